This is an optimization exercise on Yosys and OpenROAD, whose aim is small area, a short achievable clock period and few clock cycles, not a production implementation.
At most, simulation tests tie the RTL to the original design; equivalence was not proved.
Runs are listed by start time; runs that overlapped did not see each other's results, and the first one shown may already differ from the original design.
Not every run is shown, and edits may drop behaviour that the tests do not exercise.
The RTL of runs 6 to 19 was laid out without a check of its function.

## run.sh

```bash
#!/bin/bash
# synth_recipe.tcl (not shown) runs the flow's synth.tcl, then flattens the netlist and writes it again
# the make line also repeats each setting of config.mk as NAME=value (left out here)
make -C /OpenROAD-flow-scripts/flow DESIGN_CONFIG=/design/flow/config.mk WORK_HOME=/design/flow/orfs CLKGATE_MAP_FILE= SYNTH_SCRIPT=/design/flow/synth_recipe.tcl finish
```

## config.mk

```make
export PLATFORM = sky130hd
export DESIGN_NAME = process
export DESIGN_NICKNAME = process
export VERILOG_FILES = /design/flow/design.v
export SDC_FILE = /design/flow/constraint.sdc
export NUM_CORES = 4
export LEC_CHECK = 0
export CAP_MARGIN = 20
export CORE_MARGIN = 2
export CORE_UTILIZATION = 40
export SLEW_MARGIN = 20
```

## constraint.sdc

```tcl
create_clock -name core_clock -period 8.0 [get_ports {clk}]
set_input_delay 1.6000 -clock core_clock [delete_from_list [all_inputs] [get_ports {clk}]]
set_output_delay 1.6000 -clock core_clock [all_outputs]
set_load 0.01 [all_outputs]
```

## design.v

```verilog
`timescale 1ns / 1ps
module process(
  input clk,  
  input rst,  
  input [23:0] in_pix,  
  output reg [5:0] row, col,  
  output reg out_we,  
  output reg [23:0] out_pix,  
  output reg mirror_done,  
  output reg gray_done,  
  output reg filter_done  
);
reg [5:0] state;
reg [5:0] in_row_mirror;
reg [7:0] gray_value;
reg [23:0] min_val, max_val;
reg [23:0] copy_1, copy_2;
reg [7:0] max_pix, min_pix;
reg freq1, freq2, freq3, freq4, freq5, freq6, freq7, freq8, freq9;
reg[23:0] sum1, sum2, sum_both;
reg[5:0] copy_row, copy_col;
parameter S0 = 0;
parameter S1 = 1;
parameter S2 = 2;
parameter S3 = 3;
parameter S23 = 29;
parameter S4 = 4;
parameter S5 = 5;
parameter S6 = 6;
parameter S7 = 7;
parameter S8 = 8;
parameter S9 = 9;
parameter S10 = 10;
parameter S11 = 11;
parameter S12 = 12;
parameter S13 = 13;
parameter S14 = 14;
parameter S15 = 15;
parameter S_in_between = 28;
parameter Sanother = 27;
parameter Sceva = 26;
parameter Scoord = 25;
always @(posedge clk) begin
	if(rst) begin
		state <= S0;
		row <= 0;
		col <= 0;
		out_we <= 0;
		mirror_done <= 0;
		gray_done <= 0;
		filter_done <= 0;
	end
	else case(state)
		S0: begin
			row <= 0;
			col <= 0;
			mirror_done <= 0;
			gray_done <= 0;
			filter_done <= 0;
			state <= S1;
		end
		S1: begin
			out_we <= 0;
			copy_1 <= in_pix;
			state <= Sanother;
		end
		Sanother: begin
			row <= 63 - row;
			col <= col;
			state <= S2;
		end
		S2: begin
			out_we <= 1;
			copy_2 <= in_pix;
			out_pix <= copy_1;
			state <= S23;
		end
		S23: begin
		   row <= 63 - row;
			col <= col;
			out_pix <= copy_2;
			state <= S3;
		end
		S3: begin
		   out_we <= 0;
			if(row == 31 && col == 63) begin
				mirror_done <= 1;
				state <= S4;
			end
			else if(col == 63) begin
				col <= 0;
				row <= row + 1;
				state <= S1;
			end
			else begin
				col <= col + 1;
				row <= row;
				state <= S1;
			end
		end
		S4: begin
			row <= 0;
			col <= 0;
			state <= S5;
		end
		S5: begin
			max_pix <= (in_pix[23:16] >= in_pix[15:8] ? in_pix[23:16] : in_pix[15:8]) >= (in_pix[23:16] >= in_pix[7:0] ? in_pix[23:16] : in_pix[7:0]) ? (in_pix[23:16] >= in_pix[15:8] ? in_pix[23:16] : in_pix[15:8]) : (in_pix[23:16] >= in_pix[7:0] ? in_pix[23:16] : in_pix[7:0]);
			min_pix <= (in_pix[23:16] <= in_pix[15:8] ? in_pix[23:16] : in_pix[15:8]) <= (in_pix[23:16] <= in_pix[7:0] ? in_pix[23:16] : in_pix[7:0]) ? (in_pix[23:16] <= in_pix[15:8] ? in_pix[23:16] : in_pix[15:8]) : (in_pix[23:16] <= in_pix[7:0] ? in_pix[23:16] : in_pix[7:0]);
			state <= S6;
		end
		S6: begin
			out_we <= 1;
			out_pix[23:16] <= 0;
			out_pix[15:8] <= (max_pix + min_pix)/2;
			out_pix[7:0] <= 0;
			state <= Sceva;
		end
		Sceva: begin
			out_we <= 0;
			if(row == 63 && col == 63) begin
				gray_done <= 1;
				state <= S7;
			end
			else if(col == 63) begin
				col <= 0;
				row <= row + 1;
				state <= S5;
			end
			else begin
				col <= col + 1;
				row <= row;
				state <= S5;
			end
		end
		S7: begin
			row <= 0;
			col <= 0;
			state <= S8;
		end
		S8: begin
			sum1 <= 0;
			sum2 <= 0;
			sum_both <= 0;
			if(row == 0) begin
				freq1 <= 0;
				freq2 <= 0;
				freq3 <= 0;
				if(col == 0) begin
					freq1 <= 0;
					freq4 <= 0;
					freq7 <= 0;
					freq5 <= 1;
					freq6 <= 1;
					freq8 <= 1;
					freq9 <= 1;
					state <= S9;
				end
				else if(col == 63) begin
					freq3 <= 0;
					freq6 <= 0;
					freq9 <= 0;
					freq4 <= 1;
					freq8 <= 1;
					freq5 <= 1;
					freq7 <= 1;
					state <= S9;
				end
				else begin
					freq4 <= 1;
					freq7 <= 1;
					freq5 <= 1;
					freq6 <= 1;
					freq8 <= 1;
					freq9 <= 1;
					state <= S9;
				end
			end
			else if(row == 63) begin
				freq7 <= 0;
				freq8 <= 0;
				freq9 <= 0;
				if(col == 0) begin
					freq1 <= 0;
					freq4 <= 0;
					freq7 <= 0;
					freq2 <= 1;
					freq3 <= 1;
					freq5 <= 1;
					freq6 <= 1;
					state <= S9;
				end
				else if(col == 63) begin
					freq3 <= 0;
					freq6 <= 0;
					freq9 <= 0;
					freq1 <= 1;
					freq2 <= 1;
					freq4 <= 1;
					freq5 <= 1;
					state <= S9;
				end
				else begin
					freq1 <= 1;
					freq2 <= 1;
					freq3 <= 1;
					freq4 <= 1;
					freq5 <= 1;
					freq6 <= 1;
					state <= S9;
				end
			end
			else begin
				if(col == 0) begin
					freq1 <= 0;
					freq2 <= 1;
					freq3 <= 1;
					freq4 <= 0;
					freq5 <= 1;
					freq6 <= 1;
					freq7 <= 0;
					freq8 <= 1;
					freq9 <= 1;
					state <= S9;
				end
				else if(col == 63) begin
					freq1 <= 1;
					freq2 <= 1;
					freq3 <= 0;
					freq4 <= 1;
					freq5 <= 1;
					freq6 <= 0;
					freq7 <= 1;
					freq8 <= 1;
					freq9 <= 0;
					state <= S9;
				end
				else begin
					freq1 <= 1;
					freq2 <= 1;
					freq3 <= 1;
					freq4 <= 1;
					freq5 <= 1;
					freq6 <= 1;
					freq7 <= 1;
					freq8 <= 1;
					freq9 <= 1;
					state <= S9;
				end
			end
		end
		S9: begin
			if(freq1 > 0) begin
				copy_row <= row;
				copy_col <= col;
				row <= row - 1;
				col <= col - 1;
				freq1 <= 0;
				state <= S10;
			end
			else if(freq2 > 0) begin
				copy_row <= row;
				copy_col <= col;
				row <= row - 1;
				col <= col;
				freq2 <= 0;
				state <= S10;
			end
			else if(freq3 > 0) begin
				copy_row <= row;
				copy_col <= col;
				row <= row - 1;
				col <= col + 1;
				freq3 <= 0;
				state <= S10;
			end
			else if(freq4 > 0) begin
				copy_row <= row;
				copy_col <= col;
				row <= row;
				col <= col - 1;
				freq4 <= 0;
				state <= S10;
			end
			else if(freq5 > 0) begin
				sum1 <= 9 * in_pix[15:8];
				freq5 <= 0;
				state <= S9;
			end
			else if(freq6 > 0) begin
				freq6 <= 0;
				copy_row <= row;
				copy_col <= col;
				row <= row;
				col <= col + 1;
				state <= S10;
			end
			else if(freq7 > 0) begin
				freq7 <= 0;
				copy_row <= row;
				copy_col <= col;
				row <= row + 1;
				col <= col - 1;
				state <= S10;
			end
			else if(freq8 > 0) begin
				freq8 <= 0;
				copy_row <= row;
				copy_col <= col;
				row <= row + 1;
				col <= col;
				state <= S10;
			end
			else if(freq9 > 0) begin
				freq9 <= 0;
				copy_row <= row;
				copy_col <= col;
				row <= row + 1;
				col <= col + 1;
				state <= S10;
			end
			else begin
				if(sum1 > sum2) begin
					sum_both <= sum1 - sum2;
				end
				else begin
					sum_both <= 0;
				end
				state <= S_in_between;
			end
		end
		S_in_between: begin
			out_we <= 1;
			out_pix[15:8] <= in_pix[15:8];
			out_pix[7:0] <= in_pix[7:0];
			if(sum_both < 255) begin
				out_pix[23:16] <= sum_both;
			end
			else if(sum_both >= 255) begin
				out_pix[23:16] <= 255;
			end
			state <= S11;
		end
		S10: begin
			sum2 <= sum2 + in_pix[15:8];
			state <= Scoord;
		end
		Scoord: begin
			row <= copy_row;
			col <= copy_col;
			state <= S9;
		end
		S11: begin
			out_we <= 0;
			if(row == 63 && col == 63) begin
				state <= S12;
			end
			else if(col == 63) begin
				col <= 0;
				row <= row + 1;
				state <= S8;
			end
			else begin
				col <= col + 1;
				row <= row;
				state <= S8;
			end
		end
		S12: begin
			row <= 0;
			col <= 0;
			state <= S13;
		end
		S13: begin
			out_pix[15:8] <= in_pix[23:16];
			out_we <= 1;
			state <= S14;
		end
		S14: begin
			out_pix[23:16] <= 0;
			out_pix[7:0] <= 0;
			state <= S15;
		end
		S15: begin
			out_we <= 0;
			if(row == 63 && col == 63) begin
				filter_done <= 1;
			end
			else if(col == 63) begin
				col <= 0;
				row <= row + 1;
				state <= S13;
			end
			else begin
				col <= col + 1;
				row <= row;
				state <= S13;
			end
		end
	endcase
end
endmodule
```

==> results of run 1 <==
## final timing paths
| kind | slack (ps) | end | startpoint |
|---|---|---|---|
| worst max register to register | 4970 | col[1] | state[0] |
| worst max-delay path | 1650 | max_pix[2] | in_pix[17] |
| worst min register to register | 470 | gray_done | gray_done |
| worst min-delay path | 470 | gray_done | gray_done |
## Yosys cell counts (all sizes together), types with 6 or more instances
library cell / number / share of area
a221oi: 7 / 0.0052
a211oi: 12 / 0.0081
clkbuf: 31 / 0.0099
nor3b: 6 / 0.0039
o21a: 14 / 0.0090
nand3: 28 / 0.012
nor3: 56 / 0.025
a222oi: 13 / 0.011
a22oi: 11 / 0.0071
a31oi: 7 / 0.0037
and3: 9 / 0.0048
a21o: 14 / 0.0090
nor2: 83 / 0.027
dfxtp: 21 / 0.036
xor2: 17 / 0.013
o21ai: 89 / 0.039
xnor2: 22 / 0.016
a311oi: 21 / 0.016
and2: 9 / 0.0048
nand4: 14 / 0.0080
or3: 13 / 0.0074
ha: 74 / 0.079
mux2i: 7 / 0.0060
edfxtp: 169 / 0.43
a21oi: 79 / 0.034
inv: 70 / 0.022
nand2b: 19 / 0.011
nand2: 62 / 0.020
nor4: 44 / 0.027
nor2b: 20 / 0.011
buf: 28 / 0.012
## final cells by class
class / instances / area [sq um] / area share
clock buffer: 24 / 589 / 0.0440
multi-input combinational: 835 / 5720 / 0.427
clock inverter: 8 / 78.8 / 0.00588
tap: 384 / 480 / 0.0358
timing repair buffer: 82 / 778 / 0.0580
inverter: 71 / 267 / 0.0199
sequential: 190 / 5500 / 0.410
## kinds of logic (layout without fill, tap and decap cells)
group,count (synthesis),after routing,synth area share
compound gates,320,320,0.186
xor+xnor,39,39,0.0292
fa+ha+maj,78,78,0.0860
buf+inv,131,185,0.0458
flops,190,190,0.470
mux,9,9,0.00792
other cells,1,6,0.000321
simple gates,383,383,0.175
## routing by layer
| layer | vias up | track usage |
|---|---|---|
| met1 | 4456 | 0.287 |
| met3 | 46 | 0.0322 |
| met5 | - | 0 |
| li1 | 4479 | - |
| met4 | 0 | 0.0635 |
| met2 | 329 | 0.315 |
## flip-flops by register name (all words and copies together), names as in the netlist, 5 cells and up
register,flops
out_pix,24
sum2,24
copy_col,6
sum_both,24
state,5
max_pix,8
copy_row,6
copy_2,24
sum1,12
col,6
row,6
copy_1,24
min_pix,8
## worst register-to-register path: stages (launching register included)
cell	delay (ps)
dfxtp_1	780
nand2b_1	470
nor3_2	320
inv_2	250
o311ai_2	750
a21oi_1	90
a221oi_1	290
## metrics by stage
step                std cells   util  setup WS (ps)
CTS                      1594  0.466           1800
finish                   1594  0.466           1650
global placement         1562  0.442           1470
floorplan                1156      -           2930
detailed placement       1562  0.443           1350
global route             1594  0.466           1340
==> results.py, run 1 <==
metrics = {
    "status": {
        "outcome": "no timing/DRC/antenna violations",
    },
    "die": {
        "rows": 62,
        "core_sq_um": 28800,
        "die_h_um": 175,
        "initial_core_util": 0.406,
        "die_area_sq_um": 30600,
        "ioPinCount": 66,
        "dieWidth_um": 175,
    },
    "detailed_routing": {
        "ant_nets": 0,
        "avgRoutedWirePerCell_um": 19.2,
        "drt_iter0_drc": 1087,
        "met1_length_um": 14500,
        "vias": 9310,
        "wl_um": 30600,
        "first_pass_iters": 5,
        "wl_met2_um": 13800,
        "dr.max_layer_used": "met4",
        "met3_length_um": 1720,
        "drc": 0,
        "routed_via_density": 5.84,
    },
    "clock_tree": {
        "cts_root_buf": "clkbuf_16",
        "worstSkewPairLatency_ps": 440,
        "cts_tree": "built",
        "cts_made_buffers": 17,
        "clockBufferDepth": 2,
        "cts_resized": 0,
        "cts.clk_slew.worst_paths_ps": 70,
        "clkSinkCount": 190,
        "hold_buffers": 0,
        "post_cts_buffers": 0,
        "htree_levels": 4,
    },
    "setup_path": {
        "critical_path_depth": 15,
        "cpLargestDelayFamily": "simple AND/OR/NAND/NOR gates",
        "cp_data_required_time_ps": 8250,
        "crit_arrival_ps": 6600,
        "path_cells": "clkdlybuf4s50_1 > ha_1 > nor2b_1 > o21ai_1 > a21oi_1 > o32ai_4 > nand2_1 > mux2_1 > ha_1 > nand2b_4 > a211oi_2 > nor3_1 > nor4_4 > nand3_1 > a311oi_1",
        "cp_max_fo": 17,
        "cp_slowest_cell": "clkdlybuf4s50_1",
        "crit_buf_inv": 1,
        "critPathKind": "in2reg",
        "cp-end-kind": "register",
        "start_kind": "input pin",
        "slowest_delay_ps": 850,
        "crit_top_cell": "ha_1",
        "reg2regPathDepth": 6,
    },
    "sta": {
        "fin_crit_ps": 6350,
        "finalSetupViolCount": 0,
        "period_share": 0.793,
        "final.setup.tns_ps": 0,
        "finalHoldViolations": 0,
        "worst_pin_slew_ps": 816,
        "drv_slew": 0,
        "slew_headroom": 0.455,
        "max_freq_mhz": 158,
        "fin_skew_ps": 10.8,
        "grt_setup_unrepaired": "false",
        "whs_ps": 470,
    },
    "cells_and_area": {
        "drive_above_1_share": 0.0702,
        "area_growth_pct": 14.6,
        "layout_common_cells": "edfxtp_1, nor2_1, o21ai_0",
        "layout_commonest_cell": "edfxtp_1",
        "final_nets": 1301,
        "n_antenna_cell": 0,
        "num-fill-cells": 2687,
        "design_area_sq_um": 13400,
    },
    "grt": {
        "grt_overflow": 0,
        "track_usage": 0.202,
        "grt_pass1_vias": 8888,
        "grt_pass1_wl_um": 48700,
        "grt_max_degree": 42,
        "antenna_found_initial": 0,
    },
    "yosys": {
        "syn_inst": 1151,
        "synth-seq-cells": 190,
        "yosysUniqueCellTypes": 92,
        "synthesis.area_sq_um": 11700,
        "synth_edf_count": 169,
        "syn_area_per_cell_sq_um": 10.2,
        "yosys_warnings": 1,
        "ys_seq_area_frac": 0.470,
        "synthArstFlopShare": 0,
        "synth_ff_type": "edfxtp_1",
    },
    "hold_path": {
        "worstHoldPathCells": 2,
        "hold_path_class": "reg2reg",
    },
    "placement": {
        "dp_hpwl_um": 21900,
        "dpl_cell_area_sq_um": 12700,
        "io_buffers": 65,
        "place_congestion": 0.894,
    },
    "run": {
        "max_cap_viol_count": 0,
    },
}
Testbench counts, summed over its fixed seeds: cycles 1,815,744.
Power of run 1 is not shown: the default activity estimate is doubtful for this run.
==> run 2: changes to the inputs <==
==> design.v (replaced) <==
`timescale 1ns / 1ps
module process(
  input clk,
  input rst,
  input [23:0] in_pix,
  output reg [5:0] row, col,
  output reg out_we,
  output reg [23:0] out_pix,
  output reg mirror_done,
  output reg gray_done,
  output reg filter_done
);
localparam integer K   = 4;            
localparam integer NS  = 64 / K;       
localparam integer LS  = 2 * K + 2;    
localparam [1:0] ST_MIR = 2'd0, ST_GRAY = 2'd1, ST_SHP = 2'd2, ST_DONE = 2'd3;
reg [1:0]  stage;
reg [10:0] mi;        
reg [1:0]  mph;       
reg [12:0] gi;        
reg        gph;       
reg [6:0]  r0;        
reg [6:0]  sc;        
reg [4:0]  slot;      
reg [5:0] n_row, n_col;
reg       n_we;
reg [2:0] n_wsel;     
reg       n_gr;       
reg       n_sr;       
reg       n_virt;     
reg       n_proc;     
reg       n_jl;       
reg       n_jk;       
reg       n_c0;       
localparam [2:0] WS_PIX = 3'd0, WS_GRAY = 3'd1, WS_TOP = 3'd2, WS_LAST = 3'd3,
                 WS_LASTF = 3'd4, WS_S = 3'd5;
reg [1:0]  x_stage;
reg [10:0] x_mi;
reg [1:0]  x_mph;
reg [12:0] x_gi;
reg        x_gph;
reg [6:0]  x_r0, x_sc;
reg [4:0]  x_slot;
reg [11:0] gp;
reg [6:0]  rr;        
reg [6:0]  cc;
integer j, wi;
always @* begin
  n_row = 0; n_col = 0; n_we = 0; n_wsel = WS_PIX;
  n_gr = 0; n_sr = 0; n_virt = 0; n_proc = 0; n_jl = 0; n_jk = 0; n_c0 = 0;
  x_stage = stage; x_mi = mi; x_mph = mph; x_gi = gi; x_gph = gph;
  x_r0 = r0; x_sc = sc; x_slot = slot;
  gp = 0; rr = 0; cc = 0; j = 0; wi = 0;
  case (stage)
    ST_MIR: begin
      n_row = (mph == 2'd1) ? ~{1'b0, mi[10:6]} : {1'b0, mi[10:6]};
      n_col = mi[5:0];
      n_we  = (mph != 2'd0);
      n_wsel = WS_PIX;
      if (mph == 2'd2) begin
        x_mph = 0;
        x_mi = mi + 1'b1;
        if (mi == 11'h7ff) x_stage = ST_GRAY;
      end else
        x_mph = mph + 1'b1;
    end
    ST_GRAY: begin
      gp = gph ? (gi[11:0] - 1'b1) : gi[11:0];
      n_row = gp[11:6];
      n_col = gp[5:0];
      n_gr = !gph && !gi[12];
      n_we = gph && (gi != 0);
      n_wsel = WS_GRAY;
      if (gph) begin
        x_gi = gi + 1'b1;
        if (gi[12]) x_stage = ST_SHP;
      end
      x_gph = !gph;
    end
    ST_SHP: begin
      n_c0 = (sc == 0);
      cc = sc;
      if (slot == 0) begin
        rr = r0 - 1'b1;
        n_sr = 1;
        n_virt = (r0 == 0) || (sc == 64) || (r0 == 64);
      end else if (slot[0]) begin
        j = (slot + 1) >> 1;
        rr = r0 - 1 + j;
        n_sr = 1;
        n_virt = (sc == 64) || (rr >= 64);
        n_proc = (j >= 2);
        n_jl = (j == K + 1);
        n_jk = (j == K);
      end else if (slot == 2) begin
        rr = r0 - 1'b1;
        n_we = (r0 != 0) && (r0 != 64) && (sc != 64);
        n_wsel = WS_TOP;
      end else if (slot == 4) begin
        n_wsel = WS_LAST;
        if (sc == 0) begin
          rr = r0 - 1'b1;
          cc = 63;
          n_we = (r0 != 0);
          if (r0 == 64) n_wsel = WS_LASTF;
        end else begin
          rr = r0 + K - 1;
          cc = sc - 2;
          n_we = (sc >= 2);
          if (r0 == 64 - K) n_wsel = WS_LASTF;
        end
      end else begin
        wi = (slot - 4) >> 1;
        rr = r0 - 1 + wi;
        cc = sc - 1;
        n_we = (sc != 0);
        n_wsel = WS_S;
      end
      n_row = rr[5:0];
      n_col = cc[5:0];
      if (r0 == 64 && slot == 4) begin
        x_stage = ST_DONE;
      end else if (slot == LS) begin
        x_slot = 0;
        if (sc == 64) begin
          x_sc = 0;
          x_r0 = r0 + K;
        end else
          x_sc = sc + 1'b1;
      end else
        x_slot = slot + 1'b1;
    end
    default: begin
      n_we = 0;
    end
  endcase
end
reg t0_gr, t0_sr, t0_virt, t0_proc, t0_jl, t0_jk, t0_c0;
reg t1_gr, t1_sr, t1_virt, t1_proc, t1_jl, t1_jk, t1_c0;
reg t2_proc, t2_jl;
always @(posedge clk) begin
  if (rst) begin
    stage <= ST_MIR;
    mi <= 0; mph <= 2'd1;            
    gi <= 0; gph <= 0;
    r0 <= 0; sc <= 0; slot <= 0;
    row <= 0; col <= 0; out_we <= 0;
    mirror_done <= 0; gray_done <= 0; filter_done <= 0;
    t0_gr <= 0; t0_sr <= 0; t0_virt <= 0; t0_proc <= 0; t0_jl <= 0; t0_jk <= 0; t0_c0 <= 0;
  end else begin
    stage <= x_stage; mi <= x_mi; mph <= x_mph; gi <= x_gi; gph <= x_gph;
    r0 <= x_r0; sc <= x_sc; slot <= x_slot;
    row <= n_row; col <= n_col; out_we <= n_we;
    mirror_done <= (stage != ST_MIR);
    gray_done <= (stage == ST_SHP) || (stage == ST_DONE);
    filter_done <= (stage == ST_DONE);
    t0_gr <= n_gr; t0_sr <= n_sr; t0_virt <= n_virt; t0_proc <= n_proc;
    t0_jl <= n_jl; t0_jk <= n_jk; t0_c0 <= n_c0;
  end
end
always @(posedge clk) begin
  t1_gr <= t0_gr; t1_sr <= t0_sr; t1_virt <= t0_virt; t1_proc <= t0_proc;
  t1_jl <= t0_jl; t1_jk <= t0_jk; t1_c0 <= t0_c0;
  t2_proc <= t1_proc && t1_sr; t2_jl <= t1_jl;
end
reg [23:0] cap;                   
reg [7:0] mx, mn;
wire [7:0] cr = cap[23:16], cg = cap[15:8], cb = cap[7:0];
wire rg = cr >= cg, rb = cr >= cb, gb = cg >= cb;
wire [7:0] c_mx = (rg && rb) ? cr : (gb ? cg : cb);
wire [7:0] c_mn = (!rg && !rb) ? cr : (!gb ? cg : cb);
wire [8:0] gsum = mx + mn;
wire [7:0] gval = gsum[8:1];
reg  [7:0]  gu, gm;               
reg  [7:0]  gl_cur, gl_prev;      
reg  [7:0]  sl;                   
reg  [9:0]  vr;                   
reg  [12:0] tr;            
reg  [12:0] ra [0:K-1];    
reg  [9:0]  rv [0:K-1];           
wire [7:0]  gnew = t1_virt ? 8'd0 : cap[15:8];
wire [9:0]  vsum = gu + gm + gnew;
wire [9:0]  vold = t1_c0 ? 10'd0 : rv[0];
wire [12:0] ten_gm = {2'b00, gm, 3'b000} + {4'b0000, gm, 1'b0};
wire [12:0] tval = ten_gm - {3'b000, vold};
wire [12:0] sraw = ra[0] - {3'b000, vr};
wire [12:0] anew = tr - {3'b000, vr};
wire [7:0]  sclamp = sraw[12] ? 8'd0 : (|sraw[11:8] ? 8'd255 : sraw[7:0]);
integer e;
always @(posedge clk) begin
  cap <= in_pix;
  mx <= c_mx;
  mn <= c_mn;
  vr <= vsum;
  tr <= tval;
  if (t1_sr) begin
    gu <= gm;
    gm <= gnew;
  end
  if (t1_sr && t1_jk) begin
    gl_prev <= gl_cur;
    gl_cur <= gnew;
  end
  if (t2_proc) begin
    for (e = 0; e < K - 1; e = e + 1) begin
      ra[e] <= ra[e + 1];
      rv[e] <= rv[e + 1];
    end
    ra[K - 1] <= anew;
    rv[K - 1] <= vr;
    if (t2_jl) sl <= sclamp;
  end
  case (n_wsel)
    WS_PIX:   out_pix <= in_pix;
    WS_GRAY:  out_pix <= {8'd0, gval, 8'd0};
    WS_TOP:   out_pix <= {8'd0, cap[23:16], 8'd0};
    WS_LAST:  out_pix <= {sl, gl_prev, 8'd0};
    WS_LASTF: out_pix <= {8'd0, sl, 8'd0};
    default:  out_pix <= {8'd0, sclamp, 8'd0};
  endcase
end
endmodule
==> run 2 against run 1 <==
Net effect:
- still clean
- utilization decreased by 0.48 points
- critical path depth decreased by 7
- clock skew increased by 5.5 ps
- non-clock buffer count decreased by 13
- first-iteration DRC count decreased by 28%
- flip-flop and latch count increased by 105
- worst setup slack improved by 2600 ps
- clock-buffer cell count increased by 21
- largest cell class is now sequential cells
==> results.py, run 2 <==
metrics = {
    "cells_and_area": {
        "layout_commonest_cell": "dfxtp_1",
        "n_antenna_cell": 0,
        "num-fill-cells": 3251,
        "top_register": "ra",
        "layout_common_cells": "dfxtp_1, edfxtp_1, nor2_1",
        "area_growth_pct": 14.6,
        "instances_no_fill": 1841,
        "final_nets": 1511,
        "drive_above_1_share": 0.0623,
        "reg_top3": "ra: 52 flops, rv: 40 flops",
        "largest_reg_flops": 52,
    },
    "die": {
        "die_area_sq_um": 37000,
        "dieWidth_um": 192,
        "die_h_um": 192,
        "initial_core_util": 0.402,
        "rows": 69,
        "ioPinCount": 66,
        "core_sq_um": 35300,
    },
    "clock_tree": {
        "cts_tree": "built",
        "hold_buffers": 0,
        "cts_resized": 0,
        "cts.clk_slew.worst_paths_ps": 60,
        "worstSkewPairLatency_ps": 580,
        "cts_made_buffers": 31,
        "htree_levels": 1,
        "cts_root_buf": "clkbuf_16",
        "post_cts_buffers": 0,
        "clkSinkCount": 295,
        "clockBufferDepth": 3,
    },
    "detailed_routing": {
        "drt_iter0_drc": 782,
        "avgRoutedWirePerCell_um": 17.0,
        "wl_um": 31300,
        "routed_via_density": 5.15,
        "first_pass_iters": 6,
        "ant_nets": 0,
        "vias": 9477,
        "drc": 0,
    },
    "yosys": {
        "synth_top_area_frac": 0.279,
        "yosys-top-cells-count": "dfxtp_1, edfxtp_1, nor2_1",
        "yosysUniqueCellTypes": 82,
        "synth_ff_type": "dfxtp_1",
        "synthesis.area_sq_um": 14200,
        "ys_seq_area_frac": 0.509,
        "ys_top_cells_by_area": "edfxtp_1, dfxtp_1, ha_1",
        "synth_most_common_cell": "dfxtp_1",
        "syn_inst": 1298,
        "synth-seq-cells": 295,
        "yosysTopAreaCell": "edfxtp_1",
        "synth_edf_count": 132,
        "synthArstFlopShare": 0,
        "yosys_warnings": 3,
        "syn_area_per_cell_sq_um": 10.9,
    },
    "sta": {
        "grt_setup_unrepaired": "false",
        "worst_pin_slew_ps": 1060,
        "finalHoldViolations": 0,
        "fin_crit_ps": 3700,
        "fin_skew_ps": 16.3,
        "max_freq_mhz": 270,
        "post-route-worst-setup-slack_ps": 4300,
        "drv_slew": 0,
        "whs_ps": 324,
        "final.setup.tns_ps": 0,
        "slew_headroom": 0.290,
        "finalSetupViolCount": 0,
        "period_share": 0.463,
    },
    "grt": {
        "grt_max_degree": 94,
        "grt_overflow": 0,
        "grt_pass1_vias": 9156,
        "antenna_found_initial": 0,
        "grt_pass1_wl_um": 50000,
        "track_usage": 0.171,
    },
    "setup_path": {
        "cp_max_fo": 13,
        "cp_data_required_time_ps": 8410,
        "cp-end-kind": "register",
        "path_cells": "inv_1 > ha_1 > or4b_4 > o21ai_0 > o2111ai_1 > nor2_1 > and2_0 > a311oi_1",
        "critPathKind": "reg2reg",
        "start_kind": "register",
        "crit_arrival_ps": 4120,
        "cp_slowest_cell": "o21ai_0",
        "r2r-start": "sc[1]",
        "slowest_delay_ps": 690,
        "startpoint": "sc[1]",
    },
    "placement": {
        "place_congestion": 0.842,
        "io_buffers": 65,
        "pre_cts_ws_ps": 4350,
        "dp_hpwl_um": 22700,
        "dpl.cell_count": 1782,
    },
    "status": {
        "outcome": "no timing/DRC/antenna violations",
    },
    "hold_path": {
        "hold_path_class": "reg2reg",
        "hold_start": "t0_sr",
    },
    "run": {
        "max_cap_viol_count": 0,
    },
}
## run 2: cell types whose count changed in the layout (fill, tap and decap cells not counted), moves of 27 or more
| cell | previous run | this run |
|---|---|---|
| edfxtp_1 | 169 | 132 |
| ha_1 | 74 | 111 |
| xor2_1 | 17 | 48 |
| nor4_1 | 40 | 6 |
| nor3_1 | 49 | 22 |
| nor2_1 | 83 | 112 |
| dfxtp_1 | 21 | 162 |
| inv_1 | 69 | 96 |
## run 2: per-stage QoR
| step | utilization | instance area, sq um |
|---|---|---|
| after global placement | 0.433 | 15300 |
| after floorplan | - | 14200 |
| after detailed placement | 0.433 | 15300 |
| after global routing | 0.461 | 16300 |
| final | 0.461 | 16300 |
| after CTS | 0.461 | 16300 |
## run 2: critical path: cells and delay by family, from the launching register on
kind                       cells  cell delay, ps
AOI/OAI and AO/OA              3            1060
adders and majority gates      1             280
buffers and inverters          1             140
DFF                            1             380
and+or+nand+nor                3            1670
## run 2: area by class of cell
cell class / instances / area, sq um / share of cell area
multi-input cells: 862 / 6430 / 0.395
flip-flops and latches: 295 / 7230 / 0.444
clock buffers: 45 / 890 / 0.0546
inverters: 96 / 360 / 0.0221
repair buffers: 69 / 684 / 0.0420
clock inverters: 13 / 104 / 0.00638
well taps: 461 / 577 / 0.0354
## run 2: worst paths after layout
check	to	slack, ps	cells past startpoint
max reg2reg	out_pix[8]	4300	8
min	t1_sr	320	0
max	out_pix[8]	4300	8
min reg2reg	t1_sr	320	0
## run 2: kinds of logic (layout without fill, tap and decap cells)
kind of cell | Yosys count | after routing | share of synthesized area
AO/OA/AOI/OAI | 249 | 249 | 0.118
buffers and inverters | 141 | 223 | 0.0388
flip-flops | 295 | 295 | 0.509
XOR/XNOR | 90 | 90 | 0.0555
AND/OR/NAND/NOR | 349 | 349 | 0.122
adder cells (fa/ha/maj) | 130 | 130 | 0.125
multiplexers | 44 | 44 | 0.0323
## run 2: routing by layer
metal | global-route usage | up-vias | share of wire
met5 | 0 | - | 0
met4 | 0.0464 | 0 | 0.019
met3 | 0.0266 | 45 | 0.052
met2 | 0.279 | 200 | 0.46
met1 | 0.236 | 4523 | 0.47
li1 | - | 4709 | -
Testbench counts for the RTL of run 2, summed over its fixed seeds: cycles 309,396.
Power of run 2 is not shown: the default activity estimate is doubtful for this run.
==> run 3: changes to the inputs <==
--- a/config.mk
+++ b/config.mk
@@ -5,7 +5,9 @@
 export SDC_FILE = /design/flow/constraint.sdc
 export NUM_CORES = 4
 export LEC_CHECK = 0
+export ABC_CLOCK_PERIOD_IN_PS = 2500
 export CAP_MARGIN = 20
 export CORE_MARGIN = 2
 export CORE_UTILIZATION = 40
+export SETUP_SLACK_MARGIN = 5
 export SLEW_MARGIN = 20
==> run 3 against run 2 <==
Net effect:
- still clean on timing, DRC and antenna
- synthesized cell count unchanged
- flip-flop and latch count unchanged
- sequential share of layout area fell by 1.1 points
- die area stayed put
- clock skew is 1.2 ps lower
- cell count rose by 0.65%
- first-iteration DRC count is 8.4% lower
- utilization increased by 1.3 points
- non-clock buffer count rose by 9
- via count rose by 0.66%
- register-to-register slack better by 810 ps
- critical endpoint is now out_pix[16]
- largest cell class unchanged
- highest routed layer unchanged
==> results.py, run 3 <==
metrics = {
    "status": {
        "outcome": "no timing/DRC/antenna violations",
    },
    "clock_tree": {
        "clockBufferDepth": 3,
        "worstSkewPairLatency_ps": 510,
        "cts_root_buf": "clkbuf_16",
        "cts_made_buffers": 34,
        "clkSinkCount": 295,
        "cts_tree": "built",
        "htree_levels": 2,
        "cts.clk_slew.worst_paths_ps": 60,
    },
    "grt": {
        "grtUsageMet1": 0.232,
        "grt_use_met3": 0.0264,
        "grt_pass1_wl_um": 49400,
        "track_usage": 0.170,
        "grt_max_degree": 93,
        "antenna_found_initial": 0,
        "grt-busiest-layer": "met2",
        "grt_pass1_vias": 9219,
        "grt.met2_usage": 0.278,
        "grt_overflow": 0,
    },
    "die": {
        "core_sq_um": 35300,
        "initial_core_util": 0.402,
        "ioPinCount": 66,
        "dieWidth_um": 192,
        "die_area_sq_um": 37000,
        "die_h_um": 192,
        "rows": 69,
    },
    "sta": {
        "fin_skew_ps": 15.1,
        "max_freq_mhz": 339,
        "slew_headroom": 0.291,
        "worst_pin_slew_ps": 1060,
        "period_share": 0.369,
        "whs_ps": 325,
        "fin_crit_ps": 2950,
        "drv_slew": 0,
        "finalSetupViolCount": 0,
        "post-route-worst-setup-slack_ps": 5050,
        "final.setup.tns_ps": 0,
        "finalHoldViolations": 0,
        "grt_setup_unrepaired": "true",
    },
    "hold_path": {
        "hold_start": "t0_sr",
        "worstHoldPathCells": 0,
        "worst_hold_path.endpoint": "t1_sr",
        "hold_path_class": "reg2reg",
    },
    "yosys": {
        "synthesis.area_sq_um": 14200,
        "synth_ff_type": "dfxtp_1",
        "yosysUniqueCellTypes": 82,
        "synth_edf_count": 132,
        "syn_inst": 1298,
        "yosys-top-cells-count": "dfxtp_1, edfxtp_1, nor2_1",
        "synth_most_common_cell": "dfxtp_1",
        "synth_top_area_frac": 0.279,
        "synthArstFlopShare": 0,
        "ys_seq_area_frac": 0.509,
        "synth-seq-cells": 295,
        "yosys_warnings": 3,
        "syn_area_per_cell_sq_um": 10.9,
        "yosysTopAreaCell": "edfxtp_1",
        "ys_top_cells_by_area": "edfxtp_1, dfxtp_1, ha_1",
    },
    "setup_path": {
        "r2r-start": "sc[1]",
        "cp_slowest_cell": "clkdlybuf4s50_1",
        "r2r_setup_slack_ps": 5110,
        "crit_arrival_ps": 1350,
        "reg2regPathDepth": 9,
        "start_kind": "register",
        "rr_endpoint": "out_pix[11]",
        "slowest_delay_ps": 530,
        "critPathKind": "reg2out",
        "path_cells": "clkdlybuf4s50_1",
        "cp_max_fo": 1,
        "cp-end-kind": "output port",
        "cp_data_required_time_ps": 6400,
        "crit_buf_inv": 1,
        "cpLargestDelayFamily": "buffers and inverters",
    },
    "placement": {
        "pre_cts_ws_ps": 4390,
        "place_congestion": 0.872,
        "dp_hpwl_um": 22600,
        "io_buffers": 65,
    },
    "cells_and_area": {
        "n_antenna_cell": 0,
        "final_nets": 1523,
        "layout_commonest_cell": "dfxtp_1",
        "num-fill-cells": 3192,
        "multi_input_area_sq_um": 6570,
        "largest_reg_flops": 52,
        "utilization": 0.474,
        "drive_above_1_share": 0.0963,
        "area_growth_pct": 17.7,
        "layout_common_cells": "dfxtp_1, edfxtp_1, ha_1",
        "top_register": "ra",
        "reg_top3": "ra: 52 flops, rv: 40 flops",
        "regArea_sq_um": 7240,
    },
    "detailed_routing": {
        "first_pass_iters": 5,
        "wl_um": 31300,
        "routed_via_density": 5.15,
        "vias": 9540,
        "avgRoutedWirePerCell_um": 16.9,
        "ant_nets": 0,
        "drt_iter0_drc": 716,
        "drc": 0,
    },
    "run": {
        "max_cap_viol_count": 0,
    },
}
-- run 3: worst max-delay path by stage --
stage	startpoint	depth (start not counted)	end	slack (ps)
floorplan	sc[1]	10	out_pix[11]	5130
global placement	sc[1]	8	out_pix[9]	4560
detailed placement	sc[1]	8	out_pix[12]	4390
CTS	slot[0]	8	row[0]	4940
global route	slot[0]	8	col[0]	4980
finish	out_pix[16]	1	out_pix[16]	5050
-- run 3: kinds of logic after synthesis --
| kind of cell | synth area share |
|---|---|
| and+or+nand+nor | 0.122 |
| DFF | 0.509 |
| AOI/OAI and AO/OA | 0.118 |
| buffers and inverters | 0.0388 |
| adders and majority gates | 0.125 |
| xor gates and xnor gates | 0.0555 |
| muxes | 0.0323 |
-- run 3: repair_timing --
action | 4_1_cts | 5_1_grt
hold buffers | 0 | 0
setup endpoints to repair | 37 | 50
buffers inserted | 1 | 9
pin swaps | 1 | 8
gates resized for setup | 26 | 29
-- run 3: metal layers --
| metal | vias up | wire length [um] | share of wire |
|---|---|---|---|
| met3 | 50 | 1670 | 0.053 |
| met4 | 0 | 680 | 0.022 |
| met2 | 253 | 14300 | 0.46 |
| met1 | 4507 | 14700 | 0.47 |
| met5 | - | 0 | 0 |
| li1 | 4730 | - | - |
-- run 3: cell type report --
cell class                 instances  area share
clock buffer                      48      0.0633
clock inverter                    13      0.0103
inverter                          96      0.0215
multi-input combinational        862       0.393
sequential                       295       0.433
tap                              461      0.0345
timing repair buffer              78      0.0450
-- run 3: per-stage QoR --
stage               instances  instance area, sq um
floorplan                1298                 14200
global placement         1782                 15300
detailed placement       1782                 15300
CTS                      1844                 16600
global route             1853                 16700
finish                   1853                 16700
Power of run 3 is not shown: the default activity estimate is doubtful for this run.
==> run 4: changes to the inputs <==
==> design.v (replaced) <==
`timescale 1ns / 1ps
module process(
  input clk,
  input rst,
  input [23:0] in_pix,
  output reg [5:0] row, col,
  output reg out_we,
  output reg [23:0] out_pix,
  output reg mirror_done,
  output reg gray_done,
  output reg filter_done
);
localparam integer K  = 4;             
localparam integer KB = 2;              
localparam integer NS = 64 / K;        
localparam integer LS = 2 * K + 2;     
localparam [1:0] ST_MIR = 2'd0, ST_GRAY = 2'd1, ST_SHP = 2'd2, ST_DONE = 2'd3;
localparam [2:0] WS_PIX = 3'd0, WS_GRAY = 3'd1, WS_TOP = 3'd2, WS_LAST = 3'd3,
                 WS_LASTF = 3'd4, WS_S = 3'd5, WS_HOLD = 3'd6;
reg [1:0]  stage;
reg [12:0] cnt;       
reg [4:0]  slot;      
wire [12:0] inc = cnt + ((stage == ST_SHP && cnt[6]) ? 13'd64 : 13'd1);
wire [6:0]  sc = cnt[6:0];
wire [4:0]  strip = cnt[11:7];
wire [5:0]  r0 = strip[5-KB:0] << KB;
wire        c64 = sc[6];
wire        c0 = (sc == 7'd0);
wire        s_first = (strip == 0);
wire        s_last = (strip == NS - 1);
wire        s_virt = (strip == NS);
reg [5:0] n_row, n_col;
reg       n_we;
reg [2:0] n_wsel;
reg       n_gr, n_sr, n_virt, n_proc, n_swap, n_jk;
reg [1:0]  x_stage;
reg [12:0] x_cnt;
reg [4:0]  x_slot;
integer j;
always @* begin
  n_row = 0; n_col = 0; n_we = 0; n_wsel = WS_S;
  n_gr = 0; n_sr = 0; n_virt = 0; n_proc = 0; n_swap = 0; n_jk = 0;
  x_stage = stage; x_cnt = cnt; x_slot = slot;
  j = 0;
  case (stage)
    ST_MIR: begin
      n_row = (slot == 5'd1) ? ~{1'b0, cnt[10:6]} : {1'b0, cnt[10:6]};
      n_col = cnt[5:0];
      n_we  = (slot != 5'd0);
      n_wsel = WS_PIX;
      if (slot == 5'd2) begin
        x_slot = 0;
        x_cnt = inc;
        if (cnt[10:0] == 11'h7ff) begin
          x_stage = ST_GRAY;
          x_cnt = 13'h1fff;
        end
      end else
        x_slot = slot + 1'b1;
    end
    ST_GRAY: begin
      if (!slot[0]) begin
        n_row = inc[11:6];
        n_col = inc[5:0];
        n_gr = 1;
        n_wsel = WS_GRAY;
        x_slot = 1;
      end else begin
        n_row = cnt[11:6];
        n_col = cnt[5:0];
        n_we = !cnt[12];
        n_wsel = WS_HOLD;
        x_slot = 0;
        x_cnt = inc;
        if (cnt == 13'h0fff) begin
          x_stage = ST_SHP;
          x_cnt = 0;
        end
      end
    end
    ST_SHP: begin
      n_col = sc[5:0];
      if (slot == 5'd0) begin
        n_row = r0 + 1'b1;
        n_sr = 1;
        n_virt = c64 || s_virt;
        n_jk = (K == 2);
      end else if (slot == 5'd1) begin
        n_row = r0;
        n_sr = 1;
        n_virt = c64 || s_virt;
        n_wsel = s_virt ? WS_LASTF : (s_last && !c0) ? WS_LASTF : WS_LAST;
      end else if (slot == 5'd2) begin
        n_wsel = WS_HOLD;
        if (c0) begin
          n_row = r0 - 1'b1;
          n_col = 6'd63;
          n_we = !s_first;
        end else begin
          n_row = r0 + (K - 1);
          n_col = sc[5:0] - 2'd2;
          n_we = (sc != 7'd1);
        end
      end else if (slot == 5'd3) begin
        n_row = r0 - 1'b1;
        n_sr = 1;
        n_virt = c64 || s_first;
        n_proc = 1;
        n_swap = 1;
      end else if (slot == 5'd4) begin
        n_row = r0 - 1'b1;
        n_we = !s_first && !c64;
        n_wsel = WS_TOP;
      end else if (slot[0]) begin
        j = (slot + 1) >> 1;
        n_row = r0 + j - 1;
        n_sr = 1;
        n_virt = c64 || (s_last && j == K + 1);
        n_proc = 1;
        n_jk = (j == K);
      end else begin
        j = (slot - 4) >> 1;
        n_row = r0 + j - 1;
        n_col = sc[5:0] - 1'b1;
        n_we = !c0;
      end
      if (s_virt && slot == 5'd2) begin
        x_stage = ST_DONE;
      end else if (slot == LS) begin
        x_slot = 0;
        x_cnt = inc;
      end else
        x_slot = slot + 1'b1;
    end
    default: ;
  endcase
end
reg t0_gr, t0_sr, t0_virt, t0_proc, t0_swap, t0_jk, t0_c0;
reg t1_sr, t1_virt, t1_proc, t1_swap, t1_jk, t1_c0;
reg t2_proc;
always @(posedge clk) begin
  if (rst) begin
    stage <= ST_MIR;
    cnt <= 0;
    slot <= 5'd1;                    
    row <= 0; col <= 0; out_we <= 0;
    mirror_done <= 0; gray_done <= 0; filter_done <= 0;
    t0_gr <= 0; t0_sr <= 0; t0_virt <= 0; t0_proc <= 0; t0_swap <= 0; t0_jk <= 0; t0_c0 <= 0;
  end else begin
    stage <= x_stage; cnt <= x_cnt; slot <= x_slot;
    row <= n_row; col <= n_col; out_we <= n_we;
    mirror_done <= (stage != ST_MIR);
    gray_done <= stage[1];
    filter_done <= (stage == ST_DONE);
    t0_gr <= n_gr; t0_sr <= n_sr; t0_virt <= n_virt; t0_proc <= n_proc;
    t0_swap <= n_swap; t0_jk <= n_jk; t0_c0 <= c0;
  end
end
always @(posedge clk) begin
  t1_sr <= t0_sr; t1_virt <= t0_virt; t1_proc <= t0_proc && t0_sr;
  t1_swap <= t0_swap; t1_jk <= t0_jk; t1_c0 <= t0_c0;
  t2_proc <= t1_proc;
end
wire [7:0] ir = in_pix[23:16], ig = in_pix[15:8], ib = in_pix[7:0];
wire rg = ir >= ig, rb = ir >= ib, gb = ig >= ib;
wire [7:0] i_mx = (rg && rb) ? ir : (gb ? ig : ib);
wire [7:0] i_mn = (!rg && !rb) ? ir : (!gb ? ig : ib);
reg  [7:0] pa, pb;
wire [8:0] gsum = pa + pb;
wire [7:0] gval = gsum[8:1];
reg  [7:0]  gu, gm;               
reg  [7:0]  gl_cur, gl_prev;      
reg  [9:0]  vr;                   
reg  [10:0] tr;                   
reg  [9:0]  ra [0:K-1];           
reg  [9:0]  rv [0:K-1];           
wire [7:0]  gnew = t1_virt ? 8'd0 : pb;
wire [9:0]  vsum = gu + gm + gnew;
wire [9:0]  vold = t1_c0 ? 10'd0 : rv[0];
wire [12:0] tval = {2'b00, gm, 3'b000} + {4'b0000, gm, 1'b0} - {3'b000, vold};
wire [11:0] anew = {1'b0, tr} - {2'b00, vr};
wire [9:0]  asat = anew[11] ? 10'd0 : (anew[10] ? 10'd1023 : anew[9:0]);
wire [10:0] sraw = {1'b0, ra[0]} - {1'b0, vr};
wire [7:0]  sclamp = sraw[10] ? 8'd0 : (|sraw[9:8] ? 8'd255 : sraw[7:0]);
integer e;
always @(posedge clk) begin
  pa <= i_mx;
  pb <= t0_gr ? i_mn : ig;
  vr <= vsum;
  tr <= tval[12] ? 11'd0 : (tval[11] ? 11'd2047 : tval[10:0]);
  if (t1_sr) begin
    gu <= gm;
    gm <= t1_swap ? gu : gnew;
  end
  if (t1_sr && t1_jk) begin
    gl_prev <= gl_cur;
    gl_cur <= gnew;
  end
  if (t2_proc) begin
    for (e = 0; e < K - 1; e = e + 1) begin
      ra[e] <= ra[e + 1];
      rv[e] <= rv[e + 1];
    end
    ra[K - 1] <= asat;
    rv[K - 1] <= vr;
  end
  case (n_wsel)
    WS_PIX:   out_pix <= in_pix;
    WS_GRAY:  out_pix <= {8'd0, gval, 8'd0};
    WS_TOP:   out_pix <= {8'd0, ir, 8'd0};
    WS_LAST:  out_pix <= {sclamp, gl_prev, 8'd0};
    WS_LASTF: out_pix <= {8'd0, sclamp, 8'd0};
    WS_HOLD:  out_pix <= out_pix;
    default:  out_pix <= {8'd0, sclamp, 8'd0};
  endcase
end
endmodule
==> run 4 against run 3 <==
Net effect:
- hold slack hardly changed
- flip-flop and latch count fell by 72
- wire length increased by 2.4%
- global-route usage up 1.9 points
- utilization is 2.5 points higher
- non-clock buffer count is 35 higher
- critical path type is now in2reg
- highest routed layer unchanged
==> results.py, run 4 <==
metrics = {
    "sta": {
        "max_freq_mhz": 320,
        "finalSetupViolCount": 0,
        "grt_setup_unrepaired": "true",
        "worst_pin_slew_ps": 1030,
        "finalHoldViolations": 0,
        "drv_slew": 0,
        "final.setup.tns_ps": 0,
        "period_share": 0.391,
        "fin_crit_ps": 3130,
        "fin_skew_ps": 29.5,
        "slew_headroom": 0.314,
    },
    "setup_path": {
        "rr_endpoint": "out_pix[9]",
        "crit_buf_inv": 3,
        "r2r-start": "cnt[1]",
        "path_cells": "buf_12 > inv_16 > ha_4 > nand2b_4 > a21o_1 > a21oi_2 > o21ai_2 > o41a_4 > buf_12 > nand2_8 > mux2_4",
        "cp_slowest_cell": "o41a_4",
        "crit_arrival_ps": 3550,
        "critPathKind": "in2reg",
        "cpLargestDelayFamily": "compound AO/OA/AOI/OAI gates",
        "cp-end-kind": "register",
        "r2r_setup_slack_ps": 5070,
        "slowest_delay_ps": 480,
        "startpoint": "in_pix[16]",
        "critical_path_depth": 11,
        "reg2regPathDepth": 10,
        "crit_top_cell": "buf_12",
        "cp_data_required_time_ps": 8420,
        "cp_max_fo": 8,
        "start_kind": "input pin",
    },
    "hold_path": {
        "worstHoldPathCells": 0,
        "worst_hold_path.endpoint": "t1_jk",
        "hold_path_class": "reg2reg",
        "hold_start": "t0_jk",
    },
    "yosys": {
        "yosysTopAreaCell": "edfxtp_1",
        "synth_top_area_frac": 0.322,
        "ys_seq_area_frac": 0.460,
        "synthArstFlopShare": 0,
        "synthesis.area_sq_um": 12700,
        "synth_xor_area_frac": 0.0339,
        "synthSimpleGateAreaFrac": 0.118,
        "syn_inst": 1194,
        "synth_compound_area_frac": 0.171,
        "syn_area_per_cell_sq_um": 10.6,
        "synth_edf_count": 136,
        "yosys-top-cells-count": "edfxtp_1, ha_1, inv_1",
        "synth_fa_ha_area_frac": 0.145,
        "synth_top_family_by_area": "compound AO/OA/AOI/OAI gates",
        "ys_top_cells_by_area": "edfxtp_1, dfxtp_1, ha_1",
        "synth-seq-cells": 223,
        "synth_ff_type": "edfxtp_1",
        "synth_most_common_cell": "edfxtp_1",
        "yosys_warnings": 3,
        "synthMuxAreaShare": 0.0291,
        "yosysUniqueCellTypes": 80,
    },
    "die": {
        "die_h_um": 182,
        "die_area_sq_um": 33100,
        "initial_core_util": 0.404,
        "ioPinCount": 66,
        "dieWidth_um": 182,
        "rows": 65,
        "core_sq_um": 31400,
    },
    "detailed_routing": {
        "drt_iter0_drc": 740,
        "avgRoutedWirePerCell_um": 18.6,
        "routed_via_density": 5.62,
        "first_pass_iters": 5,
        "ant_nets": 0,
        "drc": 0,
        "vias": 9664,
        "wl_um": 32100,
    },
    "clock_tree": {
        "htree_levels": 1,
        "cts_root_buf": "clkbuf_16",
        "worstSkewPairLatency_ps": 540,
        "cts.clk_slew.worst_paths_ps": 60,
        "cts_made_buffers": 26,
        "clkSinkCount": 223,
        "clockBufferDepth": 3,
        "hold_buffers": 0,
        "cts_tree": "built",
    },
    "placement": {
        "io_buffers": 65,
        "dpl_cell_area_sq_um": 13800,
        "place_congestion": 0.868,
        "dp_hpwl_um": 21700,
    },
    "cells_and_area": {
        "reg_top3": "ra: 40 flops, rv: 40 flops, out_pix: 24 flops",
        "layout_common_cells": "edfxtp_1, ha_1, inv_1",
        "drive_above_1_share": 0.189,
        "n_antenna_cell": 0,
        "design_area_sq_um": 15600,
        "area_growth_pct": 23.5,
        "final_nets": 1459,
        "layout_commonest_cell": "edfxtp_1",
        "utilization": 0.498,
    },
    "grt": {
        "grt_pass1_wl_um": 50300,
        "antenna_found_initial": 0,
        "grt_max_degree": 81,
        "grt_pass1_vias": 9308,
        "track_usage": 0.188,
        "grt_overflow": 0,
    },
    "status": {
        "outcome": "no timing/DRC/antenna violations",
    },
    "run": {
        "max_cap_viol_count": 0,
    },
}
[run 4: area by class of cell]
| cell class | count | area, sq um |
|---|---|---|
| clock buffer | 35 | 724 |
| clock inverter | 13 | 105 |
| fill | 2805 | 15800 |
| inverter | 98 | 388 |
| multi-input combinational | 837 | 7040 |
| sequential | 223 | 5850 |
| tap | 402 | 503 |
| timing repair buffer | 113 | 1030 |
[run 4: logic make-up after synthesis]
logic type | after synthesis
AOI/OAI and AO/OA | 319
xor gates and xnor gates | 49
adders and majority gates | 134
buffers and inverters | 140
DFF | 223
muxes | 35
and+or+nand+nor | 294
[run 4: how the worst max path moves through the flow]
stage / end / slack [ps]
floorplan: pb[5] / 4620
global placement: pb[5] / 3510
detailed placement: pb[2] / 3400
CTS: out_pix[15] / 4980
global route: pa[5] / 4860
finish: pa[6] / 4870
[run 4: metal layers]
| layer | track usage | vias up | part of all wire |
|---|---|---|---|
| met3 | 0.0231 | 67 | 0.049 |
| met5 | 0 | - | 0 |
| met2 | 0.299 | 278 | 0.45 |
| li1 | - | 4617 | - |
| met1 | 0.271 | 4702 | 0.47 |
| met4 | 0.0539 | 0 | 0.030 |
[run 4: through the flow]
stage                     setup WS, ps  std cells  hold slack, ps
after floorplan                   4620       1194             310
after global routing              4860       1721             335
after global placement            3510       1624             312
after detailed placement          3400       1624             319
final                             4870       1721             325
after CTS                         4980       1694             329
[run 4: what timing repair did]
| item | in CTS | in global routing |
|---|---|---|
| endpoints found under the setup margin | 134 | 98 |
| resized for setup | 151 | 95 |
| cloned | 5 | 2 |
| setup buffers | 17 | 25 |
| pin swaps | 20 | 33 |
Testbench counts for the RTL of run 4, summed over its fixed seeds: cycles 309,372.
Power of run 4 is not shown: the default activity estimate is doubtful for this run.
==> run 5: changes to the inputs <==
==> design.v (replaced) <==
`timescale 1ns / 1ps
module process(
  input clk,
  input rst,
  input [23:0] in_pix,
  output reg [5:0] row, col,
  output reg out_we,
  output reg [23:0] out_pix,
  output reg mirror_done,
  output reg gray_done,
  output reg filter_done
);
localparam integer K  = 4;             
localparam integer NS = 64 / K;        
localparam integer LS = 2 * K + 2;     
localparam [1:0] ST_MIR = 2'd0, ST_GRAY = 2'd1, ST_SHP = 2'd2, ST_DONE = 2'd3;
localparam [2:0] WS_PIX = 3'd0, WS_GRAY = 3'd1, WS_TOP = 3'd2, WS_LAST = 3'd3,
                 WS_LASTF = 3'd4, WS_S = 3'd5, WS_HOLD = 3'd6;
reg [1:0]  stage;
reg [12:0] cnt;       
reg [4:0]  slot;      
wire [12:0] inc = cnt + ((stage == ST_SHP && cnt[6]) ? 13'd64 : 13'd1);
wire [6:0]  sc = cnt[6:0];
wire [4:0]  strip = cnt[11:7];
wire        c64 = sc[6];
wire        c0 = (sc == 7'd0);
wire        s_first = (strip == 0);
wire        s_last = (strip == NS - 1);
wire        s_virt = (strip == NS);
reg [5:0] n_row, n_col;
reg       n_we;
reg [2:0] n_wsel;
reg       n_sr, n_virt, n_proc, n_swap, n_jk;
reg [1:0]  x_stage;
reg [12:0] x_cnt;
reg [4:0]  x_slot;
reg [1:0] hs, lo, cs;
wire [3:0] sm1 = strip[3:0] - 1'b1, sp1 = strip[3:0] + 1'b1;
always @* begin
  n_row = 0; n_col = 0; n_we = 0; n_wsel = WS_S;
  n_sr = 0; n_virt = 0; n_proc = 0; n_swap = 0; n_jk = 0;
  x_stage = stage; x_cnt = cnt; x_slot = slot;
  hs = 0; lo = 0; cs = 0;
  case (stage)
    ST_MIR: begin
      n_row = (slot == 5'd1) ? ~{1'b0, cnt[10:6]} : {1'b0, cnt[10:6]};
      n_col = cnt[5:0];
      n_we  = (slot != 5'd0);
      n_wsel = WS_PIX;
      if (slot == 5'd2) begin
        x_slot = 0;
        x_cnt = inc;
        if (cnt[10:0] == 11'h7ff) begin
          x_stage = ST_GRAY;
          x_cnt = 13'h1fff;
        end
      end else
        x_slot = slot + 1'b1;
    end
    ST_GRAY: begin
      if (!slot[0]) begin
        n_row = inc[11:6];
        n_col = inc[5:0];
        n_wsel = WS_GRAY;
        x_slot = 1;
      end else begin
        n_row = cnt[11:6];
        n_col = cnt[5:0];
        n_we = !cnt[12];
        n_wsel = WS_HOLD;
        x_slot = 0;
        x_cnt = inc;
        if (cnt == 13'h0fff) begin
          x_stage = ST_SHP;
          x_cnt = 0;
        end
      end
    end
    ST_SHP: begin
      hs = 2'd0; lo = 2'd0; cs = 2'd0;
      case (slot[3:0])
        4'd0: begin                                    
          lo = 2'd1; n_sr = 1; n_virt = c64 || s_virt;
        end
        4'd1: begin                                    
          n_sr = 1; n_virt = c64 || s_virt;
          n_wsel = (s_virt || (s_last && !c0)) ? WS_LASTF : WS_LAST;
        end
        4'd2: begin                                    
          n_wsel = WS_HOLD; lo = 2'd3;
          if (c0) begin hs = 2'd1; cs = 2'd3; n_we = !s_first; end
          else begin cs = 2'd2; n_we = (sc != 7'd1); end
        end
        4'd3: begin                                    
          hs = 2'd1; lo = 2'd3; n_sr = 1; n_virt = c64 || s_first;
          n_proc = 1; n_swap = 1;
        end
        4'd4: begin                                    
          hs = 2'd1; lo = 2'd3; n_we = !s_first && !c64; n_wsel = WS_TOP;
        end
        4'd5: begin                                    
          lo = 2'd2; n_sr = 1; n_virt = c64; n_proc = 1;
        end
        4'd6: begin                                    
          cs = 2'd1; n_we = !c0;
        end
        4'd7: begin                                    
          lo = 2'd3; n_sr = 1; n_virt = c64; n_proc = 1; n_jk = 1;
        end
        4'd8: begin                                    
          lo = 2'd1; cs = 2'd1; n_we = !c0;
        end
        4'd9: begin                                    
          hs = 2'd2; n_sr = 1; n_virt = c64 || s_last; n_proc = 1;
        end
        default: begin                                 
          lo = 2'd2; cs = 2'd1; n_we = !c0;
        end
      endcase
      n_row = {(hs == 2'd1) ? sm1 : (hs == 2'd2) ? sp1 : strip[3:0], lo};
      n_col = (cs == 2'd0) ? sc[5:0] : (cs == 2'd1) ? sc[5:0] - 1'b1 :
              (cs == 2'd2) ? sc[5:0] - 2'd2 : 6'd63;
      if (s_virt && slot == 5'd2) begin
        x_stage = ST_DONE;
      end else if (slot == LS) begin
        x_slot = 0;
        x_cnt = inc;
      end else
        x_slot = slot + 1'b1;
    end
    default: ;
  endcase
end
reg t0_sr, t0_virt, t0_proc, t0_swap, t0_jk, t0_c0;
reg t1_sr, t1_virt, t1_proc, t1_swap, t1_jk, t1_c0;
reg t2_proc;
always @(posedge clk) begin
  if (rst) begin
    stage <= ST_MIR;
    cnt <= 0;
    slot <= 5'd1;                    
    row <= 0; col <= 0; out_we <= 0;
    mirror_done <= 0; gray_done <= 0; filter_done <= 0;
    t0_sr <= 0; t0_virt <= 0; t0_proc <= 0; t0_swap <= 0; t0_jk <= 0; t0_c0 <= 0;
  end else begin
    stage <= x_stage; cnt <= x_cnt; slot <= x_slot;
    row <= n_row; col <= n_col; out_we <= n_we;
    mirror_done <= (stage != ST_MIR);
    gray_done <= stage[1];
    filter_done <= (stage == ST_DONE);
    t0_sr <= n_sr; t0_virt <= n_virt; t0_proc <= n_proc;
    t0_swap <= n_swap; t0_jk <= n_jk; t0_c0 <= c0;
  end
end
always @(posedge clk) begin
  t1_sr <= t0_sr; t1_virt <= t0_virt; t1_proc <= t0_proc && t0_sr;
  t1_swap <= t0_swap; t1_jk <= t0_jk; t1_c0 <= t0_c0;
  t2_proc <= t1_proc;
end
reg  [23:0] cap;
wire [7:0] ir = in_pix[23:16];
wire [7:0] cr = cap[23:16], cg = cap[15:8], cb = cap[7:0];
wire rg = cr >= cg, rb = cr >= cb, gb = cg >= cb;
wire [7:0] c_mx = (rg && rb) ? cr : (gb ? cg : cb);
wire [7:0] c_mn = (!rg && !rb) ? cr : (!gb ? cg : cb);
wire [8:0] gsum = c_mx + c_mn;
wire [7:0] gval = gsum[8:1];
reg  [7:0]  gu, gm;               
reg  [7:0]  gl_cur, gl_prev;      
reg  [9:0]  vr;                   
reg  [10:0] tr;                   
reg  [9:0]  ra [0:K-1];           
reg  [9:0]  rv [0:K-1];           
wire [7:0]  gnew = t1_virt ? 8'd0 : cap[15:8];
wire [9:0]  vsum = gu + gm + gnew;
wire [9:0]  vold = t1_c0 ? 10'd0 : rv[0];
wire [12:0] tval = {2'b00, gm, 3'b000} + {4'b0000, gm, 1'b0} - {3'b000, vold};
wire [11:0] anew = {1'b0, tr} - {2'b00, vr};
wire [9:0]  asat = anew[11] ? 10'd0 : (anew[10] ? 10'd1023 : anew[9:0]);
wire [10:0] sraw = {1'b0, ra[0]} - {1'b0, vr};
wire [7:0]  sclamp = sraw[10] ? 8'd0 : (|sraw[9:8] ? 8'd255 : sraw[7:0]);
integer e;
always @(posedge clk) begin
  cap <= in_pix;
  vr <= vsum;
  tr <= tval[12] ? 11'd0 : (tval[11] ? 11'd2047 : tval[10:0]);
  if (t1_sr) begin
    gu <= gm;
    gm <= t1_swap ? gu : gnew;
  end
  if (t1_sr && t1_jk) begin
    gl_prev <= gl_cur;
    gl_cur <= gnew;
  end
  if (t2_proc) begin
    for (e = 0; e < K - 1; e = e + 1) begin
      ra[e] <= ra[e + 1];
      rv[e] <= rv[e + 1];
    end
    ra[K - 1] <= asat;
    rv[K - 1] <= vr;
  end
  case (n_wsel)
    WS_PIX:   out_pix <= in_pix;
    WS_GRAY:  out_pix <= {8'd0, gval, 8'd0};
    WS_TOP:   out_pix <= {8'd0, ir, 8'd0};
    WS_LAST:  out_pix <= {sclamp, gl_prev, 8'd0};
    WS_LASTF: out_pix <= {8'd0, sclamp, 8'd0};
    WS_HOLD:  out_pix <= out_pix;
    default:  out_pix <= {8'd0, sclamp, 8'd0};
  endcase
end
endmodule
==> run 5 against run 4 <==
Net effect:
- still clean on timing, DRC and antenna
- clock skew is 19 ps lower
- via count is 5.8% lower
- fmax is 15% lower
- register-to-register slack worse by 770 ps
- flip-flop and latch count is 7 higher
- sequential share of layout area is 1.8 points higher
- cell count is 0.70% lower
- die area is 5.0% lower
- first-iteration DRC count is 11% lower
- global-route usage is 0.58 points lower
- clock-buffer cell count is 1 lower
==> results.py, run 5 <==
metrics = {
    "run": {
        "max_cap_viol_count": 0,
    },
    "placement": {
        "dpl.cell_count": 1581,
        "dp_hpwl_um": 20000,
        "io_buffers": 65,
        "place_congestion": 0.838,
    },
    "grt": {
        "grt-busiest-layer": "met2",
        "track_usage": 0.183,
        "grt_overflow": 0,
        "antenna_found_initial": 0,
        "grt_max_degree": 81,
        "grt_use_met3": 0.0249,
        "grt_pass1_wl_um": 45700,
        "grt.met2_usage": 0.295,
        "grt_pass1_vias": 8692,
        "grtUsageMet1": 0.252,
    },
    "yosys": {
        "synth_most_common_cell": "edfxtp_1",
        "yosysTopAreaCell": "edfxtp_1",
        "synth_ff_type": "edfxtp_1",
        "synthArstFlopShare": 0,
        "synth_edf_count": 136,
        "syn_inst": 1173,
        "yosys-top-cells-count": "edfxtp_1, a21oi_1, nor2_1",
        "yosys_warnings": 3,
        "synth_top_area_frac": 0.340,
        "ys_top_cells_by_area": "edfxtp_1, dfxtp_1, ha_1",
        "synthesis.area_sq_um": 12000,
        "yosysUniqueCellTypes": 74,
        "ys_seq_area_frac": 0.496,
        "synth-seq-cells": 230,
        "syn_area_per_cell_sq_um": 10.2,
    },
    "sta": {
        "drv_slew": 0,
        "fin_crit_ps": 3700,
        "period_share": 0.462,
        "finalHoldViolations": 0,
        "fin_skew_ps": 10.1,
        "slew_headroom": 0.301,
        "final.setup.tns_ps": 0,
        "finalSetupViolCount": 0,
        "max_freq_mhz": 270,
        "worst_pin_slew_ps": 1050,
        "whs_ps": 322,
        "grt_setup_unrepaired": "true",
    },
    "setup_path": {
        "r2r-start": "cap[14]",
        "rr_endpoint": "out_pix[15]",
        "cp-end-kind": "register",
        "path_cells": "inv_2 > ha_4 > a21o_1 > a21oi_2 > o21ai_4 > buf_4 > buf_4 > nand4_1 > nand4_4 > nor2_4 > fa_2 > nor2b_1 > o21ai_1 > nand2b_1 > a21o_1 > a21o_1 > a21o_1 > a21oi_2 > o21ai_1 > a221oi_1 > o21ai_1",
        "cp_data_required_time_ps": 8280,
        "reg2regPathDepth": 21,
        "cpLargestDelayFamily": "compound AO/OA/AOI/OAI gates",
        "r2r_setup_slack_ps": 4300,
        "crit_buf_inv": 3,
        "critPathKind": "reg2reg",
        "cp_slowest_cell": "dfxtp_4",
        "startpoint": "cap[14]",
        "start_kind": "register",
        "crit_top_cell": "a21o_1",
        "cp_max_fo": 5,
        "slowest_delay_ps": 360,
        "crit_arrival_ps": 3980,
    },
    "die": {
        "die_area_sq_um": 31500,
        "initial_core_util": 0.406,
        "rows": 63,
        "die_h_um": 177,
        "dieWidth_um": 177,
        "core_sq_um": 29600,
        "ioPinCount": 66,
    },
    "clock_tree": {
        "cts_made_buffers": 27,
        "cts_root_buf": "clkbuf_16",
        "cts_tree": "built",
        "hold_buffers": 0,
        "htree_levels": 1,
        "worstSkewPairLatency_ps": 540,
        "clkSinkCount": 230,
        "clockBufferDepth": 3,
        "cts.clk_slew.worst_paths_ps": 60,
    },
    "cells_and_area": {
        "n_antenna_cell": 0,
        "layout_common_cells": "edfxtp_1, nor2_1, nand2_1",
        "area_growth_pct": 27.6,
        "drive_above_1_share": 0.221,
        "final_nets": 1436,
        "layout_commonest_cell": "edfxtp_1",
        "instances_no_fill": 1709,
        "utilization": 0.517,
        "reg_top3": "ra: 40 flops, rv: 40 flops",
    },
    "hold_path": {
        "hold_start": "t0_c0",
        "hold_path_class": "reg2reg",
        "worstHoldPathCells": 0,
        "worst_hold_path.endpoint": "t1_c0",
    },
    "detailed_routing": {
        "drc": 0,
        "avgRoutedWirePerCell_um": 17.2,
        "vias": 9099,
        "ant_nets": 0,
        "first_pass_iters": 5,
        "wl_um": 29400,
        "routed_via_density": 5.32,
        "drt_iter0_drc": 658,
    },
    "status": {
        "outcome": "no timing/DRC/antenna violations",
    },
}
==> run 5: stage by stage <==
step | instance area [sq um] | worst slack, ps
3_3_place_gp | 13100 | 3800
4_1_cts | 14800 | 4340
5_1_grt | 15300 | 4090
3_5_place_dp | 13100 | 3760
2_1_floorplan | 12100 | 4520
6_report | 15300 | 4300
==> run 5: cells by family (layout without fill, tap and decap cells) <==
kind of cell / count (synthesis) / count (layout) / share of synthesized area
DFF: 230 / 230 / 0.496
adders and majority gates: 112 / 112 / 0.128
muxes: 7 / 7 / 0.00583
AOI/OAI and AO/OA: 312 / 315 / 0.160
buffers and inverters: 145 / 288 / 0.0465
and+or+nand+nor: 327 / 327 / 0.134
xor gates and xnor gates: 40 / 40 / 0.0291
==> run 5: timing repair <==
item / in CTS / in global routing
setup buffers: 54 / 20
pin swaps: 55 / 54
gates cloned: 4 / 0
setup endpoints to repair: 91 / 75
gates resized for setup: 136 / 94
==> run 5: final cells by class <==
| type | count | area [sq um] |
|---|---|---|
| repair buffers | 143 | 1300 |
| fillers | 2624 | 14300 |
| well taps | 390 | 488 |
| clock buffers | 34 | 702 |
| flip-flops and latches | 230 | 6010 |
| clock inverters | 16 | 200 |
| multi-input cells | 801 | 6270 |
| inverters | 95 | 362 |
==> run 5: worst register-to-register path: cells and delay by family (launching register included) <==
kind            cells  cell delay, ps
compound gates     11            1650
simple gates        5             530
buf+inv             3             440
fa+ha+maj           2             440
flops               1             360
==> run 5: worst max path at each step <==
stage / to / slack (ps) / cells past startpoint
after global placement: out_pix[13] / 3800 / 19
final: out_pix[15] / 4300 / 21
after detailed placement: out_pix[13] / 3760 / 19
after floorplan: out_pix[15] / 4520 / 22
after CTS: out_pix[13] / 4340 / 18
after global routing: out_pix[13] / 4090 / 18
==> run 5: layer usage <==
layer  vias up  part of all wire
li1       4430                 -
met1      4311              0.45
met2       281              0.46
met3        77             0.059
met4         0             0.033
met5         -                 0
Testbench counts for the RTL of run 5, summed over its fixed seeds: cycles 309,372.
Power of run 5 is not shown: the default activity estimate is doubtful for this run.
==> run 6: changes to the inputs <==
--- a/design.v
+++ b/design.v
@@ -160,7 +160,8 @@
 reg  [23:0] cap;
 wire [7:0] ir = in_pix[23:16];
 wire [7:0] cr = cap[23:16], cg = cap[15:8], cb = cap[7:0];
-wire rg = cr >= cg, rb = cr >= cb, gb = cg >= cb;
+wire [7:0] ig = in_pix[15:8], ib = in_pix[7:0];
+reg  rg, rb, gb;                  
 wire [7:0] c_mx = (rg && rb) ? cr : (gb ? cg : cb);
 wire [7:0] c_mn = (!rg && !rb) ? cr : (!gb ? cg : cb);
 wire [8:0] gsum = c_mx + c_mn;
@@ -182,6 +183,9 @@
 integer e;
 always @(posedge clk) begin
   cap <= in_pix;
+  rg <= ir >= ig;
+  rb <= ir >= ib;
+  gb <= ig >= ib;
   vr <= vsum;
   tr <= tval[12] ? 11'd0 : (tval[11] ? 11'd2047 : tval[10:0]);
   if (t1_sr) begin
==> run 6 against run 5 <==
Net effect:
- still clean
- sequential share of layout area grew 2.8 points
- non-clock buffer count down 57
- cell count fell by 4.8%
- via count shrank 4.2%
- highest routed layer unchanged
==> results.py, run 6 <==
metrics = {
    "yosys": {
        "synth_ff_type": "edfxtp_1",
        "yosys-top-cells-count": "edfxtp_1, dfxtp_1, ha_1",
        "syn_area_per_cell_sq_um": 10.7,
        "synthesis.area_sq_um": 12300,
        "synth_most_common_cell": "edfxtp_1",
        "synth_top_area_frac": 0.332,
        "syn_inst": 1149,
        "yosysTopAreaCell": "edfxtp_1",
        "synth_edf_count": 136,
        "ys_top_cells_by_area": "edfxtp_1, dfxtp_1, ha_1",
        "synthArstFlopShare": 0,
        "synth-seq-cells": 233,
        "yosys_warnings": 3,
        "yosysUniqueCellTypes": 78,
        "ys_seq_area_frac": 0.489,
    },
    "detailed_routing": {
        "wl_um": 28200,
        "drt_iter0_drc": 493,
        "routed_via_density": 5.36,
        "avgRoutedWirePerCell_um": 17.3,
        "vias": 8714,
        "ant_nets": 0,
        "first_pass_iters": 5,
        "drc": 0,
    },
    "die": {
        "core_sq_um": 30400,
        "die_h_um": 179,
        "dieWidth_um": 179,
        "initial_core_util": 0.405,
        "die_area_sq_um": 32200,
        "ioPinCount": 66,
        "rows": 64,
    },
    "cells_and_area": {
        "multi_input_area_sq_um": 5920,
        "num-fill-cells": 2851,
        "design_area_sq_um": 14400,
        "layout_common_cells": "edfxtp_1, inv_1, ha_1",
        "regArea_sq_um": 6050,
        "layout_commonest_cell": "edfxtp_1",
        "final_nets": 1350,
        "drive_above_1_share": 0.115,
        "area_growth_pct": 16.9,
        "utilization": 0.473,
        "n_antenna_cell": 0,
        "reg_top3": "ra: 40 flops, rv: 40 flops",
    },
    "sta": {
        "fin_crit_ps": 3140,
        "finalSetupViolCount": 0,
        "slew_headroom": 0.314,
        "grt_setup_unrepaired": "true",
        "finalHoldViolations": 0,
        "drv_slew": 0,
        "final.setup.tns_ps": 0,
        "worst_pin_slew_ps": 1030,
        "fin_skew_ps": 9.21,
        "max_freq_mhz": 318,
        "period_share": 0.393,
    },
    "clock_tree": {
        "htree_levels": 1,
        "cts_made_buffers": 25,
        "worstSkewPairLatency_ps": 530,
        "clockBufferDepth": 3,
        "cts_tree": "built",
        "clkSinkCount": 233,
        "hold_buffers": 0,
        "cts_root_buf": "clkbuf_16",
        "cts.clk_slew.worst_paths_ps": 60,
    },
    "hold_path": {
        "worstHoldPathCells": 0,
        "hold_path_class": "reg2reg",
        "worst_hold_path.endpoint": "t2_proc",
        "hold_start": "t1_proc",
    },
    "setup_path": {
        "cp-end-kind": "register",
        "cp_max_fo": 3,
        "r2r-start": "cap[8]",
        "reg2regPathDepth": 11,
        "critPathKind": "reg2reg",
        "r2r_setup_slack_ps": 4860,
        "rr_endpoint": "out_pix[13]",
        "start_kind": "register",
        "cp_data_required_time_ps": 8270,
        "crit_arrival_ps": 3410,
    },
    "placement": {
        "dp_hpwl_um": 20000,
        "io_buffers": 65,
        "place_congestion": 0.860,
        "dpl_cell_area_sq_um": 13300,
    },
    "status": {
        "outcome": "no timing/DRC/antenna violations",
    },
    "grt": {
        "grt_max_degree": 81,
        "grt_pass1_vias": 8546,
        "grt_overflow": 0,
        "antenna_found_initial": 0,
        "track_usage": 0.173,
        "grt_pass1_wl_um": 45700,
    },
    "run": {
        "max_cap_viol_count": 0,
    },
}
-- run 6: cell types whose count changed in the layout (fill, tap and decap cells not counted), sizes merged, moves of 11 or more --
cell | previous run | this run
buf | 78 | 21
o21ai | 92 | 59
a21oi | 108 | 81
nand2 | 90 | 67
nor2 | 100 | 80
o21a | 5 | 18
xor2 | 10 | 22
clkdlybuf4s50 | 30 | 19
-- run 6: worst max path at each step --
stage | from | to | slack (ps) | depth (start not counted)
2_1_floorplan | gb | out_pix[13] | 4930 | 11
6_report | cap[8] | out_pix[13] | 4860 | 11
4_1_cts | cap[8] | out_pix[13] | 4850 | 11
3_5_place_dp | in_pix[16] | rb | 4240 | 10
5_1_grt | rg | out_pix[13] | 4680 | 11
3_3_place_gp | in_pix[16] | rb | 4320 | 10
-- run 6: cell families (layout without fill, tap and decap cells) --
kind of cell	Yosys count	count (layout)	synth area share
AND/OR/NAND/NOR	304	304	0.128
AO/OA/AOI/OAI	286	286	0.155
flip-flops	233	233	0.489
buffers and inverters	141	223	0.0459
adder cells (fa/ha/maj)	112	112	0.125
XOR/XNOR	46	46	0.0327
multiplexers	27	27	0.0239
-- run 6: layer usage --
metal / vias up / track usage / wire length [um]
li1: 4269 / - / -
met1: 4196 / 0.235 / 13100
met2: 200 / 0.284 / 13000
met3: 49 / 0.0288 / 1330
met4: 0 / 0.0485 / 658
met5: - / 0 / 0
-- run 6: cell type report --
cell class	instances	share of cell area
clock inverters	15	0.00887
multi-input cells	775	0.412
clock buffers	31	0.0450
repair buffers	86	0.0558
inverters	91	0.0237
well taps	396	0.0344
flip-flops and latches	233	0.420
-- run 6: stage by stage --
| stage | hold slack, ps | std cells | setup WS [ps] |
|---|---|---|---|
| finish | 324 | 1627 | 4860 |
| floorplan | 310 | 1149 | 4930 |
| global placement | 312 | 1563 | 4320 |
| detailed placement | 314 | 1564 | 4240 |
| global route | 335 | 1627 | 4680 |
| CTS | 326 | 1620 | 4850 |
-- run 6: critical path, stage by stage (launching register included) --
cell and delay (ps):
dfxtp_4 360, and2_4 150, mux4_2 470, a22o_1 240, fa_2 350, a211o_1 260
a31o_2 240, a21oi_2 160, xnor2_1 80, a221o_1 300, a221oi_2 200, nor3_2 60
-- run 6: repair_timing --
| item | in CTS | in global routing |
|---|---|---|
| endpoints found under the setup margin | 93 | 77 |
| pin swaps | 14 | 15 |
| hold endpoints to repair | 0 | 0 |
| resized for setup | 70 | 41 |
| buffers inserted | 10 | 7 |
| gates cloned | 0 | 0 |
Power of run 6 is not shown: the default activity estimate is doubtful for this run.
==> run 7: changes to the inputs <==
==> flow/run.sh (new file) <==
#!/bin/bash
set -euo pipefail
bash standard.sh SETUP_SLACK_MARGIN=5.6 finish > standard_flow.log 2>&1
==> standard.sh (new file) <==
#!/bin/bash
# synth_recipe.tcl (not shown) runs the flow's synth.tcl, then flattens the netlist and writes it again
# the make line also repeats each setting of config.mk as NAME=value (left out here)
make -C /OpenROAD-flow-scripts/flow DESIGN_CONFIG=/design/flow/config.mk WORK_HOME=/design/flow/orfs CLKGATE_MAP_FILE= SYNTH_SCRIPT=/design/flow/synth_recipe.tcl "${@:-finish}"
removed: run.sh
==> run 7 against run 6 <==
Net effect:
- still clean on timing, DRC and antenna
- via count increased by 5.2%
- synthesized cell count unchanged
- first-iteration DRC count increased by 18%
- global-route usage increased by 1.5 points
- area after synthesis unchanged
- fmax increased by 0.23%
- die area unchanged
- wire length increased by 10%
- critical path depth unchanged
- largest cell class is now multi-input combinational cells
==> results.py, run 7 <==
metrics = {
    "clock_tree": {
        "cts_made_buffers": 26,
        "cts_root_buf": "clkbuf_16",
        "clockBufferDepth": 3,
        "cts_tree": "built",
        "cts.clk_slew.worst_paths_ps": 70,
        "htree_levels": 1,
        "worstSkewPairLatency_ps": 530,
        "clkSinkCount": 233,
        "hold_buffers": 0,
    },
    "die": {
        "initial_core_util": 0.405,
        "ioPinCount": 66,
        "dieWidth_um": 179,
        "die_area_sq_um": 32200,
        "core_sq_um": 30400,
        "die_h_um": 179,
        "rows": 64,
    },
    "sta": {
        "slew_headroom": 0.305,
        "worst_pin_slew_ps": 1040,
        "post-route-worst-setup-slack_ps": 4870,
        "finalSetupViolCount": 0,
        "drv_slew": 0,
        "finalHoldViolations": 0,
        "whs_ps": 324,
        "fin_crit_ps": 3130,
        "final.setup.tns_ps": 0,
        "max_freq_mhz": 319,
        "fin_skew_ps": 14.1,
        "period_share": 0.392,
        "grt_setup_unrepaired": "true",
    },
    "yosys": {
        "yosysTopAreaCell": "edfxtp_1",
        "synth_ff_type": "edfxtp_1",
        "yosys_warnings": 3,
        "synth_most_common_cell": "edfxtp_1",
        "ys_top_cells_by_area": "edfxtp_1, dfxtp_1, ha_1",
        "yosysUniqueCellTypes": 78,
        "synthesis.area_sq_um": 12300,
        "syn_inst": 1149,
        "yosys-top-cells-count": "edfxtp_1, dfxtp_1, ha_1",
        "synth_edf_count": 136,
        "synth_top_area_frac": 0.332,
        "synth-seq-cells": 233,
        "ys_seq_area_frac": 0.489,
        "syn_area_per_cell_sq_um": 10.7,
        "synthArstFlopShare": 0,
    },
    "setup_path": {
        "crit_arrival_ps": 3400,
        "critPathKind": "reg2reg",
        "cp_slowest_cell": "mux4_2",
        "slowest_delay_ps": 480,
        "crit_buf_inv": 0,
        "start_kind": "register",
        "cp-end-kind": "register",
        "cp_max_fo": 3,
        "cp_data_required_time_ps": 8270,
        "path_cells": "and2_1 > mux4_2 > a22o_1 > fa_2 > a211o_1 > a31o_2 > a21oi_2 > xnor2_1 > a221o_1 > a221oi_2 > nor3_1",
        "cpLargestDelayFamily": "compound AO/OA/AOI/OAI gates",
    },
    "run": {
        "max_cap_viol_count": 0,
    },
    "detailed_routing": {
        "vias": 9171,
        "avgRoutedWirePerCell_um": 18.3,
        "first_pass_iters": 6,
        "wl_um": 31100,
        "drt_iter0_drc": 581,
        "ant_nets": 0,
        "routed_via_density": 5.39,
        "drc": 0,
    },
    "placement": {
        "pre_cts_ws_ps": 4280,
        "place_congestion": 0.855,
        "io_buffers": 65,
        "dp_hpwl_um": 20200,
    },
    "grt": {
        "track_usage": 0.188,
        "grt_pass1_wl_um": 49200,
        "grt_overflow": 0,
        "grt_pass1_vias": 9037,
        "antenna_found_initial": 0,
        "grt_max_degree": 81,
    },
    "cells_and_area": {
        "layout_commonest_cell": "edfxtp_1",
        "n_antenna_cell": 0,
        "utilization": 0.526,
        "reg_top3": "ra: 40 flops, rv: 40 flops",
        "layout_common_cells": "edfxtp_1, nor2_1, inv_1",
        "num-fill-cells": 2648,
        "final_nets": 1422,
        "area_growth_pct": 29.9,
        "drive_above_1_share": 0.328,
    },
    "hold_path": {
        "hold_path_class": "reg2reg",
    },
    "status": {
        "outcome": "no timing/DRC/antenna violations",
    },
}
-- run 7: cell counts after synthesis --
Identical to the previous run, type by type.
-- run 7: path summary, 6_finish.rpt --
path                            startpoint           to  slack, ps  depth (start not counted)
worst max-delay path                cap[8]  out_pix[13]       4870                         11
worst min-delay path               t0_swap      t1_swap        320                          0
worst max register to register      cap[8]  out_pix[13]       4870                         11
worst min register to register     t0_swap      t1_swap        320                          0
-- run 7: what timing repair did --
item | CTS | global route
gates resized for setup | 377 | 91
setup endpoints to repair | 149 | 142
gates cloned | 5 | 2
buffers inserted | 65 | 16
pin swaps | 60 | 51
-- run 7: cell type report --
cell class | instances | area [sq um] | share of cell area
Timing Repair Buffer | 153 | 1310 | 0.0816
Sequential cell | 233 | 6110 | 0.382
Clock inverter | 15 | 165 | 0.0103
Inverter | 91 | 380 | 0.0238
Multi-Input combinational cell | 779 | 6820 | 0.426
Tap cell | 396 | 495 | 0.0310
Clock buffer | 33 | 719 | 0.0450
-- run 7: worst reg2reg max path, cell delays in order (launching register included) --
cell	delay, ps
dfxtp_4	360
and2_1	150
mux4_2	480
a22o_1	240
fa_2	350
a211o_1	260
a31o_2	230
a21oi_2	160
xnor2_1	80
a221o_1	300
a221oi_2	180
nor3_1	80
-- run 7: metal layers --
metal	routed length [um]	GRT usage
met1	14500	0.262
met2	14400	0.306
met3	1340	0.0267
met4	852	0.0507
met5	0	0
-- run 7: cells by family after synthesis --
family,after synthesis,share of synthesized area
simple gates,304,0.128
compound gates,286,0.155
mux,27,0.0239
xor+xnor,46,0.0327
buf+inv,141,0.0459
fa+ha+maj,112,0.125
flops,233,0.489
-- run 7: stage by stage --
step | area [sq um] | cells
detailed placement | 13700 | 1564
global route | 16000 | 1700
CTS | 15500 | 1682
finish | 16000 | 1700
floorplan | 12800 | 1149
global placement | 13700 | 1564
Power of run 7 is not shown: the default activity estimate is doubtful for this run.
==> run 8: changes to the inputs <==
--- a/design.v
+++ b/design.v
@@ -162,22 +162,21 @@
 wire [7:0] cr = cap[23:16], cg = cap[15:8], cb = cap[7:0];
 wire [7:0] ig = in_pix[15:8], ib = in_pix[7:0];
 reg  rg, rb, gb;                  
-wire [7:0] c_mx = (rg && rb) ? cr : (gb ? cg : cb);
-wire [7:0] c_mn = (!rg && !rb) ? cr : (!gb ? cg : cb);
-wire [8:0] gsum = c_mx + c_mn;
+wire [8:0] s_rg = cr + cg, s_rb = cr + cb, s_gb = cg + cb;
+wire [8:0] gsum = (rg != rb) ? s_gb : (rg == gb) ? s_rb : s_rg;
 wire [7:0] gval = gsum[8:1];
 reg  [7:0]  gu, gm;               
 reg  [7:0]  gl_cur, gl_prev;      
 reg  [9:0]  vr;                   
-reg  [10:0] tr;                   
+reg  [12:0] tr;                   
 reg  [9:0]  ra [0:K-1];           
 reg  [9:0]  rv [0:K-1];           
 wire [7:0]  gnew = t1_virt ? 8'd0 : cap[15:8];
 wire [9:0]  vsum = gu + gm + gnew;
 wire [9:0]  vold = t1_c0 ? 10'd0 : rv[0];
 wire [12:0] tval = {2'b00, gm, 3'b000} + {4'b0000, gm, 1'b0} - {3'b000, vold};
-wire [11:0] anew = {1'b0, tr} - {2'b00, vr};
-wire [9:0]  asat = anew[11] ? 10'd0 : (anew[10] ? 10'd1023 : anew[9:0]);
+wire [12:0] anew = tr - {3'b000, vr};
+wire [9:0]  asat = anew[12] ? 10'd0 : (|anew[11:10] ? 10'd1023 : anew[9:0]);
 wire [10:0] sraw = {1'b0, ra[0]} - {1'b0, vr};
 wire [7:0]  sclamp = sraw[10] ? 8'd0 : (|sraw[9:8] ? 8'd255 : sraw[7:0]);
 integer e;
@@ -187,7 +186,7 @@
   rb <= ir >= ib;
   gb <= ig >= ib;
   vr <= vsum;
-  tr <= tval[12] ? 11'd0 : (tval[11] ? 11'd2047 : tval[10:0]);
+  tr <= tval;
   if (t1_sr) begin
     gu <= gm;
     gm <= t1_swap ? gu : gnew;
==> run.sh (new file) <==
#!/bin/bash
# synth_recipe.tcl (not shown) runs the flow's synth.tcl, then flattens the netlist and writes it again
# the make line also repeats each setting of config.mk as NAME=value (left out here)
make -C /OpenROAD-flow-scripts/flow DESIGN_CONFIG=/design/flow/config.mk WORK_HOME=/design/flow/orfs CLKGATE_MAP_FILE= SYNTH_SCRIPT=/design/flow/synth_recipe.tcl finish
removed: flow/run.sh
removed: standard.sh
==> run 8 against run 7 <==
Net effect:
- still clean on timing, DRC and antenna
- die area is 0.69% higher
- wire length down 8.4%
- clock skew is 27 ps higher
- cell count fell by 5.0%
- worst setup slack improved by 160 ps
- clock-buffer cell count down 3
- fmax is 5.4% higher
- critical endpoint is now out_pix[14]
- highest routed layer unchanged
==> results.py, run 8 <==
metrics = {
    "sta": {
        "worst_pin_slew_ps": 1030,
        "grt_setup_unrepaired": "true",
        "final.setup.tns_ps": 0,
        "drv_slew": 0,
        "fin_skew_ps": 40.6,
        "fin_crit_ps": 2970,
        "slew_headroom": 0.314,
        "whs_ps": 319,
        "period_share": 0.372,
        "finalHoldViolations": 0,
        "max_freq_mhz": 336,
        "finalSetupViolCount": 0,
    },
    "setup_path": {
        "critPathKind": "reg2reg",
        "cp-end-kind": "register",
        "path_cells": "xnor2_4 > mux2_2 > ha_1 > nand3_1 > mux2_2 > a211oi_2 > a2111oi_2 > xor2_1 > o311a_1 > a311oi_2",
        "reg2regPathDepth": 10,
        "startpoint": "gb",
        "cp_data_required_time_ps": 8380,
        "start_kind": "register",
        "crit_arrival_ps": 3350,
        "cp_slowest_cell": "o311a_1",
        "r2r-start": "gb",
        "crit_top_cell": "mux2_2",
        "cp_max_fo": 4,
        "rr_endpoint": "out_pix[14]",
        "r2r_setup_slack_ps": 5030,
        "slowest_delay_ps": 410,
    },
    "hold_path": {
        "worst_hold_path.endpoint": "t2_proc",
        "hold_path_class": "reg2reg",
        "hold_start": "t1_proc",
        "worstHoldPathCells": 0,
    },
    "detailed_routing": {
        "vias": 8768,
        "drc": 0,
        "wl_um": 28500,
        "avgRoutedWirePerCell_um": 17.6,
        "first_pass_iters": 5,
        "routed_via_density": 5.43,
        "drt_iter0_drc": 740,
        "ant_nets": 0,
    },
    "yosys": {
        "yosysTopAreaCell": "edfxtp_1",
        "synth_top_area_frac": 0.329,
        "synthesis.area_sq_um": 12400,
        "synthArstFlopShare": 0,
        "synth_edf_count": 136,
        "syn_area_per_cell_sq_um": 10.9,
        "synth_ff_type": "edfxtp_1",
        "yosys_warnings": 3,
        "synth-seq-cells": 235,
        "ys_top_cells_by_area": "edfxtp_1, dfxtp_1, ha_1",
        "ys_seq_area_frac": 0.489,
        "syn_inst": 1136,
        "yosys-top-cells-count": "edfxtp_1, ha_1, dfxtp_1",
        "yosysUniqueCellTypes": 77,
        "synth_most_common_cell": "edfxtp_1",
    },
    "die": {
        "die_h_um": 180,
        "initial_core_util": 0.405,
        "core_sq_um": 30600,
        "die_area_sq_um": 32400,
        "ioPinCount": 66,
        "rows": 64,
        "dieWidth_um": 180,
    },
    "grt": {
        "grt_pass1_vias": 8445,
        "track_usage": 0.173,
        "antenna_found_initial": 0,
        "grt_max_degree": 81,
        "grt_pass1_wl_um": 45800,
        "grt_overflow": 0,
    },
    "cells_and_area": {
        "design_area_sq_um": 14600,
        "utilization": 0.477,
        "area_growth_pct": 17.6,
        "reg_top3": "ra: 40 flops, rv: 40 flops",
        "num-fill-cells": 2837,
        "n_antenna_cell": 0,
        "drive_above_1_share": 0.116,
        "final_nets": 1345,
        "layout_commonest_cell": "edfxtp_1",
        "layout_common_cells": "edfxtp_1, ha_1, dfxtp_1",
    },
    "clock_tree": {
        "cts_made_buffers": 26,
        "htree_levels": 1,
        "cts.clk_slew.worst_paths_ps": 70,
        "clkSinkCount": 235,
        "worstSkewPairLatency_ps": 560,
        "cts_root_buf": "clkbuf_16",
        "clockBufferDepth": 3,
        "hold_buffers": 0,
        "cts_tree": "built",
    },
    "run": {
        "max_cap_viol_count": 0,
    },
    "status": {
        "outcome": "no timing/DRC/antenna violations",
    },
    "placement": {
        "dpl_cell_area_sq_um": 13500,
        "place_congestion": 0.849,
        "dp_hpwl_um": 19900,
        "io_buffers": 65,
    },
}
==> run 8: cell types whose count changed after synthesis, moves of 6 or more <==
cell      change
a21oi_1      -11
a22o_1        +8
clkbuf_1      -6
ha_1          +7
inv_1         -7
mux2_2        +6
mux2i_1       -7
nand2_1      -10
nand3_1      +13
nor2_1        -8
==> run 8: repair_timing <==
action / 4_1_cts / 5_1_grt
setup endpoints to repair: 78 / 58
cloned: 0 / 0
setup buffers: 2 / 0
gates resized for setup: 53 / 52
pin swaps: 5 / 9
==> run 8: cell families after synthesis <==
group                      synth area share
DFF                                   0.489
AOI/OAI and AO/OA                     0.163
xor gates and xnor gates             0.0312
adders and majority gates             0.133
and+or+nand+nor                       0.123
buffers and inverters                0.0386
muxes                                0.0217
==> run 8: how the worst max path moves through the flow <==
stage	endpoint	slack, ps	depth (start not counted)
6_report	out_pix[14]	5030	10
3_3_place_gp	rb	4350	10
3_5_place_dp	rb	4290	10
5_1_grt	out_pix[14]	4910	10
4_1_cts	out_pix[14]	4930	9
2_1_floorplan	out_pix[14]	5010	10
==> run 8: stage by stage <==
step,setup WS [ps],instances
after CTS,4930,1615
after global routing,4910,1615
after global placement,4350,1564
final,5030,1615
after detailed placement,4290,1565
after floorplan,5010,1136
==> run 8: final cells by class <==
class	instances	area, sq um	area share
tap	396	495	0.0340
clock buffer	30	666	0.0456
multi-input combinational	778	6120	0.420
inverter	84	315	0.0216
clock inverter	18	194	0.0133
sequential	235	6080	0.417
timing repair buffer	74	712	0.0488
==> run 8: per-layer routing <==
| layer | global-route usage | share of wire | vias to the layer above |
|---|---|---|---|
| met5 | 0 | 0 | - |
| met4 | 0.0506 | 0.029 | 0 |
| met3 | 0.0273 | 0.048 | 61 |
| met2 | 0.268 | 0.45 | 233 |
| met1 | 0.251 | 0.48 | 4201 |
| li1 | - | - | 4273 |
==> run 8: worst max-delay path: cells and delay by family, from the launching register on <==
kind                       cells  cell delay [ps]
muxes                          2              720
xor gates and xnor gates       2              400
AOI/OAI and AO/OA              4              970
DFF                            1              340
and+or+nand+nor                1               70
adders and majority gates      1              300
Power of run 8 is not shown: the default activity estimate is doubtful for this run.
==> run 9: changes to the inputs <==
--- a/config.mk
+++ b/config.mk
@@ -9,5 +9,7 @@
 export CAP_MARGIN = 20
 export CORE_MARGIN = 2
 export CORE_UTILIZATION = 40
+export CTS_CLUSTER_DIAMETER = 120
+export CTS_CLUSTER_SIZE = 30
 export SETUP_SLACK_MARGIN = 5
 export SLEW_MARGIN = 20
==> run 9 against run 8 <==
Net effect:
- still clean on timing, DRC and antenna
- worst setup slack got worse by 22 ps
- non-clock buffer count increased by 1
- hold slack got worse by 19 ps
- flip-flop and latch count unchanged
- fmax decreased by 0.74%
- die area is the same
- utilization fell by 1.6 points
- critical path depth increased by 2
- cell count decreased by 1.7%
==> results.py, run 9 <==
metrics = {
    "setup_path": {
        "cp_max_fo": 4,
        "r2r_setup_slack_ps": 5010,
        "crit_arrival_ps": 3230,
        "cp-end-kind": "register",
        "cp_data_required_time_ps": 8230,
        "start_kind": "register",
        "critPathKind": "reg2reg",
    },
    "die": {
        "initial_core_util": 0.405,
        "rows": 64,
        "die_area_sq_um": 32400,
        "die_h_um": 180,
        "core_sq_um": 30600,
        "ioPinCount": 66,
        "dieWidth_um": 180,
    },
    "yosys": {
        "yosys_warnings": 3,
        "ys_seq_area_frac": 0.489,
        "synth_top_area_frac": 0.329,
        "syn_inst": 1136,
        "synthesis.area_sq_um": 12400,
        "synth-seq-cells": 235,
        "yosysTopAreaCell": "edfxtp_1",
        "yosysUniqueCellTypes": 77,
        "synth_ff_type": "edfxtp_1",
        "synthArstFlopShare": 0,
        "syn_area_per_cell_sq_um": 10.9,
        "ys_top_cells_by_area": "edfxtp_1, dfxtp_1, ha_1",
        "synth_edf_count": 136,
        "yosys-top-cells-count": "edfxtp_1, ha_1, dfxtp_1",
        "synth_most_common_cell": "edfxtp_1",
    },
    "cells_and_area": {
        "area_growth_pct": 13.6,
        "layout_common_cells": "edfxtp_1, ha_1, dfxtp_1",
        "drive_above_1_share": 0.0923,
        "reg_top3": "ra: 40 flops, rv: 40 flops",
        "utilization": 0.460,
        "final_nets": 1332,
        "n_antenna_cell": 0,
        "layout_commonest_cell": "edfxtp_1",
    },
    "grt": {
        "grt_max_degree": 81,
        "antenna_found_initial": 0,
        "grt_pass1_vias": 8282,
        "grt-busiest-layer": "met2",
        "grtUsageMet1": 0.250,
        "grt_overflow": 0,
        "grt_use_met3": 0.0243,
        "track_usage": 0.169,
        "grt_pass1_wl_um": 45000,
        "grt.met2_usage": 0.263,
    },
    "sta": {
        "finalHoldViolations": 0,
        "final.setup.tns_ps": 0,
        "drv_slew": 0,
        "worst_pin_slew_ps": 1040,
        "finalSetupViolCount": 0,
        "fin_crit_ps": 2990,
        "max_freq_mhz": 334,
        "slew_headroom": 0.306,
        "post-route-worst-setup-slack_ps": 5010,
        "period_share": 0.374,
        "fin_skew_ps": 32.7,
        "grt_setup_unrepaired": "true",
    },
    "placement": {
        "io_buffers": 65,
        "dp_hpwl_um": 19900,
        "pre_cts_ws_ps": 4290,
        "place_congestion": 0.849,
    },
    "hold_path": {
        "hold_path_class": "reg2reg",
    },
    "detailed_routing": {
        "ant_nets": 0,
        "drc": 0,
        "vias": 8617,
        "wl_um": 27900,
        "avgRoutedWirePerCell_um": 17.6,
        "routed_via_density": 5.43,
        "drt_iter0_drc": 740,
        "first_pass_iters": 5,
    },
    "status": {
        "outcome": "no timing/DRC/antenna violations",
    },
    "clock_tree": {
        "cts.clk_slew.worst_paths_ps": 120,
        "cts_root_buf": "clkbuf_16",
        "worstSkewPairLatency_ps": 500,
        "htree_levels": 1,
        "clkSinkCount": 235,
        "clockBufferDepth": 3,
        "cts_tree": "built",
        "cts_made_buffers": 12,
    },
    "run": {
        "max_cap_viol_count": 0,
    },
}
run 9: cell counts after synthesis:
Identical to the previous run, type by type.
run 9: area by class of cell:
| class | count | area [sq um] |
|---|---|---|
| timing repair buffer | 75 | 751 |
| sequential | 235 | 6080 |
| inverter | 84 | 315 |
| multi-input combinational | 778 | 6060 |
| tap | 396 | 495 |
| clock buffer | 17 | 340 |
| clock inverter | 3 | 43.8 |
| fill | 2860 | 16500 |
run 9: worst max-delay path, cell delays in order, from the launching register on:
cell and delay (ps):
dfxtp_2 380, xnor2_4 200, buf_4 160, mux2i_1 200, nor2b_1 80, fa_2 370
a21oi_2 240, o31ai_4 100, o311a_1 290, o21ai_0 150, a22oi_1 120, a221oi_2 330
a311oi_2 90
run 9: path summary, 6_finish.rpt:
check / cells after the start / from / endpoint
min reg2reg: 0 / t1_proc / t2_proc
min: 0 / t1_proc / t2_proc
max reg2reg: 12 / rg / out_pix[15]
max: 12 / rg / out_pix[15]
run 9: per-layer routing:
layer | share of wire | routed length [um]
met1 | 0.49 | 13600
met4 | 0.021 | 593
met2 | 0.45 | 12600
met3 | 0.043 | 1190
met5 | 0 | 0
run 9: cell families after synthesis:
| kind of cell | Yosys count | share of synthesized area |
|---|---|---|
| AO/OA/AOI/OAI | 295 | 0.163 |
| XOR/XNOR | 42 | 0.0312 |
| multiplexers | 25 | 0.0217 |
| flip-flops | 235 | 0.489 |
| AND/OR/NAND/NOR | 296 | 0.123 |
| adder cells (fa/ha/maj) | 120 | 0.133 |
| buffers and inverters | 123 | 0.0386 |
run 9: stage by stage:
stage               cells  hold slack, ps  area (sq um)
detailed placement   1565             312         13500
global placement     1564             311         13400
global route         1588             307         14100
CTS                  1587             300         13900
finish               1588             300         14100
floorplan            1136             310         12400
run 9: timing repair:
item / 4_1_cts / 5_1_grt
endpoints found under the hold margin: 0 / 0
pin swaps: 4 / 6
hold buffers: 0 / 0
setup buffers: 2 / 1
resized for setup: 37 / 41
endpoints found under the setup margin: 58 / 58
Power of run 9 is not shown: the default activity estimate is doubtful for this run.
==> run 10: changes to the inputs <==
==> flow/run.sh (new file) <==
#!/bin/bash
set -euo pipefail
bash standard.sh SETUP_SLACK_MARGIN=5.4 finish > standard_flow.log 2>&1
==> standard.sh (new file) <==
#!/bin/bash
# synth_recipe.tcl (not shown) runs the flow's synth.tcl, then flattens the netlist and writes it again
# the make line also repeats each setting of config.mk as NAME=value (left out here)
make -C /OpenROAD-flow-scripts/flow DESIGN_CONFIG=/design/flow/config.mk WORK_HOME=/design/flow/orfs CLKGATE_MAP_FILE= SYNTH_SCRIPT=/design/flow/synth_recipe.tcl "${@:-finish}"
--- a/config.mk
+++ b/config.mk
@@ -10,6 +10,5 @@
 export CORE_MARGIN = 2
 export CORE_UTILIZATION = 40
 export CTS_CLUSTER_DIAMETER = 120
-export CTS_CLUSTER_SIZE = 30
-export SETUP_SLACK_MARGIN = 5
+export CTS_CLUSTER_SIZE = 25
 export SLEW_MARGIN = 20
removed: run.sh
==> run 10 against run 9 <==
Net effect:
- largest cell class is now multi-input combinational cells
- highest routed layer unchanged
- non-clock buffer count is 63 higher
- die area unchanged
- register-to-register slack worse by 20 ps
- clock skew down 9.8 ps
==> results.py, run 10 <==
metrics = {
    "cells_and_area": {
        "reg_top3": "ra: 40 flops, rv: 40 flops",
        "layout_common_cells": "edfxtp_1, dfxtp_1, ha_1",
        "design_area_sq_um": 15200,
        "n_antenna_cell": 0,
        "drive_above_1_share": 0.260,
        "area_growth_pct": 22.9,
        "num-fill-cells": 2774,
        "layout_commonest_cell": "edfxtp_1",
        "final_nets": 1398,
    },
    "sta": {
        "drv_slew": 0,
        "grt_setup_unrepaired": "true",
        "post-route-worst-setup-slack_ps": 4990,
        "finalSetupViolCount": 0,
        "slew_headroom": 0.314,
        "finalHoldViolations": 0,
        "fin_crit_ps": 3010,
        "fin_skew_ps": 22.8,
        "period_share": 0.377,
        "max_freq_mhz": 332,
        "worst_pin_slew_ps": 1030,
        "final.setup.tns_ps": 0,
    },
    "setup_path": {
        "cp-endpoint": "out_pix[14]",
        "rr_endpoint": "out_pix[14]",
        "r2r_setup_slack_ps": 4990,
        "cp_slowest_cell": "dfxtp_4",
        "crit_arrival_ps": 3330,
        "critPathKind": "reg2reg",
        "reg2regPathDepth": 11,
        "startpoint": "gb",
        "r2r-start": "gb",
        "cp_max_fo": 4,
        "start_kind": "register",
        "critical_path_depth": 11,
        "path_cells": "xnor2_4 > buf_12 > mux2_4 > ha_4 > or2_2 > a21oi_4 > a211oi_2 > a2111oi_2 > xor2_1 > o311a_1 > a311oi_2",
        "cp_data_required_time_ps": 8310,
        "cpLargestDelayFamily": "compound AO/OA/AOI/OAI gates",
        "slowest_delay_ps": 380,
        "crit_buf_inv": 1,
        "cp-end-kind": "register",
    },
    "die": {
        "core_sq_um": 30600,
        "initial_core_util": 0.405,
        "ioPinCount": 66,
        "dieWidth_um": 180,
        "die_h_um": 180,
        "die_area_sq_um": 32400,
        "rows": 64,
    },
    "placement": {
        "place_congestion": 0.865,
        "pre_cts_ws_ps": 4300,
        "dp_hpwl_um": 20000,
        "io_buffers": 65,
        "dpl_cell_area_sq_um": 13600,
    },
    "detailed_routing": {
        "drc": 0,
        "vias": 8934,
        "wl_um": 29800,
        "drt_iter0_drc": 612,
        "routed_via_density": 5.40,
        "avgRoutedWirePerCell_um": 18.0,
        "ant_nets": 0,
        "first_pass_iters": 5,
    },
    "clock_tree": {
        "cts_root_buf": "clkbuf_16",
        "cts.clk_slew.worst_paths_ps": 110,
        "worstSkewPairLatency_ps": 480,
        "cts_made_buffers": 13,
        "clkSinkCount": 235,
        "htree_levels": 1,
        "cts_tree": "built",
        "clockBufferDepth": 3,
    },
    "yosys": {
        "synth_most_common_cell": "edfxtp_1",
        "synth_edf_count": 136,
        "syn_inst": 1136,
        "synth_top_area_frac": 0.329,
        "synth-seq-cells": 235,
        "ys_seq_area_frac": 0.489,
        "yosys_warnings": 3,
        "yosysUniqueCellTypes": 77,
        "synth_ff_type": "edfxtp_1",
        "yosys-top-cells-count": "edfxtp_1, ha_1, dfxtp_1",
        "yosysTopAreaCell": "edfxtp_1",
        "syn_area_per_cell_sq_um": 10.9,
        "ys_top_cells_by_area": "edfxtp_1, dfxtp_1, ha_1",
        "synthesis.area_sq_um": 12400,
        "synthArstFlopShare": 0,
    },
    "status": {
        "outcome": "no timing/DRC/antenna violations",
    },
    "grt": {
        "grt_pass1_vias": 8645,
        "grt_pass1_wl_um": 46700,
        "grt_max_degree": 81,
        "antenna_found_initial": 0,
        "track_usage": 0.176,
        "grt_overflow": 0,
    },
    "hold_path": {
        "hold_path_class": "reg2reg",
    },
    "run": {
        "max_cap_viol_count": 0,
    },
}
==> run 10: cell counts after synthesis <==
No cell type changed its count.
==> run 10: layout make-up <==
type,count,area [sq um],area share
clock buffers,19,348,0.0228
clock inverters,2,20.0,0.00131
inverters,84,344,0.0226
multi-input cells,780,6840,0.449
flip-flops and latches,235,6120,0.402
well taps,396,495,0.0325
repair buffers,138,1070,0.0705
==> run 10: worst min-delay path by stage <==
| stage | endpoint | startpoint | depth (start not counted) |
|---|---|---|---|
| 2_1_floorplan | t1_c0 | t0_c0 | 0 |
| 3_3_place_gp | t1_virt | t0_virt | 0 |
| 3_5_place_dp | t2_proc | t1_proc | 0 |
| 4_1_cts | t1_c0 | t0_c0 | 0 |
| 5_1_grt | t1_c0 | t0_c0 | 0 |
| 6_report | t1_c0 | t0_c0 | 0 |
==> run 10: cells by family (layout without fill, tap and decap cells) <==
kind of cell	Yosys count	in the layout	share of synthesized area
flops	235	235	0.489
xor+xnor	42	43	0.0312
mux	25	26	0.0217
simple gates	296	296	0.123
fa+ha+maj	120	120	0.133
compound gates	295	295	0.163
buf+inv	123	243	0.0386
==> run 10: routing by layer <==
metal  vias to the layer above  part of all wire  GRT usage
met5                         -                 0          0
met3                        27             0.039     0.0202
met2                       174              0.47      0.289
met1                      4358              0.47      0.255
li1                       4375                 -          -
met4                         0             0.015     0.0313
==> run 10: stage by stage <==
| step | cells | hold slack [ps] | utilization |
|---|---|---|---|
| 3_5_place_dp | 1560 | 312 | 0.444 |
| 5_1_grt | 1654 | 316 | 0.498 |
| 2_1_floorplan | 1136 | 310 | - |
| 6_report | 1654 | 306 | 0.498 |
| 3_3_place_gp | 1560 | 310 | 0.443 |
| 4_1_cts | 1612 | 312 | 0.471 |
==> run 10: repair_timing <==
item | in CTS | in global routing
endpoints found under the setup margin | 138 | 100
buffers inserted | 30 | 40
resized for setup | 293 | 119
hold buffers | 0 | 0
hold endpoints to repair | 0 | 0
cloned | 1 | 2
pin swaps | 27 | 61
Power of run 10 is not shown: the default activity estimate is doubtful for this run.
==> run 11: changes to the inputs <==
==> flow/run.sh (replaced) <==
#!/bin/bash
set -euo pipefail
bash standard.sh SETUP_SLACK_MARGIN=5.7 finish > standard_flow.log 2>&1
==> run 11 against run 10 <==
Net effect:
- flip-flop and latch count did not move
- highest routed layer unchanged
- non-clock buffer count grew 35
- die area unchanged
- still clean
- critical path depth is 1 lower
- largest cell class unchanged
==> results.py, run 11 <==
metrics = {
    "status": {
        "outcome": "no timing/DRC/antenna violations",
    },
    "cells_and_area": {
        "final_nets": 1437,
        "layout_commonest_cell": "edfxtp_1",
        "reg_top3": "ra: 40 flops, rv: 40 flops",
        "num-fill-cells": 2670,
        "area_growth_pct": 28.9,
        "layout_common_cells": "edfxtp_1, buf_4, nor2_1, ha_1, inv_1",
        "drive_above_1_share": 0.324,
        "design_area_sq_um": 16000,
        "n_antenna_cell": 0,
    },
    "setup_path": {
        "r2r_setup_slack_ps": 5140,
        "r2r-start": "rg",
        "rr_endpoint": "out_pix[15]",
        "reg2regPathDepth": 10,
        "cp_max_fo": 4,
        "cp_data_required_time_ps": 8240,
        "crit_buf_inv": 0,
        "critPathKind": "reg2reg",
        "cp_slowest_cell": "fa_2",
        "start_kind": "register",
        "startpoint": "rg",
        "path_cells": "xnor2_4 > mux2_4 > fa_2 > a21oi_4 > o31ai_4 > o311a_1 > o21ai_2 > a22oi_2 > a221oi_2 > a311oi_1",
        "crit_arrival_ps": 3100,
        "critical_path_depth": 10,
        "cp-end-kind": "register",
        "cp-endpoint": "out_pix[15]",
        "slowest_delay_ps": 400,
        "cpLargestDelayFamily": "compound AO/OA/AOI/OAI gates",
    },
    "yosys": {
        "synthSimpleGateAreaFrac": 0.123,
        "synth_compound_area_frac": 0.163,
        "synth_top_area_frac": 0.329,
        "synth_edf_count": 136,
        "synth_ff_type": "edfxtp_1",
        "yosysTopAreaCell": "edfxtp_1",
        "synthArstFlopShare": 0,
        "yosys-top-cells-count": "edfxtp_1, ha_1, dfxtp_1",
        "synth_fa_ha_area_frac": 0.133,
        "yosys_warnings": 3,
        "synth-seq-cells": 235,
        "synth_xor_area_frac": 0.0312,
        "ys_top_cells_by_area": "edfxtp_1, dfxtp_1, ha_1",
        "synth_most_common_cell": "edfxtp_1",
        "syn_inst": 1136,
        "synthesis.area_sq_um": 12400,
        "ys_seq_area_frac": 0.489,
        "syn_area_per_cell_sq_um": 10.9,
        "synth_top_family_by_area": "compound AO/OA/AOI/OAI gates",
        "synthMuxAreaShare": 0.0217,
        "yosysUniqueCellTypes": 77,
    },
    "sta": {
        "grt_setup_unrepaired": "true",
        "fin_crit_ps": 2860,
        "worst_pin_slew_ps": 1080,
        "finalSetupViolCount": 0,
        "fin_skew_ps": 19.0,
        "whs_ps": 330,
        "finalHoldViolations": 0,
        "period_share": 0.357,
        "max_freq_mhz": 350,
        "drv_slew": 0,
        "slew_headroom": 0.283,
        "final.setup.tns_ps": 0,
    },
    "placement": {
        "io_buffers": 65,
        "dp_hpwl_um": 20400,
        "place_congestion": 0.854,
        "dpl_cell_area_sq_um": 13800,
    },
    "die": {
        "ioPinCount": 66,
        "die_h_um": 180,
        "die_area_sq_um": 32400,
        "rows": 64,
        "dieWidth_um": 180,
        "core_sq_um": 30600,
        "initial_core_util": 0.405,
    },
    "detailed_routing": {
        "wl_um": 31600,
        "routed_via_density": 5.44,
        "vias": 9214,
        "first_pass_iters": 5,
        "drc": 0,
        "avgRoutedWirePerCell_um": 18.7,
        "ant_nets": 0,
        "drt_iter0_drc": 683,
    },
    "clock_tree": {
        "cts_root_buf": "clkbuf_16",
        "clkSinkCount": 235,
        "htree_levels": 1,
        "worstSkewPairLatency_ps": 500,
        "cts_tree": "built",
        "hold_buffers": 0,
        "clockBufferDepth": 3,
        "cts_made_buffers": 13,
        "cts.clk_slew.worst_paths_ps": 100,
    },
    "hold_path": {
        "hold_start": "t0_c0",
        "hold_path_class": "reg2reg",
    },
    "run": {
        "max_cap_viol_count": 0,
    },
    "grt": {
        "grt_max_degree": 81,
        "grt_overflow": 0,
        "grt_pass1_wl_um": 49500,
        "track_usage": 0.189,
        "antenna_found_initial": 0,
        "grt_pass1_vias": 9008,
    },
}
## run 11: cell counts after synthesis
Identical to the previous run, type by type.
## run 11: cell type report
class | instances | area [sq um] | area share
well taps | 396 | 495 | 0.0310
inverters | 84 | 357 | 0.0223
repair buffers | 173 | 1440 | 0.0900
flip-flops and latches | 235 | 6150 | 0.385
multi-input cells | 784 | 7140 | 0.447
clock inverters | 2 | 25.0 | 0.00157
clock buffers | 20 | 373 | 0.0233
## run 11: cell families after synthesis
kind of cell,count (synthesis)
DFF,235
xor gates and xnor gates,42
buffers and inverters,123
muxes,25
AOI/OAI and AO/OA,295
adders and majority gates,120
and+or+nand+nor,296
## run 11: what timing repair did
item                       CTS  global route
gates resized for setup    410            63
setup endpoints to repair  145           122
buffers inserted            75            32
cloned                       3             3
pin swaps                   61            49
## run 11: worst min path at each step
stage,endpoint,cells after the start
2_1_floorplan,t1_c0,0
3_3_place_gp,t1_virt,0
3_5_place_dp,t1_c0,0
4_1_cts,t1_c0,0
5_1_grt,t1_c0,0
6_report,t1_c0,0
## run 11: routing by layer
metal / wire length, um / vias up / GRT usage / share of wire
met5: 0 / - / 0 / 0
met4: 597 / 0 / 0.0484 / 0.019
met3: 1330 / 40 / 0.0243 / 0.042
met2: 14600 / 210 / 0.303 / 0.46
met1: 15100 / 4496 / 0.271 / 0.48
li1: - / 4468 / - / -
## run 11: through the flow
step            util  setup slack, ps  std cells
6_report       0.522             5140       1694
5_1_grt        0.522             5050       1694
4_1_cts        0.505             5160       1659
3_5_place_dp   0.450             4320       1559
3_3_place_gp   0.450             4330       1559
2_1_floorplan      -             5200       1136
## run 11: worst reg2reg max path, cell delays in order, from the launching register on
cell and delay (ps):
dfxtp_4 380, xnor2_4 260, mux2_4 360, fa_2 400, a21oi_4 180, o31ai_4 110
o311a_1 310, o21ai_2 120, a22oi_2 90, a221oi_2 310, a311oi_1 80
Power of run 11 is not shown: the default activity estimate is doubtful for this run.
==> run 12: changes to the inputs <==
--- a/design.v
+++ b/design.v
@@ -141,37 +141,34 @@
     slot <= 5'd1;                    
     row <= 0; col <= 0; out_we <= 0;
     mirror_done <= 0; gray_done <= 0; filter_done <= 0;
-    t0_sr <= 0; t0_virt <= 0; t0_proc <= 0; t0_swap <= 0; t0_jk <= 0; t0_c0 <= 0;
   end else begin
     stage <= x_stage; cnt <= x_cnt; slot <= x_slot;
     row <= n_row; col <= n_col; out_we <= n_we;
     mirror_done <= (stage != ST_MIR);
     gray_done <= stage[1];
     filter_done <= (stage == ST_DONE);
-    t0_sr <= n_sr; t0_virt <= n_virt; t0_proc <= n_proc;
-    t0_swap <= n_swap; t0_jk <= n_jk; t0_c0 <= c0;
   end
 end
 always @(posedge clk) begin
-  t1_sr <= t0_sr; t1_virt <= t0_virt; t1_proc <= t0_proc && t0_sr;
+  t0_sr <= n_sr; t0_virt <= n_virt; t0_proc <= n_proc;
+  t0_swap <= n_swap; t0_jk <= n_jk; t0_c0 <= c0;
+  t1_sr <= t0_sr; t1_virt <= t0_virt; t1_proc <= t0_proc;
   t1_swap <= t0_swap; t1_jk <= t0_jk; t1_c0 <= t0_c0;
   t2_proc <= t1_proc;
 end
-reg  [23:0] cap;
-wire [7:0] ir = in_pix[23:16];
-wire [7:0] cr = cap[23:16], cg = cap[15:8], cb = cap[7:0];
-wire [7:0] ig = in_pix[15:8], ib = in_pix[7:0];
-reg  rg, rb, gb;                  
-wire [8:0] s_rg = cr + cg, s_rb = cr + cb, s_gb = cg + cb;
+wire [7:0] ir = in_pix[23:16], ig = in_pix[15:8], ib = in_pix[7:0];
+wire rg = ir >= ig, rb = ir >= ib, gb = ig >= ib;
+wire [8:0] s_rg = ir + ig, s_rb = ir + ib, s_gb = ig + ib;
 wire [8:0] gsum = (rg != rb) ? s_gb : (rg == gb) ? s_rb : s_rg;
-wire [7:0] gval = gsum[8:1];
+reg  [7:0] gval;                  
+reg  [7:0] capg;                  
 reg  [7:0]  gu, gm;               
 reg  [7:0]  gl_cur, gl_prev;      
 reg  [9:0]  vr;                   
 reg  [12:0] tr;                   
 reg  [9:0]  ra [0:K-1];           
 reg  [9:0]  rv [0:K-1];           
-wire [7:0]  gnew = t1_virt ? 8'd0 : cap[15:8];
+wire [7:0]  gnew = t1_virt ? 8'd0 : capg;
 wire [9:0]  vsum = gu + gm + gnew;
 wire [9:0]  vold = t1_c0 ? 10'd0 : rv[0];
 wire [12:0] tval = {2'b00, gm, 3'b000} + {4'b0000, gm, 1'b0} - {3'b000, vold};
@@ -181,10 +178,8 @@
 wire [7:0]  sclamp = sraw[10] ? 8'd0 : (|sraw[9:8] ? 8'd255 : sraw[7:0]);
 integer e;
 always @(posedge clk) begin
-  cap <= in_pix;
-  rg <= ir >= ig;
-  rb <= ir >= ib;
-  gb <= ig >= ib;
+  gval <= gsum[8:1];
+  capg <= ig;
   vr <= vsum;
   tr <= tval;
   if (t1_sr) begin
==> run.sh (new file) <==
#!/bin/bash
# synth_recipe.tcl (not shown) runs the flow's synth.tcl, then flattens the netlist and writes it again
# the make line also repeats each setting of config.mk as NAME=value (left out here)
make -C /OpenROAD-flow-scripts/flow DESIGN_CONFIG=/design/flow/config.mk WORK_HOME=/design/flow/orfs CLKGATE_MAP_FILE= SYNTH_SCRIPT=/design/flow/synth_recipe.tcl finish
--- a/config.mk
+++ b/config.mk
@@ -11,4 +11,5 @@
 export CORE_UTILIZATION = 40
 export CTS_CLUSTER_DIAMETER = 120
 export CTS_CLUSTER_SIZE = 25
+export SETUP_SLACK_MARGIN = 5
 export SLEW_MARGIN = 20
removed: flow/run.sh
removed: standard.sh
==> run 12 against run 11 <==
Net effect:
- die area fell by 2.3%
- clock-buffer cell count did not move
- utilization shrank 3.4 points
- fmax fell by 32%
- area after synthesis is 2.3% lower
- hold slack lost 1.2 ps
- global-route usage shrank 1.3 points
- critical path depth up 9
- flip-flop and latch count shrank 11
- final area down 9.2%
- clock skew grew 8.7 ps
- largest cell class unchanged
==> results.py, run 12 <==
metrics = {
    "setup_path": {
        "slowest_delay_ps": 410,
        "cp-end-kind": "register",
        "critPathKind": "in2reg",
        "path_cells": "buf_8 > clkinvlp_4 > ha_4 > a21o_1 > a31oi_4 > o21ai_4 > o41ai_4 > xnor2_4 > buf_6 > nand2_2 > o21ai_2 > ha_2 > a21o_1 > a21o_1 > a21o_1 > a21oi_2 > o21bai_1 > a21oi_1 > mux2i_1",
        "start_kind": "input pin",
        "crit_top_cell": "a21o_1",
        "cp_max_fo": 4,
        "crit_arrival_ps": 4600,
        "cpLargestDelayFamily": "compound AO/OA/AOI/OAI gates",
        "cp_data_required_time_ps": 8370,
        "cp_slowest_cell": "o41ai_4",
        "crit_buf_inv": 3,
    },
    "cells_and_area": {
        "instances_no_fill": 1624,
        "final_nets": 1374,
        "layout_common_cells": "edfxtp_1, inv_1, ha_1",
        "n_antenna_cell": 0,
        "reg_top3": "ra: 40 flops, rv: 40 flops, out_pix: 24 flops",
        "layout_commonest_cell": "edfxtp_1",
        "area_growth_pct": 19.8,
        "drive_above_1_share": 0.193,
    },
    "clock_tree": {
        "cts_made_buffers": 12,
        "worstSkewPairLatency_ps": 490,
        "clockBufferDepth": 3,
        "cts_root_buf": "clkbuf_16",
        "hold_buffers": 0,
        "cts.clk_slew.worst_paths_ps": 110,
        "htree_levels": 1,
        "cts_tree": "built",
        "clkSinkCount": 224,
    },
    "placement": {
        "place_congestion": 0.866,
        "pre_cts_ws_ps": 2320,
        "io_buffers": 65,
        "dpl.cell_count": 1557,
        "dp_hpwl_um": 19400,
    },
    "detailed_routing": {
        "ant_nets": 0,
        "avgRoutedWirePerCell_um": 17.3,
        "drc": 0,
        "routed_via_density": 5.26,
        "first_pass_iters": 5,
        "wl_um": 28200,
        "drt_iter0_drc": 751,
        "vias": 8548,
    },
    "yosys": {
        "synth_ff_type": "edfxtp_1",
        "ys_seq_area_frac": 0.483,
        "syn_area_per_cell_sq_um": 10.7,
        "yosysTopAreaCell": "edfxtp_1",
        "yosys-top-cells-count": "edfxtp_1, inv_1, ha_1",
        "synthesis.area_sq_um": 12100,
        "synth_top_area_frac": 0.337,
        "synth_most_common_cell": "edfxtp_1",
        "syn_inst": 1136,
        "ys_top_cells_by_area": "edfxtp_1, dfxtp_1, ha_1",
        "yosys_warnings": 3,
        "synthArstFlopShare": 0,
        "yosysUniqueCellTypes": 78,
        "synth_edf_count": 136,
        "synth-seq-cells": 224,
    },
    "die": {
        "core_sq_um": 29700,
        "die_h_um": 178,
        "rows": 63,
        "initial_core_util": 0.408,
        "ioPinCount": 66,
        "die_area_sq_um": 31700,
        "dieWidth_um": 178,
    },
    "sta": {
        "drv_slew": 0,
        "slew_headroom": 0.257,
        "fin_crit_ps": 4230,
        "max_freq_mhz": 237,
        "fin_skew_ps": 27.8,
        "period_share": 0.528,
        "finalSetupViolCount": 0,
        "worst_pin_slew_ps": 1110,
        "finalHoldViolations": 0,
        "post-route-worst-setup-slack_ps": 3770,
        "final.setup.tns_ps": 0,
        "grt_setup_unrepaired": "true",
    },
    "grt": {
        "grt_max_degree": 81,
        "grt_pass1_wl_um": 44500,
        "antenna_found_initial": 0,
        "grt_overflow": 0,
        "track_usage": 0.176,
        "grt_pass1_vias": 8478,
    },
    "hold_path": {
        "hold_path_class": "reg2reg",
    },
    "status": {
        "outcome": "no timing/DRC/antenna violations",
    },
    "run": {
        "max_cap_viol_count": 0,
    },
}
## run 12: cell count changes in the layout (fill, tap and decap cells not counted), moves of 11 or more
| cell | previous run | this run |
|---|---|---|
| ha_4 | 27 | 11 |
| buf_2 | 33 | 6 |
| dfxtp_4 | 16 | 5 |
| inv_1 | 62 | 93 |
| buf_4 | 89 | 42 |
| clkdlybuf4s50_1 | 10 | 27 |
| o21bai_1 | 1 | 12 |
| dfxtp_2 | 22 | 8 |
| ha_1 | 68 | 83 |
| dfxtp_1 | 61 | 75 |
| and2_1 | 18 | 6 |
| buf_6 | 25 | 9 |
| xnor2_1 | 18 | 30 |
## run 12: logic make-up after synthesis
kind of cell,Yosys count,share of synthesized area
simple gates,299,0.126
compound gates,281,0.152
flops,224,0.483
buf+inv,142,0.0483
fa+ha+maj,120,0.136
xor+xnor,46,0.0339
mux,24,0.0211
## run 12: stage by stage
stage               hold slack, ps  cell area, sq um   util
finish                         329             14500  0.488
global route                   338             14500  0.488
CTS                            330             14000  0.471
detailed placement             312             13100  0.442
global placement               311             13100  0.442
floorplan                      310             12200      -
## run 12: metal layers
layer  GRT usage  vias up  share of wire  wire, um
met5           0        -              0         0
met3      0.0226       29          0.037      1040
li1            -     4218              -         -
met2       0.297      177           0.48     13400
met4      0.0369        0          0.015       433
met1       0.243     4124           0.47     13300
## run 12: what timing repair did
item / CTS / global route
endpoints found under the setup margin: 65 / 63
pin swaps: 30 / 44
resized for setup: 150 / 109
setup buffers: 27 / 19
cloned: 0 / 1
## run 12: final timing paths
check             cells past startpoint      start  slack [ps]          end
hold reg to reg                       0    t1_proc         330      t2_proc
setup / recovery                     19  in_pix[1]        3770      gval[7]
setup reg to reg                     11      vr[0]        5060  out_pix[14]
hold / removal                        0    t1_proc         330      t2_proc
## run 12: final cells by class
cell class	count	area, sq um
Tap cell	390	488
Timing Repair Buffer	115	1060
Clock buffer	20	352
Fill cell	2703	15200
Inverter	104	397
Sequential cell	224	5870
Multi-Input combinational cell	771	6350
## run 12: worst register-to-register path, cell delays in order (launching register included)
cell	delay [ps]
dfxtp_1	380
ha_4	200
fa_2	380
nor2b_2	130
o21ai_2	70
a21boi_2	180
o21ai_2	100
a211oi_2	360
nand2b_4	230
nand2_8	70
or2_4	280
o311a_1	320
Power of run 12 is not shown: the default activity estimate is doubtful for this run.
==> run 13: changes to the inputs <==
==> flow/run.sh (new file) <==
#!/bin/bash
set -euo pipefail
bash standard.sh SETUP_SLACK_MARGIN=5.5 MATCH_CELL_FOOTPRINT=0 finish > standard_flow.log 2>&1
==> standard.sh (new file) <==
#!/bin/bash
# synth_recipe.tcl (not shown) runs the flow's synth.tcl, then flattens the netlist and writes it again
# the make line also repeats each setting of config.mk as NAME=value (left out here)
make -C /OpenROAD-flow-scripts/flow DESIGN_CONFIG=/design/flow/config.mk WORK_HOME=/design/flow/orfs CLKGATE_MAP_FILE= SYNTH_SCRIPT=/design/flow/synth_recipe.tcl "${@:-finish}"
--- a/config.mk
+++ b/config.mk
@@ -11,5 +11,4 @@
 export CORE_UTILIZATION = 40
 export CTS_CLUSTER_DIAMETER = 120
 export CTS_CLUSTER_SIZE = 25
-export SETUP_SLACK_MARGIN = 5
 export SLEW_MARGIN = 20
removed: run.sh
==> run 13 against run 12 <==
Net effect:
- still clean
- clock-buffer cell count stayed put
- register-to-register slack better by 130 ps
- area after synthesis stayed put
- wire length is 7.8% higher
- final area is 7.4% higher
- global-route usage is 1.4 points higher
- sequential share of layout area is 2.5 points lower
- fmax is 1.6% lower
- synthesized cell count stayed put
- hold slack better by 1.0 ps
- largest cell class unchanged
- highest routed layer unchanged
==> results.py, run 13 <==
metrics = {
    "sta": {
        "slew_headroom": 0.311,
        "worst_pin_slew_ps": 1030,
        "fin_skew_ps": 34.3,
        "final.setup.tns_ps": 0,
        "max_freq_mhz": 233,
        "grt_setup_unrepaired": "true",
        "period_share": 0.537,
        "finalHoldViolations": 0,
        "drv_slew": 0,
        "fin_crit_ps": 4300,
        "finalSetupViolCount": 0,
    },
    "hold_path": {
        "hold_path_class": "reg2reg",
        "hold_start": "t1_proc",
        "worstHoldPathCells": 0,
        "worst_hold_path.endpoint": "t2_proc",
    },
    "clock_tree": {
        "worstSkewPairLatency_ps": 490,
        "cts_root_buf": "clkbuf_16",
        "htree_levels": 1,
        "clockBufferDepth": 3,
        "cts.clk_slew.worst_paths_ps": 110,
        "clkSinkCount": 224,
        "cts_tree": "built",
        "cts_made_buffers": 12,
    },
    "die": {
        "rows": 63,
        "die_h_um": 178,
        "dieWidth_um": 178,
        "core_sq_um": 29700,
        "die_area_sq_um": 31700,
        "ioPinCount": 66,
        "initial_core_util": 0.408,
    },
    "grt": {
        "antenna_found_initial": 0,
        "grt_pass1_wl_um": 47700,
        "grt_pass1_vias": 8799,
        "grt_max_degree": 81,
        "grt_overflow": 0,
        "track_usage": 0.190,
    },
    "setup_path": {
        "r2r-start": "vr[0]",
        "cp_data_required_time_ps": 8380,
        "reg2regPathDepth": 11,
        "cp_max_fo": 3,
        "crit_arrival_ps": 4670,
        "rr_endpoint": "out_pix[14]",
        "critPathKind": "in2reg",
        "r2r_setup_slack_ps": 5190,
        "startpoint": "in_pix[10]",
        "start_kind": "input pin",
        "cp-end-kind": "register",
    },
    "yosys": {
        "syn_area_per_cell_sq_um": 10.7,
        "synthesis.area_sq_um": 12100,
        "synthArstFlopShare": 0,
        "synth_ff_type": "edfxtp_1",
        "yosysTopAreaCell": "edfxtp_1",
        "synth-seq-cells": 224,
        "ys_seq_area_frac": 0.483,
        "ys_top_cells_by_area": "edfxtp_1, dfxtp_1, ha_1",
        "yosys-top-cells-count": "edfxtp_1, inv_1, ha_1",
        "synth_edf_count": 136,
        "yosysUniqueCellTypes": 78,
        "yosys_warnings": 3,
        "synth_most_common_cell": "edfxtp_1",
        "synth_top_area_frac": 0.337,
        "syn_inst": 1136,
    },
    "detailed_routing": {
        "first_pass_iters": 5,
        "drt_iter0_drc": 700,
        "ant_nets": 0,
        "vias": 9134,
        "routed_via_density": 5.36,
        "wl_um": 30400,
        "drc": 0,
        "avgRoutedWirePerCell_um": 17.8,
    },
    "status": {
        "outcome": "no timing/DRC/antenna violations",
    },
    "placement": {
        "place_congestion": 0.831,
        "dpl_cell_area_sq_um": 13300,
        "dp_hpwl_um": 19400,
        "io_buffers": 65,
    },
    "cells_and_area": {
        "area_growth_pct": 28.7,
        "reg_top3": "ra: 40 flops, rv: 40 flops, out_pix: 24 flops",
        "design_area_sq_um": 15600,
        "final_nets": 1455,
        "layout_common_cells": "edfxtp_1, buf_4, inv_1",
        "utilization": 0.524,
        "drive_above_1_share": 0.331,
        "layout_commonest_cell": "edfxtp_1",
        "n_antenna_cell": 0,
    },
    "run": {
        "max_cap_viol_count": 0,
    },
}
==> run 13: cell counts after synthesis <==
No cell type changed its count.
==> run 13: repair_timing <==
action,CTS,global route
hold buffers,0,0
gates cloned,4,1
setup endpoints to repair,149,111
pin swaps,79,58
gates resized for setup,333,91
buffers inserted,80,44
==> run 13: cell families (layout without fill, tap and decap cells) <==
kind of cell | count (synthesis) | after routing | share of synthesized area
and+or+nand+nor | 299 | 301 | 0.126
AOI/OAI and AO/OA | 281 | 282 | 0.152
DFF | 224 | 224 | 0.483
buffers and inverters | 142 | 317 | 0.0483
adders and majority gates | 120 | 120 | 0.136
xor gates and xnor gates | 46 | 47 | 0.0339
muxes | 24 | 24 | 0.0211
==> run 13: layout make-up <==
class | count | area (sq um)
repair buffers | 193 | 1660
fillers | 2574 | 14100
clock buffers | 20 | 352
well taps | 390 | 488
flip-flops and latches | 224 | 5920
inverters | 104 | 399
multi-input cells | 774 | 6770
==> run 13: per-stage QoR <==
stage | hold WS (ps) | setup slack (ps) | cells
global route | 337 | 3590 | 1705
CTS | 331 | 3760 | 1660
floorplan | 310 | 3520 | 1136
global placement | 311 | 2320 | 1556
finish | 330 | 3700 | 1705
detailed placement | 312 | 2180 | 1556
==> run 13: layer usage <==
layer  global-route usage  share of wire
met2                0.317           0.47
met5                    0              0
met1                0.271           0.46
met4               0.0389          0.018
met3               0.0183          0.048
==> run 13: worst max path at each step <==
stage / to / slack (ps)
after floorplan: gval[7] / 3520
after detailed placement: gval[7] / 2180
after global placement: gval[7] / 2320
after CTS: gval[7] / 3760
after global routing: gval[5] / 3590
final: gval[5] / 3700
==> run 13: critical path, cell delays in order <==
cell	delay, ps
buf_12	110
ha_4	230
a21o_1	200
a31oi_4	150
o21ai_2	90
o41ai_4	400
xnor2_4	190
mux2i_1	280
nor2_1	80
fa_2	350
a21o_1	170
a21o_1	160
a21o_1	170
a21oi_2	150
buf_4	140
xnor2_2	110
mux2i_1	90
Power of run 13 is not shown: the default activity estimate is doubtful for this run.
==> run 14: changes to the inputs <==
--- a/design.v
+++ b/design.v
@@ -156,19 +156,21 @@
   t1_swap <= t0_swap; t1_jk <= t0_jk; t1_c0 <= t0_c0;
   t2_proc <= t1_proc;
 end
-wire [7:0] ir = in_pix[23:16], ig = in_pix[15:8], ib = in_pix[7:0];
-wire rg = ir >= ig, rb = ir >= ib, gb = ig >= ib;
-wire [8:0] s_rg = ir + ig, s_rb = ir + ib, s_gb = ig + ib;
-wire [8:0] gsum = (rg != rb) ? s_gb : (rg == gb) ? s_rb : s_rg;
-reg  [7:0] gval;                  
-reg  [7:0] capg;                  
+reg  [23:0] cap;
+wire [7:0] ir = in_pix[23:16];
+wire [7:0] cr = cap[23:16], cg = cap[15:8], cb = cap[7:0];
+wire rg = cr >= cg, rb = cr >= cb, gb = cg >= cb;
+wire [8:0] s_rg = cr + cg, s_rb = cr + cb, s_gb = cg + cb;
+wire       med_r = rg ^ rb, med_g = !med_r && (rg == gb), med_b = !med_r && (rg != gb);
+wire [8:0] gsum = ({9{med_r}} & s_gb) | ({9{med_g}} & s_rb) | ({9{med_b}} & s_rg);
+wire [7:0] gval = gsum[8:1];
 reg  [7:0]  gu, gm;               
 reg  [7:0]  gl_cur, gl_prev;      
 reg  [9:0]  vr;                   
 reg  [12:0] tr;                   
 reg  [9:0]  ra [0:K-1];           
 reg  [9:0]  rv [0:K-1];           
-wire [7:0]  gnew = t1_virt ? 8'd0 : capg;
+wire [7:0]  gnew = t1_virt ? 8'd0 : cap[15:8];
 wire [9:0]  vsum = gu + gm + gnew;
 wire [9:0]  vold = t1_c0 ? 10'd0 : rv[0];
 wire [12:0] tval = {2'b00, gm, 3'b000} + {4'b0000, gm, 1'b0} - {3'b000, vold};
@@ -178,8 +180,7 @@
 wire [7:0]  sclamp = sraw[10] ? 8'd0 : (|sraw[9:8] ? 8'd255 : sraw[7:0]);
 integer e;
 always @(posedge clk) begin
-  gval <= gsum[8:1];
-  capg <= ig;
+  cap <= in_pix;
   vr <= vsum;
   tr <= tval;
   if (t1_sr) begin
==> run.sh (new file) <==
#!/bin/bash
# synth_recipe.tcl (not shown) runs the flow's synth.tcl, then flattens the netlist and writes it again
# the make line also repeats each setting of config.mk as NAME=value (left out here)
make -C /OpenROAD-flow-scripts/flow DESIGN_CONFIG=/design/flow/config.mk WORK_HOME=/design/flow/orfs CLKGATE_MAP_FILE= SYNTH_SCRIPT=/design/flow/synth_recipe.tcl finish
--- a/config.mk
+++ b/config.mk
@@ -11,4 +11,5 @@
 export CORE_UTILIZATION = 40
 export CTS_CLUSTER_DIAMETER = 120
 export CTS_CLUSTER_SIZE = 25
+export SETUP_SLACK_MARGIN = 5
 export SLEW_MARGIN = 20
removed: flow/run.sh
removed: standard.sh
==> run 14 against run 13 <==
Net effect:
- still clean
- critical path depth is 16 lower
- worst setup slack better by 1300 ps
- cell count is 0.41% lower
- die area is 6.9% higher
- area after synthesis is 7.0% higher
- register-to-register slack worse by 120 ps
- via count is 2.3% higher
- hold slack worse by 0.62 ps
==> results.py, run 14 <==
metrics = {
    "cells_and_area": {
        "area_growth_pct": 13.0,
        "regArea_sq_um": 6030,
        "final_nets": 1446,
        "drive_above_1_share": 0.0849,
        "n_antenna_cell": 0,
        "multi_input_area_sq_um": 6590,
        "num-fill-cells": 2985,
        "layout_common_cells": "edfxtp_1, ha_1, inv_1",
        "reg_top3": "ra: 40 flops, rv: 40 flops",
        "layout_commonest_cell": "edfxtp_1",
    },
    "yosys": {
        "syn_area_per_cell_sq_um": 10.4,
        "synth-seq-cells": 232,
        "yosysTopAreaCell": "edfxtp_1",
        "ys_top_cells_by_area": "edfxtp_1, dfxtp_1, ha_1",
        "synth_ff_type": "edfxtp_1",
        "ys_seq_area_frac": 0.463,
        "synthesis.area_sq_um": 13000,
        "yosysUniqueCellTypes": 88,
        "synth_edf_count": 136,
        "syn_inst": 1242,
        "yosys-top-cells-count": "edfxtp_1, ha_1, inv_1",
        "synth_most_common_cell": "edfxtp_1",
        "yosys_warnings": 3,
        "synth_top_area_frac": 0.315,
        "synthArstFlopShare": 0,
    },
    "setup_path": {
        "start_kind": "register",
        "cp_max_fo": 1,
        "cp_slowest_cell": "clkdlybuf4s50_1",
        "r2r_setup_slack_ps": 5070,
        "crit_arrival_ps": 1360,
        "cp_data_required_time_ps": 6400,
        "cpLargestDelayFamily": "buffers and inverters",
        "path_cells": "clkdlybuf4s50_1",
        "cp-end-kind": "output port",
        "critPathKind": "reg2out",
        "r2r-start": "cap[6]",
        "reg2regPathDepth": 9,
        "slowest_delay_ps": 540,
        "rr_endpoint": "out_pix[8]",
        "crit_buf_inv": 1,
    },
    "detailed_routing": {
        "routed_via_density": 5.50,
        "drt_iter0_drc": 669,
        "wl_um": 30700,
        "first_pass_iters": 5,
        "ant_nets": 0,
        "vias": 9344,
        "drc": 0,
        "avgRoutedWirePerCell_um": 18.1,
    },
    "grt": {
        "grt_use_met3": 0.0287,
        "track_usage": 0.180,
        "grt_max_degree": 81,
        "grt-busiest-layer": "met2",
        "antenna_found_initial": 0,
        "grtUsageMet1": 0.256,
        "grt_pass1_wl_um": 48400,
        "grt_overflow": 0,
        "grt.met2_usage": 0.291,
        "grt_pass1_vias": 8890,
    },
    "die": {
        "core_sq_um": 31700,
        "rows": 65,
        "die_h_um": 184,
        "dieWidth_um": 184,
        "initial_core_util": 0.409,
        "ioPinCount": 66,
        "die_area_sq_um": 33900,
    },
    "sta": {
        "max_freq_mhz": 338,
        "final.setup.tns_ps": 0,
        "finalHoldViolations": 0,
        "fin_skew_ps": 25.6,
        "finalSetupViolCount": 0,
        "fin_crit_ps": 2960,
        "drv_slew": 0,
        "period_share": 0.370,
        "slew_headroom": 0.303,
        "grt_setup_unrepaired": "true",
        "worst_pin_slew_ps": 1050,
    },
    "clock_tree": {
        "worstSkewPairLatency_ps": 490,
        "clockBufferDepth": 3,
        "cts.clk_slew.worst_paths_ps": 100,
        "htree_levels": 1,
        "cts_root_buf": "clkbuf_16",
        "clkSinkCount": 232,
        "cts_tree": "built",
        "cts_made_buffers": 13,
    },
    "hold_path": {
        "worstHoldPathCells": 0,
        "hold_start": "t1_proc",
        "worst_hold_path.endpoint": "t2_proc",
        "hold_path_class": "reg2reg",
    },
    "placement": {
        "dp_hpwl_um": 22600,
        "place_congestion": 0.927,
        "io_buffers": 65,
    },
    "run": {
        "max_cap_viol_count": 0,
    },
    "status": {
        "outcome": "no timing/DRC/antenna violations",
    },
}
## run 14: stage by stage
step,std cells,setup slack (ps),hold WS (ps),area (sq um),utilization
final,1698,5040,329,14700,0.462
after detailed placement,1667,4330,313,14000,0.440
after global routing,1698,4910,334,14700,0.462
after floorplan,1242,5010,310,13000,-
after global placement,1667,4420,312,14000,0.440
after CTS,1689,5010,332,14400,0.454
## run 14: per-layer routing
metal	up-vias	wire length, um
met5	-	0
met4	0	401
met3	26	1770
met2	235	14100
met1	4474	14400
li1	4609	-
## run 14: kinds of logic after synthesis
logic type / share of synthesized area
flip-flops: 0.463
XOR/XNOR: 0.0357
buffers and inverters: 0.0437
adder cells (fa/ha/maj): 0.138
AND/OR/NAND/NOR: 0.140
multiplexers: 0.00309
AO/OA/AOI/OAI: 0.177
## run 14: what timing repair did
item                       CTS  global route
buffers inserted             1             8
pin swaps                    1             3
gates cloned                 0             1
hold buffers                 0             0
setup endpoints to repair   56            90
resized for setup           31            53
## run 14: layout make-up
cell class | count | share of cell area
sequential | 232 | 0.411
tap | 402 | 0.0343
multi-input combinational | 866 | 0.450
timing repair buffer | 77 | 0.0530
inverter | 100 | 0.0259
clock inverter | 2 | 0.00171
clock buffer | 19 | 0.0237
## run 14: worst max-delay path by stage
stage / start / endpoint / slack [ps] / cells past startpoint
6_report: col[2] / col[2] / 5040 / 1
4_1_cts: col[5] / col[5] / 5010 / 1
5_1_grt: cap[6] / out_pix[8] / 4910 / 9
3_3_place_gp: slot[0] / out_pix[7] / 4420 / 6
3_5_place_dp: slot[0] / out_pix[16] / 4330 / 6
2_1_floorplan: stage[0] / cnt[10] / 5010 / 15
Power of run 14 is not shown: the default activity estimate is doubtful for this run.
==> run 15: changes to the inputs <==
==> flow/run.sh (new file) <==
#!/bin/bash
set -euo pipefail
bash standard.sh SETUP_SLACK_MARGIN=5.35 MATCH_CELL_FOOTPRINT=0 finish > standard_flow.log 2>&1
==> standard.sh (new file) <==
#!/bin/bash
# synth_recipe.tcl (not shown) runs the flow's synth.tcl, then flattens the netlist and writes it again
# the make line also repeats each setting of config.mk as NAME=value (left out here)
make -C /OpenROAD-flow-scripts/flow DESIGN_CONFIG=/design/flow/config.mk WORK_HOME=/design/flow/orfs CLKGATE_MAP_FILE= SYNTH_SCRIPT=/design/flow/synth_recipe.tcl "${@:-finish}"
--- a/config.mk
+++ b/config.mk
@@ -11,5 +11,4 @@
 export CORE_UTILIZATION = 40
 export CTS_CLUSTER_DIAMETER = 120
 export CTS_CLUSTER_SIZE = 25
-export SETUP_SLACK_MARGIN = 5
 export SLEW_MARGIN = 20
removed: run.sh
==> run 15 against run 14 <==
Net effect:
- critical endpoint is now out_pix[15]
- largest cell class unchanged
- die area unchanged
- final area increased by 7.9%
- wire length increased by 6.5%
- critical path depth increased by 9
- sequential share of layout area decreased by 2.5 points
- first-iteration DRC count increased by 12%
- utilization increased by 3.6 points
- non-clock buffer count increased by 55
- highest routed layer unchanged
- worst setup slack improved by 260 ps
- synthesized cell count unchanged
- clock-buffer cell count unchanged
- flip-flop and latch count unchanged
==> results.py, run 15 <==
metrics = {
    "yosys": {
        "synth-seq-cells": 232,
        "synth_most_common_cell": "edfxtp_1",
        "synth_ff_type": "edfxtp_1",
        "synth_edf_count": 136,
        "syn_area_per_cell_sq_um": 10.4,
        "syn_inst": 1242,
        "ys_top_cells_by_area": "edfxtp_1, dfxtp_1, ha_1",
        "yosys_warnings": 3,
        "synthMuxAreaShare": 0.00309,
        "synth_top_family_by_area": "compound AO/OA/AOI/OAI gates",
        "synthArstFlopShare": 0,
        "yosysUniqueCellTypes": 88,
        "yosys-top-cells-count": "edfxtp_1, ha_1, inv_1",
        "synth_compound_area_frac": 0.177,
        "yosysTopAreaCell": "edfxtp_1",
        "synth_xor_area_frac": 0.0357,
        "ys_seq_area_frac": 0.463,
        "synth_fa_ha_area_frac": 0.138,
        "synth_top_area_frac": 0.315,
        "synthSimpleGateAreaFrac": 0.140,
        "synthesis.area_sq_um": 13000,
    },
    "setup_path": {
        "crit_buf_inv": 2,
        "cp_slowest_cell": "a2111oi_4",
        "cp_data_required_time_ps": 8240,
        "reg2regPathDepth": 10,
        "rr_endpoint": "out_pix[15]",
        "cp-end-kind": "register",
        "path_cells": "ha_4 > nand2b_4 > a2111oi_4 > o31ai_4 > buf_4 > buf_4 > nor3_1 > nor2_1 > o2111ai_1 > a21oi_1",
        "startpoint": "cap[0]",
        "slowest_delay_ps": 440,
        "r2r_setup_slack_ps": 5310,
        "r2r-start": "cap[0]",
        "cp_max_fo": 6,
        "start_kind": "register",
        "cpLargestDelayFamily": "compound AO/OA/AOI/OAI gates",
        "crit_arrival_ps": 2940,
        "critPathKind": "reg2reg",
        "cp-endpoint": "out_pix[15]",
        "crit_top_cell": "buf_4",
        "critical_path_depth": 10,
    },
    "clock_tree": {
        "htree_levels": 1,
        "cts_made_buffers": 13,
        "cts_root_buf": "clkbuf_16",
        "clockBufferDepth": 3,
        "cts_tree": "built",
        "hold_buffers": 0,
        "worstSkewPairLatency_ps": 490,
        "clkSinkCount": 232,
        "cts.clk_slew.worst_paths_ps": 100,
    },
    "sta": {
        "fin_skew_ps": 18.1,
        "slew_headroom": 0.333,
        "finalHoldViolations": 0,
        "drv_slew": 0,
        "worst_pin_slew_ps": 1000,
        "post-route-worst-setup-slack_ps": 5310,
        "fin_crit_ps": 2690,
        "period_share": 0.337,
        "finalSetupViolCount": 0,
        "final.setup.tns_ps": 0,
        "max_freq_mhz": 371,
        "grt_setup_unrepaired": "true",
    },
    "status": {
        "outcome": "no timing/DRC/antenna violations",
    },
    "placement": {
        "io_buffers": 65,
        "pre_cts_ws_ps": 4660,
        "place_congestion": 0.911,
        "dp_hpwl_um": 22600,
    },
    "grt": {
        "grt_pass1_wl_um": 50200,
        "track_usage": 0.187,
        "grt_max_degree": 81,
        "grt_overflow": 0,
        "antenna_found_initial": 0,
        "grt_pass1_vias": 9305,
    },
    "cells_and_area": {
        "num-fill-cells": 2847,
        "utilization": 0.498,
        "drive_above_1_share": 0.232,
        "final_nets": 1502,
        "n_antenna_cell": 0,
        "layout_commonest_cell": "edfxtp_1",
        "layout_common_cells": "edfxtp_1, nor2_1, inv_1",
        "area_growth_pct": 21.9,
        "reg_top3": "ra: 40 flops, rv: 40 flops",
    },
    "detailed_routing": {
        "drt_iter0_drc": 747,
        "ant_nets": 0,
        "avgRoutedWirePerCell_um": 18.6,
        "wl_um": 32700,
        "routed_via_density": 5.56,
        "first_pass_iters": 5,
        "vias": 9759,
        "drc": 0,
    },
    "die": {
        "rows": 65,
        "core_sq_um": 31700,
        "die_h_um": 184,
        "ioPinCount": 66,
        "die_area_sq_um": 33900,
        "dieWidth_um": 184,
        "initial_core_util": 0.409,
    },
    "run": {
        "max_cap_viol_count": 0,
    },
    "hold_path": {
        "hold_path_class": "reg2reg",
    },
}
## run 15: cell types whose count changed in the layout (fill, tap and decap cells not counted), sizes merged, moves of 2 or more
cell / previous run / this run
clkbuf: 19 / 45
buf: 12 / 66
clkdlybuf4s50: 40 / 24
clkinvlp: 1 / 3
dlygate4sd2: 8 / 0
## run 15: logic make-up (layout without fill, tap and decap cells)
logic type	count (synthesis)	in the layout
XOR/XNOR	52	52
AO/OA/AOI/OAI	328	329
buffers and inverters	145	253
flip-flops	232	232
multiplexers	4	4
adder cells (fa/ha/maj)	130	130
AND/OR/NAND/NOR	351	352
## run 15: repair_timing
item,4_1_cts,5_1_grt
gates cloned,2,0
setup buffers,26,40
pin swaps,19,58
setup endpoints to repair,125,67
resized for setup,167,140
## run 15: final cells by class
class / count / area [sq um] / area share
timing repair buffer: 132 / 1110 / 0.0702
multi-input combinational: 867 / 7330 / 0.463
clock inverter: 2 / 22.5 / 0.00142
inverter: 100 / 397 / 0.0251
clock buffer: 19 / 348 / 0.0220
tap: 402 / 503 / 0.0318
sequential: 232 / 6100 / 0.386
## run 15: metal layers
metal  vias to the layer above  global-route usage  part of all wire
met4                         0              0.0371             0.016
met1                      4739               0.258              0.46
met2                       263               0.313              0.47
li1                       4718                   -                 -
met3                        39              0.0273             0.055
met5                         -                   0                 0
## run 15: how the worst min path moves through the flow
stage / end / cells past startpoint / startpoint / slack [ps]
2_1_floorplan: t1_c0 / 0 / t0_c0 / 310
3_3_place_gp: t1_virt / 0 / t0_virt / 310
3_5_place_dp: t1_sr / 0 / t0_sr / 310
4_1_cts: t2_proc / 0 / t1_proc / 340
5_1_grt: t2_proc / 0 / t1_proc / 340
6_report: t2_proc / 0 / t1_proc / 330
## run 15: per-stage QoR
step / area (sq um) / hold slack [ps] / std cells
finish: 15800 / 333 / 1754
global route: 15800 / 340 / 1754
CTS: 14900 / 336 / 1714
detailed placement: 14000 / 313 / 1665
global placement: 14000 / 313 / 1665
floorplan: 13000 / 310 / 1242
Power of run 15 is not shown: the default activity estimate is doubtful for this run.
==> run 16: changes to the inputs <==
--- a/design.v
+++ b/design.v
@@ -19,7 +19,8 @@
 reg [1:0]  stage;
 reg [12:0] cnt;       
 reg [4:0]  slot;      
-wire [12:0] inc = cnt + ((stage == ST_SHP && cnt[6]) ? 13'd64 : 13'd1);
+wire [12:0] inc = cnt + 1'b1;
+wire [5:0]  strip_inc = cnt[12:7] + 1'b1;
 wire [6:0]  sc = cnt[6:0];
 wire [4:0]  strip = cnt[11:7];
 wire        c64 = sc[6];
@@ -124,7 +125,7 @@
         x_stage = ST_DONE;
       end else if (slot == LS) begin
         x_slot = 0;
-        x_cnt = inc;
+        x_cnt = c64 ? {strip_inc, 7'd0} : inc;
       end else
         x_slot = slot + 1'b1;
     end
==> run.sh (new file) <==
#!/bin/bash
# synth_recipe.tcl (not shown) runs the flow's synth.tcl, then flattens the netlist and writes it again
# the make line also repeats each setting of config.mk as NAME=value (left out here)
make -C /OpenROAD-flow-scripts/flow DESIGN_CONFIG=/design/flow/config.mk WORK_HOME=/design/flow/orfs CLKGATE_MAP_FILE= SYNTH_SCRIPT=/design/flow/synth_recipe.tcl finish
--- a/config.mk
+++ b/config.mk
@@ -11,4 +11,6 @@
 export CORE_UTILIZATION = 40
 export CTS_CLUSTER_DIAMETER = 120
 export CTS_CLUSTER_SIZE = 25
+export SETUP_SLACK_MARGIN = 5
 export SLEW_MARGIN = 20
+export TNS_END_PERCENT = 0
removed: flow/run.sh
removed: standard.sh
==> run 16 against run 15 <==
Net effect:
- critical path type unchanged
- largest cell class unchanged
- final area is 9.3% lower
- flip-flop and latch count did not move
- area after synthesis fell by 1.3%
- utilization shrank 4.4 points
- hold slack got worse by 12 ps
- sequential share of layout area up 3.4 points
- clock-buffer cell count shrank 1
- non-clock buffer count decreased by 55
- worst setup slack got worse by 370 ps
==> results.py, run 16 <==
metrics = {
    "status": {
        "outcome": "no timing/DRC/antenna violations",
    },
    "yosys": {
        "synth-seq-cells": 232,
        "synthesis.area_sq_um": 12800,
        "yosys-top-cells-count": "edfxtp_1, nor2_1, ha_1",
        "synthArstFlopShare": 0,
        "synth_most_common_cell": "edfxtp_1",
        "synth_ff_type": "edfxtp_1",
        "synth_edf_count": 136,
        "ys_top_cells_by_area": "edfxtp_1, dfxtp_1, ha_1",
        "syn_inst": 1248,
        "yosysUniqueCellTypes": 77,
        "synth_top_area_frac": 0.319,
        "yosysTopAreaCell": "edfxtp_1",
        "ys_seq_area_frac": 0.470,
        "yosys_warnings": 3,
        "syn_area_per_cell_sq_um": 10.2,
    },
    "cells_and_area": {
        "drive_above_1_share": 0.0625,
        "layout_common_cells": "edfxtp_1, ha_1, nor2_1",
        "layout_commonest_cell": "edfxtp_1",
        "area_growth_pct": 12.1,
        "design_area_sq_um": 14300,
        "reg_top3": "ra: 40 flops, rv: 40 flops",
        "final_nets": 1448,
        "utilization": 0.454,
        "n_antenna_cell": 0,
    },
    "die": {
        "dieWidth_um": 183,
        "die_area_sq_um": 33400,
        "core_sq_um": 31600,
        "ioPinCount": 66,
        "initial_core_util": 0.405,
        "rows": 65,
        "die_h_um": 183,
    },
    "clock_tree": {
        "cts_root_buf": "clkbuf_16",
        "clkSinkCount": 232,
        "cts_made_buffers": 13,
        "clockBufferDepth": 3,
        "htree_levels": 1,
        "cts.clk_slew.worst_paths_ps": 100,
        "cts_tree": "built",
        "worstSkewPairLatency_ps": 490,
    },
    "setup_path": {
        "critPathKind": "reg2reg",
        "cp_max_fo": 6,
        "crit_arrival_ps": 3310,
        "crit_top_cell": "a211o_1",
        "slowest_delay_ps": 470,
        "cp_data_required_time_ps": 8240,
        "crit_buf_inv": 1,
        "cp-end-kind": "register",
        "cp_slowest_cell": "or3b_2",
        "start_kind": "register",
        "path_cells": "inv_1 > ha_1 > a21oi_1 > o21ai_1 > a211o_1 > or3b_2 > a2111oi_1 > a211o_1 > or4_1 > a31oi_1",
        "cpLargestDelayFamily": "compound AO/OA/AOI/OAI gates",
    },
    "sta": {
        "final.setup.tns_ps": 0,
        "finalHoldViolations": 0,
        "worst_pin_slew_ps": 1000,
        "finalSetupViolCount": 0,
        "max_freq_mhz": 326,
        "grt_setup_unrepaired": "true",
        "slew_headroom": 0.331,
        "post-route-worst-setup-slack_ps": 4930,
        "fin_crit_ps": 3070,
        "period_share": 0.384,
        "fin_skew_ps": 20.3,
        "drv_slew": 0,
    },
    "run": {
        "max_cap_viol_count": 0,
    },
    "detailed_routing": {
        "ant_nets": 0,
        "first_pass_iters": 5,
        "wl_um": 31400,
        "drt_iter0_drc": 637,
        "routed_via_density": 5.53,
        "avgRoutedWirePerCell_um": 18.5,
        "drc": 0,
        "vias": 9382,
    },
    "grt": {
        "grt_pass1_wl_um": 49900,
        "grt_overflow": 0,
        "grt_max_degree": 81,
        "track_usage": 0.188,
        "grt_pass1_vias": 9229,
        "antenna_found_initial": 0,
    },
    "placement": {
        "place_congestion": 0.961,
        "io_buffers": 65,
        "dpl_cell_area_sq_um": 13800,
        "dp_hpwl_um": 23400,
        "pre_cts_ws_ps": 4460,
    },
    "hold_path": {
        "hold_path_class": "reg2reg",
    },
}
run 16: cell count changes in the layout (fill, tap and decap cells not counted), moves of 16 or more:
cell             change
ha_1                +33
o21ai_0             +16
dlymetal6s2s_1      -16
ha_4                -27
dfxtp_4             -18
dfxtp_1             +32
o21a_1              -19
clkdlybuf4s50_1     +41
buf_4               -48
clkbuf_2            -26
inv_1               +20
nor2_1              +21
run 16: layer usage:
metal	track usage	wire, um
met5	0	0
met3	0.0252	1700
met1	0.252	14200
met2	0.316	14600
met4	0.0570	876
run 16: metrics by stage:
stage / hold slack (ps) / std cells
3_3_place_gp: 312 / 1666
5_1_grt: 336 / 1698
3_5_place_dp: 312 / 1667
4_1_cts: 325 / 1694
6_report: 321 / 1698
2_1_floorplan: 310 / 1248
run 16: cell families after synthesis:
group                      share of synthesized area
and+or+nand+nor                                0.132
AOI/OAI and AO/OA                              0.166
DFF                                            0.470
buffers and inverters                         0.0473
adders and majority gates                      0.141
xor gates and xnor gates                      0.0390
muxes                                        0.00499
run 16: worst paths after layout:
path	startpoint	cells after the start	endpoint	slack [ps]
max reg2reg	cap[2]	10	out_pix[14]	4930
min reg2reg	t0_jk	0	t1_jk	320
min	t0_jk	0	t1_jk	320
max	cap[2]	10	out_pix[14]	4930
run 16: what timing repair did:
item	in CTS	in global routing
setup buffers	6	3
gates resized for setup	13	28
hold buffers	0	0
cloned	0	1
setup endpoints to repair	66	93
pin swaps	3	3
run 16: final cells by class:
class / instances / area [sq um]
clock buffer: 18 / 344
tap: 402 / 503
multi-input combinational: 861 / 6310
clock inverter: 3 / 33.8
fill: 2957 / 17200
inverter: 105 / 394
sequential: 232 / 6020
timing repair buffer: 77 / 738
Power of run 16 is not shown: the default activity estimate is doubtful for this run.
==> run 17: changes to the inputs <==
==> flow/run.sh (new file) <==
#!/bin/bash
set -euo pipefail
bash standard.sh SETUP_SLACK_MARGIN=5.35 MATCH_CELL_FOOTPRINT=0 finish > standard_flow.log 2>&1
==> standard.sh (new file) <==
#!/bin/bash
# synth_recipe.tcl (not shown) runs the flow's synth.tcl, then flattens the netlist and writes it again
# the make line also repeats each setting of config.mk as NAME=value (left out here)
make -C /OpenROAD-flow-scripts/flow DESIGN_CONFIG=/design/flow/config.mk WORK_HOME=/design/flow/orfs CLKGATE_MAP_FILE= SYNTH_SCRIPT=/design/flow/synth_recipe.tcl "${@:-finish}"
--- a/config.mk
+++ b/config.mk
@@ -11,6 +11,5 @@
 export CORE_UTILIZATION = 40
 export CTS_CLUSTER_DIAMETER = 120
 export CTS_CLUSTER_SIZE = 25
-export SETUP_SLACK_MARGIN = 5
 export SLEW_MARGIN = 20
 export TNS_END_PERCENT = 0
removed: run.sh
==> run 17 against run 16 <==
Net effect:
- worst setup slack improved by 100 ps
- non-clock buffer count increased by 5
- highest routed layer is now met5
- global-route usage increased by 0.15 points
- first-iteration DRC count increased by 16%
- clock-buffer cell count decreased by 1
- die area unchanged
==> results.py, run 17 <==
metrics = {
    "die": {
        "dieWidth_um": 183,
        "die_h_um": 183,
        "rows": 65,
        "core_sq_um": 31600,
        "initial_core_util": 0.405,
        "die_area_sq_um": 33400,
        "ioPinCount": 66,
    },
    "yosys": {
        "synth-seq-cells": 232,
        "yosysUniqueCellTypes": 77,
        "synth_ff_type": "edfxtp_1",
        "synth_edf_count": 136,
        "syn_area_per_cell_sq_um": 10.2,
        "synthesis.area_sq_um": 12800,
        "synth_most_common_cell": "edfxtp_1",
        "synth_top_area_frac": 0.319,
        "synthArstFlopShare": 0,
        "yosys-top-cells-count": "edfxtp_1, nor2_1, ha_1",
        "yosysTopAreaCell": "edfxtp_1",
        "syn_inst": 1248,
        "ys_top_cells_by_area": "edfxtp_1, dfxtp_1, ha_1",
        "ys_seq_area_frac": 0.470,
        "yosys_warnings": 3,
    },
    "status": {
        "outcome": "no timing/DRC/antenna violations",
    },
    "detailed_routing": {
        "ant_nets": 0,
        "vias": 9587,
        "wl_um": 32000,
        "first_pass_iters": 7,
        "avgRoutedWirePerCell_um": 18.8,
        "routed_via_density": 5.63,
        "drt_iter0_drc": 742,
        "drc": 0,
    },
    "grt": {
        "grt_max_degree": 81,
        "grt_use_met3": 0.0264,
        "grtUsageMet1": 0.255,
        "grt-busiest-layer": "met2",
        "antenna_found_initial": 1,
        "grt_pass1_wl_um": 50300,
        "track_usage": 0.189,
        "grt_pass1_vias": 9360,
        "grt_overflow": 0,
        "grt.met2_usage": 0.315,
    },
    "placement": {
        "dpl_cell_area_sq_um": 13800,
        "place_congestion": 0.901,
        "dp_hpwl_um": 23400,
        "io_buffers": 65,
    },
    "cells_and_area": {
        "layout_commonest_cell": "edfxtp_1",
        "utilization": 0.462,
        "regArea_sq_um": 6030,
        "design_area_sq_um": 14600,
        "reg_top3": "ra: 40 flops, rv: 40 flops",
        "n_antenna_cell": 0,
        "layout_common_cells": "edfxtp_1, nor2_1, ha_1",
        "drive_above_1_share": 0.0930,
        "multi_input_area_sq_um": 6440,
        "num-fill-cells": 2901,
        "area_growth_pct": 13.9,
        "final_nets": 1453,
    },
    "clock_tree": {
        "clockBufferDepth": 3,
        "cts_root_buf": "clkbuf_16",
        "worstSkewPairLatency_ps": 480,
        "clkSinkCount": 232,
        "cts_tree": "built",
        "htree_levels": 1,
        "cts.clk_slew.worst_paths_ps": 100,
        "cts_made_buffers": 13,
    },
    "hold_path": {
        "hold_path_class": "reg2reg",
        "hold_start": "t0_swap",
        "worstHoldPathCells": 0,
    },
    "sta": {
        "worst_pin_slew_ps": 1040,
        "slew_headroom": 0.308,
        "fin_crit_ps": 2970,
        "whs_ps": 320,
        "period_share": 0.371,
        "final.setup.tns_ps": 0,
        "max_freq_mhz": 337,
        "finalHoldViolations": 0,
        "fin_skew_ps": 22.9,
        "drv_slew": 0,
        "finalSetupViolCount": 0,
        "grt_setup_unrepaired": "true",
    },
    "setup_path": {
        "reg2regPathDepth": 11,
        "crit_arrival_ps": 1370,
        "cp_max_fo": 1,
        "critical_path_depth": 1,
        "cp-end-kind": "output port",
        "cpLargestDelayFamily": "buffers and inverters",
        "crit_buf_inv": 1,
        "path_cells": "clkdlybuf4s50_1",
        "slowest_delay_ps": 530,
        "critPathKind": "reg2out",
        "r2r-start": "cap[10]",
        "cp_slowest_cell": "clkdlybuf4s50_1",
        "startpoint": "out_pix[23]",
        "cp_data_required_time_ps": 6400,
        "start_kind": "register",
    },
    "run": {
        "max_cap_viol_count": 0,
    },
}
[run 17: cell counts after synthesis]
Identical to the previous run, type by type.
[run 17: layer usage]
layer,share of wire,wire length (um),up-vias
li1,-,-,4578
met1,0.45,14300,4600
met2,0.46,14900,341
met3,0.059,1880,66
met4,0.031,991,2
met5,0.00028,9,-
[run 17: final timing paths]
check	end	slack (ps)
worst min-delay path	t1_swap	320
worst max-delay path	out_pix[23]	5030
worst min register to register	t1_swap	320
worst max register to register	out_pix[9]	5100
[run 17: per-stage QoR]
step                      instances  worst slack (ps)
after global placement         1666              4530
after detailed placement       1666              4400
final                          1703              5030
after floorplan                1248              5190
after global routing           1703              4960
after CTS                      1692              4990
[run 17: final cells by class]
| cell class | instances | share of cell area |
|---|---|---|
| repair buffers | 82 | 0.0572 |
| clock buffers | 17 | 0.0234 |
| well taps | 402 | 0.0345 |
| clock inverters | 4 | 0.00172 |
| flip-flops and latches | 232 | 0.414 |
| multi-input cells | 861 | 0.442 |
| inverters | 105 | 0.0271 |
[run 17: repair_timing]
action | CTS | global route
setup endpoints to repair | 133 | 135
pin swaps | 3 | 8
gates cloned | 0 | 1
hold buffers | 0 | 0
setup buffers | 5 | 10
gates resized for setup | 39 | 67
[run 17: cells by family (layout without fill, tap and decap cells)]
group	Yosys count	in the layout	share of synthesized area
compound gates	320	320	0.166
xor+xnor	57	57	0.0390
fa+ha+maj	132	132	0.141
buf+inv	156	208	0.0473
flops	232	232	0.470
mux	6	6	0.00499
simple gates	345	346	0.132
[run 17: worst register-to-register path, delay by kind of cell, from the launching register on]
kind	cells	cell delay, ps
flops	1	440
compound gates	7	1270
buf+inv	2	280
simple gates	1	270
fa+ha+maj	1	390
Power of run 17 is not shown: the default activity estimate is doubtful for this run.
==> run 18: changes to the inputs <==
--- a/design.v
+++ b/design.v
@@ -15,12 +15,12 @@
 localparam integer LS = 2 * K + 2;     
 localparam [1:0] ST_MIR = 2'd0, ST_GRAY = 2'd1, ST_SHP = 2'd2, ST_DONE = 2'd3;
 localparam [2:0] WS_PIX = 3'd0, WS_GRAY = 3'd1, WS_TOP = 3'd2, WS_LAST = 3'd3,
-                 WS_LASTF = 3'd4, WS_S = 3'd5, WS_HOLD = 3'd6;
+                 WS_LASTF = 3'd4, WS_S = 3'd5;
 reg [1:0]  stage;
-reg [12:0] cnt;       
-reg [4:0]  slot;      
-wire [12:0] inc = cnt + 1'b1;
-wire [5:0]  strip_inc = cnt[12:7] + 1'b1;
+reg [11:0] cnt;       
+reg [3:0]  slot;      
+wire [11:0] inc = cnt + 1'b1;
+wire [4:0]  strip_inc = cnt[11:7] + 1'b1;
 wire [6:0]  sc = cnt[6:0];
 wire [4:0]  strip = cnt[11:7];
 wire        c64 = sc[6];
@@ -33,8 +33,8 @@
 reg [2:0] n_wsel;
 reg       n_sr, n_virt, n_proc, n_swap, n_jk;
 reg [1:0]  x_stage;
-reg [12:0] x_cnt;
-reg [4:0]  x_slot;
+reg [11:0] x_cnt;
+reg [3:0]  x_slot;
 reg [1:0] hs, lo, cs;
 wire [3:0] sm1 = strip[3:0] - 1'b1, sp1 = strip[3:0] + 1'b1;
 always @* begin
@@ -44,34 +44,29 @@
   hs = 0; lo = 0; cs = 0;
   case (stage)
     ST_MIR: begin
-      n_row = (slot == 5'd1) ? ~{1'b0, cnt[10:6]} : {1'b0, cnt[10:6]};
+      n_row = (slot == 4'd1) ? ~{1'b0, cnt[10:6]} : {1'b0, cnt[10:6]};
       n_col = cnt[5:0];
-      n_we  = (slot != 5'd0);
+      n_we  = (slot != 4'd0);
       n_wsel = WS_PIX;
-      if (slot == 5'd2) begin
+      if (slot == 4'd2) begin
         x_slot = 0;
         x_cnt = inc;
         if (cnt[10:0] == 11'h7ff) begin
           x_stage = ST_GRAY;
-          x_cnt = 13'h1fff;
+          x_cnt = 0;
         end
       end else
         x_slot = slot + 1'b1;
     end
     ST_GRAY: begin
-      if (!slot[0]) begin
-        n_row = inc[11:6];
-        n_col = inc[5:0];
-        n_wsel = WS_GRAY;
-        x_slot = 1;
-      end else begin
-        n_row = cnt[11:6];
-        n_col = cnt[5:0];
-        n_we = !cnt[12];
-        n_wsel = WS_HOLD;
+      {n_row, n_col} = {cnt[10:0], slot[0]};
+      n_we = slot[1];
+      n_wsel = WS_GRAY;
+      x_slot = slot + 1'b1;
+      if (slot == 4'd3) begin
         x_slot = 0;
         x_cnt = inc;
-        if (cnt == 13'h0fff) begin
+        if (cnt[10:0] == 11'h7ff) begin
           x_stage = ST_SHP;
           x_cnt = 0;
         end
@@ -84,13 +79,13 @@
           lo = 2'd1; n_sr = 1; n_virt = c64 || s_virt;
         end
         4'd1: begin                                    
-          n_sr = 1; n_virt = c64 || s_virt;
+          lo = 2'd3;
           n_wsel = (s_virt || (s_last && !c0)) ? WS_LASTF : WS_LAST;
-        end
-        4'd2: begin                                    
-          n_wsel = WS_HOLD; lo = 2'd3;
           if (c0) begin hs = 2'd1; cs = 2'd3; n_we = !s_first; end
           else begin cs = 2'd2; n_we = (sc != 7'd1); end
+        end
+        4'd2: begin                                    
+          n_sr = 1; n_virt = c64 || s_virt;
         end
         4'd3: begin                                    
           hs = 2'd1; lo = 2'd3; n_sr = 1; n_virt = c64 || s_first;
@@ -121,7 +116,7 @@
       n_row = {(hs == 2'd1) ? sm1 : (hs == 2'd2) ? sp1 : strip[3:0], lo};
       n_col = (cs == 2'd0) ? sc[5:0] : (cs == 2'd1) ? sc[5:0] - 1'b1 :
               (cs == 2'd2) ? sc[5:0] - 2'd2 : 6'd63;
-      if (s_virt && slot == 5'd2) begin
+      if (s_virt && slot == 4'd1) begin
         x_stage = ST_DONE;
       end else if (slot == LS) begin
         x_slot = 0;
@@ -139,7 +134,7 @@
   if (rst) begin
     stage <= ST_MIR;
     cnt <= 0;
-    slot <= 5'd1;                    
+    slot <= 4'd1;                    
     row <= 0; col <= 0; out_we <= 0;
     mirror_done <= 0; gray_done <= 0; filter_done <= 0;
   end else begin
@@ -206,7 +201,6 @@
     WS_TOP:   out_pix <= {8'd0, ir, 8'd0};
     WS_LAST:  out_pix <= {sclamp, gl_prev, 8'd0};
     WS_LASTF: out_pix <= {8'd0, sclamp, 8'd0};
-    WS_HOLD:  out_pix <= out_pix;
     default:  out_pix <= {8'd0, sclamp, 8'd0};
   endcase
 end
==> run.sh (new file) <==
#!/bin/bash
# synth_recipe.tcl (not shown) runs the flow's synth.tcl, then flattens the netlist and writes it again
# the make line also repeats each setting of config.mk as NAME=value (left out here)
make -C /OpenROAD-flow-scripts/flow DESIGN_CONFIG=/design/flow/config.mk WORK_HOME=/design/flow/orfs CLKGATE_MAP_FILE= SYNTH_SCRIPT=/design/flow/synth_recipe.tcl finish
--- a/config.mk
+++ b/config.mk
@@ -11,5 +11,5 @@
 export CORE_UTILIZATION = 40
 export CTS_CLUSTER_DIAMETER = 120
 export CTS_CLUSTER_SIZE = 25
+export SETUP_SLACK_MARGIN = 5
 export SLEW_MARGIN = 20
-export TNS_END_PERCENT = 0
removed: flow/run.sh
removed: standard.sh
==> run 18 against run 17 <==
Net effect:
- critical path type unchanged
- wire length down 17%
- flip-flop and latch count down 2
- still clean
- utilization down 0.68 points
- hold slack better by 11 ps
==> results.py, run 18 <==
metrics = {
    "status": {
        "outcome": "no timing/DRC/antenna violations",
    },
    "yosys": {
        "yosysUniqueCellTypes": 75,
        "yosysTopAreaCell": "edfxtp_1",
        "yosys-top-cells-count": "dfxtp_1, edfxtp_1, ha_1",
        "synth-seq-cells": 230,
        "ys_top_cells_by_area": "edfxtp_1, dfxtp_1, ha_1",
        "synth_edf_count": 112,
        "yosys_warnings": 3,
        "synthesis.area_sq_um": 12000,
        "syn_area_per_cell_sq_um": 10.5,
        "synth_top_area_frac": 0.281,
        "synth_most_common_cell": "dfxtp_1",
        "ys_seq_area_frac": 0.479,
        "synthArstFlopShare": 0,
        "synth_ff_type": "dfxtp_1",
        "syn_inst": 1143,
    },
    "die": {
        "rows": 63,
        "die_h_um": 177,
        "initial_core_util": 0.404,
        "die_area_sq_um": 31300,
        "core_sq_um": 29600,
        "dieWidth_um": 177,
        "ioPinCount": 66,
    },
    "sta": {
        "drv_slew": 0,
        "finalSetupViolCount": 0,
        "max_freq_mhz": 340,
        "fin_crit_ps": 2940,
        "slew_headroom": 0.313,
        "grt_setup_unrepaired": "false",
        "worst_pin_slew_ps": 1030,
        "fin_skew_ps": 19.9,
        "finalHoldViolations": 0,
        "period_share": 0.368,
        "final.setup.tns_ps": 0,
    },
    "grt": {
        "track_usage": 0.168,
        "grt_overflow": 0,
        "grt_pass1_vias": 7814,
        "grt_max_degree": 81,
        "grt_pass1_wl_um": 42200,
        "antenna_found_initial": 0,
    },
    "setup_path": {
        "slowest_delay_ps": 530,
        "cpLargestDelayFamily": "buffers and inverters",
        "crit_arrival_ps": 1340,
        "reg2regPathDepth": 11,
        "r2r_setup_slack_ps": 5120,
        "cp-end-kind": "output port",
        "critPathKind": "reg2out",
        "cp_data_required_time_ps": 6400,
        "path_cells": "clkdlybuf4s50_1",
        "crit_buf_inv": 1,
        "rr_endpoint": "ra[3][7]",
        "r2r-start": "vr[2]",
        "cp_max_fo": 1,
        "start_kind": "register",
        "cp_slowest_cell": "clkdlybuf4s50_1",
    },
    "detailed_routing": {
        "met1_length_um": 12800,
        "wl_met2_um": 12000,
        "wl_um": 26500,
        "avgRoutedWirePerCell_um": 16.7,
        "met3_length_um": 1170,
        "drt_iter0_drc": 671,
        "routed_via_density": 5.27,
        "ant_nets": 0,
        "dr.max_layer_used": "met4",
        "drc": 0,
        "first_pass_iters": 9,
        "vias": 8348,
    },
    "placement": {
        "dpl_cell_area_sq_um": 12900,
        "io_buffers": 65,
        "place_congestion": 0.869,
        "dp_hpwl_um": 19500,
    },
    "cells_and_area": {
        "design_area_sq_um": 13400,
        "drive_above_1_share": 0.0469,
        "reg_top3": "ra: 40 flops, rv: 40 flops",
        "regArea_sq_um": 5740,
        "final_nets": 1344,
        "n_antenna_cell": 0,
        "layout_common_cells": "dfxtp_1, edfxtp_1, ha_1",
        "area_growth_pct": 12.5,
        "num-fill-cells": 2794,
        "multi_input_area_sq_um": 5780,
    },
    "hold_path": {
        "worst_hold_path.endpoint": "t2_proc",
        "hold_start": "t1_proc",
        "worstHoldPathCells": 0,
        "hold_path_class": "reg2reg",
    },
    "clock_tree": {
        "cts.clk_slew.worst_paths_ps": 100,
        "cts_tree": "built",
        "clkSinkCount": 230,
        "cts_made_buffers": 13,
        "worstSkewPairLatency_ps": 480,
        "clockBufferDepth": 3,
        "htree_levels": 1,
        "hold_buffers": 0,
        "cts_root_buf": "clkbuf_16",
    },
    "run": {
        "max_cap_viol_count": 0,
    },
}
run 18: cell count changes after synthesis, moves of 10 or more:
cell      change
o21ai_0      -22
dfxtp_1      +22
edfxtp_1     -24
a222oi_1     +10
nand2_1      -11
mux2i_1      +12
a221oi_1     -17
and3_1       -12
clkbuf_1     -14
nor2_1       -21
o21ai_1      +10
run 18: cell families (layout without fill, tap and decap cells):
logic type               count (synthesis)  in the layout  synth area share
adder cells (fa/ha/maj)                131            131             0.150
AND/OR/NAND/NOR                        292            292             0.119
flip-flops                             230            230             0.479
AO/OA/AOI/OAI                          283            283             0.154
buffers and inverters                  141            190            0.0462
XOR/XNOR                                49             50            0.0365
multiplexers                            17             17            0.0144
run 18: what timing repair did:
item                       4_1_cts  5_1_grt
pin swaps                        0        3
cloned                           0        1
setup endpoints to repair        7       45
gates resized for setup          7       31
setup buffers                    0        1
run 18: worst max path at each step:
stage / from / endpoint / slack, ps / cells past startpoint
6_report: out_pix[6] / out_pix[6] / 5060 / 1
5_1_grt: vr[2] / ra[3][0] / 5000 / 11
4_1_cts: out_pix[15] / out_pix[15] / 4990 / 1
3_5_place_dp: rst / row[1] / 4680 / 3
3_3_place_gp: rst / col[3] / 4740 / 3
2_1_floorplan: t1_c0 / tr[11] / 5410 / 12
run 18: area by class of cell:
class	instances	area share
clock inverter	3	0.00214
tap	390	0.0363
timing repair buffer	69	0.0518
clock buffer	18	0.0256
sequential	230	0.426
multi-input combinational	773	0.430
inverter	100	0.0279
run 18: per-stage QoR:
stage | setup WS [ps] | utilization | hold slack [ps] | std cells
2_1_floorplan | 5410 | - | 310 | 1143
3_3_place_gp | 4740 | 0.438 | 311 | 1560
3_5_place_dp | 4680 | 0.438 | 312 | 1560
4_1_cts | 4990 | 0.450 | 332 | 1581
5_1_grt | 5000 | 0.455 | 335 | 1583
6_report | 5060 | 0.455 | 331 | 1583
run 18: metal layers:
layer | track usage | vias to the layer above
li1 | - | 4137
met1 | 0.237 | 3986
met2 | 0.274 | 196
met3 | 0.0243 | 29
met4 | 0.0375 | 0
met5 | 0 | -
Power of run 18 is not shown: the default activity estimate is doubtful for this run.
==> run 19: changes to the inputs <==
==> flow/run.sh (new file) <==
#!/bin/bash
set -euo pipefail
bash standard.sh SETUP_SLACK_MARGIN=5.35 MATCH_CELL_FOOTPRINT=0 finish > standard_flow.log 2>&1
==> standard.sh (new file) <==
#!/bin/bash
# synth_recipe.tcl (not shown) runs the flow's synth.tcl, then flattens the netlist and writes it again
# the make line also repeats each setting of config.mk as NAME=value (left out here)
make -C /OpenROAD-flow-scripts/flow DESIGN_CONFIG=/design/flow/config.mk WORK_HOME=/design/flow/orfs CLKGATE_MAP_FILE= SYNTH_SCRIPT=/design/flow/synth_recipe.tcl "${@:-finish}"
--- a/config.mk
+++ b/config.mk
@@ -11,5 +11,4 @@
 export CORE_UTILIZATION = 40
 export CTS_CLUSTER_DIAMETER = 120
 export CTS_CLUSTER_SIZE = 25
-export SETUP_SLACK_MARGIN = 5
 export SLEW_MARGIN = 20
removed: run.sh
==> run 19 against run 18 <==
Net effect:
- worst setup slack improved by 260 ps
- via count rose by 2.1%
- hold slack is essentially flat
- wire length up 4.0%
- critical path depth rose by 10
- utilization grew 2.7 points
- global-route usage increased by 0.46 points
- non-clock buffer count increased by 32
- clock skew is essentially flat
- critical endpoint is now ra[3][8]
==> results.py, run 19 <==
metrics = {
    "status": {
        "outcome": "no timing/DRC/antenna violations",
    },
    "yosys": {
        "synth_edf_count": 112,
        "syn_inst": 1143,
        "synth_top_area_frac": 0.281,
        "synth_most_common_cell": "dfxtp_1",
        "synth_ff_type": "dfxtp_1",
        "synth-seq-cells": 230,
        "yosys-top-cells-count": "dfxtp_1, edfxtp_1, ha_1",
        "synthesis.area_sq_um": 12000,
        "synthArstFlopShare": 0,
        "ys_top_cells_by_area": "edfxtp_1, dfxtp_1, ha_1",
        "ys_seq_area_frac": 0.479,
        "yosysUniqueCellTypes": 75,
        "syn_area_per_cell_sq_um": 10.5,
        "yosysTopAreaCell": "edfxtp_1",
        "yosys_warnings": 3,
    },
    "placement": {
        "dp_hpwl_um": 19500,
        "io_buffers": 65,
        "dpl_cell_area_sq_um": 12900,
        "place_congestion": 0.869,
    },
    "cells_and_area": {
        "n_antenna_cell": 0,
        "layout_commonest_cell": "edfxtp_1",
        "multi_input_area_sq_um": 6210,
        "area_growth_pct": 19.3,
        "num-fill-cells": 2709,
        "utilization": 0.482,
        "drive_above_1_share": 0.142,
        "layout_common_cells": "edfxtp_1, dfxtp_1, ha_1",
        "reg_top3": "ra: 40 flops, rv: 40 flops",
        "design_area_sq_um": 14300,
        "regArea_sq_um": 5770,
        "final_nets": 1377,
    },
    "sta": {
        "final.setup.tns_ps": 0,
        "finalSetupViolCount": 0,
        "max_freq_mhz": 374,
        "slew_headroom": 0.306,
        "period_share": 0.334,
        "worst_pin_slew_ps": 1040,
        "grt_setup_unrepaired": "true",
        "drv_slew": 0,
        "finalHoldViolations": 0,
        "fin_crit_ps": 2680,
        "fin_skew_ps": 19.6,
    },
    "detailed_routing": {
        "drc": 0,
        "wl_um": 27500,
        "routed_via_density": 5.27,
        "ant_nets": 0,
        "first_pass_iters": 5,
        "avgRoutedWirePerCell_um": 17.0,
        "vias": 8520,
        "drt_iter0_drc": 624,
    },
    "setup_path": {
        "slowest_delay_ps": 360,
        "critPathKind": "reg2reg",
        "cp_max_fo": 5,
        "cp_data_required_time_ps": 8220,
        "crit_arrival_ps": 2890,
        "cp-end-kind": "register",
        "cp_slowest_cell": "dfxtp_2",
        "start_kind": "register",
        "crit_top_cell": "o31a_1",
        "path_cells": "inv_4 > ha_4 > nor2b_1 > o31a_1 > o31a_1 > o31a_1 > o21ai_2 > nand3b_1 > buf_6 > xnor2_4 > a21oi_2",
    },
    "grt": {
        "grt_use_met3": 0.0247,
        "grtUsageMet1": 0.244,
        "grt_pass1_vias": 7920,
        "grt-busiest-layer": "met2",
        "grt.met2_usage": 0.283,
        "grt_pass1_wl_um": 43200,
        "grt_max_degree": 81,
        "grt_overflow": 0,
        "antenna_found_initial": 0,
        "track_usage": 0.173,
    },
    "clock_tree": {
        "cts_tree": "built",
        "worstSkewPairLatency_ps": 480,
        "cts.clk_slew.worst_paths_ps": 100,
        "clkSinkCount": 230,
        "clockBufferDepth": 3,
        "cts_root_buf": "clkbuf_16",
        "hold_buffers": 0,
        "cts_made_buffers": 13,
        "htree_levels": 1,
    },
    "die": {
        "die_area_sq_um": 31300,
        "dieWidth_um": 177,
        "rows": 63,
        "ioPinCount": 66,
        "initial_core_util": 0.404,
        "core_sq_um": 29600,
        "die_h_um": 177,
    },
    "hold_path": {
        "hold_path_class": "reg2reg",
    },
    "run": {
        "max_cap_viol_count": 0,
    },
}
## run 19: timing repair
action                                  CTS  global route
endpoints found under the setup margin   95            47
resized for setup                       110            77
cloned                                    2             0
setup buffers                            16            17
pin swaps                                16            28
## run 19: cells by family after synthesis
kind of cell	synth area share
buffers and inverters	0.0462
adder cells (fa/ha/maj)	0.150
flip-flops	0.479
AO/OA/AOI/OAI	0.154
AND/OR/NAND/NOR	0.119
XOR/XNOR	0.0365
multiplexers	0.0144
## run 19: worst max-delay path: cells and delay by family, from the launching register on
kind,cells,cell delay (ps)
buffers and inverters,2,210
XOR/XNOR,1,260
flip-flops,1,360
AND/OR/NAND/NOR,2,260
AO/OA/AOI/OAI,5,1090
adder cells (fa/ha/maj),1,240
## run 19: final timing paths
check / from / endpoint / slack [ps] / cells past startpoint
max: vr[2] / ra[3][8] / 5320 / 11
min: t1_proc / t2_proc / 330 / 0
max reg2reg: vr[2] / ra[3][8] / 5320 / 11
min reg2reg: t1_proc / t2_proc / 330 / 0
## run 19: final cells by class
| type | count | share of cell area |
|---|---|---|
| Sequential cell | 230 | 0.404 |
| Tap cell | 390 | 0.0342 |
| Clock inverter | 3 | 0.00202 |
| Multi-Input combinational cell | 774 | 0.435 |
| Timing Repair Buffer | 101 | 0.0730 |
| Inverter | 100 | 0.0267 |
| Clock buffer | 18 | 0.0241 |
## run 19: routing by layer
metal | part of all wire | vias up | routed length [um]
met1 | 0.47 | 4101 | 13100
li1 | - | 4212 | -
met2 | 0.46 | 186 | 12800
met5 | 0 | - | 0
met4 | 0.016 | 0 | 442
met3 | 0.045 | 21 | 1250
## run 19: through the flow
step | hold WS, ps | instances | setup WS, ps
finish | 331 | 1616 | 5320
global route | 335 | 1616 | 5210
CTS | 332 | 1599 | 4990
detailed placement | 312 | 1560 | 4680
global placement | 311 | 1560 | 4740
floorplan | 310 | 1143 | 5410
Power of run 19 is not shown: the default activity estimate is doubtful for this run.
==> run 20: changes to the inputs <==
--- a/design.v
+++ b/design.v
@@ -17,14 +17,13 @@
 localparam [2:0] WS_PIX = 3'd0, WS_GRAY = 3'd1, WS_TOP = 3'd2, WS_LAST = 3'd3,
                  WS_LASTF = 3'd4, WS_S = 3'd5;
 reg [1:0]  stage;
-reg [11:0] cnt;       
+reg [10:0] cnt;       
 reg [3:0]  slot;      
-wire [11:0] inc = cnt + 1'b1;
-wire [4:0]  strip_inc = cnt[11:7] + 1'b1;
-wire [6:0]  sc = cnt[6:0];
-wire [4:0]  strip = cnt[11:7];
-wire        c64 = sc[6];
-wire        c0 = (sc == 7'd0);
+wire [10:0] inc = cnt + 1'b1;
+wire [5:0]  sc = cnt[5:0];
+wire [4:0]  strip = cnt[10:6];
+wire        c0 = (sc == 6'd0);
+wire        clt2 = (sc[5:1] == 5'd0);
 wire        s_first = (strip == 0);
 wire        s_last = (strip == NS - 1);
 wire        s_virt = (strip == NS);
@@ -33,7 +32,7 @@
 reg [2:0] n_wsel;
 reg       n_sr, n_virt, n_proc, n_swap, n_jk;
 reg [1:0]  x_stage;
-reg [11:0] x_cnt;
+reg [10:0] x_cnt;
 reg [3:0]  x_slot;
 reg [1:0] hs, lo, cs;
 wire [3:0] sm1 = strip[3:0] - 1'b1, sp1 = strip[3:0] + 1'b1;
@@ -51,7 +50,7 @@
       if (slot == 4'd2) begin
         x_slot = 0;
         x_cnt = inc;
-        if (cnt[10:0] == 11'h7ff) begin
+        if (cnt == 11'h7ff) begin
           x_stage = ST_GRAY;
           x_cnt = 0;
         end
@@ -66,7 +65,7 @@
       if (slot == 4'd3) begin
         x_slot = 0;
         x_cnt = inc;
-        if (cnt[10:0] == 11'h7ff) begin
+        if (cnt == 11'h7ff) begin
           x_stage = ST_SHP;
           x_cnt = 0;
         end
@@ -76,51 +75,54 @@
       hs = 2'd0; lo = 2'd0; cs = 2'd0;
       case (slot[3:0])
         4'd0: begin                                    
-          lo = 2'd1; n_sr = 1; n_virt = c64 || s_virt;
+          lo = 2'd1; n_sr = 1; n_virt = s_virt;
         end
         4'd1: begin                                    
-          lo = 2'd3;
-          n_wsel = (s_virt || (s_last && !c0)) ? WS_LASTF : WS_LAST;
-          if (c0) begin hs = 2'd1; cs = 2'd3; n_we = !s_first; end
-          else begin cs = 2'd2; n_we = (sc != 7'd1); end
+          lo = 2'd3; cs = 2'd2;
+          if (clt2) begin
+            hs = 2'd1; n_we = !s_first;
+            n_wsel = s_virt ? WS_LASTF : WS_LAST;
+          end else begin
+            n_we = 1;
+            n_wsel = s_last ? WS_LASTF : WS_LAST;
+          end
         end
         4'd2: begin                                    
-          n_sr = 1; n_virt = c64 || s_virt;
+          n_sr = 1; n_virt = s_virt;
         end
         4'd3: begin                                    
-          hs = 2'd1; lo = 2'd3; n_sr = 1; n_virt = c64 || s_first;
+          hs = 2'd1; lo = 2'd3; n_sr = 1; n_virt = s_first || s_virt;
           n_proc = 1; n_swap = 1;
         end
         4'd4: begin                                    
-          hs = 2'd1; lo = 2'd3; n_we = !s_first && !c64; n_wsel = WS_TOP;
+          hs = 2'd1; lo = 2'd3; n_we = !s_first && !s_virt; n_wsel = WS_TOP;
         end
         4'd5: begin                                    
-          lo = 2'd2; n_sr = 1; n_virt = c64; n_proc = 1;
+          lo = 2'd2; n_sr = 1; n_virt = s_virt; n_proc = 1;
         end
         4'd6: begin                                    
-          cs = 2'd1; n_we = !c0;
+          hs = {1'b0, c0}; cs = 2'd1; n_we = !(c0 && s_first);
         end
         4'd7: begin                                    
-          lo = 2'd3; n_sr = 1; n_virt = c64; n_proc = 1; n_jk = 1;
+          lo = 2'd3; n_sr = 1; n_virt = s_virt; n_proc = 1; n_jk = 1;
         end
         4'd8: begin                                    
-          lo = 2'd1; cs = 2'd1; n_we = !c0;
+          hs = {1'b0, c0}; lo = 2'd1; cs = 2'd1; n_we = !(c0 && s_first);
         end
         4'd9: begin                                    
-          hs = 2'd2; n_sr = 1; n_virt = c64 || s_last; n_proc = 1;
+          hs = 2'd2; n_sr = 1; n_virt = s_last || s_virt; n_proc = 1;
         end
         default: begin                                 
-          lo = 2'd2; cs = 2'd1; n_we = !c0;
+          hs = {1'b0, c0}; lo = 2'd2; cs = 2'd1; n_we = !(c0 && s_first);
         end
       endcase
       n_row = {(hs == 2'd1) ? sm1 : (hs == 2'd2) ? sp1 : strip[3:0], lo};
-      n_col = (cs == 2'd0) ? sc[5:0] : (cs == 2'd1) ? sc[5:0] - 1'b1 :
-              (cs == 2'd2) ? sc[5:0] - 2'd2 : 6'd63;
-      if (s_virt && slot == 4'd1) begin
+      n_col = (cs == 2'd0) ? sc : (cs == 2'd1) ? sc - 1'b1 : sc - 2'd2;
+      if (s_virt && sc == 6'd1 && slot == 4'd1) begin
         x_stage = ST_DONE;
       end else if (slot == LS) begin
         x_slot = 0;
-        x_cnt = c64 ? {strip_inc, 7'd0} : inc;
+        x_cnt = inc;
       end else
         x_slot = slot + 1'b1;
     end
@@ -129,7 +131,7 @@
 end
 reg t0_sr, t0_virt, t0_proc, t0_swap, t0_jk, t0_c0;
 reg t1_sr, t1_virt, t1_proc, t1_swap, t1_jk, t1_c0;
-reg t2_proc;
+reg t2_proc, t2_c0;
 always @(posedge clk) begin
   if (rst) begin
     stage <= ST_MIR;
@@ -151,6 +153,7 @@
   t1_sr <= t0_sr; t1_virt <= t0_virt; t1_proc <= t0_proc;
   t1_swap <= t0_swap; t1_jk <= t0_jk; t1_c0 <= t0_c0;
   t2_proc <= t1_proc;
+  t2_c0 <= t1_c0;
 end
 reg  [23:0] cap;
 wire [7:0] ir = in_pix[23:16];
@@ -172,7 +175,7 @@
 wire [12:0] tval = {2'b00, gm, 3'b000} + {4'b0000, gm, 1'b0} - {3'b000, vold};
 wire [12:0] anew = tr - {3'b000, vr};
 wire [9:0]  asat = anew[12] ? 10'd0 : (|anew[11:10] ? 10'd1023 : anew[9:0]);
-wire [10:0] sraw = {1'b0, ra[0]} - {1'b0, vr};
+wire [10:0] sraw = {1'b0, ra[0]} - (t2_c0 ? 11'd0 : {1'b0, vr});
 wire [7:0]  sclamp = sraw[10] ? 8'd0 : (|sraw[9:8] ? 8'd255 : sraw[7:0]);
 integer e;
 always @(posedge clk) begin
==> run.sh (new file) <==
#!/bin/bash
# synth_recipe.tcl (not shown) runs the flow's synth.tcl, then flattens the netlist and writes it again
# the make line also repeats each setting of config.mk as NAME=value (left out here)
make -C /OpenROAD-flow-scripts/flow DESIGN_CONFIG=/design/flow/config.mk WORK_HOME=/design/flow/orfs CLKGATE_MAP_FILE= SYNTH_SCRIPT=/design/flow/synth_recipe.tcl finish
--- a/config.mk
+++ b/config.mk
@@ -11,4 +11,5 @@
 export CORE_UTILIZATION = 40
 export CTS_CLUSTER_DIAMETER = 120
 export CTS_CLUSTER_SIZE = 25
+export SETUP_SLACK_MARGIN = 5
 export SLEW_MARGIN = 20
removed: flow/run.sh
removed: standard.sh
==> run 20 against run 19 <==
Net effect:
- global-route usage is 0.51 points lower
- via count is 7.0% lower
- clock skew is 13 ps higher
- critical path depth is 10 lower
- wire length is 6.4% lower
- utilization is 2.1 points lower
- hold slack worse by 4.4 ps
- cell count is 4.9% lower
- final area is 6.6% lower
- critical endpoint is now out_pix[19]
- worst setup slack worse by 280 ps
- register-to-register slack worse by 150 ps
==> results.py, run 20 <==
metrics = {
    "detailed_routing": {
        "first_pass_iters": 6,
        "vias": 7923,
        "drt_iter0_drc": 641,
        "ant_nets": 0,
        "avgRoutedWirePerCell_um": 16.8,
        "wl_um": 25800,
        "routed_via_density": 5.15,
        "drc": 0,
    },
    "yosys": {
        "synth-seq-cells": 230,
        "synth_edf_count": 112,
        "synthArstFlopShare": 0,
        "synth_top_area_frac": 0.286,
        "yosysTopAreaCell": "edfxtp_1",
        "yosysUniqueCellTypes": 70,
        "ys_seq_area_frac": 0.487,
        "yosys-top-cells-count": "dfxtp_1, edfxtp_1, ha_1",
        "synth_ff_type": "dfxtp_1",
        "synth_most_common_cell": "dfxtp_1",
        "syn_area_per_cell_sq_um": 10.8,
        "yosys_warnings": 3,
        "synthesis.area_sq_um": 11800,
        "syn_inst": 1090,
        "ys_top_cells_by_area": "edfxtp_1, dfxtp_1, ha_1",
    },
    "clock_tree": {
        "clkSinkCount": 230,
        "worstSkewPairLatency_ps": 490,
        "clockBufferDepth": 3,
        "cts_made_buffers": 13,
        "hold_buffers": 0,
        "cts.clk_slew.worst_paths_ps": 110,
        "cts_tree": "built",
        "htree_levels": 1,
        "cts_root_buf": "clkbuf_16",
    },
    "sta": {
        "slew_headroom": 0.325,
        "fin_skew_ps": 32.6,
        "grt_setup_unrepaired": "true",
        "final.setup.tns_ps": 0,
        "fin_crit_ps": 2960,
        "max_freq_mhz": 338,
        "whs_ps": 326,
        "period_share": 0.370,
        "finalSetupViolCount": 0,
        "finalHoldViolations": 0,
        "worst_pin_slew_ps": 1010,
        "drv_slew": 0,
    },
    "placement": {
        "place_congestion": 0.910,
        "dp_hpwl_um": 19100,
        "io_buffers": 65,
        "dpl_cell_area_sq_um": 12800,
    },
    "grt": {
        "grt_max_degree": 81,
        "antenna_found_initial": 0,
        "grt_pass1_vias": 7733,
        "grt_overflow": 0,
        "track_usage": 0.168,
        "grt_pass1_wl_um": 41400,
    },
    "setup_path": {
        "cp-end-kind": "output port",
        "cp_data_required_time_ps": 6400,
        "slowest_delay_ps": 530,
        "cpLargestDelayFamily": "buffers and inverters",
        "crit_buf_inv": 1,
        "r2r-start": "vr[3]",
        "startpoint": "out_pix[19]",
        "cp_max_fo": 1,
        "path_cells": "clkdlybuf4s50_1",
        "cp_slowest_cell": "clkdlybuf4s50_1",
        "critical_path_depth": 1,
        "start_kind": "register",
        "critPathKind": "reg2out",
        "crit_arrival_ps": 1360,
        "reg2regPathDepth": 12,
    },
    "die": {
        "ioPinCount": 66,
        "core_sq_um": 28900,
        "dieWidth_um": 175,
        "rows": 62,
        "die_area_sq_um": 30800,
        "initial_core_util": 0.408,
        "die_h_um": 175,
    },
    "cells_and_area": {
        "multi_input_area_sq_um": 5620,
        "area_growth_pct": 13.3,
        "num-fill-cells": 2732,
        "regArea_sq_um": 5740,
        "final_nets": 1303,
        "n_antenna_cell": 0,
        "layout_commonest_cell": "dfxtp_1",
        "reg_top3": "ra: 40 flops, rv: 40 flops",
        "layout_common_cells": "dfxtp_1, edfxtp_1, ha_1",
        "drive_above_1_share": 0.0546,
        "design_area_sq_um": 13300,
    },
    "status": {
        "outcome": "no timing/DRC/antenna violations",
    },
    "hold_path": {
        "hold_start": "t0_c0",
        "worstHoldPathCells": 0,
        "hold_path_class": "reg2reg",
    },
    "run": {
        "max_cap_viol_count": 0,
    },
}
## run 20: worst paths after layout
kind | end | slack, ps
setup / recovery | out_pix[19] | 5040
hold / removal | t1_c0 | 330
setup reg to reg | out_pix[9] | 5170
hold reg to reg | t1_c0 | 330
## run 20: through the flow
stage	util	setup WS, ps	std cells
after global routing	0.462	4940	1537
after floorplan	-	5380	1090
after global placement	0.443	4970	1511
after CTS	0.457	5000	1534
final	0.462	5040	1537
after detailed placement	0.443	4930	1511
## run 20: per-layer routing
metal	share of wire	vias to the layer above	global-route usage
met1	0.48	3755	0.236
li1	-	3962	-
met2	0.46	175	0.276
met5	0	-	0
met3	0.041	31	0.0234
met4	0.018	0	0.0355
## run 20: logic make-up after synthesis
kind of cell / Yosys count / synth area share
AO/OA/AOI/OAI: 247 / 0.143
XOR/XNOR: 64 / 0.0477
adder cells (fa/ha/maj): 130 / 0.152
buffers and inverters: 128 / 0.0428
flip-flops: 230 / 0.487
multiplexers: 5 / 0.00426
AND/OR/NAND/NOR: 286 / 0.124
## run 20: repair_timing
item,CTS,global route
endpoints found under the setup margin,14,40
resized for setup,5,24
pin swaps,1,3
buffers inserted,2,3
## run 20: layout make-up
cell class                 count  area share
tap                          384      0.0361
sequential                   230       0.431
clock buffer                  19      0.0261
multi-input combinational    732       0.422
timing repair buffer          72      0.0540
inverter                      98      0.0276
clock inverter                 2     0.00348
Testbench counts for the RTL of run 20, summed over its fixed seeds: cycles 307,356.
Power of run 20 is not shown: the default activity estimate is doubtful for this run.
==> run 21: changes to the inputs <==
==> flow/run.sh (new file) <==
#!/bin/bash
set -euo pipefail
bash standard.sh SETUP_SLACK_MARGIN=5.35 MATCH_CELL_FOOTPRINT=0 finish > standard_flow.log 2>&1
==> standard.sh (new file) <==
#!/bin/bash
# synth_recipe.tcl (not shown) runs the flow's synth.tcl, then flattens the netlist and writes it again
# the make line also repeats each setting of config.mk as NAME=value (left out here)
make -C /OpenROAD-flow-scripts/flow DESIGN_CONFIG=/design/flow/config.mk WORK_HOME=/design/flow/orfs CLKGATE_MAP_FILE= SYNTH_SCRIPT=/design/flow/synth_recipe.tcl "${@:-finish}"
--- a/config.mk
+++ b/config.mk
@@ -11,5 +11,4 @@
 export CORE_UTILIZATION = 40
 export CTS_CLUSTER_DIAMETER = 120
 export CTS_CLUSTER_SIZE = 25
-export SETUP_SLACK_MARGIN = 5
 export SLEW_MARGIN = 20
removed: run.sh
==> run 21 against run 20 <==
Net effect:
- still clean
- worst setup slack gained 300 ps
- first-iteration DRC count is 3.0% lower
- final area is 5.6% higher
- fmax up 11%
- non-clock buffer count increased by 29
- die area unchanged
- via count grew 2.8%
- clock-buffer cell count unchanged
- highest routed layer unchanged
==> results.py, run 21 <==
metrics = {
    "clock_tree": {
        "cts.clk_slew.worst_paths_ps": 100,
        "cts_root_buf": "clkbuf_16",
        "clockBufferDepth": 3,
        "clkSinkCount": 230,
        "cts_tree": "built",
        "cts_made_buffers": 13,
        "htree_levels": 1,
        "worstSkewPairLatency_ps": 480,
    },
    "die": {
        "die_area_sq_um": 30800,
        "dieWidth_um": 175,
        "core_sq_um": 28900,
        "ioPinCount": 66,
        "rows": 62,
        "initial_core_util": 0.408,
        "die_h_um": 175,
    },
    "detailed_routing": {
        "wl_um": 26900,
        "drt_iter0_drc": 622,
        "vias": 8146,
        "ant_nets": 0,
        "routed_via_density": 5.20,
        "drc": 0,
        "first_pass_iters": 6,
        "avgRoutedWirePerCell_um": 17.2,
    },
    "grt": {
        "track_usage": 0.173,
        "grt_pass1_wl_um": 42600,
        "grt_max_degree": 81,
        "grt_pass1_vias": 7935,
        "antenna_found_initial": 0,
        "grt_overflow": 0,
    },
    "yosys": {
        "yosys-top-cells-count": "dfxtp_1, edfxtp_1, ha_1",
        "synthArstFlopShare": 0,
        "synth-seq-cells": 230,
        "synth_top_area_frac": 0.286,
        "ys_top_cells_by_area": "edfxtp_1, dfxtp_1, ha_1",
        "syn_inst": 1090,
        "syn_area_per_cell_sq_um": 10.8,
        "yosysTopAreaCell": "edfxtp_1",
        "yosysUniqueCellTypes": 70,
        "yosys_warnings": 3,
        "synthesis.area_sq_um": 11800,
        "ys_seq_area_frac": 0.487,
        "synth_most_common_cell": "dfxtp_1",
        "synth_ff_type": "dfxtp_1",
        "synth_edf_count": 112,
    },
    "cells_and_area": {
        "n_antenna_cell": 0,
        "num-fill-cells": 2629,
        "final_nets": 1334,
        "reg_top3": "ra: 40 flops, rv: 40 flops",
        "layout_commonest_cell": "edfxtp_1",
        "drive_above_1_share": 0.137,
        "area_growth_pct": 19.6,
        "layout_common_cells": "edfxtp_1, dfxtp_1, ha_1",
    },
    "setup_path": {
        "cp-end-kind": "register",
        "start_kind": "register",
        "cp_max_fo": 5,
        "rr_endpoint": "ra[3][9]",
        "r2r-start": "vr[0]",
        "cp_data_required_time_ps": 8230,
        "critPathKind": "reg2reg",
        "crit_arrival_ps": 2890,
        "r2r_setup_slack_ps": 5340,
        "reg2regPathDepth": 13,
    },
    "sta": {
        "fin_skew_ps": 31.5,
        "max_freq_mhz": 375,
        "grt_setup_unrepaired": "true",
        "whs_ps": 329,
        "fin_crit_ps": 2660,
        "period_share": 0.333,
        "worst_pin_slew_ps": 1020,
        "final.setup.tns_ps": 0,
        "slew_headroom": 0.323,
        "finalHoldViolations": 0,
        "finalSetupViolCount": 0,
        "drv_slew": 0,
    },
    "hold_path": {
        "worst_hold_path.endpoint": "t1_c0",
        "hold_path_class": "reg2reg",
        "worstHoldPathCells": 0,
        "hold_start": "t0_c0",
    },
    "placement": {
        "place_congestion": 0.910,
        "dp_hpwl_um": 19100,
        "io_buffers": 65,
    },
    "run": {
        "max_cap_viol_count": 0,
    },
    "status": {
        "outcome": "no timing/DRC/antenna violations",
    },
}
run 21: layout make-up:
| type | count | area (sq um) | area share |
|---|---|---|---|
| Clock buffer | 19 | 348 | 0.0247 |
| Inverter | 98 | 372 | 0.0264 |
| Clock inverter | 2 | 46.3 | 0.00329 |
| Tap cell | 384 | 480 | 0.0342 |
| Multi-Input combinational cell | 734 | 6020 | 0.428 |
| Timing Repair Buffer | 101 | 1030 | 0.0734 |
| Sequential cell | 230 | 5760 | 0.410 |
run 21: worst max path at each step:
stage,from,end,slack [ps],cells past startpoint
6_report,vr[0],ra[3][9],5340,13
2_1_floorplan,t1_c0,tr[11],5380,12
5_1_grt,vr[0],ra[3][9],5220,13
3_3_place_gp,rst,col[4],4970,3
3_5_place_dp,rst,col[4],4930,3
4_1_cts,vr[0],ra[3][4],5240,13
run 21: per-layer routing:
layer  up-vias  part of all wire  global-route usage
met5         -                 0                   0
met2       214              0.47               0.286
met3        35             0.051              0.0247
li1       4019                 -                   -
met1      3878              0.46               0.242
met4         0             0.019              0.0379
run 21: timing repair:
item	4_1_cts	5_1_grt
buffers inserted	17	17
gates cloned	2	0
hold buffers	0	0
endpoints found under the setup margin	82	49
gates resized for setup	107	65
pin swaps	21	32
run 21: cells by family after synthesis:
| family | after synthesis | share of synthesized area |
|---|---|---|
| adder cells (fa/ha/maj) | 130 | 0.152 |
| multiplexers | 5 | 0.00426 |
| flip-flops | 230 | 0.487 |
| XOR/XNOR | 64 | 0.0477 |
| AO/OA/AOI/OAI | 247 | 0.143 |
| AND/OR/NAND/NOR | 286 | 0.124 |
| buffers and inverters | 128 | 0.0428 |
run 21: stage by stage:
stage | util | std cells | area, sq um | setup WS, ps
global route | 0.487 | 1568 | 14100 | 5220
floorplan | - | 1090 | 11800 | 5380
CTS | 0.474 | 1551 | 13700 | 5240
finish | 0.487 | 1568 | 14100 | 5340
detailed placement | 0.443 | 1511 | 12800 | 4930
global placement | 0.443 | 1511 | 12800 | 4970
run 21: worst max-delay path, cell delays in order (launching register included):
cell,delay [ps]
dfxtp_4,370
buf_6,110
ha_4,130
fa_2,210
nand2b_4,140
a21oi_4,60
o211ai_1,290
a21oi_2,120
buf_4,160
nor2_4,190
nand3b_1,140
buf_6,180
xor2_4,200
o21a_1,140
Power of run 21 is not shown: the default activity estimate is doubtful for this run.
==> run 22: changes to the inputs <==
==> run.sh (new file) <==
#!/bin/bash
# synth_recipe.tcl (not shown) runs the flow's synth.tcl, then flattens the netlist and writes it again
# the make line also repeats each setting of config.mk as NAME=value (left out here)
make -C /OpenROAD-flow-scripts/flow DESIGN_CONFIG=/design/flow/config.mk WORK_HOME=/design/flow/orfs CLKGATE_MAP_FILE= SYNTH_SCRIPT=/design/flow/synth_recipe.tcl finish
--- a/config.mk
+++ b/config.mk
@@ -5,10 +5,11 @@
 export SDC_FILE = /design/flow/constraint.sdc
 export NUM_CORES = 4
 export LEC_CHECK = 0
-export ABC_CLOCK_PERIOD_IN_PS = 2500
+export ABC_AREA = 1
 export CAP_MARGIN = 20
 export CORE_MARGIN = 2
 export CORE_UTILIZATION = 40
 export CTS_CLUSTER_DIAMETER = 120
 export CTS_CLUSTER_SIZE = 25
+export SETUP_SLACK_MARGIN = 5
 export SLEW_MARGIN = 20
removed: flow/run.sh
removed: standard.sh
==> run 22 against run 21 <==
Net effect:
- sequential share of layout area up 0.63 points
- critical endpoint is now out_pix[15]
- non-clock buffer count shrank 36
- critical path depth shrank 12
- worst setup slack got worse by 310 ps
- cell count increased by 18%
- register-to-register slack lost 120 ps
- die area increased by 4.6%
- fmax is 10% lower
==> results.py, run 22 <==
metrics = {
    "setup_path": {
        "cp_max_fo": 1,
        "cp_data_required_time_ps": 6400,
        "rr_endpoint": "vr[8]",
        "cp_slowest_cell": "clkdlybuf4s50_1",
        "crit_buf_inv": 1,
        "r2r-start": "cap[11]",
        "r2r_setup_slack_ps": 5220,
        "critPathKind": "reg2out",
        "critical_path_depth": 1,
        "slowest_delay_ps": 540,
        "cpLargestDelayFamily": "buffers and inverters",
        "reg2regPathDepth": 12,
        "startpoint": "out_pix[15]",
        "crit_arrival_ps": 1370,
        "cp-end-kind": "output port",
        "cp-endpoint": "out_pix[15]",
        "start_kind": "register",
        "path_cells": "clkdlybuf4s50_1",
    },
    "die": {
        "die_area_sq_um": 32200,
        "rows": 64,
        "ioPinCount": 66,
        "core_sq_um": 30400,
        "dieWidth_um": 179,
        "initial_core_util": 0.405,
        "die_h_um": 179,
    },
    "grt": {
        "grt_overflow": 0,
        "grt_pass1_vias": 8698,
        "track_usage": 0.168,
        "antenna_found_initial": 0,
        "grt_max_degree": 81,
        "grt_pass1_wl_um": 44700,
    },
    "yosys": {
        "synth_top_area_frac": 0.273,
        "yosys_warnings": 3,
        "yosys-top-cells-count": "nand2_1, inv_1, dfxtp_1",
        "synth_most_common_cell": "nand2_1",
        "syn_area_per_cell_sq_um": 8.92,
        "yosysTopAreaCell": "edfxtp_1",
        "syn_inst": 1380,
        "ys_seq_area_frac": 0.465,
        "synth_edf_count": 112,
        "ys_top_cells_by_area": "edfxtp_1, dfxtp_1, ha_1",
        "synthesis.area_sq_um": 12300,
        "synthArstFlopShare": 0,
        "synth_ff_type": "dfxtp_1",
        "synth-seq-cells": 230,
        "yosysUniqueCellTypes": 49,
    },
    "placement": {
        "io_buffers": 65,
        "place_congestion": 0.884,
        "dp_hpwl_um": 20500,
    },
    "detailed_routing": {
        "wl_um": 26900,
        "drc": 0,
        "ant_nets": 0,
        "routed_via_density": 4.93,
        "drt_iter0_drc": 603,
        "first_pass_iters": 5,
        "avgRoutedWirePerCell_um": 14.6,
        "vias": 9088,
    },
    "sta": {
        "final.setup.tns_ps": 0,
        "finalHoldViolations": 0,
        "period_share": 0.371,
        "grt_setup_unrepaired": "false",
        "slew_headroom": 0.327,
        "fin_crit_ps": 2970,
        "max_freq_mhz": 336,
        "worst_pin_slew_ps": 1010,
        "drv_slew": 0,
        "fin_skew_ps": 21.7,
        "finalSetupViolCount": 0,
    },
    "clock_tree": {
        "htree_levels": 1,
        "cts_root_buf": "clkbuf_16",
        "worstSkewPairLatency_ps": 490,
        "cts_made_buffers": 13,
        "clkSinkCount": 230,
        "cts_tree": "built",
        "cts.clk_slew.worst_paths_ps": 100,
        "clockBufferDepth": 3,
    },
    "hold_path": {
        "hold_start": "t1_proc",
        "hold_path_class": "reg2reg",
    },
    "cells_and_area": {
        "final_nets": 1598,
        "layout_commonest_cell": "nand2_1",
        "drive_above_1_share": 0.0428,
        "n_antenna_cell": 0,
        "layout_common_cells": "nand2_1, inv_1, dfxtp_1",
        "reg_top3": "ra: 40 flops, rv: 40 flops",
        "area_growth_pct": 11.9,
    },
    "status": {
        "outcome": "no timing/DRC/antenna violations",
    },
    "run": {
        "max_cap_viol_count": 0,
    },
}
[run 22: cell types whose count changed after synthesis, moves of 25 or more]
cell      before  now
nand2_1       61  265
inv_1         97  208
nand3_1       15  100
nand2b_1      35    2
nor2_1        72  105
xnor2_1       46   13
nor2b_1       25    0
[run 22: worst min path at each step]
stage / slack, ps / to / cells after the start
5_1_grt: 340 / t2_proc / 0
3_5_place_dp: 310 / t1_sr / 0
3_3_place_gp: 310 / t1_sr / 0
2_1_floorplan: 310 / t1_c0 / 0
4_1_cts: 340 / t2_proc / 0
6_report: 330 / t2_proc / 0
[run 22: through the flow]
step	utilization	instance area [sq um]	std cells	hold slack [ps]	worst slack [ps]
floorplan	-	12300	1380	310	5450
global placement	0.439	13400	1823	312	4870
detailed placement	0.439	13400	1823	315	4820
CTS	0.452	13800	1843	338	4980
global route	0.453	13800	1843	341	5000
finish	0.453	13800	1843	333	5030
[run 22: cell families after synthesis]
family | share of synthesized area
flip-flops | 0.465
AO/OA/AOI/OAI | 0.0864
buffers and inverters | 0.0758
adder cells (fa/ha/maj) | 0.145
AND/OR/NAND/NOR | 0.191
XOR/XNOR | 0.0363
[run 22: layout make-up]
type | count | area [sq um]
Tap cell | 396 | 495
Clock inverter | 3 | 50.0
Multi-Input combinational cell | 908 | 5660
Timing Repair Buffer | 65 | 657
Sequential cell | 230 | 5730
Fill cell | 2978 | 16700
Inverter | 224 | 843
Clock buffer | 17 | 340
[run 22: routing by layer]
| metal | track usage | share of wire |
|---|---|---|
| met1 | 0.246 | 0.49 |
| met2 | 0.268 | 0.44 |
| met3 | 0.0197 | 0.052 |
| met4 | 0.0341 | 0.015 |
| met5 | 0 | 0 |
[run 22: repair_timing]
item / CTS / global route
endpoints found under the setup margin: 6 / 14
setup buffers: 0 / 0
gates resized for setup: 6 / 8
endpoints found under the hold margin: 0 / 0
hold buffers: 0 / 0
Power of run 22 is not shown: the default activity estimate is doubtful for this run.
==> run 23: changes to the inputs <==
==> flow/run.sh (new file) <==
#!/bin/bash
set -euo pipefail
bash standard.sh SETUP_SLACK_MARGIN=5.3 MATCH_CELL_FOOTPRINT=0 finish > standard_flow.log 2>&1
==> standard.sh (new file) <==
#!/bin/bash
# synth_recipe.tcl (not shown) runs the flow's synth.tcl, then flattens the netlist and writes it again
# the make line also repeats each setting of config.mk as NAME=value (left out here)
make -C /OpenROAD-flow-scripts/flow DESIGN_CONFIG=/design/flow/config.mk WORK_HOME=/design/flow/orfs CLKGATE_MAP_FILE= SYNTH_SCRIPT=/design/flow/synth_recipe.tcl "${@:-finish}"
--- a/config.mk
+++ b/config.mk
@@ -5,11 +5,10 @@
 export SDC_FILE = /design/flow/constraint.sdc
 export NUM_CORES = 4
 export LEC_CHECK = 0
-export ABC_AREA = 1
+export ABC_CLOCK_PERIOD_IN_PS = 2500
 export CAP_MARGIN = 20
 export CORE_MARGIN = 2
 export CORE_UTILIZATION = 40
 export CTS_CLUSTER_DIAMETER = 120
 export CTS_CLUSTER_SIZE = 25
-export SETUP_SLACK_MARGIN = 5
 export SLEW_MARGIN = 20
removed: run.sh
==> run 23 against run 22 <==
Net effect:
- still clean
- wire length down 0.51%
- die area down 4.4%
- critical path depth increased by 11
- clock skew increased by 5.4 ps
- worst setup slack gained 290 ps
- via count down 11%
==> results.py, run 23 <==
metrics = {
    "status": {
        "outcome": "no timing/DRC/antenna violations",
    },
    "die": {
        "die_area_sq_um": 30800,
        "core_sq_um": 28900,
        "dieWidth_um": 175,
        "initial_core_util": 0.408,
        "die_h_um": 175,
        "ioPinCount": 66,
        "rows": 62,
    },
    "cells_and_area": {
        "drive_above_1_share": 0.135,
        "area_growth_pct": 18.8,
        "final_nets": 1328,
        "reg_top3": "ra: 40 flops, rv: 40 flops",
        "instances_no_fill": 1562,
        "layout_commonest_cell": "edfxtp_1",
        "layout_common_cells": "edfxtp_1, dfxtp_1, ha_1",
        "utilization": 0.484,
        "n_antenna_cell": 0,
    },
    "yosys": {
        "synthArstFlopShare": 0,
        "synth_most_common_cell": "dfxtp_1",
        "yosysTopAreaCell": "edfxtp_1",
        "synth-seq-cells": 230,
        "yosysUniqueCellTypes": 70,
        "synth_edf_count": 112,
        "synth_top_area_frac": 0.286,
        "yosys-top-cells-count": "dfxtp_1, edfxtp_1, ha_1",
        "synth_ff_type": "dfxtp_1",
        "syn_area_per_cell_sq_um": 10.8,
        "ys_seq_area_frac": 0.487,
        "syn_inst": 1090,
        "synthesis.area_sq_um": 11800,
        "yosys_warnings": 3,
        "ys_top_cells_by_area": "edfxtp_1, dfxtp_1, ha_1",
    },
    "detailed_routing": {
        "vias": 8120,
        "drc": 0,
        "wl_um": 26800,
        "drt_iter0_drc": 652,
        "avgRoutedWirePerCell_um": 17.2,
        "ant_nets": 0,
        "routed_via_density": 5.20,
        "first_pass_iters": 5,
    },
    "sta": {
        "fin_skew_ps": 27.1,
        "finalHoldViolations": 0,
        "slew_headroom": 0.313,
        "max_freq_mhz": 373,
        "final.setup.tns_ps": 0,
        "finalSetupViolCount": 0,
        "grt_setup_unrepaired": "true",
        "period_share": 0.335,
        "drv_slew": 0,
        "fin_crit_ps": 2680,
        "worst_pin_slew_ps": 1030,
    },
    "clock_tree": {
        "cts.clk_slew.worst_paths_ps": 110,
        "cts_root_buf": "clkbuf_16",
        "clkSinkCount": 230,
        "clockBufferDepth": 3,
        "cts_made_buffers": 13,
        "worstSkewPairLatency_ps": 480,
        "cts_tree": "built",
        "hold_buffers": 0,
        "htree_levels": 1,
    },
    "hold_path": {
        "hold_path_class": "reg2reg",
        "worstHoldPathCells": 0,
    },
    "run": {
        "max_cap_viol_count": 0,
    },
    "grt": {
        "grt_pass1_wl_um": 42100,
        "grt_max_degree": 81,
        "track_usage": 0.171,
        "grt_overflow": 0,
        "antenna_found_initial": 0,
        "grt_pass1_vias": 7838,
    },
    "setup_path": {
        "cp_max_fo": 10,
        "cp_data_required_time_ps": 8400,
        "reg2regPathDepth": 12,
        "critPathKind": "reg2reg",
        "slowest_delay_ps": 410,
        "cp-end-kind": "register",
        "cp_slowest_cell": "dfxtp_2",
        "start_kind": "register",
        "crit_arrival_ps": 3080,
        "path_cells": "nand2b_1 > ha_2 > o21ai_2 > a21oi_4 > o31a_1 > buf_4 > o2111ai_1 > o221ai_2 > a21boi_2 > buf_6 > o21ai_1 > a211oi_1",
    },
    "placement": {
        "dp_hpwl_um": 19100,
        "io_buffers": 65,
        "place_congestion": 0.910,
        "dpl.cell_count": 1511,
    },
}
run 23: final cells by class:
type                       count  area, sq um
clock buffer                  19          348
fill                        2658        14900
tap                          384          480
timing repair buffer          95          983
multi-input combinational    734         5990
sequential                   230         5760
clock inverter                 2         46.3
inverter                      98          372
run 23: final timing paths:
kind / to / from / slack (ps)
max: out_pix[12] / t2_c0 / 5320
min: t1_c0 / t0_c0 / 330
max reg2reg: out_pix[12] / t2_c0 / 5320
min reg2reg: t1_c0 / t0_c0 / 330
run 23: worst max-delay path: cells and delay by family, from the launching register on:
family / cells / cell delay [ps]
adder cells (fa/ha/maj): 1 / 310
flip-flops: 1 / 410
AO/OA/AOI/OAI: 8 / 1410
buffers and inverters: 2 / 340
AND/OR/NAND/NOR: 1 / 130
run 23: routing by layer:
metal  vias to the layer above  track usage  wire length (um)
met5                         -            0                 0
met2                       203        0.282             12600
met3                        37       0.0229              1150
met1                      3874        0.240             12600
met4                         0       0.0368               537
li1                       4006            -                 -
run 23: kinds of logic (layout without fill, tap and decap cells):
| logic type | Yosys count | after routing | share of synthesized area |
|---|---|---|---|
| muxes | 5 | 5 | 0.00426 |
| AOI/OAI and AO/OA | 247 | 248 | 0.143 |
| adders and majority gates | 130 | 130 | 0.152 |
| DFF | 230 | 230 | 0.487 |
| buffers and inverters | 128 | 214 | 0.0428 |
| xor gates and xnor gates | 64 | 65 | 0.0477 |
| and+or+nand+nor | 286 | 286 | 0.124 |
run 23: per-stage QoR:
stage               hold WS [ps]  instance area (sq um)  worst slack [ps]
floorplan                    310                  11800              5380
global placement             310                  12800              4970
detailed placement           312                  12800              4930
CTS                          333                  13500              5290
global route                 341                  14000              5210
finish                       328                  14000              5320
run 23: repair_timing:
action	4_1_cts	5_1_grt
hold endpoints to repair	0	0
gates resized for setup	80	88
gates cloned	1	1
buffers inserted	11	17
setup endpoints to repair	79	41
pin swaps	13	47
Power of run 23 is not shown: the default activity estimate is doubtful for this run.
==> run 24: changes to the inputs <==
==> flow/run.sh (replaced) <==
#!/bin/bash
set -euo pipefail
bash standard.sh SETUP_SLACK_MARGIN=5.45 MATCH_CELL_FOOTPRINT=0 finish > standard_flow.log 2>&1
==> run 24 against run 23 <==
Net effect:
- clock-buffer cell count is the same
- sequential share of layout area down 0.097 points
- register-to-register slack about the same
- non-clock buffer count rose by 19
- first-iteration DRC count is 13% lower
- clock skew down 9.0 ps
- hold slack gained 2.4 ps
- area after synthesis did not move
- critical path depth grew 1
- wire length shrank 1.4%
- global-route usage about the same
- critical path type unchanged
==> results.py, run 24 <==
metrics = {
    "setup_path": {
        "start_kind": "register",
        "r2r-start": "vr[0]",
        "crit_arrival_ps": 3030,
        "path_cells": "nor2b_4 > ha_4 > fa_2 > nand2b_4 > a21oi_4 > o31a_1 > buf_4 > and4_1 > a21oi_2 > a21boi_4 > buf_8 > nor2b_4 > o211ai_1",
        "cp_max_fo": 6,
        "cpLargestDelayFamily": "compound AO/OA/AOI/OAI gates",
        "slowest_delay_ps": 380,
        "crit_top_cell": "nor2b_4",
        "cp_data_required_time_ps": 8350,
        "critPathKind": "reg2reg",
        "cp_slowest_cell": "dfxtp_4",
        "startpoint": "vr[0]",
        "crit_buf_inv": 2,
        "cp-end-kind": "register",
    },
    "placement": {
        "dp_hpwl_um": 18700,
        "dpl_cell_area_sq_um": 12800,
        "place_congestion": 0.885,
        "io_buffers": 65,
    },
    "yosys": {
        "yosys_warnings": 3,
        "synthesis.area_sq_um": 11800,
        "ys_seq_area_frac": 0.487,
        "synth_ff_type": "dfxtp_1",
        "synth-seq-cells": 230,
        "synth_edf_count": 112,
        "ys_top_cells_by_area": "edfxtp_1, dfxtp_1, ha_1",
        "yosysTopAreaCell": "edfxtp_1",
        "yosys-top-cells-count": "dfxtp_1, edfxtp_1, ha_1",
        "synth_most_common_cell": "dfxtp_1",
        "syn_area_per_cell_sq_um": 10.8,
        "synthArstFlopShare": 0,
        "yosysUniqueCellTypes": 70,
        "synth_top_area_frac": 0.286,
        "syn_inst": 1090,
    },
    "grt": {
        "grt_overflow": 0,
        "grt_max_degree": 81,
        "track_usage": 0.171,
        "antenna_found_initial": 0,
        "grt_pass1_wl_um": 42200,
        "grt_pass1_vias": 7943,
    },
    "die": {
        "dieWidth_um": 175,
        "ioPinCount": 66,
        "die_h_um": 175,
        "core_sq_um": 28900,
        "die_area_sq_um": 30800,
        "rows": 62,
        "initial_core_util": 0.408,
    },
    "sta": {
        "finalSetupViolCount": 0,
        "drv_slew": 0,
        "fin_crit_ps": 2670,
        "fin_skew_ps": 18.1,
        "slew_headroom": 0.312,
        "final.setup.tns_ps": 0,
        "max_freq_mhz": 374,
        "grt_setup_unrepaired": "true",
        "finalHoldViolations": 0,
        "period_share": 0.334,
        "worst_pin_slew_ps": 1030,
    },
    "status": {
        "outcome": "no timing/DRC/antenna violations",
    },
    "detailed_routing": {
        "drt_iter0_drc": 567,
        "vias": 8161,
        "routed_via_density": 5.17,
        "first_pass_iters": 6,
        "wl_um": 26400,
        "avgRoutedWirePerCell_um": 16.7,
        "ant_nets": 0,
        "drc": 0,
    },
    "cells_and_area": {
        "layout_common_cells": "edfxtp_1, ha_1, inv_1",
        "n_antenna_cell": 0,
        "drive_above_1_share": 0.211,
        "layout_commonest_cell": "edfxtp_1",
        "final_nets": 1345,
        "area_growth_pct": 20.1,
        "regArea_sq_um": 5800,
        "design_area_sq_um": 14100,
        "multi_input_area_sq_um": 6040,
        "num-fill-cells": 2626,
        "utilization": 0.489,
        "reg_top3": "ra: 40 flops, rv: 40 flops",
    },
    "clock_tree": {
        "clockBufferDepth": 3,
        "cts_root_buf": "clkbuf_16",
        "worstSkewPairLatency_ps": 490,
        "cts_made_buffers": 13,
        "cts_tree": "built",
        "clkSinkCount": 230,
        "cts.clk_slew.worst_paths_ps": 100,
        "htree_levels": 1,
    },
    "hold_path": {
        "hold_start": "t0_c0",
        "hold_path_class": "reg2reg",
    },
    "run": {
        "max_cap_viol_count": 0,
    },
}
-- run 24: cell counts after synthesis --
Identical to the previous run, type by type.
-- run 24: kinds of logic after synthesis --
group                      after synthesis  share of synthesized area
adders and majority gates              130                      0.152
muxes                                    5                    0.00426
buffers and inverters                  128                     0.0428
AOI/OAI and AO/OA                      247                      0.143
xor gates and xnor gates                64                     0.0477
and+or+nand+nor                        286                      0.124
DFF                                    230                      0.487
-- run 24: layout make-up --
cell class / count / area share
sequential: 230 / 0.411
timing repair buffer: 114 / 0.0747
tap: 384 / 0.0340
clock buffer: 19 / 0.0246
inverter: 98 / 0.0263
clock inverter: 2 / 0.00168
multi-input combinational: 732 / 0.428
-- run 24: metrics by stage --
stage	cells	hold slack, ps	worst slack (ps)
floorplan	1090	310	5410
global placement	1511	312	4960
detailed placement	1511	313	4930
CTS	1556	331	5390
global route	1579	336	5230
finish	1579	331	5330
-- run 24: timing repair --
action                                  4_1_cts  5_1_grt
hold endpoints to repair                      0        0
resized for setup                           220      100
pin swaps                                    39       51
endpoints found under the setup margin       90       84
hold buffers                                  0        0
gates cloned                                  1        0
setup buffers                                23       23
-- run 24: worst paths after layout --
path	end	slack [ps]	cells past startpoint
worst min register to register	t1_c0	330	0
worst max-delay path	out_pix[9]	5330	13
worst min-delay path	t1_c0	330	0
worst max register to register	out_pix[9]	5330	13
-- run 24: layer usage --
metal  global-route usage  vias up  part of all wire
li1                     -     4035                 -
met1                0.234     3941              0.46
met2                0.281      156              0.47
met3               0.0273       29             0.049
met4               0.0472        0             0.021
met5                    0        -                 0
Power of run 24 is not shown: the default activity estimate is doubtful for this run.
==> run 25: changes to the inputs <==
==> flow/run.sh (replaced) <==
#!/bin/bash
set -euo pipefail
bash standard.sh SETUP_SLACK_MARGIN=5.35 MATCH_CELL_FOOTPRINT=0 finish > standard_flow.log 2>&1
--- a/config.mk
+++ b/config.mk
@@ -8,7 +8,8 @@
 export ABC_CLOCK_PERIOD_IN_PS = 2500
 export CAP_MARGIN = 20
 export CORE_MARGIN = 2
-export CORE_UTILIZATION = 40
+export CORE_UTILIZATION = 60
 export CTS_CLUSTER_DIAMETER = 120
 export CTS_CLUSTER_SIZE = 25
+export PLACE_DENSITY = 0.75
 export SLEW_MARGIN = 20
==> run 25 against run 24 <==
Net effect:
- still clean on timing, DRC and antenna
- largest cell class unchanged
- die area fell by 33%
- first-iteration DRC count is 37% higher
- non-clock buffer count shrank 16
- synthesized cell count did not move
- clock skew rose by 13 ps
- final area decreased by 1.5%
- hold slack worse by 9.7 ps
- worst setup slack is essentially flat
==> results.py, run 25 <==
metrics = {
    "run": {
        "max_cap_viol_count": 0,
    },
    "placement": {
        "dp_hpwl_um": 17800,
        "place_congestion": 0.916,
        "io_buffers": 65,
    },
    "detailed_routing": {
        "routed_via_density": 5.74,
        "wl_um": 26300,
        "drt_iter0_drc": 779,
        "ant_nets": 0,
        "drc": 0,
        "avgRoutedWirePerCell_um": 18.2,
        "vias": 8308,
        "first_pass_iters": 8,
    },
    "sta": {
        "final.setup.tns_ps": 0,
        "grt_setup_unrepaired": "true",
        "finalHoldViolations": 0,
        "slew_headroom": 0.326,
        "fin_crit_ps": 2670,
        "drv_slew": 0,
        "worst_pin_slew_ps": 1010,
        "max_freq_mhz": 374,
        "finalSetupViolCount": 0,
        "fin_skew_ps": 30.9,
        "period_share": 0.334,
        "whs_ps": 321,
    },
    "yosys": {
        "ys_seq_area_frac": 0.487,
        "synth_most_common_cell": "dfxtp_1",
        "synth_top_area_frac": 0.286,
        "syn_area_per_cell_sq_um": 10.8,
        "yosys-top-cells-count": "dfxtp_1, edfxtp_1, ha_1",
        "synth_ff_type": "dfxtp_1",
        "synthArstFlopShare": 0,
        "ys_top_cells_by_area": "edfxtp_1, dfxtp_1, ha_1",
        "synthesis.area_sq_um": 11800,
        "syn_inst": 1090,
        "yosys_warnings": 3,
        "synth_edf_count": 112,
        "yosysUniqueCellTypes": 70,
        "yosysTopAreaCell": "edfxtp_1",
        "synth-seq-cells": 230,
    },
    "status": {
        "outcome": "no timing/DRC/antenna violations",
    },
    "setup_path": {
        "startpoint": "vr[0]",
        "cp_max_fo": 7,
        "rr_endpoint": "out_pix[11]",
        "critPathKind": "reg2reg",
        "crit_arrival_ps": 3080,
        "r2r-start": "vr[0]",
        "r2r_setup_slack_ps": 5330,
        "reg2regPathDepth": 14,
        "cp_data_required_time_ps": 8410,
        "cp-endpoint": "out_pix[11]",
        "cp-end-kind": "register",
        "start_kind": "register",
    },
    "hold_path": {
        "hold_path_class": "reg2reg",
    },
    "die": {
        "initial_core_util": 0.608,
        "core_sq_um": 19300,
        "ioPinCount": 66,
        "rows": 51,
        "die_area_sq_um": 20700,
        "die_h_um": 144,
        "dieWidth_um": 144,
    },
    "cells_and_area": {
        "layout_common_cells": "edfxtp_1, dfxtp_1, ha_1",
        "layout_commonest_cell": "edfxtp_1",
        "n_antenna_cell": 0,
        "drive_above_1_share": 0.140,
        "final_nets": 1332,
        "area_growth_pct": 18.2,
        "reg_top3": "ra: 40 flops, rv: 40 flops",
    },
    "grt": {
        "track_usage": 0.242,
        "antenna_found_initial": 1,
        "grt_overflow": 0,
        "grt_pass1_wl_um": 39700,
        "grt_pass1_vias": 7507,
        "grt_max_degree": 81,
    },
    "clock_tree": {
        "hold_buffers": 0,
        "htree_levels": 1,
        "cts_made_buffers": 13,
        "cts_root_buf": "clkbuf_16",
        "cts_tree": "built",
        "cts.clk_slew.worst_paths_ps": 100,
        "clockBufferDepth": 3,
        "clkSinkCount": 230,
        "worstSkewPairLatency_ps": 480,
    },
}
run 25: cell counts after synthesis:
No cell type changed its count.
run 25: repair_timing:
action / 4_1_cts / 5_1_grt
resized for setup: 90 / 93
setup buffers: 7 / 25
endpoints found under the setup margin: 77 / 39
gates cloned: 0 / 3
pin swaps: 8 / 46
run 25: cell families after synthesis:
kind of cell | Yosys count | synth area share
multiplexers | 5 | 0.00426
buffers and inverters | 128 | 0.0428
AO/OA/AOI/OAI | 247 | 0.143
XOR/XNOR | 64 | 0.0477
flip-flops | 230 | 0.487
AND/OR/NAND/NOR | 286 | 0.124
adder cells (fa/ha/maj) | 130 | 0.152
run 25: per-layer routing:
layer	up-vias	global-route usage	routed length (um)
met2	242	0.384	12300
li1	4024	-	-
met1	4006	0.358	12000
met4	0	0.0588	517
met3	36	0.0298	1450
met5	-	0	0
run 25: how the worst min path moves through the flow:
stage                     endpoint  depth (start not counted)     from
after floorplan              t1_c0                          0    t0_c0
after global placement     t1_swap                          0  t0_swap
after detailed placement   t1_virt                          0  t0_virt
after CTS                  t2_proc                          0  t1_proc
after global routing         t1_jk                          0    t0_jk
final                      t2_proc                          0  t1_proc
run 25: critical path, stage by stage (launching register included):
cell and delay [ps]:
dfxtp_4 370, nor2b_4 130, ha_4 150, fa_2 340, nand2b_4 170, a21oi_4 150, o31a_1 230, buf_4 150
o21a_1 140, o221ai_2 110, a21boi_2 200, buf_6 170, buf_6 100, nor2_2 40, o211ai_1 140
run 25: area by class of cell:
class | count | area, sq um
tap | 265 | 332
timing repair buffer | 98 | 1020
sequential | 230 | 5760
clock buffer | 20 | 352
fill | 1386 | 5430
multi-input combinational | 735 | 6040
inverter | 98 | 372
clock inverter | 1 | 20.0
run 25: stage by stage:
| step | instances | util | cell area, sq um | setup slack (ps) |
|---|---|---|---|---|
| global route | 1447 | 0.719 | 13900 | 5230 |
| CTS | 1419 | 0.689 | 13300 | 5300 |
| global placement | 1391 | 0.653 | 12600 | 4940 |
| floorplan | 1090 | - | 11800 | 5380 |
| finish | 1447 | 0.719 | 13900 | 5330 |
| detailed placement | 1391 | 0.653 | 12600 | 4940 |
Power of run 25 is not shown: the default activity estimate is doubtful for this run.
==> run 26: changes to the inputs <==
==> flow/run.sh (replaced) <==
#!/bin/bash
set -euo pipefail
bash standard.sh "BUFFER_PORTS_ARGS=-inputs -outputs -buffer_cell sky130_fd_sc_hd__buf_1" SETUP_SLACK_MARGIN=5.35 MATCH_CELL_FOOTPRINT=0 finish > standard_flow.log 2>&1
--- a/config.mk
+++ b/config.mk
@@ -8,8 +8,7 @@
 export ABC_CLOCK_PERIOD_IN_PS = 2500
 export CAP_MARGIN = 20
 export CORE_MARGIN = 2
-export CORE_UTILIZATION = 60
+export CORE_UTILIZATION = 40
 export CTS_CLUSTER_DIAMETER = 120
 export CTS_CLUSTER_SIZE = 25
-export PLACE_DENSITY = 0.75
 export SLEW_MARGIN = 20
==> run 26 against run 25 <==
Net effect:
- critical endpoint is now out_pix[9]
- utilization is 25 points lower
- final area down 3.2%
- via count is 3.3% lower
- cell count increased by 8.2%
- flip-flop and latch count stayed put
- global-route usage shrank 7.5 points
- still clean on timing, DRC and antenna
- area after synthesis unchanged
- register-to-register slack better by 30 ps
- sequential share of layout area up 1.4 points
- clock-buffer cell count unchanged
- worst setup slack better by 29 ps
- critical path depth decreased by 1
==> results.py, run 26 <==
metrics = {
    "detailed_routing": {
        "wl_um": 26300,
        "avgRoutedWirePerCell_um": 16.8,
        "first_pass_iters": 7,
        "vias": 8032,
        "ant_nets": 0,
        "drt_iter0_drc": 607,
        "drc": 0,
        "routed_via_density": 5.13,
    },
    "hold_path": {
        "hold_path_class": "reg2reg",
    },
    "sta": {
        "worst_pin_slew_ps": 1000,
        "finalSetupViolCount": 0,
        "finalHoldViolations": 0,
        "period_share": 0.331,
        "max_freq_mhz": 378,
        "fin_skew_ps": 27.7,
        "final.setup.tns_ps": 0,
        "drv_slew": 0,
        "slew_headroom": 0.332,
        "fin_crit_ps": 2650,
        "whs_ps": 329,
        "grt_setup_unrepaired": "true",
    },
    "clock_tree": {
        "worstSkewPairLatency_ps": 490,
        "cts_tree": "built",
        "hold_buffers": 0,
        "clkSinkCount": 230,
        "cts.clk_slew.worst_paths_ps": 110,
        "cts_made_buffers": 13,
        "clockBufferDepth": 3,
        "htree_levels": 1,
        "cts_root_buf": "clkbuf_16",
    },
    "yosys": {
        "ys_seq_area_frac": 0.487,
        "ys_top_cells_by_area": "edfxtp_1, dfxtp_1, ha_1",
        "synth_compound_area_frac": 0.143,
        "yosys_warnings": 3,
        "synth_fa_ha_area_frac": 0.152,
        "synth_xor_area_frac": 0.0477,
        "synth_top_area_frac": 0.286,
        "synth_most_common_cell": "dfxtp_1",
        "synthArstFlopShare": 0,
        "synthesis.area_sq_um": 11800,
        "syn_inst": 1090,
        "synth-seq-cells": 230,
        "yosys-top-cells-count": "dfxtp_1, edfxtp_1, ha_1",
        "synthMuxAreaShare": 0.00426,
        "yosysTopAreaCell": "edfxtp_1",
        "synthSimpleGateAreaFrac": 0.124,
        "yosysUniqueCellTypes": 70,
        "syn_area_per_cell_sq_um": 10.8,
        "synth_edf_count": 112,
        "synth_ff_type": "dfxtp_1",
        "synth_top_family_by_area": "adder cells",
    },
    "setup_path": {
        "crit_top_cell": "buf_6",
        "critPathKind": "reg2reg",
        "path_cells": "nor2b_1 > ha_2 > fa_2 > nand2b_4 > a21oi_4 > o31a_1 > and4_1 > a21oi_1 > a21boi_2 > buf_6 > buf_6 > nor2b_4 > o211ai_1",
        "cpLargestDelayFamily": "compound AO/OA/AOI/OAI gates",
        "cp_data_required_time_ps": 8370,
        "cp_slowest_cell": "dfxtp_2",
        "cp_max_fo": 8,
        "slowest_delay_ps": 350,
        "crit_arrival_ps": 3010,
        "crit_buf_inv": 2,
        "start_kind": "register",
        "cp-end-kind": "register",
    },
    "cells_and_area": {
        "design_area_sq_um": 13500,
        "regArea_sq_um": 5760,
        "layout_commonest_cell": "edfxtp_1",
        "area_growth_pct": 14.4,
        "reg_top3": "ra: 40 flops, rv: 40 flops",
        "instances_no_fill": 1566,
        "multi_input_area_sq_um": 5950,
        "final_nets": 1332,
        "layout_common_cells": "edfxtp_1, dfxtp_1, ha_1",
        "n_antenna_cell": 0,
        "num-fill-cells": 2706,
        "drive_above_1_share": 0.140,
    },
    "die": {
        "dieWidth_um": 175,
        "die_h_um": 175,
        "rows": 62,
        "core_sq_um": 28900,
        "initial_core_util": 0.408,
        "die_area_sq_um": 30800,
        "ioPinCount": 66,
    },
    "placement": {
        "dp_hpwl_um": 18900,
        "dpl.cell_count": 1510,
        "dpl_cell_area_sq_um": 12400,
        "io_buffers": 65,
        "place_congestion": 0.868,
    },
    "grt": {
        "track_usage": 0.168,
        "grt_overflow": 0,
        "grt_pass1_vias": 7777,
        "grt_pass1_wl_um": 41300,
        "antenna_found_initial": 0,
        "grt_max_degree": 81,
    },
    "status": {
        "outcome": "no timing/DRC/antenna violations",
    },
    "run": {
        "max_cap_viol_count": 0,
    },
}
run 26: per-layer routing:
| metal | wire length, um | up-vias | track usage |
|---|---|---|---|
| met5 | 0 | - | 0 |
| met4 | 380 | 0 | 0.0313 |
| met3 | 1150 | 26 | 0.0221 |
| met2 | 12100 | 155 | 0.276 |
| met1 | 12600 | 3836 | 0.239 |
| li1 | - | 4015 | - |
run 26: final timing paths:
kind,startpoint,to,slack [ps],cells past startpoint
max,vr[0],out_pix[9],5350,13
min,t0_proc,t1_proc,330,0
max reg2reg,vr[0],out_pix[9],5350,13
min reg2reg,t0_proc,t1_proc,330,0
run 26: layout make-up:
| cell class | instances | share of cell area |
|---|---|---|
| Sequential cell | 230 | 0.428 |
| Timing Repair Buffer | 101 | 0.0387 |
| Inverter | 98 | 0.0273 |
| Clock buffer | 20 | 0.0261 |
| Clock inverter | 1 | 0.00149 |
| Tap cell | 384 | 0.0357 |
| Multi-Input combinational cell | 732 | 0.442 |
run 26: cell families after synthesis:
group / after synthesis
DFF: 230
AOI/OAI and AO/OA: 247
adders and majority gates: 130
and+or+nand+nor: 286
buffers and inverters: 128
xor gates and xnor gates: 64
muxes: 5
run 26: timing repair:
item / CTS / global route
setup buffers: 18 / 17
setup endpoints to repair: 43 / 45
gates resized for setup: 57 / 75
cloned: 0 / 0
pin swaps: 14 / 24
run 26: worst register-to-register path, stage by stage, from the launching register on:
cell and delay, ps:
dfxtp_2 350, nor2b_1 130, ha_2 180, fa_2 340, nand2b_4 160, a21oi_4 130, o31a_1 250, and4_1 220
a21oi_1 80, a21boi_2 160, buf_6 150, buf_6 130, nor2b_4 150, o211ai_1 120
run 26: per-stage QoR:
stage	setup slack (ps)	util
2_1_floorplan	5380	-
3_3_place_gp	4990	0.429
5_1_grt	5250	0.466
3_5_place_dp	4960	0.429
4_1_cts	5280	0.453
6_report	5350	0.466
Power of run 26 is not shown: the default activity estimate is doubtful for this run.
==> run 27: changes to the inputs <==
==> flow/run.sh (replaced) <==
#!/bin/bash
set -euo pipefail
bash standard.sh "BUFFER_PORTS_ARGS=-inputs -outputs -buffer_cell sky130_fd_sc_hd__buf_2" SETUP_SLACK_MARGIN=5.35 MATCH_CELL_FOOTPRINT=0 finish > standard_flow.log 2>&1
==> run 27 against run 26 <==
Net effect:
- clock skew is 10 ps higher
- critical path depth shrank 12
- register-to-register slack gained 50 ps
- final area is 1.5% higher
- hold slack improved by 2.2 ps
- die area is the same
- sequential share of layout area is 0.63 points lower
- flip-flop and latch count unchanged
- global-route usage rose by 0.12 points
- via count is 2.0% higher
- first-iteration DRC count increased by 3.3%
- critical path type is now reg2out
==> results.py, run 27 <==
metrics = {
    "status": {
        "outcome": "no timing/DRC/antenna violations",
    },
    "yosys": {
        "synth_ff_type": "dfxtp_1",
        "syn_area_per_cell_sq_um": 10.8,
        "synthArstFlopShare": 0,
        "synth_fa_ha_area_frac": 0.152,
        "yosys-top-cells-count": "dfxtp_1, edfxtp_1, ha_1",
        "synth_compound_area_frac": 0.143,
        "synth_edf_count": 112,
        "yosysTopAreaCell": "edfxtp_1",
        "synthSimpleGateAreaFrac": 0.124,
        "synthMuxAreaShare": 0.00426,
        "synth_top_family_by_area": "adder cells",
        "synth-seq-cells": 230,
        "synth_top_area_frac": 0.286,
        "synth_xor_area_frac": 0.0477,
        "syn_inst": 1090,
        "ys_seq_area_frac": 0.487,
        "synth_most_common_cell": "dfxtp_1",
        "synthesis.area_sq_um": 11800,
        "yosysUniqueCellTypes": 70,
        "ys_top_cells_by_area": "edfxtp_1, dfxtp_1, ha_1",
        "yosys_warnings": 3,
    },
    "clock_tree": {
        "clkSinkCount": 230,
        "htree_levels": 1,
        "worstSkewPairLatency_ps": 500,
        "clockBufferDepth": 3,
        "cts_made_buffers": 13,
        "cts_root_buf": "clkbuf_16",
        "hold_buffers": 0,
        "cts_tree": "built",
        "cts.clk_slew.worst_paths_ps": 100,
    },
    "detailed_routing": {
        "ant_nets": 0,
        "met1_length_um": 12600,
        "drc": 0,
        "wl_um": 26500,
        "routed_via_density": 5.22,
        "drt_iter0_drc": 627,
        "met3_length_um": 1120,
        "wl_met2_um": 12400,
        "vias": 8190,
        "first_pass_iters": 6,
        "dr.max_layer_used": "met4",
        "avgRoutedWirePerCell_um": 16.9,
    },
    "setup_path": {
        "cp-end-kind": "output port",
        "startpoint": "out_pix[8]",
        "cp_slowest_cell": "dfxtp_1",
        "crit_arrival_ps": 990,
        "cp_data_required_time_ps": 6400,
        "slowest_delay_ps": 360,
        "crit_buf_inv": 1,
        "r2r-start": "vr[3]",
        "cp_max_fo": 1,
        "cpLargestDelayFamily": "flip-flops",
        "start_kind": "register",
        "critPathKind": "reg2out",
        "path_cells": "buf_2",
    },
    "grt": {
        "grt_overflow": 0,
        "antenna_found_initial": 0,
        "grt_max_degree": 81,
        "track_usage": 0.169,
        "grt_pass1_vias": 7751,
        "grt_pass1_wl_um": 41400,
    },
    "cells_and_area": {
        "reg_top3": "ra: 40 flops, rv: 40 flops",
        "final_nets": 1333,
        "area_growth_pct": 16.1,
        "layout_common_cells": "edfxtp_1, dfxtp_1, ha_1",
        "layout_commonest_cell": "edfxtp_1",
        "drive_above_1_share": 0.202,
        "utilization": 0.473,
        "n_antenna_cell": 0,
    },
    "sta": {
        "finalHoldViolations": 0,
        "fin_skew_ps": 38.1,
        "fin_crit_ps": 2590,
        "slew_headroom": 0.322,
        "final.setup.tns_ps": 0,
        "worst_pin_slew_ps": 1020,
        "max_freq_mhz": 386,
        "drv_slew": 0,
        "period_share": 0.324,
        "finalSetupViolCount": 0,
        "grt_setup_unrepaired": "true",
    },
    "placement": {
        "place_congestion": 0.874,
        "io_buffers": 65,
        "dp_hpwl_um": 19100,
    },
    "die": {
        "dieWidth_um": 175,
        "die_area_sq_um": 30800,
        "initial_core_util": 0.408,
        "die_h_um": 175,
        "core_sq_um": 28900,
        "ioPinCount": 66,
        "rows": 62,
    },
    "run": {
        "max_cap_viol_count": 0,
    },
    "hold_path": {
        "hold_path_class": "reg2reg",
        "hold_start": "t0_c0",
    },
}
run 27: changes by cell type in the layout (fill, tap and decap cells not counted), sizes merged:
cell / previous run / this run
inv: 99 / 100
xor2: 18 / 19
dlymetal6s2s: 0 / 1
clkinv: 0 / 2
buf: 99 / 100
clkbuf: 22 / 18
run 27: worst paths after layout:
check	end	slack, ps	cells after the start
worst max-delay path	out_pix[8]	5410	1
worst max register to register	ra[3][9]	5410	12
worst min-delay path	t1_c0	330	0
worst min register to register	t1_c0	330	0
run 27: cell families after synthesis:
family / count (synthesis)
AND/OR/NAND/NOR: 286
AO/OA/AOI/OAI: 247
flip-flops: 230
adder cells (fa/ha/maj): 130
buffers and inverters: 128
XOR/XNOR: 64
multiplexers: 5
run 27: cell type report:
cell class / instances / area [sq um]
Fill cell: 2701 / 15200
Clock buffer: 18 / 344
Timing Repair Buffer: 101 / 616
Inverter: 98 / 368
Tap cell: 384 / 480
Sequential cell: 230 / 5760
Clock inverter: 4 / 33.8
Multi-Input combinational cell: 733 / 6050
run 27: repair_timing:
action | 4_1_cts | 5_1_grt
buffers inserted | 11 | 22
setup endpoints to repair | 39 | 40
gates resized for setup | 53 | 96
cloned | 1 | 1
pin swaps | 10 | 43
run 27: metal layers:
metal,track usage,vias to the layer above
met5,0,-
met4,0.0399,0
met3,0.0203,31
met2,0.275,202
met1,0.240,3936
li1,-,4021
run 27: metrics by stage:
| step | worst slack, ps | hold WS (ps) | cells | cell area (sq um) |
|---|---|---|---|---|
| finish | 5410 | 331 | 1568 | 13700 |
| global route | 5240 | 342 | 1568 | 13700 |
| CTS | 5350 | 334 | 1545 | 13100 |
| detailed placement | 4940 | 312 | 1511 | 12500 |
| global placement | 4950 | 310 | 1511 | 12500 |
| floorplan | 5380 | 310 | 1090 | 11800 |
Power of run 27 is not shown: the default activity estimate is doubtful for this run.
==> run 28: changes to the inputs <==
==> flow/run.sh (replaced) <==
#!/bin/bash
set -euo pipefail
bash standard.sh "BUFFER_PORTS_ARGS=-inputs -outputs -buffer_cell sky130_fd_sc_hd__buf_2" SETUP_SLACK_MARGIN=5.45 MATCH_CELL_FOOTPRINT=0 finish > standard_flow.log 2>&1
==> run 28 against run 27 <==
Net effect:
- largest cell class unchanged
- clock skew is 5.5 ps lower
- synthesized cell count stayed put
- critical endpoint is now out_pix[10]
- clock-buffer cell count stayed put
- hold slack better by 2.7 ps
- non-clock buffer count is 9 higher
- area after synthesis stayed put
- highest routed layer unchanged
- fmax is 1.8% lower
- worst setup slack worse by 48 ps
- die area stayed put
- register-to-register slack worse by 50 ps
- via count is 0.70% higher
==> results.py, run 28 <==
metrics = {
    "die": {
        "initial_core_util": 0.408,
        "ioPinCount": 66,
        "rows": 62,
        "dieWidth_um": 175,
        "die_area_sq_um": 30800,
        "core_sq_um": 28900,
        "die_h_um": 175,
    },
    "clock_tree": {
        "cts_made_buffers": 13,
        "cts_tree": "built",
        "cts_root_buf": "clkbuf_16",
        "htree_levels": 1,
        "clockBufferDepth": 3,
        "worstSkewPairLatency_ps": 490,
        "hold_buffers": 0,
        "clkSinkCount": 230,
        "cts.clk_slew.worst_paths_ps": 100,
    },
    "grt": {
        "grt_pass1_vias": 7898,
        "grtUsageMet1": 0.244,
        "grt.met2_usage": 0.286,
        "grt_use_met3": 0.0229,
        "grt_max_degree": 81,
        "grt-busiest-layer": "met2",
        "antenna_found_initial": 0,
        "track_usage": 0.173,
        "grt_pass1_wl_um": 42600,
        "grt_overflow": 0,
    },
    "cells_and_area": {
        "area_growth_pct": 19.1,
        "layout_commonest_cell": "edfxtp_1",
        "num-fill-cells": 2624,
        "layout_common_cells": "edfxtp_1, ha_1, inv_1",
        "reg_top3": "ra: 40 flops, rv: 40 flops",
        "final_nets": 1341,
        "drive_above_1_share": 0.239,
        "n_antenna_cell": 0,
    },
    "setup_path": {
        "cp_data_required_time_ps": 8400,
        "cp_max_fo": 7,
        "crit_arrival_ps": 3050,
        "reg2regPathDepth": 13,
        "startpoint": "t2_c0",
        "r2r-start": "t2_c0",
        "critPathKind": "reg2reg",
        "cp-end-kind": "register",
        "start_kind": "register",
    },
    "sta": {
        "max_freq_mhz": 379,
        "fin_skew_ps": 32.6,
        "grt_setup_unrepaired": "true",
        "slew_headroom": 0.317,
        "fin_crit_ps": 2640,
        "drv_slew": 0,
        "finalHoldViolations": 0,
        "finalSetupViolCount": 0,
        "period_share": 0.330,
        "worst_pin_slew_ps": 1020,
        "final.setup.tns_ps": 0,
    },
    "yosys": {
        "synth_ff_type": "dfxtp_1",
        "synthesis.area_sq_um": 11800,
        "synth_top_area_frac": 0.286,
        "yosysUniqueCellTypes": 70,
        "yosys_warnings": 3,
        "synth-seq-cells": 230,
        "yosysTopAreaCell": "edfxtp_1",
        "synthArstFlopShare": 0,
        "synth_edf_count": 112,
        "syn_area_per_cell_sq_um": 10.8,
        "yosys-top-cells-count": "dfxtp_1, edfxtp_1, ha_1",
        "synth_most_common_cell": "dfxtp_1",
        "ys_top_cells_by_area": "edfxtp_1, dfxtp_1, ha_1",
        "syn_inst": 1090,
        "ys_seq_area_frac": 0.487,
    },
    "detailed_routing": {
        "drc": 0,
        "avgRoutedWirePerCell_um": 17.1,
        "first_pass_iters": 8,
        "ant_nets": 0,
        "drt_iter0_drc": 707,
        "vias": 8247,
        "routed_via_density": 5.24,
        "wl_um": 27000,
    },
    "hold_path": {
        "worstHoldPathCells": 0,
        "hold_path_class": "reg2reg",
        "hold_start": "t0_swap",
    },
    "placement": {
        "io_buffers": 65,
        "dp_hpwl_um": 19100,
        "place_congestion": 0.888,
    },
    "run": {
        "max_cap_viol_count": 0,
    },
    "status": {
        "outcome": "no timing/DRC/antenna violations",
    },
}
[run 28: per-stage QoR]
stage               setup WS [ps]  std cells   util  area [sq um]  hold WS [ps]
global placement             4940       1510  0.432         12500           311
global route                 5250       1575  0.485         14000           343
finish                       5360       1575  0.485         14000           334
CTS                          5360       1560  0.471         13600           335
detailed placement           4880       1510  0.432         12500           312
floorplan                    5410       1090      -         11800           310
[run 28: repair_timing]
action                                  CTS  global route
setup buffers                            29            15
endpoints found under the setup margin   67            82
gates resized for setup                 141            74
pin swaps                                41            45
[run 28: final timing paths]
kind         slack [ps]          end
max                5360  out_pix[10]
min                 330      t1_swap
max reg2reg        5360  out_pix[10]
min reg2reg         330      t1_swap
[run 28: per-layer routing]
metal | part of all wire | vias up
met3 | 0.049 | 34
met1 | 0.46 | 3964
met2 | 0.47 | 211
li1 | - | 4038
met5 | 0 | -
met4 | 0.015 | 0
[run 28: final cells by class]
type	count	area (sq um)	area share
flip-flops and latches	230	5800	0.414
repair buffers	110	847	0.0605
clock buffers	18	344	0.0246
well taps	384	480	0.0343
multi-input cells	732	6140	0.438
inverters	98	370	0.0264
clock inverters	3	27.5	0.00197
[run 28: cells by family (layout without fill, tap and decap cells)]
kind of cell / count (synthesis) / after routing / share of synthesized area
AND/OR/NAND/NOR: 286 / 286 / 0.124
AO/OA/AOI/OAI: 247 / 247 / 0.143
multiplexers: 5 / 5 / 0.00426
buffers and inverters: 128 / 229 / 0.0428
adder cells (fa/ha/maj): 130 / 130 / 0.152
flip-flops: 230 / 230 / 0.487
XOR/XNOR: 64 / 64 / 0.0477
[run 28: critical path, cell delays in order (launching register included)]
cell and delay, ps:
dfxtp_4 390, nor2b_4 150, ha_4 150, fa_2 200
nand2b_4 140, a21oi_4 50, o31a_1 360, buf_4 170
o2111ai_4 190, o221ai_4 150, a21boi_4 200, buf_12 160
a21oi_4 40, o211ai_1 210
Power of run 28 is not shown: the default activity estimate is doubtful for this run.

-- re-timing with driven ports --
The flow's constraints put no driver on any port. The routed layouts listed below were extracted and timed again, unchanged, in two steps.
Step 1 assumes that a clkbuf_16 drives the clock port and a buf_2 every other input.
Step 2 adds t to the input delays and takes it off the output delays; t is the mean of the earliest and latest rising clock arrival at the registers after step 1. Input paths then give back, and output paths get back, about the clock's delay inside the block.
Slacks: ideal ports / drivers / drivers and shift; pairs: ideal ports / drivers.
run	shift t [ns]	slack for setup (ns)	hold WS [ns]	worst setup path at the end
run 1	0.483	1.654 / 1.679 / 1.195	0.470 / 0.470 / 0.470	input to register
run 2	0.625	4.298 / 4.298 / 4.298	0.324 / 0.324 / 0.324	register to register
run 3	0.553	5.052 / 5.000 / 4.719	0.325 / 0.325 / 0.325	input to register
run 4	0.574	4.873 / 4.874 / 4.300	0.325 / 0.325 / 0.325	input to register
run 5	0.587	4.300 / 4.300 / 4.300	0.322 / 0.322 / 0.322	register to register
run 6	0.577	4.859 / 4.859 / 4.546	0.324 / 0.324 / 0.324	input to register
run 7	0.572	4.866 / 4.866 / 4.856	0.324 / 0.324 / 0.324	input to register
run 8	0.584	5.027 / 5.009 / 4.508	0.319 / 0.319 / 0.319	input to register
run 9	0.524	5.005 / 4.993 / 4.598	0.300 / 0.300 / 0.300	input to register
run 10	0.518	4.985 / 4.985 / 4.735	0.306 / 0.306 / 0.306	input to register
run 11	0.538	5.144 / 5.144 / 4.798	0.330 / 0.330 / 0.330	input to register
run 12	0.520	3.772 / 3.768 / 3.248	0.329 / 0.329 / 0.329	input to register
run 13	0.524	3.705 / 3.703 / 3.180	0.330 / 0.330 / 0.330	input to register
run 14	0.531	5.041 / 4.988 / 4.709	0.329 / 0.329 / 0.329	input to register
run 15	0.533	5.306 / 5.273 / 4.992	0.333 / 0.333 / 0.333	input to register
run 16	0.536	4.931 / 4.890 / 4.555	0.321 / 0.321 / 0.321	input to register
run 17	0.520	5.033 / 4.986 / 5.025	0.320 / 0.320 / 0.320	input to register
run 18	0.519	5.060 / 5.012 / 4.661	0.331 / 0.331 / 0.331	input to register
run 19	0.520	5.324 / 5.311 / 4.980	0.331 / 0.331 / 0.331	input to register
run 20	0.518	5.041 / 4.992 / 4.886	0.326 / 0.326 / 0.326	input to register
run 21	0.516	5.337 / 5.337 / 5.063	0.329 / 0.329 / 0.329	input to register
run 22	0.527	5.028 / 4.978 / 4.835	0.333 / 0.333 / 0.333	input to register
run 23	0.516	5.317 / 5.275 / 4.880	0.328 / 0.328 / 0.328	input to register
run 24	0.528	5.326 / 5.326 / 5.018	0.331 / 0.331 / 0.331	input to register
run 25	0.510	5.326 / 5.326 / 5.046	0.321 / 0.321 / 0.321	input to register
run 26	0.524	5.354 / 5.348 / 5.191	0.329 / 0.329 / 0.329	input to register
run 27	0.527	5.406 / 5.357 / 5.398	0.331 / 0.331 / 0.331	input to register
run 28	0.524	5.358 / 5.358 / 5.358	0.334 / 0.334 / 0.334	register to register
After both steps every run listed still meets setup and hold. The setup slack of run 4, which loses most, moves by +0.001 ns with the drivers and by -0.573 ns with both steps.
